This design comes from an exercise in tuning for small area and a short achievable clock period on the open sky130 flow, not from production work. Where RTL was checked, it was by simulation tests only, not by an equivalence proof against the original. Runs are listed by start time; runs that overlapped did not see each other's results, and the first one shown may already differ from the original design. Some runs may be left out. An edit can pass the tests and still lose a function that they never use. The RTL of runs 3 to 8, 13 and 16 was laid out without a check of its function.

**flow/design.v**
```verilog
module GCC(READY_, Xc, Yc, Xi, Yi, Wi, RESET_, CLK);
input CLK, RESET_;
input [7:0] Xi, Yi;
input [3:0] Wi;
output READY_;
output [7:0] Xc, Yc;
reg READY_, delay;
reg [7:0] Xc, Yc;
reg [7:0] X_tmp[0:5];
reg [7:0] Y_tmp[0:5];
reg [3:0] W_tmp[0:5];
reg rm_valid;
reg [2:0] num, rm_num;
reg [16:0] distance[0:5];
reg [16:0] max_dis;
reg same_dis[0:5];
wire [14:0] XW_sum = X_tmp[0] * W_tmp[0] + X_tmp[1] * W_tmp[1] + X_tmp[2] * W_tmp[2] + X_tmp[3] * W_tmp[3] + X_tmp[4] * W_tmp[4] + X_tmp[5] * W_tmp[5];
wire [14:0] YW_sum = Y_tmp[0] * W_tmp[0] + Y_tmp[1] * W_tmp[1] + Y_tmp[2] * W_tmp[2] + Y_tmp[3] * W_tmp[3] + Y_tmp[4] * W_tmp[4] + Y_tmp[5] * W_tmp[5];
wire [6:0] W_sum = W_tmp[0] + W_tmp[1] + W_tmp[2] + W_tmp[3] + W_tmp[4] + W_tmp[5];
wire [7:0] Xc_n = (W_sum == 7'd0) ? 8'd0 : (XW_sum + W_sum[6:1]) / W_sum;
wire [7:0] Yc_n = (W_sum == 7'd0) ? 8'd0 : (YW_sum + W_sum[6:1]) / W_sum;
integer i, j;
always@(posedge CLK, negedge RESET_)begin
    if(!RESET_)begin
        for(i = 0; i < 6; i = i + 1)begin
            X_tmp[i] <= 8'd0;
            Y_tmp[i] <= 8'd0;
            W_tmp[i] <= 4'd0;
        end
    end
    else begin
        if(rm_valid)begin
            X_tmp[rm_num] <= Xi;
            Y_tmp[rm_num] <= Yi;
            W_tmp[rm_num] <= Wi;
        end
        else begin
            X_tmp[num] <= Xi;
            Y_tmp[num] <= Yi;
            W_tmp[num] <= Wi;
        end
    end
end
always@(posedge CLK, negedge RESET_)begin
    if(!RESET_)begin
        READY_ <= 1'b1;
        delay <= 1'b1;
        Xc <= 8'd0;
        Yc <= 8'd0;
        num <= 3'd0;
        rm_valid <= 1'b0;
    end
    else begin
        Xc <= Xc_n;
        Yc <= Yc_n;
        delay <= 1'b0;
        READY_ <= delay;
        if(num < 3'd6) num <= num + 1'd1;
        if(num > 3'd4) rm_valid <= 1'b1;
    end
end
always@(*)begin
    for(j = 0; j < 6; j = j + 1)begin
        distance[j] = (X_tmp[j] - Xc_n) * (X_tmp[j] - Xc_n) + (Y_tmp[j] - Yc_n) * (Y_tmp[j] - Yc_n);
    end
    max_dis = distance[0];
    rm_num = 3'd0;
    for(j = 1; j < 6; j = j + 1)begin
        if(max_dis < distance[j])begin
            max_dis = distance[j];
            rm_num = j;
        end
    end
end
endmodule
```
**flow/run.sh**
```bash
#!/bin/bash
# synth_recipe.tcl (not shown) runs the flow's synth.tcl, then flattens the netlist and writes it again
# the make line also repeats each setting of config.mk as NAME=value (left out here)
make -C /OpenROAD-flow-scripts/flow DESIGN_CONFIG=/design/flow/config.mk WORK_HOME=/design/flow/orfs CLKGATE_MAP_FILE= SYNTH_SCRIPT=/design/flow/synth_recipe.tcl finish
```
**flow/config.mk**
```make
export PLATFORM = sky130hd
export DESIGN_NAME = GCC
export DESIGN_NICKNAME = GCC
export VERILOG_FILES = /design/flow/design.v
export SDC_FILE = /design/flow/constraint.sdc
export NUM_CORES = 4
export LEC_CHECK = 0
export CAP_MARGIN = 20
export CORE_MARGIN = 2
export CORE_UTILIZATION = 40
export PLACE_DENSITY = 0.6
export SLEW_MARGIN = 20
```
**flow/constraint.sdc**
```tcl
create_clock -name core_clock -period 52.0 [get_ports {CLK}]
set_input_delay 10.4000 -clock core_clock [delete_from_list [all_inputs] [get_ports {CLK}]]
set_output_delay 10.4000 -clock core_clock [all_outputs]
set_load 0.01 [all_outputs]
```
==> qor_table.md, run 1 <==
| Stage | Metric | This run |
| --- | --- | --- |
| route | Via density per instance | 5.17 |
| route | Total Routed Length | 187 mm |
| worst setup path | Worst R2R Start | W_tmp[5][2] |
| yosys | Synth Warn # | 5 |
| floorplan | Core Region | 160000 um2 |
| hold path | Worst Min Path Start | delay |
| yosys | Adder-Cell Fraction of Synth Area | 0.534 |
| yosys | Syn Std Cell Area | 64400 um2 |
| cells and area | # nets final | 9505 |
| floorplan | Boundary pin count | 39 |
| floorplan | Vertical die dimension | 405 um |
| yosys | Most used standard cells in the synthesized netlist | inv_1, fa_1, ha_1, nand2_1, nor2_1 |
| cells and area | Synth-to-Final Area Change | 10.9% |
| flow run | Max-Cap Viols | 0 |
| global routing | Number of antenna violations at the first check in global routing | 20 |
| yosys | Net count of the mapped netlist | 9236 |
| hold path | Hold Path Sink | READY_ |
| timing | Final-report hold violation count | 0 |
| timing | Max Fclk | 20.1 MHz |
| global routing | Pin count of the biggest net entering global routing | 76 |
| yosys | Xor and xnor fraction of the mapped netlist area | 0.0424 |
| global routing | Number of global-route vias before repair | 52500 |
| clocking | Number of CTS-inserted buffers | 17 |
| timing | Relative slew slack | 0.156 |
| clocking | Root Driver | clkbuf_16 |
| yosys | Synthesized instance count | 7173 |
| cells and area | Number of fill cells in the layout | 15500 |
| clocking | Worst-Skew Late Latency | 0.52 ns |
| floorplan | Effective utilization at floorplan | 0.402 |
| placed design | HPWL after detailed placement | 159 mm |
| yosys | Post-synthesis sequential area ratio | 0.0552 |
| worst setup path | Terminus of the critical flop-to-flop path | Y_tmp[2][4] |
| timing | Slew at the pin with the worst max-slew slack | 1.26 ns |
| clocking | Maximum root-to-sink buffer count | 2 |
| worst setup path | FF-to-FF setup slack | 2.29 ns |
| worst setup path | Cell type with the highest occurrence count on the critical path | o21a_1 |
| placed design | Placer congestion estimate | 0.971 |
| yosys | Fraction of post-synthesis cell area in the top cell type by area | 0.367 |
| yosys | Multiplexer fraction of the synthesized cell area | 0.0313 |
| cells and area | Final design utilization | 0.446 |
| yosys | Post-synthesis share of cell area spent on and, or, nand and nor gates | 0.130 |
| route | DR pass1 iterations | 6 |
| yosys | Share of synthesized flip-flops with an asynchronous set or reset | 1.00 |
| yosys | Largest cells by area after synthesis | fa_1, ha_1, inv_1, dfrtp_1, nand2_1 |
| worst setup path | Category of the worst setup path capture point | register |
| outcome | Status | no timing/DRC/antenna violations |
| yosys | Combinational family with the most area after synthesis | adder cells |
| timing | Count of endpoints failing setup in the final report | 0 |
| clocking | Clock H-tree levels | 4 |
| floorplan | Die area | 164000 um2 |
| global routing | Global-route usage over all layers | 0.232 |
| yosys | Top-count cell post-synth | inv_1 |
| route | Number of vias after detailed routing | 49800 |
| worst setup path | Worst-path fanout max | 20 |
| route | Violation count after the first detailed-routing iteration | 3192 |
| clocking | Clock tree from TritonCTS | done |
| worst setup path | Kind of start point of the critical path | register |
| yosys | Most area-hungry cell type in the Yosys netlist | fa_1 |
| worst setup path | Number of cells on the worst reg-to-reg path | 251 |
| yosys | Synthesized flop and latch total | 142 |
| global routing | Overall overflow remaining after global route | 0 |
| timing | Setup skew after layout | 0.0252 ns |
| timing | Time the final worst path needs with I/O delays and setup | 49.71 ns |
| route | Count of nets left with antenna violations after detail routing | 0 |
| global routing | Wire length of the first global-routing pass | 296 mm |
| placed design | Count of input and output buffers | 38 |
| yosys | Synthesized-area fraction occupied by ao, oa, aoi and oai cells | 0.102 |
| worst setup path | Worst stage delay on the critical path | 0.58 ns |
| hold path | Type of the tightest min-delay check | reg2reg |
| timing | Pins Over Slew Limit | 0 |
| route | Remaining DRCs | 0 |
| yosys | Synthesized area per cell | 8.98 um2 |
| clocking | Count of clock tree sinks | 142 |
| clocking | Post-cts hold buffer count | 0 |
| worst setup path | Data required time at the worst endpoint | 52.39 ns |
| worst setup path | Cell with the biggest individual delay on the critical path | or4b_4 |
| floorplan | Die W | 405 um |
| yosys | Prevailing post-synth register cell | dfrtp_1 |
| yosys | Number of distinct standard cells referenced by the synthesized netlist | 115 |
| route | Avg WL per Cell | 19.4 um |
| timing | Fraction of the cycle the final worst path needs | 0.956 |
| worst setup path | Arrival time reported for the critical path endpoint | 50.10 ns |
| worst setup path | Type of the worst setup path | reg2reg |
| yosys | Number of synthesized flops with an enable pin | 0 |
| clocking | CTS clk-pin slew, worst paths | 0.09 ns |
| hold path | WHS Path Cells | 0 |
| cells and area | Share of layout cells above drive strength 1 | 0.105 |
| floorplan | Number of cell rows | 147 |
## per-stage QoR
step	area, um2	setup TNS [ns]	hold slack, ns	worst slack, ns	std cells
after floorplan	64400	0	0.345	0.0775	7173
after global placement	68900	-0.631	0.347	-0.0764	9490
after detailed placement	68900	-112.29	0.347	-1.15	9490
after CTS	69700	0	0.358	0.000881	9522
after global routing	71400	-37.70	0.361	-0.382	9614
final	71400	0	0.357	2.29	9620
## cell usage in the layout (no fill, tap or decap), types with 79 or more instances in the layout
master,instances
inv_1,1654
fa_1,1170
ha_1,843
nand2_1,645
nor2_1,338
buf_4,308
and2_1,298
xnor2_1,219
a21oi_1,180
mux2_2,141
dfrtp_1,140
a21o_1,131
nor3_1,102
o21a_1,93
o21ai_0,86
xor2_1,79
## flip-flops by register name, summed over array words and instances (netlist names)
signal,cells
delay,1
Y_tmp,48
Yc,8
Xc,8
READY_,1
X_tmp,48
num,3
W_tmp,24
rm_valid,1
## what timing repair did
action                     in CTS  in global routing
pin swaps                       3                120
gates cloned                    0                  3
setup endpoints to repair     120                120
gates resized for setup        35                273
buffers inserted                1                 89
## critical path, delay by kind of cell (launching register included)
family	cells	cell delay, ns
compound gates	125	22.47
xor+xnor	2	0.36
buf+inv	22	2.22
simple gates	55	7.59
mux	7	1.95
fa+ha+maj	40	14.56
flops	1	0.41
## area by class of cell
class                   instances  area, um2  area share
flip-flops and latches        142       3560      0.0498
repair buffers                361       2930      0.0410
well taps                    2160       2700      0.0378
clock buffers                  18        429     0.00601
inverters                    1680       6320      0.0884
multi-input cells            5240      55300       0.774
clock inverters                13        181     0.00254
diodes                          6       15.0    0.000210
## worst max path at each step
| stage | from | end | slack [ns] |
|---|---|---|---|
| finish | W_tmp[5][2] | Y_tmp[2][4] | 2.29 |
| global route | W_tmp[2][2] | Y_tmp[1][7] | -0.38 |
| CTS | W_tmp[0][3] | W_tmp[0][1] | 0.0009 |
| detailed placement | W_tmp[3][3] | X_tmp[0][0] | -1.15 |
| global placement | W_tmp[3][3] | W_tmp[0][3] | -0.08 |
| floorplan | W_tmp[4][3] | W_tmp[3][0] | 0.08 |
## cell families after synthesis
family | after synthesis
xor gates and xnor gates | 312
other | 1
and+or+nand+nor | 1751
muxes | 180
AOI/OAI and AO/OA | 955
adders and majority gates | 2041
DFF | 142
buffers and inverters | 1791
## layer usage
| layer | share of wire | global-route usage | wire [um] |
|---|---|---|---|
| met5 | 0.00040 | 0 | 75 |
| met4 | 0.033 | 0.0685 | 6240 |
| met3 | 0.065 | 0.0365 | 12100 |
| met2 | 0.47 | 0.384 | 88000 |
| met1 | 0.43 | 0.314 | 80500 |
Power of run 1 is left out: the tool's default activity adds up to more than one toggle a clock period on the data nets, which glitch-free logic cannot reach.
## Run 2: large edit since run 1, in outline
flow/design.v: 75 -> 5313 lines; modules unchanged: 0
  GCC: edited, 75 -> 5306 lines, shown in part
  fa: new, 7 lines
==> module GCC, changes in run 2, first 55 of 5357 lines <==
@@ -6,70 +6,5301 @@
 output [7:0] Xc, Yc;
 reg READY_, delay;
 reg [7:0] Xc, Yc;
-reg [7:0] X_tmp[0:5];
-reg [7:0] Y_tmp[0:5];
-reg [3:0] W_tmp[0:5];
-reg rm_valid;
-reg [2:0] num, rm_num;
-reg [16:0] distance[0:5];
-reg [16:0] max_dis;
-reg same_dis[0:5];
-wire [14:0] XW_sum = X_tmp[0] * W_tmp[0] + X_tmp[1] * W_tmp[1] + X_tmp[2] * W_tmp[2] + X_tmp[3] * W_tmp[3] + X_tmp[4] * W_tmp[4] + X_tmp[5] * W_tmp[5];
-wire [14:0] YW_sum = Y_tmp[0] * W_tmp[0] + Y_tmp[1] * W_tmp[1] + Y_tmp[2] * W_tmp[2] + Y_tmp[3] * W_tmp[3] + Y_tmp[4] * W_tmp[4] + Y_tmp[5] * W_tmp[5];
-wire [6:0] W_sum = W_tmp[0] + W_tmp[1] + W_tmp[2] + W_tmp[3] + W_tmp[4] + W_tmp[5];
-wire [7:0] Xc_n = (W_sum == 7'd0) ? 8'd0 : (XW_sum + W_sum[6:1]) / W_sum;
-wire [7:0] Yc_n = (W_sum == 7'd0) ? 8'd0 : (YW_sum + W_sum[6:1]) / W_sum;
-integer i, j;
-always@(posedge CLK, negedge RESET_)begin
-    if(!RESET_)begin
-        for(i = 0; i < 6; i = i + 1)begin
-            X_tmp[i] <= 8'd0;
-            Y_tmp[i] <= 8'd0;
-            W_tmp[i] <= 4'd0;
-        end
-    end
-    else begin
-        if(rm_valid)begin
-            X_tmp[rm_num] <= Xi;
-            Y_tmp[rm_num] <= Yi;
-            W_tmp[rm_num] <= Wi;
-        end
-        else begin
-            X_tmp[num] <= Xi;
-            Y_tmp[num] <= Yi;
-            W_tmp[num] <= Wi;
-        end
+reg [7:0] x0, x1, x2, x3, x4, x5;
+reg [7:0] y0, y1, y2, y3, y4, y5;
+reg [3:0] w0, w1, w2, w3, w4, w5;
+reg [2:0] num;
+reg full;
+reg [6:0] S;
+reg [14:0] NX, NY;
+wire [7:0] cx, cy;       
+wire [5:0] e;            
+wire [6:0] Sn;           
+wire [14:0] NXn, NYn;    
+wire [5:0] fe;
+assign fe[0] = num == 3'd0;
+assign fe[1] = num == 3'd1;
+assign fe[2] = num == 3'd2;
+assign fe[3] = num == 3'd3;
+assign fe[4] = num == 3'd4;
+assign fe[5] = num == 3'd5;
==> module fa as of run 2 <==
module fa(a, b, c, s, co);
input a, b, c;
output s, co;
wire x = a ^ b;
assign s = x ^ c;
assign co = (a & b) | (x & c);
endmodule
--- a/flow/config.mk
+++ b/flow/config.mk
@@ -5,8 +5,10 @@
 export SDC_FILE = /design/flow/constraint.sdc
 export NUM_CORES = 4
 export LEC_CHECK = 0
+export ABC_AREA = 1
 export CAP_MARGIN = 20
 export CORE_MARGIN = 2
 export CORE_UTILIZATION = 40
 export PLACE_DENSITY = 0.6
 export SLEW_MARGIN = 20
+export SYNTH_HIERARCHICAL = 1
==> qor_table.md, run 2 <==
| Stage | Metric | This run | Delta |
| --- | --- | --- | --- |
| outcome | Status | no timing/DRC/antenna violations |  |
| yosys | Synth Warn # | 7 | +2 |
| timing | Slew at the pin with the worst max-slew slack | 1.09 ns | -0.169 ns |
| worst setup path | Cell type with the highest occurrence count on the critical path | inv_1 |  |
| worst setup path | FF-to-FF setup slack | 28.57 ns | +26.27 ns |
| timing | Count of endpoints failing setup in the final report | 0 | unchanged |
| clocking | CTS clk-pin slew, worst paths | 0.07 ns | -0.02 ns |
| cells and area | Seq. cell area | 4480 um2 | +26% |
| yosys | Most used standard cells in the synthesized netlist | nand2_1, fa_1, inv_1, nor2_1, ha_1 |  |
| clocking | Clock tree from TritonCTS | done |  |
| worst setup path | Arrival time reported for the critical path endpoint | 23.84 ns | -26.26 ns |
| clocking | Root Driver | clkbuf_16 |  |
| floorplan | Vertical die dimension | 313 um | -23% |
| worst setup path | Terminus of the critical flop-to-flop path | NY[12] |  |
| clocking | Worst-Skew Late Latency | 0.48 ns | -0.04 ns |
| worst setup path | Worst-path fanout max | 41 | +110% |
| worst setup path | Kind of start point of the critical path | register |  |
| clocking | Post-cts hold buffer count | 0 | unchanged |
| yosys | Share of synthesized flip-flops with an asynchronous set or reset | 1.00 | unchanged |
| cells and area | Antenna diode instance count | 0 | -6 |
| floorplan | Boundary pin count | 39 | unchanged |
| clocking | Maximum root-to-sink buffer count | 2 | unchanged |
| global routing | Global-route usage over all layers | 0.235 | +0.00207 |
| hold path | Type of the tightest min-delay check | reg2reg |  |
| clocking | Resize count post-CTS | 0 | -100% |
| placed design | HPWL after detailed placement | 92.7 mm | -42% |
| worst setup path | Data required time at the worst endpoint | 52.41 ns | +0.02 ns |
| yosys | Synthesized area per cell | 8.85 um2 | -1.5% |
| cells and area | Most frequent standard cell in the layout excluding fill and tap cells | nand2_1 |  |
| timing | Max Fclk | 42.7 MHz | +110% |
| yosys | Fraction of post-synthesis cell area in the top cell type by area | 0.345 | -0.0217 |
| placed design | Placer congestion estimate | 0.939 | -3.2% |
| floorplan | Core Region | 94700 um2 | -41% |
| global routing | Wire length of the first global-routing pass | 177 mm | -40% |
| worst setup path | Worst stage delay on the critical path | 0.81 ns | +0.23 ns |
| yosys | Syn Std Cell Area | 38100 um2 | -41% |
| cells and area | Area of the multi-input gates | 30700 um2 | -45% |
| floorplan | Number of cell rows | 113 | -23% |
| cells and area | Synth-to-Final Area Change | 5.88% |  |
| cells and area | # nets final | 5386 | -43% |
| yosys | Post-synthesis sequential area ratio | 0.118 | +0.0625 |
| timing | Relative slew slack | 0.269 | +0.114 |
| route | Number of vias after detailed routing | 29700 | -40% |
| worst setup path | Combined buffer and inverter count along the critical path | 22 | unchanged |
| timing | Setup skew after layout | 0.0183 ns | -0.00691 ns |
| yosys | Synthesized flop and latch total | 179 | +26% |
| timing | Unrepaired setup endpoints after global routing | no |  |
| timing | Final-report hold violation count | 0 | unchanged |
| cells and area | Share of layout cells above drive strength 1 | 0.0593 | -0.0461 |
| hold path | Worst Min Path Start | delay |  |
| global routing | Number of antenna violations at the first check in global routing | 0 | -100% |
| clocking | Count of clock tree sinks | 179 | +26% |
| route | DR pass1 iterations | 7 | +1 |
| timing | Pins Over Slew Limit | 0 | unchanged |
| global routing | Number of global-route vias before repair | 30100 | -43% |
| route | Count of nets left with antenna violations after detail routing | 0 | unchanged |
| route | Remaining DRCs | 0 | unchanged |
| yosys | Most area-hungry cell type in the Yosys netlist | fa_1 |  |
| cells and area | Commonest non-fill, non-tap cells in the layout | nand2_1, fa_1, inv_1 |  |
| clocking | Number of CTS-inserted buffers | 17 | unchanged |
| clocking | Total setup buffers inserted after CTS | 0 | -1 |
| worst setup path | Worst R2R Start | S[6] |  |
| clocking | Clock H-tree levels | 4 | unchanged |
| worst setup path | Type of the worst setup path | reg2reg |  |
| hold path | Hold Path Sink | READY_ |  |
| worst setup path | Category of the worst setup path capture point | register |  |
| worst setup path | Cell with the biggest individual delay on the critical path | xnor2_1 |  |
| flow run | Max-Cap Viols | 0 | unchanged |
| floorplan | Die W | 313 um | -23% |
| timing | Time the final worst path needs with I/O delays and setup | 23.43 ns | -26.27 ns |
| route | Total Routed Length | 113 mm | -39% |
| yosys | Largest cells by area after synthesis | fa_1, ha_1, dfrtp_1, nand2_1, inv_1 |  |
| floorplan | Effective utilization at floorplan | 0.402 | about the same |
| timing | Accumulated negative setup slack | 0 ns | unchanged |
| global routing | Overall overflow remaining after global route | 0 | unchanged |
| floorplan | Die area | 97700 um2 | -41% |
| hold path | WHS Path Cells | 0 | unchanged |
| yosys | Top-count cell post-synth | nand2_1 |  |
| route | Via density per instance | 5.37 | +3.8% |
| yosys | Prevailing post-synth register cell | dfrtp_1 |  |
| route | Violation count after the first detailed-routing iteration | 2359 | -26% |
| yosys | Number of distinct standard cells referenced by the synthesized netlist | 60 | -48% |
| placed design | Count of input and output buffers | 38 | unchanged |
| worst setup path | Largest delay contributor family on the critical path | adder cells |  |
| yosys | Number of synthesized flops with an enable pin | 0 | unchanged |
| yosys | Net count of the mapped netlist | 5441 | -41% |
| global routing | Pin count of the biggest net entering global routing | 75 | -1.3% |
| cells and area | Registers with the most flip-flops | NX x15, NY x15 |  |
| worst setup path | Number of cells on the worst reg-to-reg path | 104 | -59% |
| route | Avg WL per Cell | 20.5 um | +5.3% |
| timing | Fraction of the cycle the final worst path needs | 0.451 | -0.505 |
| yosys | Synthesized instance count | 4305 | -40% |
| cells and area | Number of fill cells in the layout | 9399 | -39% |
[run 2: area by class of cell]
cell class | instances | share of cell area
Clock inverter | 9 | 0.00202
Timing Repair Buffer | 82 | 0.0176
Inverter | 612 | 0.0573
Sequential cell | 179 | 0.111
Tap cell | 1265 | 0.0393
Clock buffer | 23 | 0.0123
Multi-Input combinational cell | 3358 | 0.760
[run 2: how the worst max path moves through the flow]
stage,startpoint,end,slack (ns),depth (start not counted)
after CTS,S[4],NX[12],28.59,103
final,S[6],NY[12],28.57,104
after global routing,S[3],NX[12],26.68,116
after detailed placement,S[4],NX[12],28.67,103
after global placement,S[4],NX[12],28.97,107
after floorplan,S[1],NX[12],32.37,102
[run 2: cell families after synthesis]
logic type | Yosys count | synth area share
simple gates | 1387 | 0.151
fa+ha+maj | 1114 | 0.495
buf+inv | 768 | 0.0777
compound gates | 622 | 0.0972
flops | 179 | 0.118
xor+xnor | 151 | 0.0361
mux | 83 | 0.0245
other cells | 1 | 0.0000985
[run 2: Yosys stat by module (local to each module, per instance)]
module	cells	times used	area, um2	flip-flops and latches
GCC	3776	1	27500	179
fa	1	529	20.0	0
[run 2: per-stage QoR]
step	instance area [um2]	hold WS [ns]	std cells	worst slack [ns]	utilization
final	40300	0.360	5528	28.57	0.426
after floorplan	38100	0.345	4305	32.37	-
after CTS	40300	0.361	5528	28.59	0.426
after global routing	40300	0.367	5528	26.68	0.426
after global placement	39700	0.349	5496	28.97	0.420
after detailed placement	39700	0.351	5496	28.67	0.420
[run 2: per-layer routing]
layer / vias to the layer above / GRT usage / share of wire
li1: 13700 / - / -
met4: 0 / 0.0779 / 0.037
met3: 164 / 0.0230 / 0.056
met1: 14800 / 0.326 / 0.43
met2: 997 / 0.385 / 0.47
met5: - / 0 / 0
Power of run 2 is left out for the same reason.
==> run 3: too many edits to list; what changed since run 2 <==
flow/design.v: 5313 -> 4772 lines; modules unchanged: 1
  GCC: edited, 5306 -> 4765 lines, shown in part
==> module GCC, changes in run 3, first 76 of 9951 lines <==
@@ -13,6 +13,8 @@
 reg full;
 reg [6:0] S;
 reg [14:0] NX, NY;
+reg [8:0] S3;        
+wire [8:0] S3n;
 wire [7:0] cx, cy;       
 wire [5:0] e;            
 wire [6:0] Sn;           
@@ -30,5246 +32,4703 @@
 wire n3 = n2 | S[4];
 wire n4 = n3 | S[5];
 wire n5 = n4 | S[6];
-wire n6 = S[1] & S[0];
-wire n7 = S[2] & S[1];
-wire n8 = S[3] & S[2];
-wire n9 = S[4] & S[3];
-wire n10 = S[5] & S[4];
-wire n11 = S[6] & S[5];
-wire n12 = S[1] ^ S[0];
-wire n13 = S[2] ^ S[1];
-wire n14 = S[3] ^ S[2];
-wire n15 = S[4] ^ S[3];
-wire n16 = S[5] ^ S[4];
-wire n17 = S[6] ^ S[5];
-wire n18 = n12 & S[0];
-wire n19 = n14 & n7;
-wire n20 = n8 | n19;
-wire n21 = n14 & n13;
-wire n22 = n16 & n9;
-wire n23 = n10 | n22;
-wire n24 = n16 & n15;
-wire n25 = S[6] & n11;
-wire n26 = S[6] & n17;
-wire n27 = n21 & n6;
-wire n28 = n20 | n27;
-wire n29 = n21 & n18;
-wire n30 = n26 & n23;
-wire n31 = n25 | n30;
-wire n32 = n26 & n24;
-wire n33 = n32 & n28;
-wire n34 = n31 | n33;
-wire n35 = n32 & n29;
-wire n36 = n24 & n28;
-wire n37 = n23 | n36;
-wire n38 = n24 & n29;
-wire n39 = n13 & n6;
-wire n40 = n7 | n39;
-wire n41 = n13 & n18;
-wire n42 = n15 & n28;
-wire n43 = n9 | n42;
-wire n44 = n15 & n29;
+wire n6 = NX[6] & ~S[0];
+wire n7 = NX[7] & ~S[1];
+wire n8 = NX[8] & ~S[2];
+wire n9 = NX[9] & ~S[3];
+wire n10 = NX[10] & ~S[4];
+wire n11 = NX[11] & ~S[5];
+wire n12 = NX[12] & ~S[6];
+wire n13 = NX[6] ^ ~S[0];
+wire n14 = NX[7] ^ ~S[1];
+wire n15 = NX[8] ^ ~S[2];
+wire n16 = NX[9] ^ ~S[3];
+wire n17 = NX[10] ^ ~S[4];
+wire n18 = NX[11] ^ ~S[5];
+wire n19 = NX[12] ^ ~S[6];
+wire n20 = n6 | n13;
+wire n21 = n14 & n20;
+wire n22 = n7 | n21;
+wire n23 = n14 & n13;
+wire n24 = n16 & n8;
+wire n25 = n9 | n24;
+wire n26 = n16 & n15;
+wire n27 = n18 & n10;
+wire n28 = n11 | n27;
+wire n29 = n18 & n17;
==> qor_table.md, run 3 <==
| Stage | Metric | This run | Delta |
| --- | --- | --- | --- |
| global routing | Overall overflow remaining after global route | 0 | unchanged |
| worst setup path | Worst-path fanout max | 60 | +46% |
| clocking | Total setup buffers inserted after CTS | 0 | unchanged |
| yosys | Top-count cell post-synth | nand2_1 |  |
| route | Number of vias after detailed routing | 31000 | +4.6% |
| floorplan | Effective utilization at floorplan | 0.402 | about the same |
| yosys | Prevailing post-synth register cell | dfrtp_1 |  |
| outcome | Status | no timing/DRC/antenna violations |  |
| global routing | Number of antenna violations at the first check in global routing | 2 | +2 |
| route | Violation count after the first detailed-routing iteration | 2980 | +26% |
| global routing | Wire length of the first global-routing pass | 186 mm | +5.3% |
| clocking | Clock tree from TritonCTS | done |  |
| floorplan | Vertical die dimension | 315 um | +0.87% |
| route | Count of nets left with antenna violations after detail routing | 0 | unchanged |
| timing | Slew at the pin with the worst max-slew slack | 1.09 ns | +0.00568 ns |
| worst setup path | Instance count on the critical path | 87 | -16% |
| yosys | Syn Std Cell Area | 38800 um2 | +1.8% |
| clocking | Count of clock tree sinks | 187 | +4.5% |
| floorplan | Number of cell rows | 114 | +0.88% |
| placed design | HPWL after detailed placement | 98.7 mm | +6.4% |
| yosys | Largest cells by area after synthesis | fa_1, ha_1, dfrtp_1, nand2_1, inv_1 |  |
| clocking | Worst-Skew Late Latency | 0.46 ns | -0.02 ns |
| yosys | Synthesized instance count | 4557 | +5.9% |
| global routing | Number of global-route vias before repair | 31300 | +4.1% |
| yosys | Most used standard cells in the synthesized netlist | nand2_1, inv_1, fa_1, nor2_1, ha_1 |  |
| cells and area | Antenna diode instance count | 0 | unchanged |
| timing | Final-report hold violation count | 0 | unchanged |
| hold path | Type of the tightest min-delay check | reg2reg |  |
| placed design | Placer congestion estimate | 0.975 | +3.8% |
| timing | Fraction of the cycle the final worst path needs | 0.428 | -0.0228 |
| worst setup path | Number of cells on the worst reg-to-reg path | 87 | -16% |
| cells and area | Commonest non-fill, non-tap cells in the layout | nand2_1, inv_1, fa_1 |  |
| yosys | Number of synthesized flops with an enable pin | 0 | unchanged |
| cells and area | Share of layout cells above drive strength 1 | 0.0477 | -0.0117 |
| yosys | Synth Warn # | 7 | unchanged |
| floorplan | Die W | 315 um | +0.87% |
| yosys | Share of synthesized flip-flops with an asynchronous set or reset | 1.00 | unchanged |
| worst setup path | Worst R2R Start | S[6] |  |
| cells and area | Registers with the most flip-flops | NX x15, NY x15, S3 x9 |  |
| clocking | Post-cts hold buffer count | 0 | unchanged |
| cells and area | Synth-to-Final Area Change | 5.56% |  |
| timing | Accumulated negative setup slack | 0 ns | unchanged |
| worst setup path | Cell with the biggest individual delay on the critical path | xnor2_1 |  |
| clocking | Resize count post-CTS | 0 | unchanged |
| timing | Max Fclk | 45.0 MHz | +5.3% |
| placed design | Count of input and output buffers | 38 | unchanged |
| yosys | Number of distinct standard cells referenced by the synthesized netlist | 64 | +6.7% |
| yosys | Net count of the mapped netlist | 5672 | +4.2% |
| worst setup path | Arrival time reported for the critical path endpoint | 22.64 ns | -1.20 ns |
| route | Total Routed Length | 120 mm | +5.7% |
| floorplan | Die area | 99400 um2 | +1.7% |
| yosys | Synthesized flop and latch total | 187 | +4.5% |
| timing | Pins Over Slew Limit | 0 | unchanged |
| worst setup path | Worst setup path startpoint | S[6] |  |
| timing | Time the final worst path needs with I/O delays and setup | 22.24 ns | -1.19 ns |
| yosys | Synthesized area per cell | 8.50 um2 | -3.9% |
| clocking | Clock H-tree levels | 4 | unchanged |
| worst setup path | Worst stage delay on the critical path | 0.74 ns | -0.07 ns |
| yosys | Post-synthesis sequential area ratio | 0.121 | +0.00312 |
| worst setup path | Combined buffer and inverter count along the critical path | 14 | -36% |
| hold path | Worst Min Path Start | delay |  |
| floorplan | Core Region | 96400 um2 | +1.8% |
| timing | Count of endpoints failing setup in the final report | 0 | unchanged |
| clocking | CTS clk-pin slew, worst paths | 0.10 ns | +0.03 ns |
| route | Remaining DRCs | 0 | unchanged |
| route | DR pass1 iterations | 7 | unchanged |
| global routing | Pin count of the biggest net entering global routing | 71 | -5.3% |
| cells and area | # nets final | 5611 | +4.2% |
| global routing | Global-route usage over all layers | 0.243 | +0.00853 |
| route | Avg WL per Cell | 20.7 um | +0.96% |
| hold path | WHS Path Cells | 0 | unchanged |
| timing | Setup skew after layout | 0.0220 ns | +0.00367 ns |
| clocking | Number of CTS-inserted buffers | 17 | unchanged |
| yosys | Fraction of post-synthesis cell area in the top cell type by area | 0.333 | -0.0122 |
| worst setup path | Category of the worst setup path capture point | register |  |
| route | Via density per instance | 5.37 | about the same |
| timing | Unrepaired setup endpoints after global routing | no |  |
| worst setup path | Type of the worst setup path | reg2reg |  |
| worst setup path | Kind of start point of the critical path | register |  |
| worst setup path | Data required time at the worst endpoint | 52.40 ns | about the same |
| flow run | Max-Cap Viols | 0 | unchanged |
| floorplan | Boundary pin count | 39 | unchanged |
| yosys | Most area-hungry cell type in the Yosys netlist | fa_1 |  |
| cells and area | Number of fill cells in the layout | 9681 | +3.0% |
| timing | Relative slew slack | 0.265 | -0.00382 |
| clocking | Maximum root-to-sink buffer count | 2 | unchanged |
| cells and area | Most frequent standard cell in the layout excluding fill and tap cells | nand2_1 |  |
| clocking | Root Driver | clkbuf_16 |  |
| worst setup path | Largest delay contributor family on the critical path | adder cells |  |
## run 3: changes by cell type after synthesis, sizes merged, moves of 31 or more
cell   previous run  this run
nand3           136       188
nor2            483       614
a21oi           227       265
inv             595       678
nand2           733       764
mux2             82         0
## run 3: modules after synthesis (local to each module, per instance)
module,cells,flops+latches,copies in the design,cell area [um2]
fa,1,0,535,20.0
GCC,4022,187,1,28000
## run 3: area by class of cell
type | instances | area, um2 | area share
Clock inverter | 15 | 196 | 0.00480
Timing Repair Buffer | 78 | 684 | 0.0167
Sequential cell | 187 | 4680 | 0.114
Multi-Input combinational cell | 3528 | 30800 | 0.752
Clock buffer | 17 | 425 | 0.0104
Tap cell | 1276 | 1600 | 0.0390
Inverter | 684 | 2570 | 0.0629
## run 3: final timing paths
| path | end | slack, ns |
|---|---|---|
| worst max register to register | NY[12] | 29.76 |
| worst min register to register | READY_ | 0.37 |
| worst max-delay path | NY[12] | 29.76 |
| min in group asynchronous | x4[6] | 9.91 |
| max in group asynchronous | NY[10] | 40.78 |
| worst min-delay path | READY_ | 0.37 |
## run 3: cell families after synthesis
family | count (synthesis) | share of synthesized area
flops | 187 | 0.121
buf+inv | 842 | 0.0861
other cells | 1 | 0.0000968
xor+xnor | 145 | 0.0352
simple gates | 1617 | 0.175
fa+ha+maj | 1094 | 0.478
mux | 1 | 0.000258
compound gates | 670 | 0.105
## run 3: metrics by stage
step | hold slack, ns | instances | util | setup WS, ns | cell area (um2)
6_report | 0.372 | 5785 | 0.424 | 29.76 | 40900
4_1_cts | 0.372 | 5785 | 0.424 | 29.81 | 40900
3_5_place_dp | 0.351 | 5753 | 0.418 | 29.90 | 40300
3_3_place_gp | 0.355 | 5753 | 0.418 | 30.03 | 40300
2_1_floorplan | 0.345 | 4557 | - | 33.80 | 38800
5_1_grt | 0.376 | 5785 | 0.424 | 28.01 | 40900
## run 3: per-layer routing
metal  up-vias  global-route usage  wire length, um
met5         -                   0                0
met4         0              0.0788             4310
met3       160              0.0205             6600
met2      1085               0.400            55900
met1     15400               0.339            52700
li1      14400                   -                -
Power of run 3 is left out for the same reason.
==> run 4, diff against run 3 <==
--- a/flow/config.mk
+++ b/flow/config.mk
@@ -8,7 +8,7 @@
 export ABC_AREA = 1
 export CAP_MARGIN = 20
 export CORE_MARGIN = 2
-export CORE_UTILIZATION = 40
-export PLACE_DENSITY = 0.6
+export CORE_UTILIZATION = 60
+export PLACE_DENSITY = 0.75
 export SLEW_MARGIN = 20
 export SYNTH_HIERARCHICAL = 1
==> qor_table.md, run 4 <==
| Stage | Metric | This run | Delta |
| --- | --- | --- | --- |
| cells and area | # nets final | 5608 | -0.053% |
| yosys | Syn Std Cell Area | 38800 um2 | unchanged |
| cells and area | Non-filler instance count after layout | 5362 | -7.3% |
| worst setup path | Worst setup path startpoint | S[5] |  |
| worst setup path | Category of the worst setup path capture point | register |  |
| clocking | CTS clk-pin slew, worst paths | 0.08 ns | -0.02 ns |
| placed design | Count of input and output buffers | 38 | unchanged |
| cells and area | Area of the multi-input gates | 30700 um2 | about the same |
| global routing | Global-route usage over all layers | 0.347 | +0.104 |
| clocking | Root Driver | clkbuf_16 |  |
| clocking | Worst-Skew Late Latency | 0.48 ns | +0.02 ns |
| worst setup path | Capturing instance or port of the critical path | NX[12] |  |
| timing | Setup skew after layout | 0.0244 ns | +0.00247 ns |
| yosys | Combinational family with the most area after synthesis | adder cells |  |
| global routing | Overall overflow remaining after global route | 0 | unchanged |
| timing | Fraction of the cycle the final worst path needs | 0.430 | +0.00252 |
| timing | Relative slew slack | 0.270 | +0.00440 |
| yosys | Synthesized-area fraction occupied by ao, oa, aoi and oai cells | 0.105 | unchanged |
| placed design | HPWL after detailed placement | 92.9 mm | -5.8% |
| yosys | Synthesized area per cell | 8.50 um2 | unchanged |
| worst setup path | Cell with the biggest individual delay on the critical path | xnor2_1 |  |
| clocking | Maximum root-to-sink buffer count | 2 | unchanged |
| timing | Count of endpoints failing setup in the final report | 0 | unchanged |
| floorplan | Die W | 258 um | -18% |
| clocking | Clock tree from TritonCTS | done |  |
| timing | Worst hold margin | 0.358 ns | -0.0140 ns |
| yosys | Share of synthesized flip-flops with an asynchronous set or reset | 1.00 | unchanged |
| route | Count of nets left with antenna violations after detail routing | 0 | unchanged |
| floorplan | Die area | 66600 um2 | -33% |
| clocking | Resize count post-CTS | 0 | unchanged |
| cells and area | Most frequent standard cell in the layout excluding fill and tap cells | nand2_1 |  |
| clocking | Post-cts hold buffer count | 0 | unchanged |
| yosys | Synthesized flop and latch total | 187 | unchanged |
| cells and area | Commonest non-fill, non-tap cells in the layout | nand2_1, inv_1, fa_1 |  |
| hold path | Type of the tightest min-delay check | reg2reg |  |
| cells and area | Registers with the most flip-flops | NX x15, NY x15, S3 x9 |  |
| floorplan | Boundary pin count | 39 | unchanged |
| worst setup path | Instance count on the critical path | 100 | +15% |
| floorplan | Number of cell rows | 93 | -18% |
| cells and area | Final std cell area, no fill | 40400 um2 | -1.3% |
| outcome | Status | no timing/DRC/antenna violations |  |
| route | Number of vias after detailed routing | 31600 | +1.9% |
| clocking | Number of CTS-inserted buffers | 17 | unchanged |
| yosys | Top-count cell post-synth | nand2_1 |  |
| global routing | Pin count of the biggest net entering global routing | 111 | +56% |
| worst setup path | Cell type with the highest occurrence count on the critical path | nand2_1 |  |
| yosys | Synthesized instance count | 4557 | unchanged |
| worst setup path | Worst stage delay on the critical path | 0.73 ns | about the same |
| clocking | Clock H-tree levels | 4 | unchanged |
| yosys | Multiplexer fraction of the synthesized cell area | 0.000258 | unchanged |
| worst setup path | Number of cells on the worst reg-to-reg path | 100 | +15% |
| route | DR pass1 iterations | 6 | -1 |
| cells and area | Seq. cell area | 4680 um2 | unchanged |
| yosys | Synth Warn # | 7 | unchanged |
| flow run | Max-Cap Viols | 0 | unchanged |
| placed design | Instance area after placement | 39700 um2 | -1.4% |
| clocking | Count of clock tree sinks | 187 | unchanged |
| placed design | Number of cells in the design after placement | 5329 | -7.4% |
| worst setup path | Kind of start point of the critical path | register |  |
| yosys | Prevailing post-synth register cell | dfrtp_1 |  |
| global routing | Number of global-route vias before repair | 31500 | +0.58% |
| timing | Unrepaired setup endpoints after global routing | no |  |
| yosys | Post-synthesis share of cell area spent on and, or, nand and nor gates | 0.175 | unchanged |
| yosys | Adder-Cell Fraction of Synth Area | 0.478 | unchanged |
| route | Total Routed Length | 113 mm | -5.6% |
| worst setup path | Terminus of the critical flop-to-flop path | NX[12] |  |
| floorplan | Effective utilization at floorplan | 0.604 | +0.203 |
| worst setup path | Worst R2R Start | S[5] |  |
| yosys | Fraction of post-synthesis cell area in the top cell type by area | 0.333 | unchanged |
| timing | Max Fclk | 44.7 MHz | -0.59% |
| yosys | Number of synthesized flops with an enable pin | 0 | unchanged |
| yosys | Xor and xnor fraction of the mapped netlist area | 0.0352 | unchanged |
| timing | Final-report hold violation count | 0 | unchanged |
| route | Avg WL per Cell | 21.0 um | +1.9% |
| clocking | Total setup buffers inserted after CTS | 0 | unchanged |
| worst setup path | Arrival time reported for the critical path endpoint | 22.80 ns | +0.16 ns |
| route | Remaining DRCs | 0 | unchanged |
| worst setup path | Worst-path fanout max | 60 | unchanged |
| yosys | Most used standard cells in the synthesized netlist | nand2_1, inv_1, fa_1, nor2_1, ha_1 |  |
| timing | Slew at the pin with the worst max-slew slack | 1.09 ns | -0.00216 ns |
| worst setup path | Combined buffer and inverter count along the critical path | 19 | +5 |
| yosys | Number of distinct standard cells referenced by the synthesized netlist | 64 | unchanged |
| floorplan | Vertical die dimension | 258 um | -18% |
| worst setup path | Type of the worst setup path | reg2reg |  |
| global routing | Number of antenna violations at the first check in global routing | 3 | +1 |
| yosys | Post-synthesis sequential area ratio | 0.121 | unchanged |
| route | Violation count after the first detailed-routing iteration | 3356 | +13% |
| cells and area | Synth-to-Final Area Change | 4.20% |  |
| worst setup path | Data required time at the worst endpoint | 52.42 ns | +0.02 ns |
| yosys | Most area-hungry cell type in the Yosys netlist | fa_1 |  |
| yosys | Largest cells by area after synthesis | fa_1, ha_1, dfrtp_1, nand2_1, inv_1 |  |
| timing | Pins Over Slew Limit | 0 | unchanged |
| cells and area | Number of fill cells in the layout | 5501 | -43% |
| route | Via density per instance | 5.90 | +9.9% |
| placed design | Placer congestion estimate | 0.985 | +1.0% |
| global routing | Wire length of the first global-routing pass | 178 mm | -4.4% |
| floorplan | Core Region | 64100 um2 | -34% |
| worst setup path | Largest delay contributor family on the critical path | adder cells |  |
| cells and area | Share of layout cells above drive strength 1 | 0.0470 | -0.000634 |
| worst setup path | FF-to-FF setup slack | 29.63 ns | -0.13 ns |
| yosys | Net count of the mapped netlist | 5672 | unchanged |
| timing | Accumulated negative setup slack | 0 ns | unchanged |
| timing | Time the final worst path needs with I/O delays and setup | 22.37 ns | +0.131 ns |
[run 4: cell counts after synthesis]
No cell type changed its count.
[run 4: worst min path at each step]
stage               start     end  slack (ns)  cells past startpoint
floorplan           delay  READY_        0.35                      0
global placement    delay  READY_        0.35                      0
detailed placement  delay  READY_        0.35                      0
CTS                 delay  READY_        0.36                      0
global route        delay  READY_        0.36                      0
finish              delay  READY_        0.36                      0
[run 4: metrics by stage]
step / worst slack [ns] / util
after floorplan: 33.80 / -
after global placement: 30.29 / 0.620
after detailed placement: 30.04 / 0.620
after CTS: 30.02 / 0.630
after global routing: 28.15 / 0.630
final: 29.63 / 0.630
[run 4: logic make-up after synthesis]
kind of cell               Yosys count
adders and majority gates         1094
xor gates and xnor gates           145
DFF                                187
buffers and inverters              842
other                                1
muxes                                1
AOI/OAI and AO/OA                  670
and+or+nand+nor                   1617
[run 4: area by class of cell]
class | instances | share of cell area
clock inverter | 13 | 0.00474
multi-input combinational | 3528 | 0.761
clock buffer | 19 | 0.0112
sequential | 187 | 0.116
inverter | 684 | 0.0637
timing repair buffer | 75 | 0.0164
antenna | 1 | 0.0000620
tap | 855 | 0.0265
[run 4: Yosys stat by module, one instance, submodules excluded]
module	cells	flops+latches	area (um2)
GCC	4022	187	28000
fa	1	0	20.0
[run 4: per-layer routing]
| metal | part of all wire | vias up | track usage |
|---|---|---|---|
| li1 | - | 14400 | - |
| met1 | 0.42 | 15500 | 0.504 |
| met2 | 0.44 | 1527 | 0.529 |
| met3 | 0.11 | 181 | 0.0834 |
| met4 | 0.022 | 4 | 0.0785 |
| met5 | 0.00022 | - | 0 |
[run 4: worst reg2reg max path: cells and delay by family, from the launching register on]
family          cells  cell delay (ns)
fa+ha+maj          25             9.10
simple gates       36             3.77
compound gates     19             5.33
xor+xnor            1             0.73
buf+inv            19             2.82
flops               1             0.57
Power of run 4 is left out for the same reason.
==> run 5, diff against run 4 <==
--- a/flow/config.mk
+++ b/flow/config.mk
@@ -8,7 +8,7 @@
 export ABC_AREA = 1
 export CAP_MARGIN = 20
 export CORE_MARGIN = 2
-export CORE_UTILIZATION = 60
-export PLACE_DENSITY = 0.75
-export SLEW_MARGIN = 20
+export CORE_UTILIZATION = 40
+export PLACE_DENSITY = 0.6
+export SLEW_MARGIN = 70
 export SYNTH_HIERARCHICAL = 1
==> qor_table.md, run 5 <==
| Stage | Metric | This run | Delta |
| --- | --- | --- | --- |
| cells and area | Share of layout cells above drive strength 1 | 0.0760 | +0.0289 |
| worst setup path | Worst-path fanout max | 60 | unchanged |
| clocking | Maximum root-to-sink buffer count | 2 | unchanged |
| cells and area | Seq. cell area | 4690 um2 | +0.13% |
| timing | Accumulated negative setup slack | 0 ns | unchanged |
| timing | Unrepaired setup endpoints after global routing | no |  |
| yosys | Share of synthesized flip-flops with an asynchronous set or reset | 1.00 | unchanged |
| clocking | Resize count post-CTS | 0 | unchanged |
| worst setup path | Number of cells on the worst reg-to-reg path | 101 | +1.0% |
| route | Met2 WL | 56.7 mm | +13% |
| yosys | Net count of the mapped netlist | 5672 | unchanged |
| floorplan | Effective utilization at floorplan | 0.402 | -0.203 |
| floorplan | Vertical die dimension | 315 um | +22% |
| timing | Setup skew after layout | 0.0237 ns | -0.000724 ns |
| clocking | Count of clock tree sinks | 187 | unchanged |
| floorplan | Die area | 99400 um2 | +49% |
| yosys | Most used standard cells in the synthesized netlist | nand2_1, inv_1, fa_1, nor2_1, ha_1 |  |
| route | Avg WL per Cell | 20.6 um | -2.2% |
| floorplan | Die W | 315 um | +22% |
| global routing | Number of antenna violations at the first check in global routing | 0 | -3 |
| yosys | Syn Std Cell Area | 38800 um2 | unchanged |
| clocking | Root Driver | clkbuf_16 |  |
| worst setup path | Capturing instance or port of the critical path | NX[12] |  |
| worst setup path | Worst R2R Start | S[6] |  |
| yosys | Largest cells by area after synthesis | fa_1, ha_1, dfrtp_1, nand2_1, inv_1 |  |
| clocking | Worst-Skew Late Latency | 0.46 ns | -0.02 ns |
| worst setup path | Cell type with the highest occurrence count on the critical path | inv_1 |  |
| cells and area | Registers with the most flip-flops | NX x15, NY x15, S3 x9 |  |
| worst setup path | Data required time at the worst endpoint | 52.40 ns | -0.02 ns |
| yosys | Synth Warn # | 7 | unchanged |
| cells and area | Area of the multi-input gates | 31400 um2 | +2.1% |
| route | Highest Signal Layer | met4 |  |
| yosys | Xor and xnor fraction of the mapped netlist area | 0.0352 | unchanged |
| yosys | Synthesized flop and latch total | 187 | unchanged |
| route | M1 wire length | 52.4 mm | +9.6% |
| worst setup path | Kind of start point of the critical path | register |  |
| route | Total Routed Length | 120 mm | +6.1% |
| timing | Fraction of the cycle the final worst path needs | 0.402 | -0.0285 |
| global routing | Global-route usage over all layers | 0.244 | -0.103 |
| timing | Count of endpoints failing setup in the final report | 0 | unchanged |
| yosys | Post-synthesis sequential area ratio | 0.121 | unchanged |
| yosys | Combinational family with the most area after synthesis | adder cells |  |
| route | Count of nets left with antenna violations after detail routing | 0 | unchanged |
| placed design | Count of input and output buffers | 38 | unchanged |
| yosys | Most area-hungry cell type in the Yosys netlist | fa_1 |  |
| hold path | WHS Path Cells | 0 | unchanged |
| yosys | Multiplexer fraction of the synthesized cell area | 0.000258 | unchanged |
| worst setup path | Arrival time reported for the critical path endpoint | 21.30 ns | -1.50 ns |
| outcome | Status | no timing/DRC/antenna violations |  |
| worst setup path | Worst stage delay on the critical path | 0.57 ns | -0.16 ns |
| yosys | Synthesized-area fraction occupied by ao, oa, aoi and oai cells | 0.105 | unchanged |
| global routing | Overall overflow remaining after global route | 0 | unchanged |
| route | Remaining DRCs | 0 | unchanged |
| cells and area | Synth-to-Final Area Change | 8.07% |  |
| route | Via density per instance | 5.39 | -8.7% |
| route | Met3 wire length | 6.42 mm | -48% |
| route | DR pass1 iterations | 7 | +1 |
| clocking | Number of CTS-inserted buffers | 17 | unchanged |
| yosys | Number of distinct standard cells referenced by the synthesized netlist | 64 | unchanged |
| cells and area | Most frequent standard cell in the layout excluding fill and tap cells | nand2_1 |  |
| yosys | Fraction of post-synthesis cell area in the top cell type by area | 0.333 | unchanged |
| timing | Max Fclk | 47.9 MHz | +7.1% |
| placed design | HPWL after detailed placement | 99.3 mm | +6.9% |
| global routing | Wire length of the first global-routing pass | 187 mm | +5.2% |
| worst setup path | FF-to-FF setup slack | 31.11 ns | +1.48 ns |
| route | Violation count after the first detailed-routing iteration | 2997 | -11% |
| worst setup path | Worst setup path startpoint | S[6] |  |
| timing | Final-report hold violation count | 0 | unchanged |
| clocking | Clock tree from TritonCTS | done |  |
| yosys | Post-synthesis share of cell area spent on and, or, nand and nor gates | 0.175 | unchanged |
| yosys | Number of synthesized flops with an enable pin | 0 | unchanged |
| clocking | Total setup buffers inserted after CTS | 0 | unchanged |
| global routing | Pin count of the biggest net entering global routing | 61 | -45% |
| cells and area | # nets final | 5643 | +0.62% |
| route | Number of vias after detailed routing | 31300 | -0.93% |
| floorplan | Boundary pin count | 39 | unchanged |
| flow run | Max-Cap Viols | 0 | unchanged |
| worst setup path | Cell with the biggest individual delay on the critical path | fa_1 |  |
| worst setup path | Terminus of the critical flop-to-flop path | NX[12] |  |
| timing | Pins Over Slew Limit | 0 | unchanged |
| clocking | Post-cts hold buffer count | 0 | unchanged |
| global routing | Number of global-route vias before repair | 31700 | +0.74% |
| placed design | Placer congestion estimate | 0.975 | -1.0% |
| clocking | CTS clk-pin slew, worst paths | 0.09 ns | about the same |
| floorplan | Number of cell rows | 114 | +23% |
| clocking | Clock H-tree levels | 4 | unchanged |
| yosys | Adder-Cell Fraction of Synth Area | 0.478 | unchanged |
| yosys | Synthesized area per cell | 8.50 um2 | unchanged |
| yosys | Top-count cell post-synth | nand2_1 |  |
| cells and area | Number of fill cells in the layout | 9607 | +75% |
| hold path | Type of the tightest min-delay check | reg2reg |  |
| floorplan | Core Region | 96400 um2 | +50% |
| worst setup path | Type of the worst setup path | reg2reg |  |
| worst setup path | Category of the worst setup path capture point | register |  |
| cells and area | Antenna diode instance count | 0 | -1 |
| yosys | Synthesized instance count | 4557 | unchanged |
| yosys | Prevailing post-synth register cell | dfrtp_1 |  |
| timing | Time the final worst path needs with I/O delays and setup | 20.89 ns | -1.48 ns |
| cells and area | Commonest non-fill, non-tap cells in the layout | nand2_1, inv_1, fa_1 |  |
-- run 5: cells by family after synthesis --
| kind of cell | Yosys count |
|---|---|
| AOI/OAI and AO/OA | 670 |
| buffers and inverters | 842 |
| and+or+nand+nor | 1617 |
| muxes | 1 |
| xor gates and xnor gates | 145 |
| adders and majority gates | 1094 |
| other | 1 |
| DFF | 187 |
-- run 5: layer usage --
| layer | GRT usage | vias up |
|---|---|---|
| met3 | 0.0247 | 168 |
| met1 | 0.337 | 15600 |
| met2 | 0.401 | 1109 |
| met5 | 0 | - |
| met4 | 0.0830 | 0 |
| li1 | - | 14500 |
-- run 5: cell type report --
class	count	share of cell area
tap	1276	0.0381
timing repair buffer	110	0.0237
multi-input combinational	3528	0.749
clock inverter	15	0.00496
sequential	187	0.112
clock buffer	17	0.0102
inverter	684	0.0617
-- run 5: worst min path at each step --
stage / from / slack, ns / endpoint
after CTS: delay / 0.37 / READY_
after detailed placement: delay / 0.35 / READY_
after global placement: delay / 0.35 / READY_
after global routing: delay / 0.38 / READY_
after floorplan: delay / 0.35 / READY_
final: delay / 0.37 / READY_
-- run 5: modules after synthesis (local to each module, per instance) --
module	flip-flops and latches	cell area, um2
GCC	187	28000
fa	0	20.0
-- run 5: worst max-delay path, delay by kind of cell, from the launching register on --
family                     cells  cell delay (ns)
DFF                            1             0.53
and+or+nand+nor               34             3.74
xor gates and xnor gates       2             0.55
adders and majority gates     25             8.83
buffers and inverters         23             3.40
AOI/OAI and AO/OA             17             3.78
-- run 5: metrics by stage --
stage          area, um2  std cells  worst slack [ns]  hold WS [ns]   util
2_1_floorplan      38800       4557             33.80         0.345      -
3_3_place_gp       40300       5753             30.03         0.355  0.418
3_5_place_dp       41100       5781             31.35         0.351  0.426
4_1_cts            41700       5813             31.25         0.372  0.432
5_1_grt            41900       5817             29.70         0.376  0.434
6_report           41900       5817             31.11         0.371  0.434
Power of run 5 is left out for the same reason.
==> run 6, diff against run 5 <==
--- a/flow/config.mk
+++ b/flow/config.mk
@@ -6,9 +6,9 @@
 export NUM_CORES = 4
 export LEC_CHECK = 0
 export ABC_AREA = 1
-export CAP_MARGIN = 20
+export CAP_MARGIN = 60
 export CORE_MARGIN = 2
 export CORE_UTILIZATION = 40
 export PLACE_DENSITY = 0.6
-export SLEW_MARGIN = 70
+export SLEW_MARGIN = 50
 export SYNTH_HIERARCHICAL = 1
==> qor_table.md, run 6 <==
| Stage | Metric | This run | Delta |
| --- | --- | --- | --- |
| outcome | Status | no timing/DRC/antenna violations |  |
| timing | Pins Over Slew Limit | 0 | unchanged |
| yosys | Top-count cell post-synth | nand2_1 |  |
| global routing | Pin count of the biggest net entering global routing | 61 | unchanged |
| timing | Time the final worst path needs with I/O delays and setup | 21.04 ns | +0.149 ns |
| yosys | Synthesized instance count | 4557 | unchanged |
| timing | Setup skew after layout | 0.0194 ns | -0.00429 ns |
| yosys | Share of synthesized flip-flops with an asynchronous set or reset | 1.00 | unchanged |
| placed design | HPWL after detailed placement | 99.4 mm | +0.13% |
| clocking | Maximum root-to-sink buffer count | 2 | unchanged |
| cells and area | Commonest non-fill, non-tap cells in the layout | nand2_1, inv_1, fa_1 |  |
| floorplan | Die W | 315 um | unchanged |
| cells and area | # nets final | 5660 | +0.30% |
| global routing | Number of antenna violations at the first check in global routing | 0 | unchanged |
| hold path | Hold Path Sink | READY_ |  |
| cells and area | Share of layout cells above drive strength 1 | 0.0643 | -0.0117 |
| timing | Final-report hold violation count | 0 | unchanged |
| clocking | Clock H-tree levels | 4 | unchanged |
| yosys | Net count of the mapped netlist | 5672 | unchanged |
| global routing | Global-route usage over all layers | 0.244 | -0.000479 |
| cells and area | Synth-to-Final Area Change | 7.13% |  |
| yosys | Synthesized flop and latch total | 187 | unchanged |
| cells and area | Antenna diode instance count | 0 | unchanged |
| cells and area | Seq. cell area | 4680 um2 | -0.13% |
| floorplan | Vertical die dimension | 315 um | unchanged |
| timing | Relative slew slack | 0.589 |  |
| worst setup path | Cell with the biggest individual delay on the critical path | fa_1 |  |
| worst setup path | Type of the worst setup path | reg2reg |  |
| yosys | Prevailing post-synth register cell | dfrtp_1 |  |
| route | Violation count after the first detailed-routing iteration | 2948 | -1.6% |
| worst setup path | Worst-path fanout max | 51 | -15% |
| floorplan | Boundary pin count | 39 | unchanged |
| yosys | Syn Std Cell Area | 38800 um2 | unchanged |
| clocking | Count of clock tree sinks | 187 | unchanged |
| yosys | Number of distinct standard cells referenced by the synthesized netlist | 64 | unchanged |
| route | DR pass1 iterations | 8 | +1 |
| timing | Count of endpoints failing setup in the final report | 0 | unchanged |
| worst setup path | Cell type with the highest occurrence count on the critical path | nand2_1 |  |
| clocking | Post-cts hold buffer count | 0 | unchanged |
| cells and area | Most frequent standard cell in the layout excluding fill and tap cells | nand2_1 |  |
| clocking | Clock tree from TritonCTS | done |  |
| hold path | Worst Min Path Start | delay |  |
| worst setup path | Worst stage delay on the critical path | 0.61 ns | +0.04 ns |
| global routing | Wire length of the first global-routing pass | 187 mm | -0.22% |
| worst setup path | Combined buffer and inverter count along the critical path | 21 | -8.7% |
| route | Number of vias after detailed routing | 31400 | +0.093% |
| placed design | Placer congestion estimate | 0.975 | unchanged |
| worst setup path | Category of the worst setup path capture point | register |  |
| clocking | CTS clk-pin slew, worst paths | 0.09 ns | about the same |
| worst setup path | Kind of start point of the critical path | register |  |
| worst setup path | Arrival time reported for the critical path endpoint | 21.46 ns | +0.16 ns |
| cells and area | Registers with the most flip-flops | NX x15, NY x15, S3 x9 |  |
| route | Remaining DRCs | 0 | unchanged |
| floorplan | Die area | 99400 um2 | unchanged |
| timing | Fraction of the cycle the final worst path needs | 0.405 | +0.00286 |
| worst setup path | Largest delay contributor family on the critical path | adder cells |  |
| placed design | Count of input and output buffers | 38 | unchanged |
| route | Avg WL per Cell | 20.6 um | about the same |
| yosys | Most area-hungry cell type in the Yosys netlist | fa_1 |  |
| global routing | Overall overflow remaining after global route | 0 | unchanged |
| timing | Max Fclk | 47.5 MHz | -0.71% |
| worst setup path | Data required time at the worst endpoint | 52.41 ns | about the same |
| floorplan | Number of cell rows | 114 | unchanged |
| worst setup path | FF-to-FF setup slack | 30.96 ns | -0.15 ns |
| worst setup path | Terminus of the critical flop-to-flop path | NX[12] |  |
| yosys | Number of synthesized flops with an enable pin | 0 | unchanged |
| clocking | Resize count post-CTS | 0 | unchanged |
| yosys | Largest cells by area after synthesis | fa_1, ha_1, dfrtp_1, nand2_1, inv_1 |  |
| timing | Unrepaired setup endpoints after global routing | no |  |
| floorplan | Effective utilization at floorplan | 0.402 | unchanged |
| route | Count of nets left with antenna violations after detail routing | 0 | unchanged |
| timing | Accumulated negative setup slack | 0 ns | unchanged |
| clocking | Total setup buffers inserted after CTS | 0 | unchanged |
| yosys | Most used standard cells in the synthesized netlist | nand2_1, inv_1, fa_1, nor2_1, ha_1 |  |
| worst setup path | Worst R2R Start | S[6] |  |
| cells and area | Number of fill cells in the layout | 9601 | -0.062% |
| yosys | Synthesized area per cell | 8.50 um2 | unchanged |
| clocking | Worst-Skew Late Latency | 0.47 ns | about the same |
| cells and area | Area of the multi-input gates | 30900 um2 | -1.6% |
| route | Via density per instance | 5.37 | -0.20% |
| yosys | Post-synthesis sequential area ratio | 0.121 | unchanged |
| route | Total Routed Length | 120 mm | +0.25% |
| timing | Slew at the pin with the worst max-slew slack | 0.614 ns |  |
| worst setup path | Number of cells on the worst reg-to-reg path | 101 | unchanged |
| flow run | Max-Cap Viols | 0 | unchanged |
| clocking | Number of CTS-inserted buffers | 17 | unchanged |
| hold path | Type of the tightest min-delay check | reg2reg |  |
| floorplan | Core Region | 96400 um2 | unchanged |
| clocking | Root Driver | clkbuf_16 |  |
| global routing | Number of global-route vias before repair | 31600 | -0.39% |
| hold path | WHS Path Cells | 0 | unchanged |
| yosys | Fraction of post-synthesis cell area in the top cell type by area | 0.333 | unchanged |
| yosys | Synth Warn # | 7 | unchanged |
## run 6: cell counts after synthesis
No cell type changed its count.
## run 6: worst max-delay path by stage
| stage | from | endpoint | slack, ns | cells past startpoint |
|---|---|---|---|---|
| floorplan | S[1] | NX[12] | 33.80 | 92 |
| global placement | S[6] | NX[12] | 30.03 | 89 |
| detailed placement | S[6] | NX[12] | 30.88 | 101 |
| CTS | S[6] | NX[12] | 30.80 | 101 |
| global route | S[6] | NX[14] | 29.27 | 105 |
| finish | S[6] | NX[12] | 30.96 | 101 |
## run 6: worst register-to-register path, delay by kind of cell, from the launching register on
family                     cells  cell delay (ns)
xor gates and xnor gates       1             0.42
DFF                            1             0.52
AOI/OAI and AO/OA             19             4.53
buffers and inverters         21             3.01
adders and majority gates     24             8.84
and+or+nand+nor               36             3.67
## run 6: per-layer routing
layer	routed length, um	up-vias	global-route usage
met5	0	-	0
met4	4600	0	0.0837
met3	6390	169	0.0247
met2	56200	1079	0.399
met1	52900	15600	0.337
li1	-	14500	-
## run 6: logic make-up (layout without fill, tap and decap cells)
| family | count (synthesis) | after routing | synth area share |
|---|---|---|---|
| flops | 187 | 187 | 0.121 |
| compound gates | 670 | 670 | 0.105 |
| xor+xnor | 145 | 145 | 0.0352 |
| buf+inv | 842 | 843 | 0.0861 |
| other cells | 1 | 1 | 0.0000968 |
| fa+ha+maj | 1094 | 1094 | 0.478 |
| mux | 1 | 1 | 0.000258 |
| simple gates | 1617 | 1617 | 0.175 |
## run 6: cell type report
cell class	instances	share of cell area
clock buffers	17	0.0102
inverters	684	0.0620
well taps	1276	0.0385
clock inverters	15	0.00470
multi-input cells	3528	0.744
repair buffers	127	0.0276
flip-flops and latches	187	0.113
## run 6: stage by stage
| step | util | cell area (um2) | setup WS (ns) | instances | hold WS, ns |
|---|---|---|---|---|---|
| CTS | 0.429 | 41400 | 30.80 | 5820 | 0.372 |
| detailed placement | 0.422 | 40700 | 30.88 | 5788 | 0.351 |
| global route | 0.431 | 41500 | 29.27 | 5834 | 0.376 |
| global placement | 0.418 | 40300 | 30.03 | 5753 | 0.355 |
| finish | 0.431 | 41500 | 30.96 | 5834 | 0.371 |
| floorplan | - | 38800 | 33.80 | 4557 | 0.345 |
## run 6: modules after synthesis, one instance, submodules excluded
module / flip-flops and latches / times used / area (um2) / cells inside
GCC: 187 / 1 / 28000 / 4022
fa: 0 / 535 / 20.0 / 1
Power of run 6 is left out for the same reason.
==> run 7, diff against run 6 <==
==> flow/flow/run.sh (new file) <==
#!/bin/bash
cd "$(dirname "$0")/.."
cp standard.sh standard_sh.copy.log
cp config.mk config_mk.copy.log
export SETUP_SLACK_MARGIN=32
bash standard.sh > standard.log 2>&1
rc=$?
exit $rc
==> flow/standard.sh (new file) <==
#!/bin/bash
# synth_recipe.tcl (not shown) runs the flow's synth.tcl, then flattens the netlist and writes it again
# the make line also repeats each setting of config.mk as NAME=value (left out here)
make -C /OpenROAD-flow-scripts/flow DESIGN_CONFIG=/design/flow/config.mk WORK_HOME=/design/flow/orfs CLKGATE_MAP_FILE= SYNTH_SCRIPT=/design/flow/synth_recipe.tcl "${@:-finish}"
removed: flow/run.sh
==> qor_table.md, run 7 <==
| Stage | Metric | This run | Delta |
| --- | --- | --- | --- |
| worst setup path | Data required time at the worst endpoint | 52.42 ns | about the same |
| placed design | Placer congestion estimate | 0.975 | unchanged |
| global routing | Grt peak-use layer | met2 |  |
| global routing | Number of global-route vias before repair | 31700 | +0.50% |
| timing | Unrepaired setup endpoints after global routing | no |  |
| cells and area | Most frequent standard cell in the layout excluding fill and tap cells | nand2_1 |  |
| global routing | Routing usage on met1 | 0.337 | about the same |
| cells and area | Antenna diode instance count | 0 | unchanged |
| global routing | Wire length of the first global-routing pass | 188 mm | +0.31% |
| floorplan | Boundary pin count | 39 | unchanged |
| yosys | Prevailing post-synth register cell | dfrtp_1 |  |
| yosys | Most used standard cells in the synthesized netlist | nand2_1, inv_1, fa_1, nor2_1, ha_1 |  |
| cells and area | Number of fill cells in the layout | 9425 | -1.8% |
| yosys | Syn Std Cell Area | 38800 um2 | unchanged |
| timing | Slew at the pin with the worst max-slew slack | 0.603 ns | -0.0114 ns |
| yosys | Largest cells by area after synthesis | fa_1, ha_1, dfrtp_1, nand2_1, inv_1 |  |
| floorplan | Effective utilization at floorplan | 0.402 | unchanged |
| placed design | HPWL after detailed placement | 99.4 mm | unchanged |
| route | Total Routed Length | 124 mm | +2.9% |
| worst setup path | Type of the worst setup path | reg2reg |  |
| worst setup path | Cell with the biggest individual delay on the critical path | fa_2 |  |
| floorplan | Vertical die dimension | 315 um | unchanged |
| flow run | Max-Cap Viols | 0 | unchanged |
| clocking | Clock tree from TritonCTS | done |  |
| yosys | Synthesized area per cell | 8.50 um2 | unchanged |
| timing | Setup skew after layout | 0.0200 ns | +0.000556 ns |
| floorplan | Core Region | 96400 um2 | unchanged |
| global routing | Global-route usage over all layers | 0.245 | +0.000744 |
| clocking | Maximum root-to-sink buffer count | 2 | unchanged |
| route | Count of nets left with antenna violations after detail routing | 0 | unchanged |
| yosys | Number of distinct standard cells referenced by the synthesized netlist | 64 | unchanged |
| cells and area | Commonest non-fill, non-tap cells in the layout | nand2_1, inv_1, fa_1 |  |
| cells and area | Synth-to-Final Area Change | 11.3% |  |
| timing | Time the final worst path needs with I/O delays and setup | 18.91 ns | -2.14 ns |
| timing | Max Fclk | 52.9 MHz | +11% |
| hold path | Type of the tightest min-delay check | reg2reg |  |
| yosys | Top-count cell post-synth | nand2_1 |  |
| yosys | Most area-hungry cell type in the Yosys netlist | fa_1 |  |
| yosys | Synthesized flop and latch total | 187 | unchanged |
| clocking | Clock H-tree levels | 4 | unchanged |
| yosys | Post-synthesis sequential area ratio | 0.121 | unchanged |
| global routing | Number of antenna violations at the first check in global routing | 0 | unchanged |
| outcome | Status | no timing/DRC/antenna violations |  |
| placed design | Instance area after placement | 40700 um2 | unchanged |
| worst setup path | Worst-path fanout max | 21 | -59% |
| timing | Count of endpoints failing setup in the final report | 0 | unchanged |
| clocking | Count of clock tree sinks | 187 | unchanged |
| clocking | Worst-Skew Late Latency | 0.47 ns | about the same |
| yosys | Synth Warn # | 7 | unchanged |
| timing | Final-report hold violation count | 0 | unchanged |
| route | Remaining DRCs | 0 | unchanged |
| yosys | Share of synthesized flip-flops with an asynchronous set or reset | 1.00 | unchanged |
| yosys | Net count of the mapped netlist | 5672 | unchanged |
| global routing | Pin count of the biggest net entering global routing | 61 | unchanged |
| timing | Relative slew slack | 0.595 | +0.00671 |
| worst setup path | Cell type with the highest occurrence count on the critical path | nand2_1 |  |
| floorplan | Die W | 315 um | unchanged |
| yosys | Synthesized instance count | 4557 | unchanged |
| route | DR pass1 iterations | 6 | -2 |
| clocking | Post-cts hold buffer count | 0 | unchanged |
| cells and area | Share of layout cells above drive strength 1 | 0.109 | +0.0449 |
| yosys | Number of synthesized flops with an enable pin | 0 | unchanged |
| worst setup path | Kind of start point of the critical path | register |  |
| route | Violation count after the first detailed-routing iteration | 2963 | +0.51% |
| clocking | Number of CTS-inserted buffers | 17 | unchanged |
| global routing | Met2 demand-to-capacity share in global routing | 0.399 | about the same |
| global routing | Met3 layer usage reported by global route | 0.0264 | +0.00171 |
| placed design | Count of input and output buffers | 38 | unchanged |
| global routing | Overall overflow remaining after global route | 0 | unchanged |
| clocking | Root Driver | clkbuf_16 |  |
| timing | Accumulated negative setup slack | 0 ns | unchanged |
| worst setup path | Arrival time reported for the critical path endpoint | 19.32 ns | -2.14 ns |
| route | Avg WL per Cell | 21.0 um | +1.9% |
| route | Number of vias after detailed routing | 32000 | +2.0% |
| clocking | CTS clk-pin slew, worst paths | 0.09 ns | about the same |
| cells and area | # nets final | 5718 | +1.0% |
| floorplan | Die area | 99400 um2 | unchanged |
| yosys | Fraction of post-synthesis cell area in the top cell type by area | 0.333 | unchanged |
| route | Via density per instance | 5.43 | +0.97% |
| floorplan | Number of cell rows | 114 | unchanged |
| timing | Fraction of the cycle the final worst path needs | 0.364 | -0.0411 |
| cells and area | Final std cell area, no fill | 43100 um2 | +3.9% |
| worst setup path | Category of the worst setup path capture point | register |  |
| worst setup path | Worst stage delay on the critical path | 0.55 ns | -0.06 ns |
| cells and area | Registers with the most flip-flops | NX x15, NY x15, S3 x9 |  |
| timing | Pins Over Slew Limit | 0 | unchanged |
## run 7: routing by layer
layer | routed length (um) | share of wire | vias to the layer above
met2 | 57800 | 0.47 | 1193
li1 | - | - | 14600
met4 | 5310 | 0.043 | 0
met5 | 0 | 0 | -
met3 | 7090 | 0.057 | 205
met1 | 53300 | 0.43 | 15900
## run 7: timing repair
action | CTS | global route
resized for setup | 52 | 216
endpoints found under the setup margin | 20 | 28
pin swaps | 2 | 22
gates cloned | 0 | 7
buffers inserted | 12 | 46
## run 7: worst paths after layout
path / from / end / slack [ns] / cells after the start
min reg2reg: delay / READY_ / 0.37 / 0
max in group asynchronous: RESET_ / w2[0] / 41.15 / 3
max reg2reg: S[2] / NY[12] / 33.09 / 96
max: S[2] / NY[12] / 33.09 / 96
min: delay / READY_ / 0.37 / 0
min in group asynchronous: RESET_ / x4[6] / 9.89 / 1
## run 7: critical path, delay by kind of cell, from the launching register on
family	cells	cell delay (ns)
DFF	1	0.37
buffers and inverters	18	2.28
adders and majority gates	24	8.81
and+or+nand+nor	33	3.58
AOI/OAI and AO/OA	21	3.68
## run 7: cell type report
cell class / count / area, um2 / area share
Clock buffer: 17 / 425 / 0.00986
Timing Repair Buffer: 184 / 1840 / 0.0428
Clock inverter: 15 / 195 / 0.00453
Tap cell: 1276 / 1600 / 0.0370
Sequential cell: 187 / 4680 / 0.109
Inverter: 684 / 2610 / 0.0606
Multi-Input combinational cell: 3529 / 31800 / 0.737
## run 7: logic make-up after synthesis
logic type / Yosys count / synth area share
AO/OA/AOI/OAI: 670 / 0.105
XOR/XNOR: 145 / 0.0352
flip-flops: 187 / 0.121
buffers and inverters: 842 / 0.0861
adder cells (fa/ha/maj): 1094 / 0.478
AND/OR/NAND/NOR: 1617 / 0.175
other: 1 / 0.0000968
multiplexers: 1 / 0.000258
## run 7: Yosys stat by module, one instance, submodules excluded
module | flip-flops and latches | copies in the design
GCC | 187 | 1
fa | 0 | 535
## run 7: metrics by stage
| step | instances | setup WS (ns) | hold slack (ns) | util |
|---|---|---|---|---|
| 2_1_floorplan | 4557 | 33.80 | 0.345 | - |
| 3_3_place_gp | 5753 | 30.03 | 0.355 | 0.418 |
| 3_5_place_dp | 5788 | 30.88 | 0.351 | 0.422 |
| 4_1_cts | 5832 | 31.99 | 0.372 | 0.432 |
| 5_1_grt | 5892 | 31.89 | 0.376 | 0.447 |
| 6_report | 5892 | 33.09 | 0.371 | 0.447 |
Power of run 7 is left out for the same reason.
==> run 8, diff against run 7 <==
==> flow/flow/run.sh (replaced) <==
#!/bin/bash
cd "$(dirname "$0")/.."
cp standard.sh standard_sh.copy.log
cp config.mk config_mk.copy.log
export SETUP_SLACK_MARGIN=35
bash standard.sh > standard.log 2>&1
rc=$?
exit $rc
==> qor_table.md, run 8 <==
| Stage | Metric | This run | Delta |
| --- | --- | --- | --- |
| timing | Accumulated negative setup slack | 0 ns | unchanged |
| global routing | Overall overflow remaining after global route | 0 | unchanged |
| worst setup path | Worst stage delay on the critical path | 0.59 ns | +0.04 ns |
| yosys | Synthesized flop and latch total | 187 | unchanged |
| cells and area | Final design utilization | 0.508 | +0.0607 |
| cells and area | Number of fill cells in the layout | 8782 | -6.8% |
| timing | Count of endpoints failing setup in the final report | 0 | unchanged |
| yosys | Synth Warn # | 7 | unchanged |
| cells and area | # nets final | 6015 | +5.2% |
| floorplan | Core Region | 96400 um2 | unchanged |
| clocking | Number of CTS-inserted buffers | 17 | unchanged |
| clocking | Root Driver | clkbuf_16 |  |
| global routing | Met3 layer usage reported by global route | 0.0337 | +0.00724 |
| worst setup path | Worst-path fanout max | 8 | -62% |
| worst setup path | Largest delay contributor family on the critical path | adder cells |  |
| route | Avg WL per Cell | 21.9 um | +4.3% |
| route | Count of nets left with antenna violations after detail routing | 0 | unchanged |
| clocking | Post-cts hold buffer count | 0 | unchanged |
| floorplan | Effective utilization at floorplan | 0.402 | unchanged |
| placed design | Placer congestion estimate | 0.942 | -3.4% |
| floorplan | Die W | 315 um | unchanged |
| worst setup path | Combined buffer and inverter count along the critical path | 18 | unchanged |
| timing | Time the final worst path needs with I/O delays and setup | 17.90 ns | -1.00 ns |
| worst setup path | Type of the worst setup path | reg2reg |  |
| worst setup path | Worst R2R Start | S3[0] |  |
| worst setup path | Category of the worst setup path capture point | register |  |
| outcome | Status | no timing/DRC/antenna violations |  |
| route | Total Routed Length | 135 mm | +9.5% |
| cells and area | Synth-to-Final Area Change | 26.4% |  |
| route | Remaining DRCs | 0 | unchanged |
| worst setup path | Kind of start point of the critical path | register |  |
| yosys | Number of synthesized flops with an enable pin | 0 | unchanged |
| global routing | Number of global-route vias before repair | 34900 | +10% |
| yosys | Synthesized instance count | 4557 | unchanged |
| floorplan | Number of cell rows | 114 | unchanged |
| yosys | Top-count cell post-synth | nand2_1 |  |
| clocking | Maximum root-to-sink buffer count | 2 | unchanged |
| placed design | Count of input and output buffers | 38 | unchanged |
| clocking | CTS clk-pin slew, worst paths | 0.09 ns | about the same |
| hold path | WHS Path Cells | 0 | unchanged |
| global routing | Met2 demand-to-capacity share in global routing | 0.441 | +0.0413 |
| floorplan | Boundary pin count | 39 | unchanged |
| clocking | Worst-Skew Late Latency | 0.47 ns | about the same |
| clocking | Clock H-tree levels | 4 | unchanged |
| yosys | Share of synthesized flip-flops with an asynchronous set or reset | 1.00 | unchanged |
| timing | Final-report hold violation count | 0 | unchanged |
| worst setup path | Data required time at the worst endpoint | 52.37 ns | -0.05 ns |
| yosys | Prevailing post-synth register cell | dfrtp_1 |  |
| yosys | Syn Std Cell Area | 38800 um2 | unchanged |
| yosys | Synthesized area per cell | 8.50 um2 | unchanged |
| timing | Relative slew slack | 0.551 | -0.0447 |
| yosys | Net count of the mapped netlist | 5672 | unchanged |
| global routing | Wire length of the first global-routing pass | 206 mm | +9.9% |
| route | Number of vias after detailed routing | 34300 | +7.1% |
| worst setup path | Arrival time reported for the critical path endpoint | 18.27 ns | -1.05 ns |
| yosys | Number of distinct standard cells referenced by the synthesized netlist | 64 | unchanged |
| cells and area | Antenna diode instance count | 0 | unchanged |
| worst setup path | Number of cells on the worst reg-to-reg path | 92 | -4.2% |
| clocking | Clock tree from TritonCTS | done |  |
| timing | Pins Over Slew Limit | 0 | unchanged |
| flow run | Max-Cap Viols | 0 | unchanged |
| hold path | Type of the tightest min-delay check | reg2reg |  |
| floorplan | Die area | 99400 um2 | unchanged |
| timing | Fraction of the cycle the final worst path needs | 0.344 | -0.0193 |
| placed design | HPWL after detailed placement | 102 mm | +2.2% |
| route | Via density per instance | 5.53 | +2.0% |
| worst setup path | Terminus of the critical flop-to-flop path | NY[12] |  |
| yosys | Largest cells by area after synthesis | fa_1, ha_1, dfrtp_1, nand2_1, inv_1 |  |
| global routing | Routing usage on met1 | 0.350 | +0.0126 |
| global routing | Global-route usage over all layers | 0.270 | +0.0253 |
| worst setup path | Cell type with the highest occurrence count on the critical path | fa_2 |  |
| timing | Slew at the pin with the worst max-slew slack | 0.669 ns | +0.0666 ns |
| cells and area | Registers with the most flip-flops | NX x15, NY x15, S3 x9 |  |
| floorplan | Vertical die dimension | 315 um | unchanged |
| cells and area | Area of the multi-input gates | 34800 um2 | +9.4% |
| cells and area | Share of layout cells above drive strength 1 | 0.260 | +0.151 |
| worst setup path | FF-to-FF setup slack | 34.10 ns | +1.00 ns |
| cells and area | Most frequent standard cell in the layout excluding fill and tap cells | nand2_1 |  |
| clocking | Count of clock tree sinks | 187 | unchanged |
| route | Violation count after the first detailed-routing iteration | 3134 | +5.8% |
| yosys | Fraction of post-synthesis cell area in the top cell type by area | 0.333 | unchanged |
| yosys | Most used standard cells in the synthesized netlist | nand2_1, inv_1, fa_1, nor2_1, ha_1 |  |
| hold path | Worst Min Path Start | delay |  |
| worst setup path | Cell with the biggest individual delay on the critical path | fa_2 |  |
| timing | Setup skew after layout | 0.0183 ns | -0.00166 ns |
| cells and area | Seq. cell area | 4700 um2 | +0.43% |
| timing | Unrepaired setup endpoints after global routing | yes |  |
| route | DR pass1 iterations | 7 | +1 |
| yosys | Most area-hungry cell type in the Yosys netlist | fa_1 |  |
| yosys | Post-synthesis sequential area ratio | 0.121 | unchanged |
| cells and area | Commonest non-fill, non-tap cells in the layout | nand2_1, inv_1, nor2_1 |  |
| global routing | Number of antenna violations at the first check in global routing | 0 | unchanged |
| hold path | Hold Path Sink | READY_ |  |
| global routing | Pin count of the biggest net entering global routing | 79 | +30% |
| timing | Max Fclk | 55.9 MHz | +5.6% |
| global routing | Grt peak-use layer | met2 |  |
==> run 8: cell types whose count changed in the layout (fill, tap and decap cells not counted), sizes merged, moves of 2 or more <==
cell and change:
buf +295, clkinvlp +9, clkdlybuf4s15 -2, inv -8, clkbuf -7, bufbuf +10, clkdlybuf4s50 -4
==> run 8: how the worst max path moves through the flow <==
stage | endpoint | start | depth (start not counted)
floorplan | NX[12] | S[1] | 89
global placement | NX[12] | S[2] | 100
detailed placement | NX[12] | S[2] | 103
CTS | NY[12] | S3[0] | 99
global route | NY[12] | S[5] | 102
finish | NY[12] | S3[0] | 92
==> run 8: cells by family after synthesis <==
| group | synth area share |
|---|---|
| xor+xnor | 0.0352 |
| fa+ha+maj | 0.478 |
| flops | 0.121 |
| buf+inv | 0.0861 |
| other cells | 0.0000968 |
| compound gates | 0.105 |
| simple gates | 0.175 |
| mux | 0.000258 |
==> run 8: cell type report <==
cell class,instances,share of cell area
Multi-Input combinational cell,3532,0.709
Sequential cell,187,0.0960
Timing Repair Buffer,476,0.0943
Inverter,684,0.0547
Tap cell,1276,0.0326
Clock buffer,17,0.00868
Clock inverter,15,0.00393
Timing Repair inverter,2,0.000204
==> run 8: per-module statistics from Yosys, one instance, submodules excluded <==
module  copies in the design  cells inside
GCC                        1          4022
fa                       535             1
==> run 8: timing repair <==
action                     CTS  global route
setup endpoints to repair  141            30
buffers inserted           260           105
cloned                      17             4
gates resized for setup    551           272
pin swaps                  175           197
==> run 8: per-layer routing <==
metal	part of all wire	wire length, um
met5	0	0
met4	0.065	8840
met3	0.069	9310
met2	0.46	62900
met1	0.40	54300
==> run 8: per-stage QoR <==
stage | hold WS, ns | area (um2) | cells | setup slack [ns]
after global routing | 0.367 | 49000 | 6189 | 33.50
after global placement | 0.350 | 40700 | 5729 | 30.41
after CTS | 0.366 | 46900 | 6079 | 34.47
after floorplan | 0.345 | 39500 | 4557 | 34.98
final | 0.364 | 49000 | 6189 | 34.10
after detailed placement | 0.347 | 41300 | 5770 | 30.67
Power of run 8 is left out for the same reason.
## Run 9: large edit since run 8, in outline
flow/design.v: 4772 -> 4712 lines; modules unchanged: 1
  GCC: edited, 4765 -> 4705 lines, shown in part
==> module GCC as of run 9, first 76 of 4705 lines <==
module GCC(READY_, Xc, Yc, Xi, Yi, Wi, RESET_, CLK);
input CLK, RESET_;
input [7:0] Xi, Yi;
input [3:0] Wi;
output READY_;
output [7:0] Xc, Yc;
reg READY_, delay;
reg [7:0] Xc, Yc;
reg [7:0] x0, x1, x2, x3, x4, x5;
reg [7:0] y0, y1, y2, y3, y4, y5;
reg [3:0] w0, w1, w2, w3, w4, w5;
reg [2:0] num;
reg full;
reg [6:0] S;
reg [14:0] NX, NY;
reg [8:0] S3;        
wire [8:0] S3n;
wire [7:0] cx, cy;       
wire [5:0] e;            
wire [6:0] Sn;           
wire [14:0] NXn, NYn;    
wire [5:0] fe;
assign fe[0] = num == 3'd0;
assign fe[1] = num == 3'd1;
assign fe[2] = num == 3'd2;
assign fe[3] = num == 3'd3;
assign fe[4] = num == 3'd4;
assign fe[5] = num == 3'd5;
wire n0 = S[0] | S[1];
wire n1 = n0 | S[2];
wire n2 = n1 | S[3];
wire n3 = n2 | S[4];
wire n4 = n3 | S[5];
wire n5 = n4 | S[6];
wire n6 = NX[6] & ~S[0];
wire n7 = NX[7] & ~S[1];
wire n8 = NX[8] & ~S[2];
wire n9 = NX[9] & ~S[3];
wire n10 = NX[10] & ~S[4];
wire n11 = NX[11] & ~S[5];
wire n12 = NX[12] & ~S[6];
wire n13 = NX[6] ^ ~S[0];
wire n14 = NX[7] ^ ~S[1];
wire n15 = NX[8] ^ ~S[2];
wire n16 = NX[9] ^ ~S[3];
wire n17 = NX[10] ^ ~S[4];
wire n18 = NX[11] ^ ~S[5];
wire n19 = NX[12] ^ ~S[6];
wire n20 = n6 | n13;
wire n21 = n14 & n20;
wire n22 = n7 | n21;
wire n23 = n14 & n13;
wire n24 = n16 & n8;
wire n25 = n9 | n24;
wire n26 = n16 & n15;
wire n27 = n18 & n10;
wire n28 = n11 | n27;
wire n29 = n18 & n17;
wire n30 = ~NX[13] & n12;
wire n31 = NX[13] | n30;
wire n32 = ~NX[13] & n19;
wire n33 = n15 & n22;
wire n34 = n8 | n33;
wire n35 = n15 & n23;
wire n36 = n26 & n22;
wire n37 = n25 | n36;
wire n38 = n26 & n23;
wire n39 = n19 & n28;
wire n40 = n12 | n39;
wire n41 = n19 & n29;
wire n42 = n32 & n28;
wire n43 = n31 | n42;
wire n44 = n32 & n29;
wire n45 = n17 & n37;
wire n46 = n10 | n45;
wire n47 = n17 & n38;
==> flow/flow/run.sh (replaced) <==
#!/bin/bash
cd "$(dirname "$0")/.."
cp standard.sh standard_sh.copy.log
cp config.mk config_mk.copy.log
export SETUP_SLACK_MARGIN=32
bash standard.sh > standard.log 2>&1
rc=$?
exit $rc
==> qor_table.md, run 9 <==
| Stage | Metric | This run | Delta |
| --- | --- | --- | --- |
| yosys | Most used standard cells in the synthesized netlist | nand2_1, inv_1, fa_1, nor2_1, ha_1 |  |
| cells and area | Number of fill cells in the layout | 9478 | +7.9% |
| global routing | Number of antenna violations at the first check in global routing | 5 | +5 |
| route | Avg WL per Cell | 20.7 um | -5.2% |
| timing | Setup skew after layout | 0.0185 ns | +0.000201 ns |
| global routing | Pin count of the biggest net entering global routing | 51 | -35% |
| timing | Count of endpoints failing setup in the final report | 0 | unchanged |
| timing | Unrepaired setup endpoints after global routing | yes |  |
| worst setup path | Largest delay contributor family on the critical path | adder cells |  |
| placed design | Placer congestion estimate | 0.955 | +1.4% |
| flow run | Max-Cap Viols | 0 | unchanged |
| route | Count of nets left with antenna violations after detail routing | 0 | unchanged |
| worst setup path | Worst R2R Start | S[3] |  |
| clocking | Maximum root-to-sink buffer count | 2 | unchanged |
| timing | Pins Over Slew Limit | 0 | unchanged |
| yosys | Synthesized flop and latch total | 187 | unchanged |
| floorplan | Vertical die dimension | 313 um | -0.79% |
| worst setup path | Data required time at the worst endpoint | 52.34 ns | -0.03 ns |
| floorplan | Effective utilization at floorplan | 0.403 | +0.000650 |
| cells and area | Share of layout cells above drive strength 1 | 0.100 | -0.160 |
| yosys | Synth Warn # | 7 | unchanged |
| clocking | CTS clk-pin slew, worst paths | 0.08 ns | about the same |
| worst setup path | Cell with the biggest individual delay on the critical path | fa_1 |  |
| placed design | Count of input and output buffers | 38 | unchanged |
| yosys | Number of synthesized flops with an enable pin | 0 | unchanged |
| global routing | Global-route usage over all layers | 0.250 | -0.0195 |
| route | Via density per instance | 5.35 | -3.4% |
| yosys | Fraction of post-synthesis cell area in the top cell type by area | 0.344 | +0.0117 |
| worst setup path | Arrival time reported for the critical path endpoint | 19.28 ns | +1.01 ns |
| route | Violation count after the first detailed-routing iteration | 2846 | -9.2% |
| yosys | Synthesized area per cell | 8.45 um2 | -0.64% |
| placed design | HPWL after detailed placement | 99.7 mm | -1.9% |
| route | DR pass1 iterations | 6 | -1 |
| worst setup path | FF-to-FF setup slack | 33.06 ns | -1.04 ns |
| floorplan | Die W | 313 um | -0.79% |
| cells and area | Commonest non-fill, non-tap cells in the layout | nand2_1, inv_1, fa_1 |  |
| timing | Slew at the pin with the worst max-slew slack | 0.610 ns | -0.0598 ns |
| yosys | Most area-hungry cell type in the Yosys netlist | fa_1 |  |
| cells and area | Synth-to-Final Area Change | 9.69% |  |
| timing | Accumulated negative setup slack | 0 ns | unchanged |
| yosys | Net count of the mapped netlist | 5514 | -2.8% |
| worst setup path | Terminus of the critical flop-to-flop path | NX[10] |  |
| floorplan | Die area | 97800 um2 | -1.6% |
| clocking | Root Driver | clkbuf_16 |  |
| route | Remaining DRCs | 0 | unchanged |
| worst setup path | Type of the worst setup path | reg2reg |  |
| clocking | Number of CTS-inserted buffers | 17 | unchanged |
| cells and area | # nets final | 5579 | -7.2% |
| floorplan | Number of cell rows | 113 | -0.88% |
| hold path | Worst Min Path Start | delay |  |
| worst setup path | Number of cells on the worst reg-to-reg path | 96 | +4.3% |
| clocking | Clock tree from TritonCTS | done |  |
| hold path | WHS Path Cells | 0 | unchanged |
| route | Number of vias after detailed routing | 31300 | -8.6% |
| yosys | Syn Std Cell Area | 38100 um2 | -1.6% |
| cells and area | Most frequent standard cell in the layout excluding fill and tap cells | nand2_1 |  |
| clocking | Clock H-tree levels | 4 | unchanged |
| yosys | Prevailing post-synth register cell | dfrtp_1 |  |
| cells and area | Area of the multi-input gates | 30800 um2 | -12% |
| outcome | Status | no timing/DRC/antenna violations |  |
| timing | Relative slew slack | 0.593 | +0.0427 |
| hold path | Type of the tightest min-delay check | reg2reg |  |
| timing | Final-report hold violation count | 0 | unchanged |
| clocking | Worst-Skew Late Latency | 0.47 ns | about the same |
| yosys | Largest cells by area after synthesis | fa_1, dfrtp_1, ha_1, nand2_1, inv_1 |  |
| timing | Fraction of the cycle the final worst path needs | 0.364 | +0.0200 |
| worst setup path | Worst-path fanout max | 26 | +18 |
| timing | Max Fclk | 52.8 MHz | -5.5% |
| worst setup path | Kind of start point of the critical path | register |  |
| floorplan | Boundary pin count | 39 | unchanged |
| clocking | Count of clock tree sinks | 187 | unchanged |
| worst setup path | Category of the worst setup path capture point | register |  |
| worst setup path | Combined buffer and inverter count along the critical path | 19 | +1 |
| worst setup path | Worst stage delay on the critical path | 0.64 ns | +0.05 ns |
| yosys | Share of synthesized flip-flops with an asynchronous set or reset | 1.00 | unchanged |
| yosys | Post-synthesis sequential area ratio | 0.123 | +0.00196 |
| hold path | Hold Path Sink | READY_ |  |
| route | Total Routed Length | 121 mm | -10% |
| global routing | Wire length of the first global-routing pass | 188 mm | -8.8% |
| cells and area | Seq. cell area | 4680 um2 | -0.43% |
| yosys | Number of distinct standard cells referenced by the synthesized netlist | 64 | unchanged |
| cells and area | Registers with the most flip-flops | NX x15, NY x15, S3 x9 |  |
| yosys | Top-count cell post-synth | nand2_1 |  |
| floorplan | Core Region | 94700 um2 | -1.8% |
| yosys | Synthesized instance count | 4513 | -0.97% |
| timing | Time the final worst path needs with I/O delays and setup | 18.94 ns | +1.04 ns |
| global routing | Overall overflow remaining after global route | 0 | unchanged |
| global routing | Number of global-route vias before repair | 31900 | -8.7% |
run 9: cell count changes in the layout (fill, tap and decap cells not counted), sizes merged, moves of 14 or more:
| cell | delta |
|---|---|
| buf | -307 |
| inv | +29 |
| mux2 | +50 |
| a21oi | -63 |
| a21o | -14 |
| o22ai | -20 |
| xor2 | +27 |
| nor2 | +19 |
| xnor2 | -22 |
| a31o | -14 |
| ha | -126 |
| nand2 | +76 |
run 9: final cells by class:
cell class	count	share of cell area
sequential	187	0.112
antenna	1	0.0000598
inverter	713	0.0647
multi-input combinational	3499	0.735
clock inverter	13	0.00434
clock buffer	19	0.0103
timing repair buffer	160	0.0356
tap	1265	0.0378
run 9: cells by family (layout without fill, tap and decap cells):
group / after synthesis / count (layout) / share of synthesized area
muxes: 51 / 51 / 0.0160
buffers and inverters: 828 / 905 / 0.0872
xor gates and xnor gates: 150 / 150 / 0.0368
DFF: 187 / 187 / 0.123
other: 1 / 2 / 0.0000983
and+or+nand+nor: 1731 / 1732 / 0.192
AOI/OAI and AO/OA: 586 / 586 / 0.0945
adders and majority gates: 979 / 979 / 0.450
run 9: routing by layer:
metal / share of wire / track usage / wire length, um
met1: 0.44 / 0.345 / 52900
met2: 0.46 / 0.406 / 56400
met3: 0.071 / 0.0439 / 8590
met4: 0.029 / 0.0687 / 3520
met5: 0 / 0 / 0
run 9: how the worst max path moves through the flow:
stage / from / to / slack, ns / cells after the start
floorplan: Wi[1] / NY[12] / 34.46 / 24
global placement: S[2] / NY[12] / 31.31 / 91
detailed placement: S[6] / NY[12] / 32.04 / 103
CTS: S[6] / NY[12] / 32.14 / 102
global route: S[3] / NX[10] / 31.92 / 97
finish: S[3] / NX[10] / 33.06 / 96
run 9: Yosys stat by module (local to each module, per instance):
module,area (um2),flip-flops and latches,cells inside
fa,20.0,0,1
GCC,27500,187,3984
run 9: metrics by stage:
stage | cells | hold WS [ns] | instance area, um2 | utilization | worst slack [ns]
detailed placement | 5784 | 0.350 | 40500 | 0.428 | 32.04
finish | 5857 | 0.359 | 41800 | 0.442 | 33.06
global route | 5856 | 0.365 | 41800 | 0.442 | 31.92
global placement | 5744 | 0.346 | 39800 | 0.420 | 31.31
floorplan | 4513 | 0.345 | 38100 | - | 34.46
CTS | 5816 | 0.362 | 41100 | 0.434 | 32.14
run 9: what timing repair did:
| item | 4_1_cts | 5_1_grt |
|---|---|---|
| cloned | 0 | 2 |
| pin swaps | 0 | 5 |
| hold buffers | 0 | 0 |
| setup buffers | 0 | 22 |
| endpoints found under the setup margin | 1 | 24 |
| resized for setup | 2 | 78 |
Power of run 9 is left out for the same reason.
==> run 10, diff against run 9 <==
==> flow/flow/run.sh (replaced) <==
#!/bin/bash
cd "$(dirname "$0")/.."
cp standard.sh standard_sh.copy.log
cp config.mk config_mk.copy.log
export SETUP_SLACK_MARGIN=33
bash standard.sh > standard.log 2>&1
rc=$?
exit $rc
==> qor_table.md, run 10 <==
| Stage | Metric | This run | Delta |
| --- | --- | --- | --- |
| yosys | Prevailing post-synth register cell | dfrtp_1 |  |
| timing | Worst hold margin | 0.360 ns | +0.000194 ns |
| timing | Unrepaired setup endpoints after global routing | no |  |
| worst setup path | Type of the worst setup path | reg2reg |  |
| floorplan | Vertical die dimension | 313 um | unchanged |
| cells and area | Area of the multi-input gates | 31200 um2 | +1.4% |
| timing | Relative slew slack | 0.597 | +0.00340 |
| cells and area | Registers with the most flip-flops | NX x15, NY x15, S3 x9 |  |
| yosys | Largest cells by area after synthesis | fa_1, dfrtp_1, ha_1, nand2_1, inv_1 |  |
| clocking | Number of CTS-inserted buffers | 17 | unchanged |
| worst setup path | Worst stage delay on the critical path | 0.75 ns | +0.11 ns |
| yosys | Syn Std Cell Area | 38100 um2 | unchanged |
| hold path | Type of the tightest min-delay check | reg2reg |  |
| route | Remaining DRCs | 0 | unchanged |
| timing | Max Fclk | 54.9 MHz | +4.0% |
| yosys | Synthesized-area fraction occupied by ao, oa, aoi and oai cells | 0.0945 | unchanged |
| worst setup path | Worst-path fanout max | 13 | -50% |
| clocking | Root Driver | clkbuf_16 |  |
| placed design | HPWL after detailed placement | 99.7 mm | unchanged |
| route | Total Routed Length | 124 mm | +2.0% |
| yosys | Synth Warn # | 7 | unchanged |
| worst setup path | Terminus of the critical flop-to-flop path | NX[12] |  |
| timing | Accumulated negative setup slack | 0 ns | unchanged |
| route | Violation count after the first detailed-routing iteration | 2835 | -0.39% |
| timing | Setup skew after layout | 0.0170 ns | -0.00155 ns |
| yosys | Combinational family with the most area after synthesis | adder cells |  |
| worst setup path | Largest delay contributor family on the critical path | adder cells |  |
| yosys | Synthesized flop and latch total | 187 | unchanged |
| timing | Slew at the pin with the worst max-slew slack | 0.601 ns | -0.00890 ns |
| yosys | Synthesized area per cell | 8.45 um2 | unchanged |
| outcome | Status | no timing/DRC/antenna violations |  |
| timing | Post-layout worst setup margin | 33.79 ns | +0.734 ns |
| floorplan | Number of cell rows | 113 | unchanged |
| yosys | Multiplexer fraction of the synthesized cell area | 0.0160 | unchanged |
| yosys | Number of distinct standard cells referenced by the synthesized netlist | 64 | unchanged |
| clocking | CTS clk-pin slew, worst paths | 0.08 ns | about the same |
| yosys | Most area-hungry cell type in the Yosys netlist | fa_1 |  |
| timing | Count of endpoints failing setup in the final report | 0 | unchanged |
| worst setup path | Cell with the biggest individual delay on the critical path | fa_1 |  |
| worst setup path | Category of the worst setup path capture point | register |  |
| yosys | Number of synthesized flops with an enable pin | 0 | unchanged |
| worst setup path | Number of cells on the worst reg-to-reg path | 96 | unchanged |
| global routing | Wire length of the first global-routing pass | 188 mm | -0.18% |
| global routing | Overall overflow remaining after global route | 0 | unchanged |
| yosys | Post-synthesis sequential area ratio | 0.123 | unchanged |
| worst setup path | Kind of start point of the critical path | register |  |
| global routing | Number of global-route vias before repair | 32000 | +0.37% |
| worst setup path | FF-to-FF setup slack | 33.79 ns | +0.73 ns |
| placed design | Count of input and output buffers | 38 | unchanged |
| yosys | Fraction of post-synthesis cell area in the top cell type by area | 0.344 | unchanged |
| floorplan | Effective utilization at floorplan | 0.403 | unchanged |
| timing | Pins Over Slew Limit | 0 | unchanged |
| route | DR pass1 iterations | 6 | unchanged |
| floorplan | Core Region | 94700 um2 | unchanged |
| clocking | Worst-Skew Late Latency | 0.48 ns | about the same |
| route | Number of vias after detailed routing | 31900 | +1.7% |
| worst setup path | Data required time at the worst endpoint | 52.41 ns | +0.07 ns |
| yosys | Post-synthesis share of cell area spent on and, or, nand and nor gates | 0.192 | unchanged |
| floorplan | Boundary pin count | 39 | unchanged |
| hold path | Worst Min Path Start | delay |  |
| floorplan | Die W | 313 um | unchanged |
| yosys | Most used standard cells in the synthesized netlist | nand2_1, inv_1, fa_1, nor2_1, ha_1 |  |
| cells and area | # nets final | 5659 | +1.4% |
| worst setup path | Worst R2R Start | S[4] |  |
| timing | Final-report hold violation count | 0 | unchanged |
| clocking | Clock tree from TritonCTS | done |  |
| yosys | Net count of the mapped netlist | 5514 | unchanged |
| placed design | Placer congestion estimate | 0.955 | unchanged |
| clocking | Clock H-tree levels | 4 | unchanged |
| cells and area | Share of layout cells above drive strength 1 | 0.135 | +0.0347 |
| clocking | Post-cts hold buffer count | 0 | unchanged |
| worst setup path | Combined buffer and inverter count along the critical path | 18 | -1 |
| yosys | Adder-Cell Fraction of Synth Area | 0.450 | unchanged |
| yosys | Synthesized instance count | 4513 | unchanged |
| yosys | Share of synthesized flip-flops with an asynchronous set or reset | 1.00 | unchanged |
| floorplan | Die area | 97800 um2 | unchanged |
| flow run | Max-Cap Viols | 0 | unchanged |
| yosys | Xor and xnor fraction of the mapped netlist area | 0.0368 | unchanged |
| worst setup path | Cell type with the highest occurrence count on the critical path | nand2_1 |  |
| cells and area | Commonest non-fill, non-tap cells in the layout | nand2_1, inv_1, fa_1 |  |
| clocking | Count of clock tree sinks | 187 | unchanged |
| cells and area | Most frequent standard cell in the layout excluding fill and tap cells | nand2_1 |  |
| yosys | Top-count cell post-synth | nand2_1 |  |
| route | Via density per instance | 5.37 | +0.37% |
| clocking | Maximum root-to-sink buffer count | 2 | unchanged |
| timing | Fraction of the cycle the final worst path needs | 0.350 | -0.0141 |
| route | Count of nets left with antenna violations after detail routing | 0 | unchanged |
| global routing | Number of antenna violations at the first check in global routing | 5 | unchanged |
| placed design | Worst setup timing slack at the placement stage | 32.04 ns | unchanged |
| hold path | WHS Path Cells | 0 | unchanged |
| cells and area | Synth-to-Final Area Change | 13.0% |  |
| route | Avg WL per Cell | 20.9 um | +0.67% |
| timing | Time the final worst path needs with I/O delays and setup | 18.21 ns | -0.734 ns |
| cells and area | Number of fill cells in the layout | 9380 | -1.0% |
| cells and area | Seq. cell area | 4690 um2 | about the same |
| worst setup path | Arrival time reported for the critical path endpoint | 18.62 ns | -0.66 ns |
| global routing | Pin count of the biggest net entering global routing | 51 | unchanged |
| hold path | Hold Path Sink | READY_ |  |
| global routing | Global-route usage over all layers | 0.251 | +0.000464 |
-- run 10: cell counts after synthesis --
Identical to the previous run, type by type.
-- run 10: how the worst max path moves through the flow --
| stage | cells after the start | slack [ns] | startpoint | end |
|---|---|---|---|---|
| floorplan | 24 | 34.46 | Wi[1] | NY[12] |
| global placement | 91 | 31.31 | S[2] | NY[12] |
| detailed placement | 103 | 32.04 | S[6] | NY[12] |
| CTS | 103 | 32.97 | S[5] | NX[12] |
| global route | 102 | 32.77 | S3[0] | NY[12] |
| finish | 96 | 33.79 | S[4] | NX[12] |
-- run 10: layer usage --
layer	vias up	part of all wire	GRT usage	routed length, um
li1	14600	-	-	-
met1	15900	0.42	0.338	52200
met2	1232	0.46	0.402	57300
met3	199	0.084	0.0538	10400
met4	0	0.033	0.0826	4090
met5	-	0	0	0
-- run 10: worst reg2reg max path: cells and delay by family (launching register included) --
| family | cells | cell delay (ns) |
|---|---|---|
| adders and majority gates | 23 | 8.87 |
| xor gates and xnor gates | 1 | 0.49 |
| AOI/OAI and AO/OA | 11 | 1.84 |
| DFF | 1 | 0.38 |
| and+or+nand+nor | 43 | 4.23 |
| buffers and inverters | 18 | 2.37 |
-- run 10: cell type report --
class / count / area share
antenna: 1 / 0.0000581
clock buffer: 19 / 0.0100
clock inverter: 13 / 0.00421
inverter: 713 / 0.0633
multi-input combinational: 3505 / 0.724
sequential: 187 / 0.109
tap: 1265 / 0.0367
timing repair buffer: 234 / 0.0530
-- run 10: what timing repair did --
item,4_1_cts,5_1_grt
setup buffers,10,83
pin swaps,2,50
resized for setup,48,182
cloned,0,13
setup endpoints to repair,18,29
-- run 10: cell families (layout without fill, tap and decap cells) --
logic type	count (synthesis)	count (layout)
AND/OR/NAND/NOR	1731	1738
multiplexers	51	51
buffers and inverters	828	979
flip-flops	187	187
AO/OA/AOI/OAI	586	586
XOR/XNOR	150	150
adder cells (fa/ha/maj)	979	979
other	1	2
-- run 10: modules after synthesis (local to each module, per instance) --
module,flops+latches,copies in the design
GCC,187,1
fa,0,529
-- run 10: stage by stage --
stage | cell area, um2 | instances | utilization
final | 43100 | 5937 | 0.455
after global routing | 43100 | 5937 | 0.455
after CTS | 41400 | 5826 | 0.437
after detailed placement | 40500 | 5784 | 0.428
after global placement | 39800 | 5744 | 0.420
after floorplan | 38100 | 4513 | -
Power of run 10 is left out for the same reason.
==> run 11, diff against run 10 <==
--- a/flow/design.v
+++ b/flow/design.v
@@ -4199,113 +4199,113 @@
 assign S3n[6] = n4526;
 assign S3n[7] = n4527;
 assign S3n[8] = n4508;
-wire n4528 = Xi[0] & Wi[0];
-wire n4529 = Xi[0] & Wi[1];
-wire n4530 = Xi[0] & Wi[2];
-wire n4531 = Xi[0] & Wi[3];
-wire n4532 = Xi[1] & Wi[0];
-wire n4533 = Xi[1] & Wi[1];
-wire n4534 = Xi[1] & Wi[2];
-wire n4535 = Xi[1] & Wi[3];
-wire n4536 = Xi[2] & Wi[0];
-wire n4537 = Xi[2] & Wi[1];
-wire n4538 = Xi[2] & Wi[2];
-wire n4539 = Xi[2] & Wi[3];
-wire n4540 = Xi[3] & Wi[0];
-wire n4541 = Xi[3] & Wi[1];
-wire n4542 = Xi[3] & Wi[2];
-wire n4543 = Xi[3] & Wi[3];
-wire n4544 = Xi[4] & Wi[0];
-wire n4545 = Xi[4] & Wi[1];
-wire n4546 = Xi[4] & Wi[2];
-wire n4547 = Xi[4] & Wi[3];
-wire n4548 = Xi[5] & Wi[0];
-wire n4549 = Xi[5] & Wi[1];
-wire n4550 = Xi[5] & Wi[2];
-wire n4551 = Xi[5] & Wi[3];
-wire n4552 = Xi[6] & Wi[0];
-wire n4553 = Xi[6] & Wi[1];
-wire n4554 = Xi[6] & Wi[2];
-wire n4555 = Xi[6] & Wi[3];
-wire n4556 = Xi[7] & Wi[0];
-wire n4557 = Xi[7] & Wi[1];
-wire n4558 = Xi[7] & Wi[2];
-wire n4559 = Xi[7] & Wi[3];
-wire n4560 = n4261 & n4217;
-wire n4561 = n4261 & n4228;
-wire n4562 = n4261 & n4239;
-wire n4563 = n4261 & n4250;
-wire n4564 = n4272 & n4217;
-wire n4565 = n4272 & n4228;
-wire n4566 = n4272 & n4239;
-wire n4567 = n4272 & n4250;
-wire n4568 = n4283 & n4217;
-wire n4569 = n4283 & n4228;
-wire n4570 = n4283 & n4239;
-wire n4571 = n4283 & n4250;
-wire n4572 = n4294 & n4217;
-wire n4573 = n4294 & n4228;
-wire n4574 = n4294 & n4239;
-wire n4575 = n4294 & n4250;
-wire n4576 = n4305 & n4217;
-wire n4577 = n4305 & n4228;
-wire n4578 = n4305 & n4239;
-wire n4579 = n4305 & n4250;
-wire n4580 = n4316 & n4217;
-wire n4581 = n4316 & n4228;
-wire n4582 = n4316 & n4239;
-wire n4583 = n4316 & n4250;
-wire n4584 = n4327 & n4217;
-wire n4585 = n4327 & n4228;
-wire n4586 = n4327 & n4239;
-wire n4587 = n4327 & n4250;
-wire n4588 = n4338 & n4217;
-wire n4589 = n4338 & n4228;
-wire n4590 = n4338 & n4239;
-wire n4591 = n4338 & n4250;
-wire n4592, n4593; fa un4592(NX[0], ~S[1], n4528, n4592, n4593);
-wire n4594, n4595; fa un4594(n4592, ~n4560, n4474, n4594, n4595);
-wire n4596, n4597; fa un4596(NX[1], n4529, n4532, n4596, n4597);
-wire n4598, n4599; fa un4598(~S[2], n4593, n4596, n4598, n4599);
+wire n4528 = ~(Xi[0] & Wi[0]);
+wire n4529 = ~(Xi[0] & Wi[1]);
+wire n4530 = ~(Xi[0] & Wi[2]);
+wire n4531 = ~(Xi[0] & Wi[3]);
+wire n4532 = ~(Xi[1] & Wi[0]);
+wire n4533 = ~(Xi[1] & Wi[1]);
+wire n4534 = ~(Xi[1] & Wi[2]);
+wire n4535 = ~(Xi[1] & Wi[3]);
+wire n4536 = ~(Xi[2] & Wi[0]);
+wire n4537 = ~(Xi[2] & Wi[1]);
+wire n4538 = ~(Xi[2] & Wi[2]);
+wire n4539 = ~(Xi[2] & Wi[3]);
+wire n4540 = ~(Xi[3] & Wi[0]);
+wire n4541 = ~(Xi[3] & Wi[1]);
+wire n4542 = ~(Xi[3] & Wi[2]);
+wire n4543 = ~(Xi[3] & Wi[3]);
+wire n4544 = ~(Xi[4] & Wi[0]);
+wire n4545 = ~(Xi[4] & Wi[1]);
+wire n4546 = ~(Xi[4] & Wi[2]);
+wire n4547 = ~(Xi[4] & Wi[3]);
+wire n4548 = ~(Xi[5] & Wi[0]);
+wire n4549 = ~(Xi[5] & Wi[1]);
+wire n4550 = ~(Xi[5] & Wi[2]);
+wire n4551 = ~(Xi[5] & Wi[3]);
+wire n4552 = ~(Xi[6] & Wi[0]);
+wire n4553 = ~(Xi[6] & Wi[1]);
+wire n4554 = ~(Xi[6] & Wi[2]);
+wire n4555 = ~(Xi[6] & Wi[3]);
+wire n4556 = ~(Xi[7] & Wi[0]);
+wire n4557 = ~(Xi[7] & Wi[1]);
+wire n4558 = ~(Xi[7] & Wi[2]);
+wire n4559 = ~(Xi[7] & Wi[3]);
+wire n4560 = ~(n4261 & n4217);
+wire n4561 = ~(n4261 & n4228);
+wire n4562 = ~(n4261 & n4239);
+wire n4563 = ~(n4261 & n4250);
+wire n4564 = ~(n4272 & n4217);
+wire n4565 = ~(n4272 & n4228);
+wire n4566 = ~(n4272 & n4239);
+wire n4567 = ~(n4272 & n4250);
+wire n4568 = ~(n4283 & n4217);
+wire n4569 = ~(n4283 & n4228);
+wire n4570 = ~(n4283 & n4239);
+wire n4571 = ~(n4283 & n4250);
+wire n4572 = ~(n4294 & n4217);
+wire n4573 = ~(n4294 & n4228);
+wire n4574 = ~(n4294 & n4239);
+wire n4575 = ~(n4294 & n4250);
+wire n4576 = ~(n4305 & n4217);
+wire n4577 = ~(n4305 & n4228);
+wire n4578 = ~(n4305 & n4239);
+wire n4579 = ~(n4305 & n4250);
+wire n4580 = ~(n4316 & n4217);
+wire n4581 = ~(n4316 & n4228);
+wire n4582 = ~(n4316 & n4239);
+wire n4583 = ~(n4316 & n4250);
+wire n4584 = ~(n4327 & n4217);
+wire n4585 = ~(n4327 & n4228);
+wire n4586 = ~(n4327 & n4239);
+wire n4587 = ~(n4327 & n4250);
+wire n4588 = ~(n4338 & n4217);
+wire n4589 = ~(n4338 & n4228);
+wire n4590 = ~(n4338 & n4239);
+wire n4591 = ~(n4338 & n4250);
+wire n4592, n4593; fa un4592(~NX[0], S[1], n4528, n4592, n4593);
+wire n4594, n4595; fa un4594(~n4592, n4560, n4474, n4594, n4595);
+wire n4596, n4597; fa un4596(S[2], n4529, n4532, n4596, n4597);
+wire n4598, n4599; fa un4598(~NX[1], n4593, n4596, n4598, n4599);
 wire n4600, n4601; fa un4600(~n4598, n4561, n4564, n4600, n4601);
-wire n4602, n4603; fa un4602(~n4600, n4475, n4595, n4602, n4603);
-wire n4604, n4605; fa un4604(NX[2], n4530, n4533, n4604, n4605);
-wire n4606, n4607; fa un4606(~S[3], n4536, n4597, n4606, n4607);
+wire n4602, n4603; fa un4602(n4600, n4475, n4595, n4602, n4603);
+wire n4604, n4605; fa un4604(S[3], n4530, n4533, n4604, n4605);
+wire n4606, n4607; fa un4606(~NX[2], n4536, n4597, n4606, n4607);
 wire n4608, n4609; fa un4608(n4604, n4599, n4606, n4608, n4609);
 wire n4610, n4611; fa un4610(n4562, n4565, n4568, n4610, n4611);
 wire n4612, n4613; fa un4612(~n4608, n4601, n4610, n4612, n4613);
-wire n4614, n4615; fa un4614(~n4612, n4476, n4603, n4614, n4615);
-wire n4616, n4617; fa un4616(NX[3], n4531, n4534, n4616, n4617);
-wire n4618, n4619; fa un4618(~S[4], n4537, n4540, n4618, n4619);
+wire n4614, n4615; fa un4614(n4612, n4476, n4603, n4614, n4615);
+wire n4616, n4617; fa un4616(S[4], n4531, n4534, n4616, n4617);
+wire n4618, n4619; fa un4618(~NX[3], n4537, n4540, n4618, n4619);
 wire n4620, n4621; fa un4620(n4605, n4616, n4618, n4620, n4621);
 wire n4622, n4623; fa un4622(n4607, n4620, n4609, n4622, n4623);
 wire n4624, n4625; fa un4624(n4563, n4566, n4569, n4624, n4625);
 wire n4626, n4627; fa un4626(~n4622, n4572, n4611, n4626, n4627);
 wire n4628, n4629; fa un4628(n4624, n4613, n4626, n4628, n4629);
-wire n4630, n4631; fa un4630(n4477, ~n4628, n4615, n4630, n4631);
+wire n4630, n4631; fa un4630(n4477, n4628, n4615, n4630, n4631);
 wire n4632 = NX[4] ^ ~S[5];
 wire n4633 = NX[4] | ~S[5];
-wire n4634, n4635; fa un4634(n4535, n4538, n4541, n4634, n4635);
-wire n4636, n4637; fa un4636(n4544, n4617, n4619, n4636, n4637);
-wire n4638, n4639; fa un4638(n4634, n4621, n4636, n4638, n4639);
-wire n4640, n4641; fa un4640(~n4632, n4638, n4623, n4640, n4641);
+wire n4634, n4635; fa un4634(n4632, n4535, n4538, n4634, n4635);
+wire n4636, n4637; fa un4636(n4541, n4544, n4617, n4636, n4637);
+wire n4638, n4639; fa un4638(n4619, n4634, n4621, n4638, n4639);
+wire n4640, n4641; fa un4640(n4636, n4638, n4623, n4640, n4641);
 wire n4642, n4643; fa un4642(n4567, n4570, n4573, n4642, n4643);
 wire n4644, n4645; fa un4644(~n4640, n4576, n4625, n4644, n4645);
 wire n4646, n4647; fa un4646(n4642, n4627, n4644, n4646, n4647);
-wire n4648, n4649; fa un4648(n4629, n4646, ~n4478, n4648, n4649);
+wire n4648, n4649; fa un4648(n4629, n4646, n4478, n4648, n4649);
 wire n4650, n4651; fa un4650(NX[5], ~S[6], n4633, n4650, n4651);
-wire n4652, n4653; fa un4652(n4650, n4539, n4542, n4652, n4653);
-wire n4654, n4655; fa un4654(n4545, n4548, n4635, n4654, n4655);
+wire n4652, n4653; fa un4652(n4539, n4542, n4545, n4652, n4653);
+wire n4654, n4655; fa un4654(~n4650, n4548, n4635, n4654, n4655);
 wire n4656, n4657; fa un4656(n4652, n4637, n4654, n4656, n4657);
 wire n4658, n4659; fa un4658(n4639, n4656, n4641, n4658, n4659);
 wire n4660, n4661; fa un4660(n4571, n4574, n4577, n4660, n4661);
 wire n4662, n4663; fa un4662(~n4658, n4580, n4643, n4662, n4663);
 wire n4664, n4665; fa un4664(n4660, n4645, n4662, n4664, n4665);
-wire n4666, n4667; fa un4666(n4647, n4664, ~n4479, n4666, n4667);
+wire n4666, n4667; fa un4666(n4647, n4664, n4479, n4666, n4667);
 wire n4668 = NX[6] ^ n4651;
 wire n4669 = NX[6] | n4651;
-wire n4670, n4671; fa un4670(n4543, n4546, n4549, n4670, n4671);
-wire n4672, n4673; fa un4672(~n4668, n4552, n4653, n4672, n4673);
+wire n4670, n4671; fa un4670(n4668, n4543, n4546, n4670, n4671);
+wire n4672, n4673; fa un4672(n4549, n4552, n4653, n4672, n4673);
 wire n4674, n4675; fa un4674(n4670, n4655, n4672, n4674, n4675);
 wire n4676, n4677; fa un4676(n4657, n4674, n4659, n4676, n4677);
 wire n4678, n4679; fa un4678(n4575, n4578, n4581, n4678, n4679);
@@ -4314,57 +4314,57 @@
 wire n4684, n4685; fa un4684(n4665, n4682, n4667, n4684, n4685);
 wire n4686 = NX[7] ^ n4669;
 wire n4687 = NX[7] | n4669;
-wire n4688, n4689; fa un4688(n4547, n4550, n4553, n4688, n4689);
-wire n4690, n4691; fa un4690(~n4686, n4556, n4671, n4690, n4691);
+wire n4688, n4689; fa un4688(n4686, n4547, n4550, n4688, n4689);
+wire n4690, n4691; fa un4690(n4553, n4556, n4671, n4690, n4691);
 wire n4692, n4693; fa un4692(n4688, n4673, n4690, n4692, n4693);
 wire n4694, n4695; fa un4694(n4675, n4692, n4677, n4694, n4695);
 wire n4696, n4697; fa un4696(n4579, n4582, n4585, n4696, n4697);
 wire n4698, n4699; fa un4698(~n4694, n4588, n4679, n4698, n4699);
 wire n4700, n4701; fa un4700(n4696, n4681, n4698, n4700, n4701);
-wire n4702 = ~n4683 ^ ~n4700;
-wire n4703 = ~n4683 & ~n4700;
-wire n4704, n4705; fa un4704(NX[8], n4687, n4551, n4704, n4705);
-wire n4706, n4707; fa un4706(n4554, n4557, n4689, n4706, n4707);
-wire n4708, n4709; fa un4708(n4704, n4691, n4706, n4708, n4709);
+wire n4702 = n4683 ^ n4700;
+wire n4703 = n4683 & n4700;
+wire n4704, n4705; fa un4704(n4551, n4554, n4557, n4704, n4705);
+wire n4706, n4707; fa un4706(NX[8], n4687, ~n4689, n4706, n4707);
+wire n4708, n4709; fa un4708(n4704, n4691, ~n4706, n4708, n4709);
 wire n4710, n4711; fa un4710(n4693, n4708, n4695, n4710, n4711);
 wire n4712, n4713; fa un4712(n4583, n4586, n4589, n4712, n4713);
 wire n4714, n4715; fa un4714(~n4710, n4697, n4712, n4714, n4715);
 wire n4716, n4717; fa un4716(n4699, n4714, n4701, n4716, n4717);
-wire n4718, n4719; fa un4718(NX[9], n4555, n4558, n4718, n4719);
-wire n4720, n4721; fa un4720(n4705, n4718, n4707, n4720, n4721);
+wire n4718, n4719; fa un4718(~NX[9], n4555, n4558, n4718, n4719);
+wire n4720, n4721; fa un4720(n4705, n4718, ~n4707, n4720, n4721);
 wire n4722, n4723; fa un4722(n4709, n4720, n4711, n4722, n4723);
 wire n4724, n4725; fa un4724(~n4722, n4587, n4590, n4724, n4725);
 wire n4726, n4727; fa un4726(n4713, n4724, n4715, n4726, n4727);
-wire n4728, n4729; fa un4728(NX[10], n4559, n4719, n4728, n4729);
+wire n4728, n4729; fa un4728(~NX[10], n4559, n4719, n4728, n4729);
 wire n4730, n4731; fa un4730(n4728, n4721, n4723, n4730, n4731);
 wire n4732, n4733; fa un4732(~n4730, n4591, n4725, n4732, n4733);
-wire n4734, n4735; fa un4734(NX[11], n4729, n4731, n4734, n4735);
+wire n4734, n4735; fa un4734(~NX[11], n4729, n4731, n4734, n4735);
 wire n4736 = NX[13] ^ NX[12];
 wire n4737 = NX[13] | NX[12];
 wire n4738 = NX[14] ^ n4737;
 wire n4739 = NX[14] | n4737;
-wire n4740 = n4631 & ~n4648;
-wire n4741 = ~n4649 & ~n4666;
-wire n4742 = ~n4685 & n4702;
-wire n4743 = n4703 & ~n4716;
-wire n4744 = ~n4717 & ~n4726;
-wire n4745 = ~n4727 & ~n4732;
-wire n4746 = ~n4733 & n4734;
-wire n4747 = n4735 & ~NX[12];
-wire n4748 = n4631 ^ ~n4648;
-wire n4749 = ~n4649 ^ ~n4666;
-wire n4750 = ~n4685 ^ n4702;
-wire n4751 = n4703 ^ ~n4716;
-wire n4752 = ~n4717 ^ ~n4726;
-wire n4753 = ~n4727 ^ ~n4732;
-wire n4754 = ~n4733 ^ n4734;
-wire n4755 = n4735 ^ ~NX[12];
+wire n4740 = n4631 & n4648;
+wire n4741 = n4649 & n4666;
+wire n4742 = n4685 & n4702;
+wire n4743 = n4703 & n4716;
+wire n4744 = n4717 & n4726;
+wire n4745 = n4727 & n4732;
+wire n4746 = n4733 & ~n4734;
+wire n4747 = ~n4735 & ~NX[12];
+wire n4748 = n4631 ^ n4648;
+wire n4749 = n4649 ^ n4666;
+wire n4750 = n4685 ^ n4702;
+wire n4751 = n4703 ^ n4716;
+wire n4752 = n4717 ^ n4726;
+wire n4753 = n4727 ^ n4732;
+wire n4754 = n4733 ^ ~n4734;
+wire n4755 = ~n4735 ^ ~NX[12];
 wire n4756 = n4602 & n4594;
 wire n4757 = n4630 & n4614;
 wire n4758 = n4749 & n4740;
 wire n4759 = n4741 | n4758;
 wire n4760 = n4749 & n4748;
-wire n4761 = n4750 & ~n4684;
+wire n4761 = n4750 & n4684;
 wire n4762 = n4752 & n4743;
 wire n4763 = n4744 | n4762;
 wire n4764 = n4752 & n4751;
@@ -4393,8 +4393,8 @@
 wire n4787 = n4769 & n4780;
 wire n4788 = n4614 & n4756;
 wire n4789 = n4748 & n4770;
-wire n4790 = ~n4684 & n4759;
-wire n4791 = ~n4684 & n4781;
+wire n4790 = n4684 & n4759;
+wire n4791 = n4684 & n4781;
 wire n4792 = n4751 & n4772;
 wire n4793 = n4743 | n4792;
 wire n4794 = n4751 & n4777;
@@ -4407,7 +4407,7 @@
 wire n4801 = ~n4738 & n4786;
 wire n4802 = ~n4738 & n4787;
 wire n4803 = n4749 ^ n4740;
-wire n4804 = ~n4684 ^ n4759;
+wire n4804 = n4684 ^ n4759;
 wire n4805 = n4750 ^ n4790;
 wire n4806 = n4751 ^ n4772;
 wire n4807 = n4752 ^ n4793;
@@ -4431,113 +4431,113 @@
 assign NXn[12] = n4810;
 assign NXn[13] = n4811;
 assign NXn[14] = n4812;
-wire n4813 = Yi[0] & Wi[0];
-wire n4814 = Yi[0] & Wi[1];
-wire n4815 = Yi[0] & Wi[2];
-wire n4816 = Yi[0] & Wi[3];
-wire n4817 = Yi[1] & Wi[0];
-wire n4818 = Yi[1] & Wi[1];
-wire n4819 = Yi[1] & Wi[2];
-wire n4820 = Yi[1] & Wi[3];
-wire n4821 = Yi[2] & Wi[0];
-wire n4822 = Yi[2] & Wi[1];
-wire n4823 = Yi[2] & Wi[2];
-wire n4824 = Yi[2] & Wi[3];
-wire n4825 = Yi[3] & Wi[0];
-wire n4826 = Yi[3] & Wi[1];
-wire n4827 = Yi[3] & Wi[2];
-wire n4828 = Yi[3] & Wi[3];
-wire n4829 = Yi[4] & Wi[0];
-wire n4830 = Yi[4] & Wi[1];
-wire n4831 = Yi[4] & Wi[2];
-wire n4832 = Yi[4] & Wi[3];
-wire n4833 = Yi[5] & Wi[0];
-wire n4834 = Yi[5] & Wi[1];
-wire n4835 = Yi[5] & Wi[2];
-wire n4836 = Yi[5] & Wi[3];
-wire n4837 = Yi[6] & Wi[0];
-wire n4838 = Yi[6] & Wi[1];
-wire n4839 = Yi[6] & Wi[2];
-wire n4840 = Yi[6] & Wi[3];
-wire n4841 = Yi[7] & Wi[0];
-wire n4842 = Yi[7] & Wi[1];
-wire n4843 = Yi[7] & Wi[2];
-wire n4844 = Yi[7] & Wi[3];
-wire n4845 = n4349 & n4217;
-wire n4846 = n4349 & n4228;
-wire n4847 = n4349 & n4239;
-wire n4848 = n4349 & n4250;
-wire n4849 = n4360 & n4217;
-wire n4850 = n4360 & n4228;
-wire n4851 = n4360 & n4239;
-wire n4852 = n4360 & n4250;
-wire n4853 = n4371 & n4217;
-wire n4854 = n4371 & n4228;
-wire n4855 = n4371 & n4239;
-wire n4856 = n4371 & n4250;
-wire n4857 = n4382 & n4217;
-wire n4858 = n4382 & n4228;
-wire n4859 = n4382 & n4239;
-wire n4860 = n4382 & n4250;
-wire n4861 = n4393 & n4217;
-wire n4862 = n4393 & n4228;
-wire n4863 = n4393 & n4239;
-wire n4864 = n4393 & n4250;
-wire n4865 = n4404 & n4217;
-wire n4866 = n4404 & n4228;
-wire n4867 = n4404 & n4239;
-wire n4868 = n4404 & n4250;
-wire n4869 = n4415 & n4217;
-wire n4870 = n4415 & n4228;
-wire n4871 = n4415 & n4239;
-wire n4872 = n4415 & n4250;
-wire n4873 = n4426 & n4217;
-wire n4874 = n4426 & n4228;
-wire n4875 = n4426 & n4239;
-wire n4876 = n4426 & n4250;
-wire n4877, n4878; fa un4877(NY[0], ~S[1], n4813, n4877, n4878);
-wire n4879, n4880; fa un4879(n4877, ~n4845, n4474, n4879, n4880);
-wire n4881, n4882; fa un4881(NY[1], n4814, n4817, n4881, n4882);
-wire n4883, n4884; fa un4883(~S[2], n4878, n4881, n4883, n4884);
+wire n4813 = ~(Yi[0] & Wi[0]);
+wire n4814 = ~(Yi[0] & Wi[1]);
+wire n4815 = ~(Yi[0] & Wi[2]);
+wire n4816 = ~(Yi[0] & Wi[3]);
+wire n4817 = ~(Yi[1] & Wi[0]);
+wire n4818 = ~(Yi[1] & Wi[1]);
+wire n4819 = ~(Yi[1] & Wi[2]);
+wire n4820 = ~(Yi[1] & Wi[3]);
+wire n4821 = ~(Yi[2] & Wi[0]);
+wire n4822 = ~(Yi[2] & Wi[1]);
+wire n4823 = ~(Yi[2] & Wi[2]);
+wire n4824 = ~(Yi[2] & Wi[3]);
+wire n4825 = ~(Yi[3] & Wi[0]);
+wire n4826 = ~(Yi[3] & Wi[1]);
+wire n4827 = ~(Yi[3] & Wi[2]);
+wire n4828 = ~(Yi[3] & Wi[3]);
+wire n4829 = ~(Yi[4] & Wi[0]);
+wire n4830 = ~(Yi[4] & Wi[1]);
+wire n4831 = ~(Yi[4] & Wi[2]);
+wire n4832 = ~(Yi[4] & Wi[3]);
+wire n4833 = ~(Yi[5] & Wi[0]);
+wire n4834 = ~(Yi[5] & Wi[1]);
+wire n4835 = ~(Yi[5] & Wi[2]);
+wire n4836 = ~(Yi[5] & Wi[3]);
+wire n4837 = ~(Yi[6] & Wi[0]);
+wire n4838 = ~(Yi[6] & Wi[1]);
+wire n4839 = ~(Yi[6] & Wi[2]);
+wire n4840 = ~(Yi[6] & Wi[3]);
+wire n4841 = ~(Yi[7] & Wi[0]);
+wire n4842 = ~(Yi[7] & Wi[1]);
+wire n4843 = ~(Yi[7] & Wi[2]);
+wire n4844 = ~(Yi[7] & Wi[3]);
+wire n4845 = ~(n4349 & n4217);
+wire n4846 = ~(n4349 & n4228);
+wire n4847 = ~(n4349 & n4239);
+wire n4848 = ~(n4349 & n4250);
+wire n4849 = ~(n4360 & n4217);
+wire n4850 = ~(n4360 & n4228);
+wire n4851 = ~(n4360 & n4239);
+wire n4852 = ~(n4360 & n4250);
+wire n4853 = ~(n4371 & n4217);
+wire n4854 = ~(n4371 & n4228);
+wire n4855 = ~(n4371 & n4239);
+wire n4856 = ~(n4371 & n4250);
+wire n4857 = ~(n4382 & n4217);
+wire n4858 = ~(n4382 & n4228);
+wire n4859 = ~(n4382 & n4239);
+wire n4860 = ~(n4382 & n4250);
+wire n4861 = ~(n4393 & n4217);
+wire n4862 = ~(n4393 & n4228);
+wire n4863 = ~(n4393 & n4239);
+wire n4864 = ~(n4393 & n4250);
+wire n4865 = ~(n4404 & n4217);
+wire n4866 = ~(n4404 & n4228);
+wire n4867 = ~(n4404 & n4239);
+wire n4868 = ~(n4404 & n4250);
+wire n4869 = ~(n4415 & n4217);
+wire n4870 = ~(n4415 & n4228);
+wire n4871 = ~(n4415 & n4239);
+wire n4872 = ~(n4415 & n4250);
+wire n4873 = ~(n4426 & n4217);
+wire n4874 = ~(n4426 & n4228);
+wire n4875 = ~(n4426 & n4239);
+wire n4876 = ~(n4426 & n4250);
+wire n4877, n4878; fa un4877(~NY[0], S[1], n4813, n4877, n4878);
+wire n4879, n4880; fa un4879(~n4877, n4845, n4474, n4879, n4880);
+wire n4881, n4882; fa un4881(S[2], n4814, n4817, n4881, n4882);
+wire n4883, n4884; fa un4883(~NY[1], n4878, n4881, n4883, n4884);
 wire n4885, n4886; fa un4885(~n4883, n4846, n4849, n4885, n4886);
-wire n4887, n4888; fa un4887(~n4885, n4475, n4880, n4887, n4888);
-wire n4889, n4890; fa un4889(NY[2], n4815, n4818, n4889, n4890);
-wire n4891, n4892; fa un4891(~S[3], n4821, n4882, n4891, n4892);
+wire n4887, n4888; fa un4887(n4885, n4475, n4880, n4887, n4888);
+wire n4889, n4890; fa un4889(S[3], n4815, n4818, n4889, n4890);
+wire n4891, n4892; fa un4891(~NY[2], n4821, n4882, n4891, n4892);
 wire n4893, n4894; fa un4893(n4889, n4884, n4891, n4893, n4894);
 wire n4895, n4896; fa un4895(n4847, n4850, n4853, n4895, n4896);
 wire n4897, n4898; fa un4897(~n4893, n4886, n4895, n4897, n4898);
-wire n4899, n4900; fa un4899(~n4897, n4476, n4888, n4899, n4900);
-wire n4901, n4902; fa un4901(NY[3], n4816, n4819, n4901, n4902);
-wire n4903, n4904; fa un4903(~S[4], n4822, n4825, n4903, n4904);
+wire n4899, n4900; fa un4899(n4897, n4476, n4888, n4899, n4900);
+wire n4901, n4902; fa un4901(S[4], n4816, n4819, n4901, n4902);
+wire n4903, n4904; fa un4903(~NY[3], n4822, n4825, n4903, n4904);
 wire n4905, n4906; fa un4905(n4890, n4901, n4903, n4905, n4906);
 wire n4907, n4908; fa un4907(n4892, n4905, n4894, n4907, n4908);
 wire n4909, n4910; fa un4909(n4848, n4851, n4854, n4909, n4910);
 wire n4911, n4912; fa un4911(~n4907, n4857, n4896, n4911, n4912);
 wire n4913, n4914; fa un4913(n4909, n4898, n4911, n4913, n4914);
-wire n4915, n4916; fa un4915(n4477, ~n4913, n4900, n4915, n4916);
+wire n4915, n4916; fa un4915(n4477, n4913, n4900, n4915, n4916);
 wire n4917 = NY[4] ^ ~S[5];
 wire n4918 = NY[4] | ~S[5];
-wire n4919, n4920; fa un4919(n4820, n4823, n4826, n4919, n4920);
-wire n4921, n4922; fa un4921(n4829, n4902, n4904, n4921, n4922);
-wire n4923, n4924; fa un4923(n4919, n4906, n4921, n4923, n4924);
-wire n4925, n4926; fa un4925(~n4917, n4923, n4908, n4925, n4926);
+wire n4919, n4920; fa un4919(n4917, n4820, n4823, n4919, n4920);
+wire n4921, n4922; fa un4921(n4826, n4829, n4902, n4921, n4922);
+wire n4923, n4924; fa un4923(n4904, n4919, n4906, n4923, n4924);
+wire n4925, n4926; fa un4925(n4921, n4923, n4908, n4925, n4926);
 wire n4927, n4928; fa un4927(n4852, n4855, n4858, n4927, n4928);
 wire n4929, n4930; fa un4929(~n4925, n4861, n4910, n4929, n4930);
 wire n4931, n4932; fa un4931(n4927, n4912, n4929, n4931, n4932);
-wire n4933, n4934; fa un4933(n4914, n4931, ~n4478, n4933, n4934);
+wire n4933, n4934; fa un4933(n4914, n4931, n4478, n4933, n4934);
 wire n4935, n4936; fa un4935(NY[5], ~S[6], n4918, n4935, n4936);
-wire n4937, n4938; fa un4937(n4935, n4824, n4827, n4937, n4938);
-wire n4939, n4940; fa un4939(n4830, n4833, n4920, n4939, n4940);
+wire n4937, n4938; fa un4937(n4824, n4827, n4830, n4937, n4938);
+wire n4939, n4940; fa un4939(~n4935, n4833, n4920, n4939, n4940);
 wire n4941, n4942; fa un4941(n4937, n4922, n4939, n4941, n4942);
 wire n4943, n4944; fa un4943(n4924, n4941, n4926, n4943, n4944);
 wire n4945, n4946; fa un4945(n4856, n4859, n4862, n4945, n4946);
 wire n4947, n4948; fa un4947(~n4943, n4865, n4928, n4947, n4948);
 wire n4949, n4950; fa un4949(n4945, n4930, n4947, n4949, n4950);
-wire n4951, n4952; fa un4951(n4932, n4949, ~n4479, n4951, n4952);
+wire n4951, n4952; fa un4951(n4932, n4949, n4479, n4951, n4952);
 wire n4953 = NY[6] ^ n4936;
 wire n4954 = NY[6] | n4936;
-wire n4955, n4956; fa un4955(n4828, n4831, n4834, n4955, n4956);
-wire n4957, n4958; fa un4957(~n4953, n4837, n4938, n4957, n4958);
+wire n4955, n4956; fa un4955(n4953, n4828, n4831, n4955, n4956);
+wire n4957, n4958; fa un4957(n4834, n4837, n4938, n4957, n4958);
 wire n4959, n4960; fa un4959(n4955, n4940, n4957, n4959, n4960);
 wire n4961, n4962; fa un4961(n4942, n4959, n4944, n4961, n4962);
 wire n4963, n4964; fa un4963(n4860, n4863, n4866, n4963, n4964);
@@ -4546,57 +4546,57 @@
 wire n4969, n4970; fa un4969(n4950, n4967, n4952, n4969, n4970);
 wire n4971 = NY[7] ^ n4954;
 wire n4972 = NY[7] | n4954;
-wire n4973, n4974; fa un4973(n4832, n4835, n4838, n4973, n4974);
-wire n4975, n4976; fa un4975(~n4971, n4841, n4956, n4975, n4976);
+wire n4973, n4974; fa un4973(n4971, n4832, n4835, n4973, n4974);
+wire n4975, n4976; fa un4975(n4838, n4841, n4956, n4975, n4976);
 wire n4977, n4978; fa un4977(n4973, n4958, n4975, n4977, n4978);
 wire n4979, n4980; fa un4979(n4960, n4977, n4962, n4979, n4980);
 wire n4981, n4982; fa un4981(n4864, n4867, n4870, n4981, n4982);
 wire n4983, n4984; fa un4983(~n4979, n4873, n4964, n4983, n4984);
 wire n4985, n4986; fa un4985(n4981, n4966, n4983, n4985, n4986);
-wire n4987 = ~n4968 ^ ~n4985;
-wire n4988 = ~n4968 & ~n4985;
-wire n4989, n4990; fa un4989(NY[8], n4972, n4836, n4989, n4990);
-wire n4991, n4992; fa un4991(n4839, n4842, n4974, n4991, n4992);
-wire n4993, n4994; fa un4993(n4989, n4976, n4991, n4993, n4994);
+wire n4987 = n4968 ^ n4985;
+wire n4988 = n4968 & n4985;
+wire n4989, n4990; fa un4989(n4836, n4839, n4842, n4989, n4990);
+wire n4991, n4992; fa un4991(NY[8], n4972, ~n4974, n4991, n4992);
+wire n4993, n4994; fa un4993(n4989, n4976, ~n4991, n4993, n4994);
 wire n4995, n4996; fa un4995(n4978, n4993, n4980, n4995, n4996);
 wire n4997, n4998; fa un4997(n4868, n4871, n4874, n4997, n4998);
 wire n4999, n5000; fa un4999(~n4995, n4982, n4997, n4999, n5000);
 wire n5001, n5002; fa un5001(n4984, n4999, n4986, n5001, n5002);
-wire n5003, n5004; fa un5003(NY[9], n4840, n4843, n5003, n5004);
-wire n5005, n5006; fa un5005(n4990, n5003, n4992, n5005, n5006);
+wire n5003, n5004; fa un5003(~NY[9], n4840, n4843, n5003, n5004);
+wire n5005, n5006; fa un5005(n4990, n5003, ~n4992, n5005, n5006);
 wire n5007, n5008; fa un5007(n4994, n5005, n4996, n5007, n5008);
 wire n5009, n5010; fa un5009(~n5007, n4872, n4875, n5009, n5010);
 wire n5011, n5012; fa un5011(n4998, n5009, n5000, n5011, n5012);
-wire n5013, n5014; fa un5013(NY[10], n4844, n5004, n5013, n5014);
+wire n5013, n5014; fa un5013(~NY[10], n4844, n5004, n5013, n5014);
 wire n5015, n5016; fa un5015(n5013, n5006, n5008, n5015, n5016);
 wire n5017, n5018; fa un5017(~n5015, n4876, n5010, n5017, n5018);
-wire n5019, n5020; fa un5019(NY[11], n5014, n5016, n5019, n5020);
+wire n5019, n5020; fa un5019(~NY[11], n5014, n5016, n5019, n5020);
 wire n5021 = NY[13] ^ NY[12];
 wire n5022 = NY[13] | NY[12];
 wire n5023 = NY[14] ^ n5022;
 wire n5024 = NY[14] | n5022;
-wire n5025 = n4916 & ~n4933;
-wire n5026 = ~n4934 & ~n4951;
-wire n5027 = ~n4970 & n4987;
-wire n5028 = n4988 & ~n5001;
-wire n5029 = ~n5002 & ~n5011;
-wire n5030 = ~n5012 & ~n5017;
-wire n5031 = ~n5018 & n5019;
-wire n5032 = n5020 & ~NY[12];
-wire n5033 = n4916 ^ ~n4933;
-wire n5034 = ~n4934 ^ ~n4951;
-wire n5035 = ~n4970 ^ n4987;
-wire n5036 = n4988 ^ ~n5001;
-wire n5037 = ~n5002 ^ ~n5011;
-wire n5038 = ~n5012 ^ ~n5017;
-wire n5039 = ~n5018 ^ n5019;
-wire n5040 = n5020 ^ ~NY[12];
+wire n5025 = n4916 & n4933;
+wire n5026 = n4934 & n4951;
+wire n5027 = n4970 & n4987;
+wire n5028 = n4988 & n5001;
+wire n5029 = n5002 & n5011;
+wire n5030 = n5012 & n5017;
+wire n5031 = n5018 & ~n5019;
+wire n5032 = ~n5020 & ~NY[12];
+wire n5033 = n4916 ^ n4933;
+wire n5034 = n4934 ^ n4951;
+wire n5035 = n4970 ^ n4987;
+wire n5036 = n4988 ^ n5001;
+wire n5037 = n5002 ^ n5011;
+wire n5038 = n5012 ^ n5017;
+wire n5039 = n5018 ^ ~n5019;
+wire n5040 = ~n5020 ^ ~NY[12];
 wire n5041 = n4887 & n4879;
 wire n5042 = n4915 & n4899;
 wire n5043 = n5034 & n5025;
 wire n5044 = n5026 | n5043;
 wire n5045 = n5034 & n5033;
-wire n5046 = n5035 & ~n4969;
+wire n5046 = n5035 & n4969;
 wire n5047 = n5037 & n5028;
 wire n5048 = n5029 | n5047;
 wire n5049 = n5037 & n5036;
@@ -4625,8 +4625,8 @@
 wire n5072 = n5054 & n5065;
 wire n5073 = n4899 & n5041;
 wire n5074 = n5033 & n5055;
-wire n5075 = ~n4969 & n5044;
-wire n5076 = ~n4969 & n5066;
+wire n5075 = n4969 & n5044;
+wire n5076 = n4969 & n5066;
 wire n5077 = n5036 & n5057;
 wire n5078 = n5028 | n5077;
 wire n5079 = n5036 & n5062;
@@ -4639,7 +4639,7 @@
 wire n5086 = ~n5023 & n5071;
 wire n5087 = ~n5023 & n5072;
 wire n5088 = n5034 ^ n5025;
-wire n5089 = ~n4969 ^ n5044;
+wire n5089 = n4969 ^ n5044;
 wire n5090 = n5035 ^ n5075;
 wire n5091 = n5036 ^ n5057;
 wire n5092 = n5037 ^ n5078;
==> flow/flow/run.sh (replaced) <==
#!/bin/bash
cd "$(dirname "$0")/.."
cp standard.sh standard_sh.copy.log
cp config.mk config_mk.copy.log
export SETUP_SLACK_MARGIN=34
bash standard.sh > standard.log 2>&1
rc=$?
exit $rc
==> qor_table.md, run 11 <==
| Stage | Metric | This run | Delta |
| --- | --- | --- | --- |
| route | Avg WL per Cell | 20.9 um | +0.14% |
| floorplan | Effective utilization at floorplan | 0.405 | +0.00205 |
| clocking | CTS clk-pin slew, worst paths | 0.08 ns | about the same |
| clocking | Clock H-tree levels | 4 | unchanged |
| worst setup path | Data required time at the worst endpoint | 52.36 ns | -0.05 ns |
| worst setup path | Kind of start point of the critical path | register |  |
| clocking | Clock tree from TritonCTS | done |  |
| worst setup path | FF-to-FF setup slack | 34.28 ns | +0.48 ns |
| yosys | Most area-hungry cell type in the Yosys netlist | fa_1 |  |
| timing | Final-report hold violation count | 0 | unchanged |
| cells and area | Number of fill cells in the layout | 8797 | -6.2% |
| floorplan | Boundary pin count | 39 | unchanged |
| cells and area | Registers with the most flip-flops | NX x15, NY x15, S3 x9 |  |
| hold path | WHS Path Cells | 0 | unchanged |
| timing | Pins Over Slew Limit | 0 | unchanged |
| yosys | Prevailing post-synth register cell | dfrtp_1 |  |
| hold path | Worst Min Path Start | delay |  |
| worst setup path | Terminus of the critical flop-to-flop path | NX[13] |  |
| yosys | Syn Std Cell Area | 37800 um2 | -0.83% |
| yosys | Net count of the mapped netlist | 5534 | +0.36% |
| placed design | HPWL after detailed placement | 96.4 mm | -3.3% |
| worst setup path | Worst stage delay on the critical path | 0.63 ns | -0.12 ns |
| global routing | Global-route usage over all layers | 0.251 | +0.000402 |
| route | Via density per instance | 5.37 | about the same |
| cells and area | Share of layout cells above drive strength 1 | 0.234 | +0.0991 |
| timing | Fraction of the cycle the final worst path needs | 0.341 | -0.00929 |
| cells and area | Area of the multi-input gates | 32500 um2 | +4.3% |
| timing | Relative slew slack | 0.592 | -0.00464 |
| floorplan | Die area | 97000 um2 | -0.82% |
| yosys | Synthesized flop and latch total | 187 | unchanged |
| yosys | Synthesized instance count | 4533 | +0.44% |
| yosys | Post-synthesis sequential area ratio | 0.124 | +0.00102 |
| clocking | Maximum root-to-sink buffer count | 2 | unchanged |
| route | Number of vias after detailed routing | 33100 | +3.9% |
| worst setup path | Cell type with the highest occurrence count on the critical path | fa_2 |  |
| route | Remaining DRCs | 0 | unchanged |
| worst setup path | Category of the worst setup path capture point | register |  |
| global routing | Number of antenna violations at the first check in global routing | 4 | -1 |
| global routing | Overall overflow remaining after global route | 0 | unchanged |
| cells and area | # nets final | 5896 | +4.2% |
| yosys | Fraction of post-synthesis cell area in the top cell type by area | 0.347 | +0.00287 |
| floorplan | Number of cell rows | 112 | -0.88% |
| global routing | Pin count of the biggest net entering global routing | 61 | +20% |
| yosys | Top-count cell post-synth | nand2_1 |  |
| placed design | Placer congestion estimate | 0.926 | -3.1% |
| route | Count of nets left with antenna violations after detail routing | 0 | unchanged |
| worst setup path | Worst-path fanout max | 8 | -5 |
| worst setup path | Arrival time reported for the critical path endpoint | 18.08 ns | -0.54 ns |
| cells and area | Commonest non-fill, non-tap cells in the layout | nand2_1, nor2_1, fa_1 |  |
| placed design | Count of input and output buffers | 38 | unchanged |
| worst setup path | Type of the worst setup path | reg2reg |  |
| global routing | Number of global-route vias before repair | 32100 | +0.26% |
| timing | Max Fclk | 56.4 MHz | +2.7% |
| route | Total Routed Length | 129 mm | +4.0% |
| outcome | Status | no timing/DRC/antenna violations |  |
| timing | Time the final worst path needs with I/O delays and setup | 17.72 ns | -0.483 ns |
| hold path | Hold Path Sink | READY_ |  |
| cells and area | Most frequent standard cell in the layout excluding fill and tap cells | nand2_1 |  |
| yosys | Synthesized area per cell | 8.34 um2 | -1.3% |
| hold path | Type of the tightest min-delay check | reg2reg |  |
| yosys | Number of distinct standard cells referenced by the synthesized netlist | 66 | +3.1% |
| cells and area | Synth-to-Final Area Change | 22.1% |  |
| worst setup path | Worst R2R Start | S[2] |  |
| flow run | Max-Cap Viols | 0 | unchanged |
| yosys | Share of synthesized flip-flops with an asynchronous set or reset | 1.00 | unchanged |
| worst setup path | Cell with the biggest individual delay on the critical path | fa_2 |  |
| floorplan | Vertical die dimension | 312 um | -0.41% |
| timing | Unrepaired setup endpoints after global routing | yes |  |
| route | Violation count after the first detailed-routing iteration | 3023 | +6.6% |
| worst setup path | Number of cells on the worst reg-to-reg path | 103 | +7.3% |
| clocking | Root Driver | clkbuf_16 |  |
| timing | Slew at the pin with the worst max-slew slack | 0.609 ns | +0.00829 ns |
| yosys | Most used standard cells in the synthesized netlist | nand2_1, fa_1, inv_1, nor2_1, ha_1 |  |
| floorplan | Core Region | 93500 um2 | -1.3% |
| clocking | Worst-Skew Late Latency | 0.47 ns | about the same |
| global routing | Wire length of the first global-routing pass | 189 mm | +0.83% |
| timing | Setup skew after layout | 0.0156 ns | -0.00139 ns |
| floorplan | Die W | 312 um | -0.41% |
| timing | Count of endpoints failing setup in the final report | 0 | unchanged |
| clocking | Count of clock tree sinks | 187 | unchanged |
| yosys | Synth Warn # | 7 | unchanged |
| route | DR pass1 iterations | 8 | +2 |
| clocking | Number of CTS-inserted buffers | 17 | unchanged |
| yosys | Number of synthesized flops with an enable pin | 0 | unchanged |
| yosys | Largest cells by area after synthesis | fa_1, dfrtp_1, ha_1, nand2_1, inv_1 |  |
| cells and area | Seq. cell area | 4690 um2 | +0.11% |
| timing | Accumulated negative setup slack | 0 ns | unchanged |
## run 11: cell types whose count changed after synthesis, moves of 10 or more
| cell | delta |
|---|---|
| nor2_1 | +17 |
| a21oi_1 | +56 |
| o21ai_0 | +15 |
| nand3_1 | -47 |
| mux2_2 | -24 |
| inv_1 | -50 |
| nor2_2 | -13 |
| nand2_1 | +85 |
| mux2_4 | -10 |
| o22ai_1 | +11 |
## run 11: cells by family (layout without fill, tap and decap cells)
logic type,count (synthesis),in the layout,share of synthesized area
other cells,1,3,0.0000991
fa+ha+maj,980,980,0.454
xor+xnor,148,148,0.0361
buf+inv,783,1153,0.0831
compound gates,658,658,0.105
flops,187,187,0.124
mux,9,9,0.00265
simple gates,1767,1771,0.195
## run 11: per-module statistics from Yosys, one instance, submodules excluded
module  cell area (um2)  times used  cells inside
GCC               27200           1          4004
fa                 20.0         529             1
## run 11: metal layers
metal  up-vias  wire [um]  GRT usage
met5         -         24          0
met4         4       6010     0.0903
met2      1291      61100      0.417
met3       288       7990     0.0264
met1     16400      53800      0.340
li1      15100          -          -
## run 11: what timing repair did
item                                    CTS  global route
cloned                                    4            15
pin swaps                                23           261
resized for setup                       178           543
setup buffers                            38           281
endpoints found under the setup margin   31            29
hold buffers                              0             0
## run 11: final cells by class
type,count,share of cell area
multi-input combinational,3567,0.704
antenna,2,0.000108
sequential,187,0.102
clock buffer,17,0.00921
inverter,670,0.0573
clock inverter,14,0.00284
tap,1254,0.0340
timing repair buffer,451,0.0907
timing repair inverter,1,0.000108
## run 11: critical path, delay by kind of cell, from the launching register on
family          cells  cell delay, ns
buf+inv            25            2.50
flops               1            0.40
fa+ha+maj          23            8.44
compound gates     19            2.94
xor+xnor            1            0.12
simple gates       35            3.18
## run 11: how the worst max path moves through the flow
stage | cells past startpoint | startpoint | slack [ns] | to
after floorplan | 22 | Wi[1] | 34.48 | NY[12]
after global placement | 86 | S[5] | 31.90 | NX[13]
after detailed placement | 91 | S[5] | 31.96 | NY[12]
after CTS | 101 | S3[0] | 34.01 | NX[13]
after global routing | 103 | S[2] | 33.60 | NX[12]
final | 103 | S[2] | 34.28 | NX[13]
## run 11: through the flow
stage	area, um2	hold WS [ns]	setup WS (ns)	instances	utilization
after floorplan	37800	0.345	34.48	4533	-
after global placement	39500	0.347	31.90	5756	0.423
after detailed placement	40000	0.348	31.96	5783	0.428
after CTS	41500	0.362	34.01	5856	0.444
after global routing	46200	0.367	33.60	6161	0.494
final	46200	0.359	34.28	6163	0.494
Power of run 11 is left out for the same reason.
==> run 12, diff against run 11 <==
==> flow/flow/run.sh (replaced) <==
#!/bin/bash
cd "$(dirname "$0")/.."
cp standard.sh standard_sh.copy.log
cp config.mk config_mk.copy.log
export SETUP_SLACK_MARGIN=33
bash standard.sh > standard.log 2>&1
rc=$?
exit $rc
==> qor_table.md, run 12 <==
| Stage | Metric | This run | Delta |
| --- | --- | --- | --- |
| worst setup path | Cell with the biggest individual delay on the critical path | fa_2 |  |
| route | DR pass1 iterations | 6 | -2 |
| timing | Time the final worst path needs with I/O delays and setup | 18.06 ns | +0.338 ns |
| yosys | Synthesized instance count | 4533 | unchanged |
| cells and area | Synth-to-Final Area Change | 11.6% |  |
| clocking | Clock H-tree levels | 4 | unchanged |
| yosys | Share of synthesized flip-flops with an asynchronous set or reset | 1.00 | unchanged |
| cells and area | Share of layout cells above drive strength 1 | 0.123 | -0.111 |
| clocking | Clock tree from TritonCTS | done |  |
| worst setup path | Worst-path fanout max | 29 | +21 |
| global routing | Global-route usage over all layers | 0.247 | -0.00442 |
| worst setup path | Worst R2R Start | S3[0] |  |
| yosys | Number of synthesized flops with an enable pin | 0 | unchanged |
| yosys | Fraction of post-synthesis cell area in the top cell type by area | 0.347 | unchanged |
| worst setup path | Kind of start point of the critical path | register |  |
| worst setup path | Worst stage delay on the critical path | 0.64 ns | about the same |
| worst setup path | Arrival time reported for the critical path endpoint | 18.42 ns | +0.34 ns |
| yosys | Net count of the mapped netlist | 5534 | unchanged |
| timing | Count of endpoints failing setup in the final report | 0 | unchanged |
| route | Number of vias after detailed routing | 31400 | -5.2% |
| route | Total Routed Length | 120 mm | -6.8% |
| route | Via density per instance | 5.31 | -1.2% |
| global routing | Number of antenna violations at the first check in global routing | 4 | unchanged |
| global routing | Number of global-route vias before repair | 31700 | -1.4% |
| global routing | Pin count of the biggest net entering global routing | 61 | unchanged |
| hold path | Hold Path Sink | READY_ |  |
| clocking | Number of CTS-inserted buffers | 17 | unchanged |
| yosys | Syn Std Cell Area | 37800 um2 | unchanged |
| clocking | Count of clock tree sinks | 187 | unchanged |
| floorplan | Die area | 97000 um2 | unchanged |
| timing | Setup skew after layout | 0.0149 ns | -0.000700 ns |
| route | Avg WL per Cell | 20.3 um | -2.9% |
| yosys | Largest cells by area after synthesis | fa_1, dfrtp_1, ha_1, nand2_1, inv_1 |  |
| placed design | Placer congestion estimate | 0.926 | unchanged |
| timing | Final-report hold violation count | 0 | unchanged |
| floorplan | Number of cell rows | 112 | unchanged |
| timing | Max Fclk | 55.4 MHz | -1.9% |
| timing | Pins Over Slew Limit | 0 | unchanged |
| clocking | Worst-Skew Late Latency | 0.47 ns | about the same |
| timing | Slew at the pin with the worst max-slew slack | 0.610 ns | +0.000868 ns |
| yosys | Synthesized flop and latch total | 187 | unchanged |
| outcome | Status | no timing/DRC/antenna violations |  |
| flow run | Max-Cap Viols | 0 | unchanged |
| route | Remaining DRCs | 0 | unchanged |
| floorplan | Die W | 312 um | unchanged |
| worst setup path | Cell type with the highest occurrence count on the critical path | nand2_1 |  |
| yosys | Top-count cell post-synth | nand2_1 |  |
| worst setup path | Category of the worst setup path capture point | register |  |
| hold path | WHS Path Cells | 0 | unchanged |
| timing | Unrepaired setup endpoints after global routing | no |  |
| yosys | Most area-hungry cell type in the Yosys netlist | fa_1 |  |
| yosys | Number of distinct standard cells referenced by the synthesized netlist | 66 | unchanged |
| timing | Relative slew slack | 0.591 | about the same |
| placed design | Count of input and output buffers | 38 | unchanged |
| cells and area | Number of fill cells in the layout | 9242 | +5.1% |
| worst setup path | Data required time at the worst endpoint | 52.36 ns | about the same |
| floorplan | Core Region | 93500 um2 | unchanged |
| yosys | Synth Warn # | 7 | unchanged |
| placed design | HPWL after detailed placement | 96.4 mm | unchanged |
| worst setup path | FF-to-FF setup slack | 33.94 ns | -0.34 ns |
| clocking | Root Driver | clkbuf_16 |  |
| cells and area | Registers with the most flip-flops | NX x15, NY x15, S3 x9 |  |
| cells and area | # nets final | 5646 | -4.2% |
| yosys | Most used standard cells in the synthesized netlist | nand2_1, fa_1, inv_1, nor2_1, ha_1 |  |
| clocking | Post-cts hold buffer count | 0 | unchanged |
| worst setup path | Number of cells on the worst reg-to-reg path | 100 | -2.9% |
| floorplan | Vertical die dimension | 312 um | unchanged |
| route | Count of nets left with antenna violations after detail routing | 0 | unchanged |
| hold path | Type of the tightest min-delay check | reg2reg |  |
| route | Violation count after the first detailed-routing iteration | 2700 | -11% |
| global routing | Overall overflow remaining after global route | 0 | unchanged |
| timing | Fraction of the cycle the final worst path needs | 0.347 | +0.00649 |
| cells and area | Most frequent standard cell in the layout excluding fill and tap cells | nand2_1 |  |
| yosys | Prevailing post-synth register cell | dfrtp_1 |  |
| global routing | Wire length of the first global-routing pass | 186 mm | -1.6% |
| floorplan | Boundary pin count | 39 | unchanged |
| clocking | CTS clk-pin slew, worst paths | 0.08 ns | about the same |
| timing | Accumulated negative setup slack | 0 ns | unchanged |
| floorplan | Effective utilization at floorplan | 0.405 | unchanged |
| worst setup path | Type of the worst setup path | reg2reg |  |
| worst setup path | Terminus of the critical flop-to-flop path | NX[13] |  |
| yosys | Post-synthesis sequential area ratio | 0.124 | unchanged |
| clocking | Maximum root-to-sink buffer count | 2 | unchanged |
| hold path | Worst Min Path Start | delay |  |
| yosys | Synthesized area per cell | 8.34 um2 | unchanged |
| cells and area | Commonest non-fill, non-tap cells in the layout | nand2_1, nor2_1, fa_1 |  |
[run 12: cell counts after synthesis]
Identical to the previous run, type by type.
[run 12: worst max-delay path by stage]
stage          startpoint     end  slack [ns]  cells after the start
2_1_floorplan       Wi[1]  NY[12]       34.48                     22
5_1_grt             S3[0]  NY[13]       32.88                     99
3_3_place_gp         S[5]  NX[13]       31.90                     86
6_report            S3[0]  NX[13]       33.94                    100
3_5_place_dp         S[5]  NY[12]       31.96                     91
4_1_cts              S[2]  NX[13]       33.00                     98
[run 12: metrics by stage]
stage / hold WS (ns) / worst slack, ns / instances / utilization / instance area (um2)
floorplan: 0.345 / 34.48 / 4533 / - / 37800
global placement: 0.347 / 31.90 / 5756 / 0.423 / 39500
detailed placement: 0.348 / 31.96 / 5783 / 0.428 / 40000
CTS: 0.362 / 33.00 / 5820 / 0.436 / 40800
global route: 0.367 / 32.88 / 5911 / 0.451 / 42200
finish: 0.359 / 33.94 / 5912 / 0.451 / 42200
[run 12: cell type report]
class	count	area, um2	share of cell area
Multi-Input combinational cell	3564	30900	0.733
Clock buffer	17	425	0.0101
Inverter	670	2570	0.0610
Clock inverter	14	131	0.00311
Sequential cell	187	4690	0.111
Timing Repair Buffer	205	1880	0.0446
Tap cell	1254	1570	0.0372
Antenna cell	1	2.50	0.0000593
[run 12: worst max-delay path, delay by kind of cell, from the launching register on]
| family | cells | cell delay (ns) |
|---|---|---|
| buffers and inverters | 18 | 1.83 |
| flip-flops | 1 | 0.40 |
| AND/OR/NAND/NOR | 39 | 3.72 |
| adder cells (fa/ha/maj) | 25 | 9.11 |
| XOR/XNOR | 2 | 0.31 |
| AO/OA/AOI/OAI | 16 | 2.56 |
[run 12: cells by family after synthesis]
| kind of cell | synth area share |
|---|---|
| compound gates | 0.105 |
| xor+xnor | 0.0361 |
| fa+ha+maj | 0.454 |
| buf+inv | 0.0831 |
| flops | 0.124 |
| mux | 0.00265 |
| other cells | 0.0000991 |
| simple gates | 0.195 |
[run 12: routing by layer]
layer / vias to the layer above / wire length (um) / GRT usage
met5: - / 24 / 0
met4: 4 / 4430 / 0.0823
met3: 199 / 6590 / 0.0237
met2: 1073 / 57100 / 0.411
met1: 15500 / 51900 / 0.337
li1: 14600 / - / -
[run 12: repair_timing]
action                     CTS  global route
setup buffers                6            77
pin swaps                    1            38
setup endpoints to repair   20            29
gates cloned                 0             5
resized for setup           48           205
[run 12: per-module statistics from Yosys, one instance, submodules excluded]
module  flip-flops and latches  cell area, um2  times used  cells inside
fa                           0            20.0         529             1
GCC                        187           27200           1          4004
Power of run 12 is left out for the same reason.
==> run 13, diff against run 12 <==
--- a/flow/design.v
+++ b/flow/design.v
@@ -4665,17 +4665,9 @@
 assign NYn[14] = n5097;
 always @(posedge CLK, negedge RESET_) begin
     if (!RESET_) begin
-        x0 <= 8'd0; x1 <= 8'd0; x2 <= 8'd0; x3 <= 8'd0; x4 <= 8'd0; x5 <= 8'd0;
-        y0 <= 8'd0; y1 <= 8'd0; y2 <= 8'd0; y3 <= 8'd0; y4 <= 8'd0; y5 <= 8'd0;
         w0 <= 4'd0; w1 <= 4'd0; w2 <= 4'd0; w3 <= 4'd0; w4 <= 4'd0; w5 <= 4'd0;
         S <= 7'd0; NX <= 15'd0; NY <= 15'd0; S3 <= 9'd0;
     end else begin
-        if (e[0]) begin x0 <= Xi; y0 <= Yi; end
-        if (e[1]) begin x1 <= Xi; y1 <= Yi; end
-        if (e[2]) begin x2 <= Xi; y2 <= Yi; end
-        if (e[3]) begin x3 <= Xi; y3 <= Yi; end
-        if (e[4]) begin x4 <= Xi; y4 <= Yi; end
-        if (e[5]) begin x5 <= Xi; y5 <= Yi; end
         if (e[0]) w0 <= Wi;
         if (e[1]) w1 <= Wi;
         if (e[2]) w2 <= Wi;
@@ -4685,6 +4677,14 @@
         S <= Sn; NX <= NXn; NY <= NYn; S3 <= S3n;
     end
 end
+always @(posedge CLK) begin
+        if (e[0]) begin x0 <= Xi; y0 <= Yi; end
+        if (e[1]) begin x1 <= Xi; y1 <= Yi; end
+        if (e[2]) begin x2 <= Xi; y2 <= Yi; end
+        if (e[3]) begin x3 <= Xi; y3 <= Yi; end
+        if (e[4]) begin x4 <= Xi; y4 <= Yi; end
+        if (e[5]) begin x5 <= Xi; y5 <= Yi; end
+end
 always @(posedge CLK, negedge RESET_) begin
     if (!RESET_) begin
         READY_ <= 1'b1;
==> qor_table.md, run 13 <==
| Stage | Metric | This run | Delta |
| --- | --- | --- | --- |
| outcome | Status | no timing/DRC/antenna violations |  |
| global routing | Overall overflow remaining after global route | 0 | unchanged |
| floorplan | Die area | 95400 um2 | -1.7% |
| worst setup path | Type of the worst setup path | reg2reg |  |
| placed design | HPWL after detailed placement | 95.9 mm | -0.56% |
| floorplan | Effective utilization at floorplan | 0.404 | about the same |
| timing | Final-report hold violation count | 0 | unchanged |
| route | Number of vias after detailed routing | 30900 | -1.6% |
| global routing | Global-route usage over all layers | 0.252 | +0.00512 |
| clocking | Root Driver | clkbuf_16 |  |
| yosys | Net count of the mapped netlist | 5322 | -3.8% |
| cells and area | Final std cell area, no fill | 42300 um2 | +0.14% |
| global routing | Wire length of the first global-routing pass | 182 mm | -2.1% |
| worst setup path | Combined buffer and inverter count along the critical path | 13 | -5 |
| floorplan | Core Region | 91900 um2 | -1.6% |
| yosys | Most used standard cells in the synthesized netlist | nand2_1, fa_1, inv_1, nor2_1, ha_1 |  |
| worst setup path | Kind of start point of the critical path | register |  |
| hold path | Worst Min Path Start | delay |  |
| yosys | Syn Std Cell Area | 37200 um2 | -1.7% |
| route | Avg WL per Cell | 20.9 um | +3.0% |
| worst setup path | FF-to-FF setup slack | 33.87 ns | -0.07 ns |
| worst setup path | Category of the worst setup path capture point | register |  |
| global routing | Number of global-route vias before repair | 30600 | -3.2% |
| yosys | Post-synthesis sequential area ratio | 0.139 | +0.0151 |
| yosys | Synthesized instance count | 4321 | -4.7% |
| worst setup path | Terminus of the critical flop-to-flop path | NX[12] |  |
| hold path | Type of the tightest min-delay check | reg2reg |  |
| timing | Slew at the pin with the worst max-slew slack | 0.621 ns | +0.0108 ns |
| floorplan | Die W | 309 um | -0.85% |
| worst setup path | Largest delay contributor family on the critical path | adder cells |  |
| route | Count of nets left with antenna violations after detail routing | 0 | unchanged |
| timing | Max Fclk | 55.1 MHz | -0.40% |
| route | Total Routed Length | 121 mm | +0.44% |
| yosys | Number of synthesized flops with an enable pin | 96 | +96 |
| timing | Post-layout worst setup margin | 33.87 ns | -0.0731 ns |
| flow run | Max-Cap Viols | 0 | unchanged |
| timing | Accumulated negative setup slack | 0 ns | unchanged |
| worst setup path | Worst-path fanout max | 44 | +52% |
| route | DR pass1 iterations | 7 | +1 |
| timing | Count of endpoints failing setup in the final report | 0 | unchanged |
| clocking | Clock tree from TritonCTS | done |  |
| worst setup path | Arrival time reported for the critical path endpoint | 18.49 ns | +0.07 ns |
| cells and area | Most frequent standard cell in the layout excluding fill and tap cells | nand2_1 |  |
| cells and area | Registers with the most flip-flops | NX x15, NY x15, S3 x9 |  |
| worst setup path | Capturing instance or port of the critical path | NX[12] |  |
| timing | Pins Over Slew Limit | 0 | unchanged |
| hold path | WHS Path Cells | 0 | unchanged |
| clocking | CTS clk-pin slew, worst paths | 0.09 ns | about the same |
| floorplan | Vertical die dimension | 309 um | -0.85% |
| worst setup path | Worst R2R Start | S3[0] |  |
| worst setup path | Instance count on the critical path | 93 | -7.0% |
| clocking | Number of CTS-inserted buffers | 17 | unchanged |
| yosys | Synthesized flop and latch total | 187 | unchanged |
| timing | Relative slew slack | 0.584 | -0.00721 |
| route | Remaining DRCs | 0 | unchanged |
| worst setup path | Cell with the biggest individual delay on the critical path | fa_1 |  |
| floorplan | Number of cell rows | 111 | -0.89% |
| worst setup path | Worst setup path startpoint | S3[0] |  |
| yosys | Largest cells by area after synthesis | fa_1, ha_1, nand2_1, edfxtp_1, inv_1 |  |
| placed design | Instance area after placement | 39600 um2 | -0.93% |
| clocking | Clock H-tree levels | 4 | unchanged |
| clocking | Count of clock tree sinks | 187 | unchanged |
| yosys | Top-count cell post-synth | nand2_1 |  |
| route | Violation count after the first detailed-routing iteration | 2929 | +8.5% |
| timing | Unrepaired setup endpoints after global routing | no |  |
| cells and area | Commonest non-fill, non-tap cells in the layout | nand2_1, fa_1, nor2_1 |  |
| yosys | Synth Warn # | 7 | unchanged |
| clocking | Post-cts hold buffer count | 0 | unchanged |
| yosys | Share of synthesized flip-flops with an asynchronous set or reset | 0.487 | -0.513 |
| cells and area | # nets final | 5507 | -2.5% |
| global routing | Pin count of the biggest net entering global routing | 52 | -15% |
| yosys | Most area-hungry cell type in the Yosys netlist | fa_1 |  |
| worst setup path | Number of cells on the worst reg-to-reg path | 93 | -7.0% |
| cells and area | Share of layout cells above drive strength 1 | 0.137 | +0.0135 |
| clocking | Maximum root-to-sink buffer count | 2 | unchanged |
| yosys | Number of distinct standard cells referenced by the synthesized netlist | 62 | -6.1% |
| placed design | Placer congestion estimate | 0.977 | +5.5% |
| route | Via density per instance | 5.35 | +0.92% |
| clocking | Worst-Skew Late Latency | 0.48 ns | about the same |
| timing | Setup skew after layout | 0.0238 ns | +0.00890 ns |
| floorplan | Boundary pin count | 39 | unchanged |
| placed design | Count of input and output buffers | 38 | unchanged |
| timing | Fraction of the cycle the final worst path needs | 0.349 | +0.00141 |
| worst setup path | Worst stage delay on the critical path | 0.77 ns | +0.13 ns |
| yosys | Fraction of post-synthesis cell area in the top cell type by area | 0.353 | +0.00603 |
| yosys | Prevailing post-synth register cell | edfxtp_1 |  |
| timing | Time the final worst path needs with I/O delays and setup | 18.13 ns | +0.0731 ns |
| cells and area | Synth-to-Final Area Change | 13.7% |  |
| global routing | Number of antenna violations at the first check in global routing | 5 | +1 |
| worst setup path | Data required time at the worst endpoint | 52.35 ns | about the same |
| yosys | Synthesized area per cell | 8.60 um2 | +3.1% |
| placed design | Worst setup timing slack at the placement stage | 31.77 ns | -0.190 ns |
-- run 13: worst min-delay path by stage --
stage / to / slack [ns]
floorplan: READY_ / 0.35
global placement: READY_ / 0.35
detailed placement: READY_ / 0.35
CTS: READY_ / 0.36
global route: READY_ / 0.36
finish: READY_ / 0.36
-- run 13: final cells by class --
cell class | count | area (um2)
repair buffers | 247 | 2150
flip-flops and latches | 187 | 5170
multi-input cells | 3400 | 30200
fillers | 9053 | 49700
diodes | 4 | 10.0
well taps | 1243 | 1560
clock buffers | 18 | 450
clock inverters | 14 | 153
inverters | 653 | 2530
-- run 13: logic make-up (layout without fill, tap and decap cells) --
group / after synthesis / after routing / synth area share
simple gates: 1714 / 1719 / 0.192
fa+ha+maj: 980 / 980 / 0.462
buf+inv: 739 / 932 / 0.0788
compound gates: 549 / 549 / 0.0903
flops: 187 / 187 / 0.139
xor+xnor: 150 / 150 / 0.0376
other cells: 1 / 5 / 0.000101
mux: 1 / 1 / 0.000269
-- run 13: worst register-to-register path: cells and delay by family, from the launching register on --
family	cells	cell delay, ns
buffers and inverters	13	1.76
and+or+nand+nor	38	3.47
AOI/OAI and AO/OA	18	3.02
adders and majority gates	23	9.10
DFF	1	0.37
xor gates and xnor gates	1	0.27
-- run 13: routing by layer --
metal	up-vias	GRT usage	wire length, um
met2	1271	0.408	56400
li1	14100	-	-
met3	176	0.0355	9250
met1	15400	0.354	51200
met5	-	0	0
met4	0	0.0682	3750
-- run 13: timing repair --
action	CTS	global route
setup buffers	8	115
gates resized for setup	72	206
gates cloned	0	6
pin swaps	4	54
setup endpoints to repair	21	25
-- run 13: modules after synthesis, one instance, submodules excluded --
module  times used  cell area [um2]  cells inside  flip-flops and latches
GCC              1            26600          3792                     187
fa             529             20.0             1                       0
-- run 13: stage by stage --
stage | utilization | hold slack [ns] | instances
2_1_floorplan | - | 0.345 | 4321
3_3_place_gp | 0.424 | 0.346 | 5564
3_5_place_dp | 0.431 | 0.348 | 5596
4_1_cts | 0.441 | 0.361 | 5636
5_1_grt | 0.460 | 0.362 | 5766
6_report | 0.460 | 0.360 | 5766
Power of run 13 is left out for the same reason.
==> run 14, diff against run 13 <==
--- a/flow/design.v
+++ b/flow/design.v
@@ -4665,9 +4665,17 @@
 assign NYn[14] = n5097;
 always @(posedge CLK, negedge RESET_) begin
     if (!RESET_) begin
+        x0 <= 8'd0; x1 <= 8'd0; x2 <= 8'd0; x3 <= 8'd0; x4 <= 8'd0; x5 <= 8'd0;
+        y0 <= 8'd0; y1 <= 8'd0; y2 <= 8'd0; y3 <= 8'd0; y4 <= 8'd0; y5 <= 8'd0;
         w0 <= 4'd0; w1 <= 4'd0; w2 <= 4'd0; w3 <= 4'd0; w4 <= 4'd0; w5 <= 4'd0;
         S <= 7'd0; NX <= 15'd0; NY <= 15'd0; S3 <= 9'd0;
     end else begin
+        if (e[0]) begin x0 <= Xi; y0 <= Yi; end
+        if (e[1]) begin x1 <= Xi; y1 <= Yi; end
+        if (e[2]) begin x2 <= Xi; y2 <= Yi; end
+        if (e[3]) begin x3 <= Xi; y3 <= Yi; end
+        if (e[4]) begin x4 <= Xi; y4 <= Yi; end
+        if (e[5]) begin x5 <= Xi; y5 <= Yi; end
         if (e[0]) w0 <= Wi;
         if (e[1]) w1 <= Wi;
         if (e[2]) w2 <= Wi;
@@ -4677,14 +4685,6 @@
         S <= Sn; NX <= NXn; NY <= NYn; S3 <= S3n;
     end
 end
-always @(posedge CLK) begin
-        if (e[0]) begin x0 <= Xi; y0 <= Yi; end
-        if (e[1]) begin x1 <= Xi; y1 <= Yi; end
-        if (e[2]) begin x2 <= Xi; y2 <= Yi; end
-        if (e[3]) begin x3 <= Xi; y3 <= Yi; end
-        if (e[4]) begin x4 <= Xi; y4 <= Yi; end
-        if (e[5]) begin x5 <= Xi; y5 <= Yi; end
-end
 always @(posedge CLK, negedge RESET_) begin
     if (!RESET_) begin
         READY_ <= 1'b1;
--- a/flow/config.mk
+++ b/flow/config.mk
@@ -8,7 +8,7 @@
 export ABC_AREA = 1
 export CAP_MARGIN = 60
 export CORE_MARGIN = 2
-export CORE_UTILIZATION = 40
-export PLACE_DENSITY = 0.6
+export CORE_UTILIZATION = 55
+export PLACE_DENSITY = 0.7
 export SLEW_MARGIN = 50
 export SYNTH_HIERARCHICAL = 1
==> qor_table.md, run 14 <==
| Stage | Metric | This run | Delta |
| --- | --- | --- | --- |
| worst setup path | Kind of start point of the critical path | register |  |
| timing | Slew at the pin with the worst max-slew slack | 0.634 ns | +0.0135 ns |
| worst setup path | Arrival time reported for the critical path endpoint | 18.49 ns | about the same |
| yosys | Synthesized flop and latch total | 187 | unchanged |
| worst setup path | Worst stage delay on the critical path | 0.55 ns | -0.22 ns |
| yosys | Synthesized instance count | 4533 | +4.9% |
| worst setup path | Data required time at the worst endpoint | 52.34 ns | about the same |
| worst setup path | Worst setup path startpoint | S3[0] |  |
| timing | Final-report hold violation count | 0 | unchanged |
| worst setup path | Cell type with the highest occurrence count on the critical path | nand2_1 |  |
| global routing | Overall overflow remaining after global route | 0 | unchanged |
| route | Remaining DRCs | 0 | unchanged |
| route | Via density per instance | 5.81 | +8.5% |
| cells and area | Synth-to-Final Area Change | 10.5% |  |
| clocking | CTS clk-pin slew, worst paths | 0.07 ns | -0.02 ns |
| route | Avg WL per Cell | 21.1 um | +1.0% |
| global routing | Number of antenna violations at the first check in global routing | 1 | -4 |
| yosys | Synth Warn # | 7 | unchanged |
| clocking | Count of clock tree sinks | 187 | unchanged |
| timing | Setup skew after layout | 0.0168 ns | -0.00694 ns |
| placed design | Placer congestion estimate | 0.981 | +0.43% |
| cells and area | Antenna diode instance count | 0 | -4 |
| clocking | Post-cts hold buffer count | 0 | unchanged |
| worst setup path | Category of the worst setup path capture point | register |  |
| global routing | Number of global-route vias before repair | 32300 | +5.5% |
| hold path | Type of the tightest min-delay check | reg2reg |  |
| cells and area | Commonest non-fill, non-tap cells in the layout | nand2_1, nor2_1, fa_1 |  |
| yosys | Fraction of post-synthesis cell area in the top cell type by area | 0.347 | -0.00603 |
| timing | Unrepaired setup endpoints after global routing | no |  |
| timing | Fraction of the cycle the final worst path needs | 0.349 | about the same |
| cells and area | Share of layout cells above drive strength 1 | 0.118 | -0.0183 |
| placed design | HPWL after detailed placement | 93.2 mm | -2.8% |
| floorplan | Number of cell rows | 96 | -14% |
| yosys | Most area-hungry cell type in the Yosys netlist | fa_1 |  |
| clocking | Clock H-tree levels | 4 | unchanged |
| global routing | Global-route usage over all layers | 0.331 | +0.0790 |
| clocking | Number of CTS-inserted buffers | 17 | unchanged |
| yosys | Number of synthesized flops with an enable pin | 0 | -100% |
| route | Count of nets left with antenna violations after detail routing | 0 | unchanged |
| floorplan | Effective utilization at floorplan | 0.553 | +0.149 |
| yosys | Largest cells by area after synthesis | fa_1, dfrtp_1, ha_1, nand2_1, inv_1 |  |
| yosys | Number of distinct standard cells referenced by the synthesized netlist | 66 | +6.5% |
| floorplan | Boundary pin count | 39 | unchanged |
| clocking | Root Driver | clkbuf_16 |  |
| yosys | Share of synthesized flip-flops with an asynchronous set or reset | 1.00 | +0.513 |
| floorplan | Core Region | 68300 um2 | -26% |
| route | Violation count after the first detailed-routing iteration | 2989 | +2.0% |
| cells and area | Final design utilization | 0.611 | +0.152 |
| route | Total Routed Length | 117 mm | -3.0% |
| floorplan | Vertical die dimension | 266 um | -14% |
| route | DR pass1 iterations | 7 | unchanged |
| timing | Time the final worst path needs with I/O delays and setup | 18.15 ns | +0.0145 ns |
| worst setup path | Type of the worst setup path | reg2reg |  |
| worst setup path | Worst-path fanout max | 29 | -34% |
| cells and area | Registers with the most flip-flops | NX x15, NY x15, S3 x9 |  |
| worst setup path | Cell with the biggest individual delay on the critical path | fa_2 |  |
| cells and area | # nets final | 5642 | +2.5% |
| yosys | Syn Std Cell Area | 37800 um2 | +1.7% |
| yosys | Top-count cell post-synth | nand2_1 |  |
| worst setup path | Number of cells on the worst reg-to-reg path | 101 | +8.6% |
| placed design | Instance area after placement | 39700 um2 | +0.17% |
| route | Number of vias after detailed routing | 32200 | +4.2% |
| cells and area | Final std cell area, no fill | 41800 um2 | -1.1% |
| worst setup path | FF-to-FF setup slack | 33.85 ns | about the same |
| yosys | Post-synthesis sequential area ratio | 0.124 | -0.0151 |
| timing | Pins Over Slew Limit | 0 | unchanged |
| clocking | Maximum root-to-sink buffer count | 2 | unchanged |
| cells and area | Area of the multi-input gates | 30900 um2 | +2.2% |
| timing | Max Fclk | 55.1 MHz | about the same |
| yosys | Synthesized area per cell | 8.34 um2 | -3.0% |
| timing | Relative slew slack | 0.575 | -0.00902 |
| global routing | Wire length of the first global-routing pass | 181 mm | -0.96% |
| yosys | Prevailing post-synth register cell | dfrtp_1 |  |
| cells and area | Number of fill cells in the layout | 5910 | -35% |
| worst setup path | Worst R2R Start | S3[0] |  |
| outcome | Status | no timing/DRC/antenna violations |  |
| timing | Count of endpoints failing setup in the final report | 0 | unchanged |
| placed design | Count of input and output buffers | 38 | unchanged |
| global routing | Pin count of the biggest net entering global routing | 79 | +52% |
| worst setup path | Terminus of the critical flop-to-flop path | NX[13] |  |
| floorplan | Die W | 266 um | -14% |
| timing | Worst hold margin | 0.357 ns | -0.00307 ns |
| flow run | Max-Cap Viols | 0 | unchanged |
| cells and area | Most frequent standard cell in the layout excluding fill and tap cells | nand2_1 |  |
| clocking | Clock tree from TritonCTS | done |  |
| floorplan | Die area | 70900 um2 | -26% |
| clocking | Worst-Skew Late Latency | 0.46 ns | -0.02 ns |
| cells and area | Seq. cell area | 4680 um2 | -9.4% |
| yosys | Most used standard cells in the synthesized netlist | nand2_1, fa_1, inv_1, nor2_1, ha_1 |  |
| hold path | WHS Path Cells | 0 | unchanged |
| worst setup path | Capturing instance or port of the critical path | NX[13] |  |
| yosys | Net count of the mapped netlist | 5534 | +4.0% |
| timing | Accumulated negative setup slack | 0 ns | unchanged |
-- run 14: changes by cell type after synthesis, moves of 8 or more --
cell | before | now
dfrtp_1 | 89 | 185
edfxtp_1 | 96 | 0
a21oi_1 | 190 | 246
nand2_1 | 857 | 883
o21ai_0 | 106 | 132
nor2_1 | 603 | 627
buf_2 | 4 | 20
nand3_1 | 108 | 124
o22ai_1 | 28 | 39
inv_1 | 627 | 637
nor2_2 | 16 | 6
nand4_1 | 37 | 29
-- run 14: cell type report --
type | count | share of cell area
Timing Repair Buffer | 201 | 0.0462
Inverter | 670 | 0.0608
Clock buffer | 22 | 0.0113
Clock inverter | 9 | 0.00326
Multi-Input combinational cell | 3564 | 0.740
Tap cell | 882 | 0.0264
Sequential cell | 187 | 0.112
-- run 14: worst max-delay path: cells and delay by family, from the launching register on --
family          cells  cell delay [ns]
compound gates     15             2.46
xor+xnor            1             0.13
simple gates       42             3.66
fa+ha+maj          25             9.34
flops               1             0.40
buf+inv            18             1.99
-- run 14: stage by stage --
stage | cells | setup WS [ns]
6_report | 5535 | 33.85
5_1_grt | 5535 | 32.85
4_1_cts | 5454 | 33.00
3_5_place_dp | 5422 | 32.44
3_3_place_gp | 5386 | 31.92
2_1_floorplan | 4533 | 34.48
-- run 14: how the worst min path moves through the flow --
stage / startpoint / to / slack [ns]
5_1_grt: delay / READY_ / 0.37
4_1_cts: delay / READY_ / 0.36
6_report: delay / READY_ / 0.36
3_3_place_gp: delay / READY_ / 0.35
2_1_floorplan: delay / READY_ / 0.35
3_5_place_dp: delay / READY_ / 0.35
-- run 14: kinds of logic (layout without fill, tap and decap cells) --
family,Yosys count,in the layout,share of synthesized area
flops,187,187,0.124
xor+xnor,148,148,0.0361
compound gates,658,658,0.105
buf+inv,783,902,0.0831
other cells,1,1,0.0000991
simple gates,1767,1768,0.195
fa+ha+maj,980,980,0.454
mux,9,9,0.00265
-- run 14: per-layer routing --
| metal | wire length [um] | global-route usage | vias to the layer above | share of wire |
|---|---|---|---|---|
| li1 | - | - | 14500 | - |
| met1 | 46300 | 0.426 | 15900 | 0.40 |
| met2 | 55600 | 0.543 | 1435 | 0.48 |
| met3 | 8270 | 0.0501 | 315 | 0.071 |
| met4 | 6830 | 0.170 | 2 | 0.058 |
| met5 | 13 | 0 | - | 0.00011 |
-- run 14: repair_timing --
item	CTS	global route
buffers inserted	1	70
pin swaps	1	49
cloned	0	6
resized for setup	33	209
setup endpoints to repair	14	28
-- run 14: modules after synthesis (local to each module, per instance) --
module | cells | flops+latches
fa | 1 | 0
GCC | 4004 | 187
Power of run 14 is left out for the same reason.
==> run 15, diff against run 14 <==
--- a/flow/config.mk
+++ b/flow/config.mk
@@ -8,7 +8,8 @@
 export ABC_AREA = 1
 export CAP_MARGIN = 60
 export CORE_MARGIN = 2
-export CORE_UTILIZATION = 55
-export PLACE_DENSITY = 0.7
+export CORE_UTILIZATION = 40
+export PLACE_DENSITY = 0.6
 export SLEW_MARGIN = 50
 export SYNTH_HIERARCHICAL = 1
+export TNS_END_PERCENT = 20
==> qor_table.md, run 15 <==
| Stage | Metric | This run | Delta |
| --- | --- | --- | --- |
| outcome | Status | no timing/DRC/antenna violations |  |
| global routing | Number of global-route vias before repair | 31700 | -2.1% |
| timing | Pins Over Slew Limit | 0 | unchanged |
| yosys | Top-count cell post-synth | nand2_1 |  |
| yosys | Synthesized flop and latch total | 187 | unchanged |
| clocking | Number of CTS-inserted buffers | 17 | unchanged |
| yosys | Share of synthesized flip-flops with an asynchronous set or reset | 1.00 | unchanged |
| timing | Relative slew slack | 0.591 | +0.0162 |
| global routing | Overall overflow remaining after global route | 0 | unchanged |
| floorplan | Core Region | 93500 um2 | +37% |
| yosys | Number of synthesized flops with an enable pin | 0 | unchanged |
| worst setup path | Cell type with the highest occurrence count on the critical path | nand2_1 |  |
| global routing | Global-route usage over all layers | 0.247 | -0.0841 |
| placed design | Count of input and output buffers | 38 | unchanged |
| placed design | Placer congestion estimate | 0.926 | -5.6% |
| timing | Count of endpoints failing setup in the final report | 0 | unchanged |
| yosys | Largest cells by area after synthesis | fa_1, dfrtp_1, ha_1, nand2_1, inv_1 |  |
| placed design | HPWL after detailed placement | 96.4 mm | +3.4% |
| floorplan | Boundary pin count | 39 | unchanged |
| yosys | Most used standard cells in the synthesized netlist | nand2_1, fa_1, inv_1, nor2_1, ha_1 |  |
| yosys | Synth Warn # | 7 | unchanged |
| route | Remaining DRCs | 0 | unchanged |
| timing | Accumulated negative setup slack | 0 ns | unchanged |
| clocking | Clock tree from TritonCTS | done |  |
| timing | Fraction of the cycle the final worst path needs | 0.347 | -0.00168 |
| cells and area | Synth-to-Final Area Change | 11.6% |  |
| yosys | Net count of the mapped netlist | 5534 | unchanged |
| floorplan | Die W | 312 um | +17% |
| route | Count of nets left with antenna violations after detail routing | 0 | unchanged |
| cells and area | Commonest non-fill, non-tap cells in the layout | nand2_1, nor2_1, fa_1 |  |
| yosys | Prevailing post-synth register cell | dfrtp_1 |  |
| yosys | Synthesized instance count | 4533 | unchanged |
| timing | Final-report hold violation count | 0 | unchanged |
| floorplan | Number of cell rows | 112 | +17% |
| timing | Worst hold margin | 0.359 ns | +0.00257 ns |
| worst setup path | Category of the worst setup path capture point | register |  |
| worst setup path | Type of the worst setup path | reg2reg |  |
| route | Number of vias after detailed routing | 31400 | -2.5% |
| clocking | Worst-Skew Late Latency | 0.47 ns | about the same |
| cells and area | Most frequent standard cell in the layout excluding fill and tap cells | nand2_1 |  |
| global routing | Number of antenna violations at the first check in global routing | 4 | +3 |
| global routing | Pin count of the biggest net entering global routing | 61 | -23% |
| timing | Unrepaired setup endpoints after global routing | no |  |
| cells and area | # nets final | 5646 | +0.071% |
| worst setup path | Worst-path fanout max | 29 | unchanged |
| timing | Time the final worst path needs with I/O delays and setup | 18.06 ns | -0.0876 ns |
| floorplan | Effective utilization at floorplan | 0.405 | -0.149 |
| timing | Slew at the pin with the worst max-slew slack | 0.610 ns | -0.0242 ns |
| route | Total Routed Length | 120 mm | +2.7% |
| route | DR pass1 iterations | 6 | -1 |
| global routing | Wire length of the first global-routing pass | 186 mm | +3.1% |
| worst setup path | Kind of start point of the critical path | register |  |
| timing | Setup skew after layout | 0.0149 ns | -0.00196 ns |
| floorplan | Vertical die dimension | 312 um | +17% |
| yosys | Syn Std Cell Area | 37800 um2 | unchanged |
| floorplan | Die area | 97000 um2 | +37% |
| cells and area | Final design utilization | 0.451 | -0.160 |
| hold path | Type of the tightest min-delay check | reg2reg |  |
| route | Violation count after the first detailed-routing iteration | 2700 | -9.7% |
| clocking | Root Driver | clkbuf_16 |  |
| worst setup path | Arrival time reported for the critical path endpoint | 18.42 ns | -0.07 ns |
| yosys | Most area-hungry cell type in the Yosys netlist | fa_1 |  |
| clocking | CTS clk-pin slew, worst paths | 0.08 ns | about the same |
| clocking | Clock H-tree levels | 4 | unchanged |
| worst setup path | Data required time at the worst endpoint | 52.36 ns | +0.02 ns |
| flow run | Max-Cap Viols | 0 | unchanged |
| clocking | Count of clock tree sinks | 187 | unchanged |
| worst setup path | Cell with the biggest individual delay on the critical path | fa_2 |  |
| worst setup path | Worst stage delay on the critical path | 0.64 ns | +0.09 ns |
| cells and area | Registers with the most flip-flops | NX x15, NY x15, S3 x9 |  |
| yosys | Post-synthesis sequential area ratio | 0.124 | unchanged |
| cells and area | Share of layout cells above drive strength 1 | 0.123 | +0.00484 |
| route | Via density per instance | 5.31 | -8.7% |
| clocking | Maximum root-to-sink buffer count | 2 | unchanged |
| route | Avg WL per Cell | 20.3 um | -3.9% |
| cells and area | Number of fill cells in the layout | 9242 | +56% |
| timing | Max Fclk | 55.4 MHz | +0.49% |
| yosys | Fraction of post-synthesis cell area in the top cell type by area | 0.347 | unchanged |
| yosys | Number of distinct standard cells referenced by the synthesized netlist | 66 | unchanged |
| yosys | Synthesized area per cell | 8.34 um2 | unchanged |
## run 15: cell counts after synthesis
Identical to the previous run, type by type.
## run 15: cell families (layout without fill, tap and decap cells)
family                   after synthesis  count (layout)  synth area share
buffers and inverters                783             906            0.0831
other                                  1               2         0.0000991
multiplexers                           9               9           0.00265
XOR/XNOR                             148             148            0.0361
flip-flops                           187             187             0.124
AO/OA/AOI/OAI                        658             658             0.105
AND/OR/NAND/NOR                     1767            1768             0.195
adder cells (fa/ha/maj)              980             980             0.454
## run 15: worst paths after layout
kind                        start     end  slack (ns)  cells after the start
setup / recovery            S3[0]  NX[13]       33.94                    100
hold / removal              delay  READY_        0.36                      0
setup reg to reg            S3[0]  NX[13]       33.94                    100
hold reg to reg             delay  READY_        0.36                      0
max in group asynchronous  RESET_   x5[2]       40.58                      5
min in group asynchronous  RESET_   Yc[7]        9.89                      1
## run 15: worst max-delay path: cells and delay by family (launching register included)
family	cells	cell delay [ns]
simple gates	39	3.72
compound gates	16	2.56
flops	1	0.40
fa+ha+maj	25	9.11
buf+inv	18	1.83
xor+xnor	2	0.31
## run 15: final cells by class
cell class | count | area, um2 | area share
repair buffers | 205 | 1880 | 0.0446
multi-input cells | 3564 | 30900 | 0.733
diodes | 1 | 2.50 | 0.0000593
clock inverters | 14 | 131 | 0.00311
inverters | 670 | 2570 | 0.0610
well taps | 1254 | 1570 | 0.0372
clock buffers | 17 | 425 | 0.0101
flip-flops and latches | 187 | 4690 | 0.111
## run 15: timing repair
action | CTS | global route
pin swaps | 1 | 38
gates resized for setup | 48 | 205
hold buffers | 0 | 0
setup endpoints to repair | 20 | 29
buffers inserted | 6 | 77
gates cloned | 0 | 5
## run 15: metal layers
| layer | vias up | wire, um | GRT usage |
|---|---|---|---|
| met5 | - | 24 | 0 |
| met4 | 4 | 4430 | 0.0823 |
| met3 | 199 | 6590 | 0.0237 |
| met2 | 1073 | 57100 | 0.411 |
| met1 | 15500 | 51900 | 0.337 |
| li1 | 14600 | - | - |
## run 15: metrics by stage
step	std cells	cell area (um2)	setup slack [ns]
final	5912	42200	33.94
after global routing	5911	42200	32.88
after global placement	5756	39500	31.90
after floorplan	4533	37800	34.48
after CTS	5820	40800	33.00
after detailed placement	5783	40000	31.96
## run 15: Yosys stat by module, one instance, submodules excluded
module,area [um2],flops+latches
fa,20.0,0
GCC,27200,187
Power of run 15 is left out for the same reason.
--- run 16: outline of the changes from run 15 ---
flow/design.v: 4712 -> 4894 lines; modules unchanged: 1
  GCC: edited, 4705 -> 4887 lines, shown in part
==> module GCC as of run 16, first 76 of 4887 lines <==
module GCC(READY_, Xc, Yc, Xi, Yi, Wi, RESET_, CLK);
input CLK, RESET_;
input [7:0] Xi, Yi;
input [3:0] Wi;
output READY_;
output [7:0] Xc, Yc;
reg READY_, delay;
reg [7:0] Xc, Yc;
reg [7:0] x0, x1, x2, x3, x4, x5;
reg [7:0] y0, y1, y2, y3, y4, y5;
reg [3:0] w0, w1, w2, w3, w4, w5;
reg [2:0] num;
reg full;
reg [6:0] S;
reg [14:0] NX, NY;
reg [8:0] S3;        
wire [8:0] S3n;
wire [7:0] cx, cy;       
wire [5:0] e;            
wire [6:0] Sn;           
wire [14:0] NXn, NYn;    
wire [5:0] fe;
assign fe[0] = num == 3'd0;
assign fe[1] = num == 3'd1;
assign fe[2] = num == 3'd2;
assign fe[3] = num == 3'd3;
assign fe[4] = num == 3'd4;
assign fe[5] = num == 3'd5;
wire n0 = S[0] | S[1];
wire n1 = n0 | S[2];
wire n2 = n1 | S[3];
wire n3 = n2 | S[4];
wire n4 = n3 | S[5];
wire n5 = n4 | S[6];
wire n6 = NX[6] & ~S[0];
wire n7 = NX[7] & ~S[1];
wire n8 = NX[8] & ~S[2];
wire n9 = NX[9] & ~S[3];
wire n10 = NX[10] & ~S[4];
wire n11 = NX[11] & ~S[5];
wire n12 = NX[12] & ~S[6];
wire n13 = NX[6] ^ ~S[0];
wire n14 = NX[7] ^ ~S[1];
wire n15 = NX[8] ^ ~S[2];
wire n16 = NX[9] ^ ~S[3];
wire n17 = NX[10] ^ ~S[4];
wire n18 = NX[11] ^ ~S[5];
wire n19 = NX[12] ^ ~S[6];
wire n20 = n6 | n13;
wire n21 = n14 & n20;
wire n22 = n7 | n21;
wire n23 = n14 & n13;
wire n24 = n16 & n8;
wire n25 = n9 | n24;
wire n26 = n16 & n15;
wire n27 = n18 & n10;
wire n28 = n11 | n27;
wire n29 = n18 & n17;
wire n30 = ~NX[13] & n12;
wire n31 = NX[13] | n30;
wire n32 = ~NX[13] & n19;
wire n33 = n15 & n22;
wire n34 = n8 | n33;
wire n35 = n15 & n23;
wire n36 = n26 & n22;
wire n37 = n25 | n36;
wire n38 = n26 & n23;
wire n39 = n19 & n28;
wire n40 = n12 | n39;
wire n41 = n19 & n29;
wire n42 = n32 & n28;
wire n43 = n31 | n42;
wire n44 = n32 & n29;
wire n45 = n17 & n37;
wire n46 = n10 | n45;
wire n47 = n17 & n38;
--- a/flow/config.mk
+++ b/flow/config.mk
@@ -12,4 +12,3 @@
 export PLACE_DENSITY = 0.6
 export SLEW_MARGIN = 50
 export SYNTH_HIERARCHICAL = 1
-export TNS_END_PERCENT = 20
==> qor_table.md, run 16 <==
| Stage | Metric | This run | Delta |
| --- | --- | --- | --- |
| route | Violation count after the first detailed-routing iteration | 2699 | -0.037% |
| floorplan | Number of cell rows | 113 | +0.89% |
| worst setup path | Type of the worst setup path | reg2reg |  |
| floorplan | Effective utilization at floorplan | 0.402 | -0.00247 |
| timing | Max Fclk | 55.3 MHz | -0.12% |
| timing | Relative slew slack | 0.466 | -0.125 |
| worst setup path | Terminus of the critical flop-to-flop path | NX[14] |  |
| yosys | Number of synthesized flops with an enable pin | 0 | unchanged |
| yosys | Number of distinct standard cells referenced by the synthesized netlist | 51 | -23% |
| floorplan | Die area | 97700 um2 | +0.72% |
| worst setup path | Cell type with the highest occurrence count on the critical path | nand2_1 |  |
| cells and area | Number of fill cells in the layout | 9474 | +2.5% |
| floorplan | Core Region | 94700 um2 | +1.3% |
| global routing | Overall overflow remaining after global route | 0 | unchanged |
| yosys | Synthesized instance count | 4895 | +8.0% |
| cells and area | Final std cell area, no fill | 43200 um2 | +2.3% |
| yosys | Share of synthesized flip-flops with an asynchronous set or reset | 1.00 | unchanged |
| yosys | Top-count cell post-synth | nand2_1 |  |
| cells and area | Share of layout cells above drive strength 1 | 0.121 | -0.00213 |
| worst setup path | Worst-path fanout max | 14 | -52% |
| clocking | Post-cts hold buffer count | 0 | unchanged |
| worst setup path | Number of cells on the worst reg-to-reg path | 106 | +6.0% |
| placed design | Placer congestion estimate | 0.967 | +4.5% |
| global routing | Pin count of the biggest net entering global routing | 84 | +38% |
| global routing | Wire length of the first global-routing pass | 190 mm | +1.8% |
| hold path | Type of the tightest min-delay check | reg2reg |  |
| worst setup path | Worst R2R Start | S3[0] |  |
| timing | Accumulated negative setup slack | 0 ns | unchanged |
| yosys | Synthesized flop and latch total | 187 | unchanged |
| timing | Time the final worst path needs with I/O delays and setup | 18.08 ns | +0.0220 ns |
| worst setup path | Data required time at the worst endpoint | 52.41 ns | +0.05 ns |
| yosys | Synthesized area per cell | 7.78 um2 | -6.7% |
| route | Count of nets left with antenna violations after detail routing | 0 | unchanged |
| placed design | Count of input and output buffers | 38 | unchanged |
| global routing | Number of antenna violations at the first check in global routing | 3 | -1 |
| worst setup path | Category of the worst setup path capture point | register |  |
| worst setup path | Worst setup path startpoint | S3[0] |  |
| route | Via density per instance | 5.23 | -1.5% |
| yosys | Largest cells by area after synthesis | fa_1, dfrtp_1, nand2_1, ha_1, nor2_1 |  |
| timing | Worst hold margin | 0.358 ns | -0.00170 ns |
| clocking | Count of clock tree sinks | 187 | unchanged |
| route | DR pass1 iterations | 8 | +2 |
| cells and area | Synth-to-Final Area Change | 13.3% |  |
| timing | Count of endpoints failing setup in the final report | 0 | unchanged |
| worst setup path | Largest delay contributor family on the critical path | adder cells |  |
| timing | Pins Over Slew Limit | 0 | unchanged |
| worst setup path | Cell with the biggest individual delay on the critical path | fa_2 |  |
| placed design | Worst setup timing slack at the placement stage | 31.81 ns | -0.147 ns |
| timing | Final-report hold violation count | 0 | unchanged |
| clocking | Clock tree from TritonCTS | done |  |
| timing | Post-layout worst setup margin | 33.92 ns | -0.0220 ns |
| yosys | Post-synthesis sequential area ratio | 0.123 | -0.000894 |
| yosys | Fraction of post-synthesis cell area in the top cell type by area | 0.332 | -0.0151 |
| worst setup path | Combined buffer and inverter count along the critical path | 16 | -2 |
| yosys | Synth Warn # | 7 | unchanged |
| clocking | Clock H-tree levels | 4 | unchanged |
| worst setup path | Worst stage delay on the critical path | 0.67 ns | +0.03 ns |
| worst setup path | FF-to-FF setup slack | 33.92 ns | -0.02 ns |
| floorplan | Die W | 313 um | +0.36% |
| cells and area | Commonest non-fill, non-tap cells in the layout | nand2_1, nor2_1, inv_1 |  |
| timing | Unrepaired setup endpoints after global routing | yes |  |
| yosys | Net count of the mapped netlist | 5866 | +6.0% |
| cells and area | Most frequent standard cell in the layout excluding fill and tap cells | nand2_1 |  |
| global routing | Global-route usage over all layers | 0.251 | +0.00408 |
| clocking | CTS clk-pin slew, worst paths | 0.08 ns | about the same |
| outcome | Status | no timing/DRC/antenna violations |  |
| cells and area | Registers with the most flip-flops | NX x15, NY x15, S3 x9 |  |
| route | Number of vias after detailed routing | 33000 | +5.1% |
| route | Remaining DRCs | 0 | unchanged |
| route | Avg WL per Cell | 19.7 um | -2.8% |
| worst setup path | Capturing instance or port of the critical path | NX[14] |  |
| global routing | Number of global-route vias before repair | 32700 | +3.2% |
| yosys | Most area-hungry cell type in the Yosys netlist | fa_1 |  |
| clocking | Worst-Skew Late Latency | 0.50 ns | +0.03 ns |
| route | Total Routed Length | 125 mm | +3.8% |
| placed design | Instance area after placement | 40400 um2 | +0.97% |
| clocking | Number of CTS-inserted buffers | 17 | unchanged |
| floorplan | Boundary pin count | 39 | unchanged |
| yosys | Prevailing post-synth register cell | dfrtp_1 |  |
| worst setup path | Instance count on the critical path | 106 | +6.0% |
| floorplan | Vertical die dimension | 313 um | +0.36% |
| placed design | HPWL after detailed placement | 99.1 mm | +2.8% |
| timing | Setup skew after layout | 0.0113 ns | -0.00361 ns |
| worst setup path | Arrival time reported for the critical path endpoint | 18.49 ns | +0.07 ns |
| cells and area | # nets final | 6005 | +6.4% |
| clocking | Root Driver | clkbuf_16 |  |
| timing | Slew at the pin with the worst max-slew slack | 0.795 ns | +0.185 ns |
| timing | Fraction of the cycle the final worst path needs | 0.348 | +0.000423 |
| yosys | Most used standard cells in the synthesized netlist | nand2_1, nor2_1, inv_1, fa_1, ha_1 |  |
| flow run | Max-Cap Viols | 0 | unchanged |
| yosys | Syn Std Cell Area | 38100 um2 | +0.73% |
| worst setup path | Kind of start point of the critical path | register |  |
| clocking | Maximum root-to-sink buffer count | 2 | unchanged |
-- run 16: cell types whose count changed after synthesis, moves of 18 or more --
cell and delta:
nand3_1 +59, a22oi_1 -92, o22ai_1 -21, inv_1 +50
mux2_2 +18, nor2_1 +67, nand2_2 +22, fa_1 -24
nand2_1 +350
-- run 16: layout make-up --
cell class / instances / area [um2] / share of cell area
Clock inverter: 8 / 133 / 0.00307
Tap cell: 1265 / 1580 / 0.0367
Clock buffer: 22 / 484 / 0.0112
Antenna cell: 2 / 5.00 / 0.000116
Inverter: 702 / 2670 / 0.0619
Multi-Input combinational cell: 3903 / 31400 / 0.728
Timing Repair Buffer: 223 / 2160 / 0.0501
Sequential cell: 187 / 4690 / 0.109
-- run 16: cells by family after synthesis --
logic type	Yosys count	synth area share
and+or+nand+nor	2261	0.241
adders and majority gates	949	0.436
buffers and inverters	809	0.0825
AOI/OAI and AO/OA	528	0.0771
DFF	187	0.123
xor gates and xnor gates	136	0.0326
muxes	24	0.00709
other	1	0.0000984
-- run 16: worst min-delay path by stage --
stage          start     end  slack, ns  depth (start not counted)
2_1_floorplan  delay  READY_       0.35                          0
3_3_place_gp   delay  READY_       0.35                          0
3_5_place_dp   delay  READY_       0.35                          0
4_1_cts        delay  READY_       0.36                          0
5_1_grt        delay  READY_       0.36                          0
6_report       delay  READY_       0.36                          0
-- run 16: through the flow --
stage               std cells   util
floorplan                4895      -
global placement         6128  0.421
detailed placement       6158  0.426
CTS                      6195  0.435
global route             6312  0.456
finish                   6312  0.456
-- run 16: modules after synthesis, one instance, submodules excluded --
module	flip-flops and latches	cells
GCC	187	4366
fa	0	1
-- run 16: metal layers --
metal / routed length (um) / global-route usage / up-vias
met3: 7650 / 0.0290 / 208
met1: 53500 / 0.339 / 16200
met4: 4560 / 0.0844 / 2
met5: 13 / 0 / -
met2: 58900 / 0.420 / 1120
li1: - / - / 15500
-- run 16: what timing repair did --
action / in CTS / in global routing
endpoints found under the setup margin: 21 / 25
hold endpoints to repair: 0 / 0
gates resized for setup: 53 / 254
gates cloned: 0 / 13
buffers inserted: 7 / 92
pin swaps: 4 / 48
Power of run 16 is left out for the same reason.
==> run 17, diff against run 16 <==
==> flow/design.v: back to that of run 11 <==
--- a/flow/config.mk
+++ b/flow/config.mk
@@ -6,9 +6,9 @@
 export NUM_CORES = 4
 export LEC_CHECK = 0
 export ABC_AREA = 1
-export CAP_MARGIN = 60
+export CAP_MARGIN = 20
 export CORE_MARGIN = 2
 export CORE_UTILIZATION = 40
 export PLACE_DENSITY = 0.6
-export SLEW_MARGIN = 50
+export SLEW_MARGIN = 20
 export SYNTH_HIERARCHICAL = 1
==> qor_table.md, run 17 <==
| Stage | Metric | This run | Delta |
| --- | --- | --- | --- |
| outcome | Status | no timing/DRC/antenna violations |  |
| yosys | Synthesized flop and latch total | 187 | unchanged |
| floorplan | Effective utilization at floorplan | 0.405 | +0.00247 |
| global routing | Wire length of the first global-routing pass | 186 mm | -1.7% |
| timing | Fraction of the cycle the final worst path needs | 0.348 | about the same |
| cells and area | Number of fill cells in the layout | 9304 | -1.8% |
| worst setup path | Worst-path fanout max | 19 | +5 |
| clocking | Clock H-tree levels | 4 | unchanged |
| global routing | Number of global-route vias before repair | 31700 | -2.9% |
| placed design | Placer congestion estimate | 0.926 | -4.3% |
| cells and area | Commonest non-fill, non-tap cells in the layout | nand2_1, nor2_1, fa_1 |  |
| clocking | Post-cts hold buffer count | 0 | unchanged |
| timing | Relative slew slack | 0.252 | -0.215 |
| hold path | Type of the tightest min-delay check | reg2reg |  |
| yosys | Synthesized area per cell | 8.34 um2 | +7.2% |
| worst setup path | Cell with the biggest individual delay on the critical path | o21ai_0 |  |
| yosys | Post-synthesis sequential area ratio | 0.124 | +0.000894 |
| flow run | Max-Cap Viols | 0 | unchanged |
| floorplan | Die area | 97000 um2 | -0.71% |
| placed design | HPWL after detailed placement | 95.8 mm | -3.3% |
| yosys | Fraction of post-synthesis cell area in the top cell type by area | 0.347 | +0.0151 |
| yosys | Syn Std Cell Area | 37800 um2 | -0.72% |
| cells and area | Share of layout cells above drive strength 1 | 0.122 | +0.00135 |
| timing | Unrepaired setup endpoints after global routing | no |  |
| global routing | Overall overflow remaining after global route | 0 | unchanged |
| route | Number of vias after detailed routing | 31500 | -4.5% |
| timing | Slew at the pin with the worst max-slew slack | 1.11 ns | +0.319 ns |
| placed design | Count of input and output buffers | 38 | unchanged |
| timing | Post-layout worst setup margin | 33.92 ns | +0.00280 ns |
| route | Remaining DRCs | 0 | unchanged |
| timing | Time the final worst path needs with I/O delays and setup | 18.08 ns | -0.00280 ns |
| worst setup path | Number of cells on the worst reg-to-reg path | 83 | -22% |
| yosys | Prevailing post-synth register cell | dfrtp_1 |  |
| global routing | Global-route usage over all layers | 0.248 | -0.00316 |
| clocking | Clock tree from TritonCTS | done |  |
| yosys | Number of distinct standard cells referenced by the synthesized netlist | 66 | +29% |
| timing | Setup skew after layout | 0.0126 ns | +0.00133 ns |
| timing | Count of endpoints failing setup in the final report | 0 | unchanged |
| floorplan | Number of cell rows | 112 | -0.88% |
| yosys | Number of synthesized flops with an enable pin | 0 | unchanged |
| worst setup path | Kind of start point of the critical path | register |  |
| clocking | CTS clk-pin slew, worst paths | 0.08 ns | about the same |
| clocking | Number of CTS-inserted buffers | 17 | unchanged |
| floorplan | Die W | 312 um | -0.36% |
| clocking | Worst-Skew Late Latency | 0.47 ns | -0.03 ns |
| route | Avg WL per Cell | 20.6 um | +4.4% |
| global routing | Pin count of the biggest net entering global routing | 68 | -19% |
| cells and area | Most frequent standard cell in the layout excluding fill and tap cells | nand2_1 |  |
| cells and area | Registers with the most flip-flops | NX x15, NY x15, S3 x9 |  |
| route | Violation count after the first detailed-routing iteration | 2839 | +5.2% |
| floorplan | Core Region | 93500 um2 | -1.3% |
| clocking | Root Driver | clkbuf_16 |  |
| floorplan | Vertical die dimension | 312 um | -0.36% |
| cells and area | # nets final | 5643 | -6.0% |
| worst setup path | Worst stage delay on the critical path | 0.62 ns | -0.05 ns |
| floorplan | Boundary pin count | 39 | unchanged |
| worst setup path | Type of the worst setup path | reg2reg |  |
| worst setup path | Cell type with the highest occurrence count on the critical path | fa_1 |  |
| yosys | Most area-hungry cell type in the Yosys netlist | fa_1 |  |
| cells and area | Synth-to-Final Area Change | 11.9% |  |
| route | Via density per instance | 5.33 | +2.0% |
| worst setup path | Data required time at the worst endpoint | 52.36 ns | -0.05 ns |
| yosys | Top-count cell post-synth | nand2_1 |  |
| route | Total Routed Length | 122 mm | -2.3% |
| timing | Accumulated negative setup slack | 0 ns | unchanged |
| worst setup path | Category of the worst setup path capture point | register |  |
| yosys | Net count of the mapped netlist | 5534 | -5.7% |
| timing | Max Fclk | 55.3 MHz | about the same |
| timing | Final-report hold violation count | 0 | unchanged |
| route | DR pass1 iterations | 6 | -2 |
| yosys | Largest cells by area after synthesis | fa_1, dfrtp_1, ha_1, nand2_1, inv_1 |  |
| worst setup path | Arrival time reported for the critical path endpoint | 18.44 ns | -0.05 ns |
| placed design | Worst setup timing slack at the placement stage | 31.55 ns | -0.268 ns |
| yosys | Synth Warn # | 7 | unchanged |
| timing | Pins Over Slew Limit | 0 | unchanged |
| clocking | Maximum root-to-sink buffer count | 2 | unchanged |
| route | Count of nets left with antenna violations after detail routing | 0 | unchanged |
| hold path | WHS Path Cells | 0 | unchanged |
| yosys | Most used standard cells in the synthesized netlist | nand2_1, fa_1, inv_1, nor2_1, ha_1 |  |
| yosys | Synthesized instance count | 4533 | -7.4% |
| clocking | Count of clock tree sinks | 187 | unchanged |
| yosys | Share of synthesized flip-flops with an asynchronous set or reset | 1.00 | unchanged |
| global routing | Number of antenna violations at the first check in global routing | 3 | unchanged |
-- run 17: through the flow --
stage | instances | hold slack [ns] | utilization | instance area [um2]
5_1_grt | 5908 | 0.367 | 0.453 | 42300
3_5_place_dp | 5756 | 0.348 | 0.423 | 39500
3_3_place_gp | 5756 | 0.347 | 0.423 | 39500
4_1_cts | 5807 | 0.362 | 0.435 | 40700
6_report | 5909 | 0.359 | 0.453 | 42300
2_1_floorplan | 4533 | 0.345 | - | 37800
-- run 17: what timing repair did --
item                                    in CTS  in global routing
gates resized for setup                     92                230
gates cloned                                 0                  8
setup buffers                               20                 93
endpoints found under the setup margin      24                 29
pin swaps                                    1                 48
hold endpoints to repair                     0                  0
-- run 17: logic make-up (layout without fill, tap and decap cells) --
logic type,count (synthesis),after routing,share of synthesized area
other cells,1,2,0.0000991
flops,187,187,0.124
compound gates,658,658,0.105
fa+ha+maj,980,980,0.454
simple gates,1767,1770,0.195
buf+inv,783,901,0.0831
xor+xnor,148,148,0.0361
mux,9,9,0.00265
-- run 17: worst max-delay path, delay by kind of cell, from the launching register on --
family / cells / cell delay (ns)
buffers and inverters: 11 / 1.39
and+or+nand+nor: 29 / 3.17
adders and majority gates: 22 / 8.79
xor gates and xnor gates: 2 / 0.45
DFF: 1 / 0.36
AOI/OAI and AO/OA: 19 / 3.76
-- run 17: final timing paths --
check,from,end,slack (ns)
worst max-delay path,S3[0],NX[13],33.92
worst min-delay path,delay,READY_,0.36
worst max register to register,S3[0],NX[13],33.92
worst min register to register,delay,READY_,0.36
max in group asynchronous,RESET_,x4[2],40.00
min in group asynchronous,RESET_,Yc[7],9.88
-- run 17: area by class of cell --
cell class                      count  area, um2  area share
Tap cell                         1254       1570      0.0371
Sequential cell                   187       4690       0.111
Antenna cell                        1       2.50   0.0000591
Multi-Input combinational cell   3566      31000       0.732
Timing Repair Buffer              200       1920      0.0453
Inverter                          670       2590      0.0612
Clock buffer                       17        425      0.0101
Clock inverter                     14        133     0.00313
-- run 17: metal layers --
metal,part of all wire,track usage,vias up
li1,-,-,14600
met4,0.040,0.0844,4
met2,0.48,0.416,1133
met1,0.43,0.334,15600
met3,0.058,0.0263,189
met5,0.00012,0,-
-- run 17: Yosys stat by module (local to each module, per instance) --
module	copies in the design	cells	flip-flops and latches
fa	529	1	0
GCC	1	4004	187
Power of run 17 is left out for the same reason.
==> run 18, diff against run 17 <==
==> flow/flow/run.sh (replaced) <==
#!/bin/bash
cd "$(dirname "$0")/.."
cp standard.sh standard_sh.copy.log
cp config.mk config_mk.copy.log
export SETUP_SLACK_MARGIN=33.5
bash standard.sh > standard.log 2>&1
rc=$?
exit $rc
==> qor_table.md, run 18 <==
| Stage | Metric | This run | Delta |
| --- | --- | --- | --- |
| outcome | Status | no timing/DRC/antenna violations |  |
| yosys | Synthesized flop and latch total | 187 | unchanged |
| clocking | Maximum root-to-sink buffer count | 2 | unchanged |
| timing | Relative slew slack | 0.274 | +0.0223 |
| worst setup path | Data required time at the worst endpoint | 52.36 ns | about the same |
| hold path | WHS Path Cells | 0 | unchanged |
| timing | Time the final worst path needs with I/O delays and setup | 18.00 ns | -0.0836 ns |
| clocking | CTS clk-pin slew, worst paths | 0.08 ns | about the same |
| worst setup path | Worst R2R Start | S[2] |  |
| floorplan | Die W | 312 um | unchanged |
| placed design | HPWL after detailed placement | 95.8 mm | unchanged |
| worst setup path | Category of the worst setup path capture point | register |  |
| global routing | Number of global-route vias before repair | 31700 | +0.063% |
| yosys | Top-count cell post-synth | nand2_1 |  |
| worst setup path | Combined buffer and inverter count along the critical path | 2 | -9 |
| yosys | Synth Warn # | 7 | unchanged |
| cells and area | Share of layout cells above drive strength 1 | 0.148 | +0.0260 |
| floorplan | Effective utilization at floorplan | 0.405 | unchanged |
| route | Via density per instance | 5.33 | about the same |
| yosys | Syn Std Cell Area | 37800 um2 | unchanged |
| route | Total Routed Length | 124 mm | +1.5% |
| hold path | Hold Path Sink | READY_ |  |
| floorplan | Boundary pin count | 39 | unchanged |
| worst setup path | Arrival time reported for the critical path endpoint | 18.36 ns | -0.08 ns |
| placed design | Count of input and output buffers | 38 | unchanged |
| yosys | Share of synthesized flip-flops with an asynchronous set or reset | 1.00 | unchanged |
| timing | Unrepaired setup endpoints after global routing | yes |  |
| route | Count of nets left with antenna violations after detail routing | 0 | unchanged |
| worst setup path | Largest delay contributor family on the critical path | adder cells |  |
| clocking | Clock H-tree levels | 4 | unchanged |
| route | Avg WL per Cell | 20.7 um | +0.60% |
| floorplan | Die area | 97000 um2 | unchanged |
| yosys | Number of distinct standard cells referenced by the synthesized netlist | 66 | unchanged |
| timing | Final-report hold violation count | 0 | unchanged |
| global routing | Wire length of the first global-routing pass | 187 mm | +0.28% |
| global routing | Global-route usage over all layers | 0.248 | +0.000683 |
| cells and area | Commonest non-fill, non-tap cells in the layout | nand2_1, nor2_1, fa_1 |  |
| yosys | Most area-hungry cell type in the Yosys netlist | fa_1 |  |
| flow run | Max-Cap Viols | 0 | unchanged |
| yosys | Prevailing post-synth register cell | dfrtp_1 |  |
| timing | Setup skew after layout | 0.00986 ns | -0.00273 ns |
| route | Violation count after the first detailed-routing iteration | 2618 | -7.8% |
| global routing | Overall overflow remaining after global route | 0 | unchanged |
| worst setup path | Kind of start point of the critical path | input port |  |
| worst setup path | Worst stage delay on the critical path | 1.10 ns | +0.48 ns |
| global routing | Number of antenna violations at the first check in global routing | 3 | unchanged |
| floorplan | Vertical die dimension | 312 um | unchanged |
| timing | Accumulated negative setup slack | 0 ns | unchanged |
| global routing | Pin count of the biggest net entering global routing | 68 | unchanged |
| worst setup path | Cell with the biggest individual delay on the critical path | clkdlybuf4s50_1 |  |
| floorplan | Core Region | 93500 um2 | unchanged |
| worst setup path | Type of the worst setup path | in2reg |  |
| yosys | Number of synthesized flops with an enable pin | 0 | unchanged |
| timing | Pins Over Slew Limit | 0 | unchanged |
| clocking | Number of CTS-inserted buffers | 17 | unchanged |
| timing | Max Fclk | 55.6 MHz | +0.46% |
| clocking | Count of clock tree sinks | 187 | unchanged |
| worst setup path | Terminus of the critical flop-to-flop path | NX[13] |  |
| cells and area | Synth-to-Final Area Change | 14.3% |  |
| cells and area | Antenna diode instance count | 0 | -1 |
| floorplan | Number of cell rows | 112 | unchanged |
| hold path | Worst Min Path Start | delay |  |
| timing | Fraction of the cycle the final worst path needs | 0.346 | -0.00161 |
| yosys | Fraction of post-synthesis cell area in the top cell type by area | 0.347 | unchanged |
| yosys | Post-synthesis sequential area ratio | 0.124 | unchanged |
| yosys | Net count of the mapped netlist | 5534 | unchanged |
| yosys | Synthesized instance count | 4533 | unchanged |
| clocking | Clock tree from TritonCTS | done |  |
| route | Number of vias after detailed routing | 31800 | +0.96% |
| worst setup path | Worst-path fanout max | 19 | unchanged |
| clocking | Post-cts hold buffer count | 0 | unchanged |
| route | Remaining DRCs | 0 | unchanged |
| timing | Slew at the pin with the worst max-slew slack | 1.08 ns | -0.0333 ns |
| route | DR pass1 iterations | 6 | unchanged |
| cells and area | Most frequent standard cell in the layout excluding fill and tap cells | nand2_1 |  |
| timing | Count of endpoints failing setup in the final report | 0 | unchanged |
| worst setup path | FF-to-FF setup slack | 34.14 ns | +0.22 ns |
| worst setup path | Number of cells on the worst reg-to-reg path | 94 | +13% |
| yosys | Largest cells by area after synthesis | fa_1, dfrtp_1, ha_1, nand2_1, inv_1 |  |
| placed design | Placer congestion estimate | 0.926 | unchanged |
| worst setup path | Cell type with the highest occurrence count on the critical path | fa_1 |  |
| clocking | Worst-Skew Late Latency | 0.47 ns | about the same |
| yosys | Synthesized area per cell | 8.34 um2 | unchanged |
| cells and area | Registers with the most flip-flops | NX x15, NY x15, S3 x9 |  |
| worst setup path | Cell breakdown of the critical path | clkdlybuf4s50_1 -> nand2_1 -> fa_1 -> fa_1 -> fa_1 -> fa_1 -> fa_1 -> fa_1 -> fa_1 -> fa_1 -> fa_1 -> fa_1 -> inv_1 -> fa_1 -> fa_1 -> ha_1 -> a21oi_1 -> o21ai_2 -> a21oi_2 -> o21bai_2 -> fa_1 -> xnor2_1 |  |
| yosys | Most used standard cells in the synthesized netlist | nand2_1, fa_1, inv_1, nor2_1, ha_1 |  |
| clocking | Root Driver | clkbuf_16 |  |
| cells and area | # nets final | 5697 | +0.96% |
| hold path | Type of the tightest min-delay check | reg2reg |  |
==> run 18: cell types whose count changed in the layout (fill, tap and decap cells not counted), moves of 7 or more <==
cell and delta:
fa_1 -11, ha_4 +9, fa_2 +11, nand2_2 +13
buf_4 +45, nand2_1 -15, inv_1 -9, ha_1 -11
nor2_4 +7, nor2_1 -8
==> run 18: metrics by stage <==
| stage | hold slack (ns) | cells | setup slack [ns] | utilization | instance area [um2] |
|---|---|---|---|---|---|
| after floorplan | 0.345 | 4533 | 34.48 | - | 37800 |
| after global placement | 0.347 | 5756 | 31.90 | 0.423 | 39500 |
| after detailed placement | 0.348 | 5756 | 31.55 | 0.423 | 39500 |
| after CTS | 0.362 | 5819 | 33.51 | 0.438 | 40900 |
| after global routing | 0.367 | 5962 | 33.29 | 0.462 | 43200 |
| final | 0.359 | 5962 | 34.00 | 0.462 | 43200 |
==> run 18: what timing repair did <==
item                       CTS  global route
gates cloned                 1            12
gates resized for setup    130           294
buffers inserted            31           131
setup endpoints to repair   31            29
pin swaps                    8           101
==> run 18: modules after synthesis, one instance, submodules excluded <==
module | times used | flip-flops and latches | cell area (um2)
GCC | 1 | 187 | 27200
fa | 529 | 0 | 20.0
==> run 18: kinds of logic (layout without fill, tap and decap cells) <==
| family | count (synthesis) | after routing | synth area share |
|---|---|---|---|
| buffers and inverters | 783 | 954 | 0.0831 |
| adders and majority gates | 980 | 980 | 0.454 |
| other | 1 | 1 | 0.0000991 |
| and+or+nand+nor | 1767 | 1771 | 0.195 |
| AOI/OAI and AO/OA | 658 | 658 | 0.105 |
| DFF | 187 | 187 | 0.124 |
| muxes | 9 | 9 | 0.00265 |
| xor gates and xnor gates | 148 | 148 | 0.0361 |
==> run 18: cell type report <==
| cell class | count | area, um2 |
|---|---|---|
| Clock inverter | 14 | 133 |
| Tap cell | 1254 | 1570 |
| Fill cell | 9184 | 50200 |
| Inverter | 670 | 2600 |
| Timing Repair Buffer | 253 | 2420 |
| Multi-Input combinational cell | 3567 | 31400 |
| Sequential cell | 187 | 4690 |
| Clock buffer | 17 | 425 |
==> run 18: routing by layer <==
metal | routed length (um) | vias to the layer above | GRT usage | part of all wire
met2 | 58600 | 1146 | 0.416 | 0.47
met4 | 5300 | 6 | 0.0860 | 0.043
met1 | 52800 | 15800 | 0.333 | 0.43
met5 | 29 | - | 0 | 0.00023
li1 | - | 14700 | - | -
met3 | 6850 | 211 | 0.0286 | 0.055
==> run 18: how the worst max path moves through the flow <==
| stage | startpoint | to | slack, ns | depth (start not counted) |
|---|---|---|---|---|
| final | Wi[1] | NX[13] | 34.00 | 22 |
| after floorplan | Wi[1] | NY[12] | 34.48 | 22 |
| after detailed placement | S[5] | NX[13] | 31.55 | 92 |
| after global routing | S[2] | NX[13] | 33.29 | 101 |
| after global placement | S[5] | NX[13] | 31.90 | 86 |
| after CTS | S[1] | NY[13] | 33.51 | 102 |
Power of run 18 is left out for the same reason.
==> run 19, diff against run 18 <==
==> flow/flow/run.sh (replaced) <==
#!/bin/bash
cd "$(dirname "$0")/.."
rm -rf scripts_alt
cp -r "$FLOW_HOME/scripts" scripts_alt
printf 'strash\ndch\nmap -a -B 0.9\ntopo\nstime -c\nbuffer -c\nupsize -c\ndnsize -c\n' > scripts_alt/abc_area.script
export SCRIPTS_DIR="$PWD/scripts_alt"
export SETUP_SLACK_MARGIN=33
bash standard.sh > standard.log 2>&1
exit $?
--- a/flow/config.mk
+++ b/flow/config.mk
@@ -6,9 +6,9 @@
 export NUM_CORES = 4
 export LEC_CHECK = 0
 export ABC_AREA = 1
-export CAP_MARGIN = 20
+export CAP_MARGIN = 60
 export CORE_MARGIN = 2
 export CORE_UTILIZATION = 40
 export PLACE_DENSITY = 0.6
-export SLEW_MARGIN = 20
+export SLEW_MARGIN = 50
 export SYNTH_HIERARCHICAL = 1
==> qor_table.md, run 19 <==
| Stage | Metric | This run | Delta |
| --- | --- | --- | --- |
| clocking | Post-cts hold buffer count | 0 | unchanged |
| route | Total Routed Length | 124 mm | +0.33% |
| floorplan | Effective utilization at floorplan | 0.403 | -0.00212 |
| global routing | Routing usage on met1 | 0.371 | +0.0379 |
| timing | Unrepaired setup endpoints after global routing | yes |  |
| cells and area | Registers with the most flip-flops | NX x15, NY x15, S3 x9 |  |
| worst setup path | Capturing instance or port of the critical path | NX[12] |  |
| worst setup path | Terminus of the critical flop-to-flop path | NX[12] |  |
| global routing | Overall overflow remaining after global route | 0 | unchanged |
| yosys | Xor and xnor fraction of the mapped netlist area | 0.0375 | +0.00142 |
| worst setup path | Number of cells on the worst reg-to-reg path | 97 | +3.2% |
| clocking | Maximum root-to-sink buffer count | 2 | unchanged |
| yosys | Net count of the mapped netlist | 4929 | -11% |
| floorplan | Die area | 91200 um2 | -6.0% |
| yosys | Synthesized flop and latch total | 187 | unchanged |
| yosys | Syn Std Cell Area | 35500 um2 | -6.1% |
| clocking | CTS clk-pin slew, worst paths | 0.09 ns | about the same |
| cells and area | Antenna diode instance count | 0 | unchanged |
| worst setup path | Data required time at the worst endpoint | 52.35 ns | about the same |
| worst setup path | Worst-path fanout max | 7 | -12 |
| worst setup path | Category of the worst setup path capture point | register |  |
| hold path | Type of the tightest min-delay check | reg2reg |  |
| floorplan | Boundary pin count | 39 | unchanged |
| timing | Setup skew after layout | 0.0251 ns | +0.0153 ns |
| placed design | HPWL after detailed placement | 93.0 mm | -2.9% |
| worst setup path | Cell with the biggest individual delay on the critical path | fa_2 |  |
| floorplan | Core Region | 88200 um2 | -5.6% |
| route | Violation count after the first detailed-routing iteration | 2723 | +4.0% |
| route | Remaining DRCs | 0 | unchanged |
| yosys | Adder-Cell Fraction of Synth Area | 0.489 | +0.0344 |
| clocking | Clock tree from TritonCTS | done |  |
| yosys | Fraction of post-synthesis cell area in the top cell type by area | 0.370 | +0.0225 |
| worst setup path | Cell type with the highest occurrence count on the critical path | fa_2 |  |
| yosys | Share of synthesized flip-flops with an asynchronous set or reset | 1.00 | unchanged |
| clocking | Number of CTS-inserted buffers | 17 | unchanged |
| yosys | Multiplexer fraction of the synthesized cell area | 0.00380 | +0.00116 |
| worst setup path | Worst setup path startpoint | S3[0] |  |
| timing | Max Fclk | 52.7 MHz | -5.2% |
| placed design | Instance area after placement | 37900 um2 | -4.0% |
| cells and area | Final std cell area, no fill | 44200 um2 | +2.3% |
| worst setup path | Arrival time reported for the critical path endpoint | 19.33 ns | +0.97 ns |
| timing | Accumulated negative setup slack | 0 ns | unchanged |
| clocking | Clock H-tree levels | 4 | unchanged |
| yosys | Most used standard cells in the synthesized netlist | fa_1, inv_1, nor2_1, nand2_1, ha_1 |  |
| worst setup path | Combined buffer and inverter count along the critical path | 19 | +17 |
| floorplan | Number of cell rows | 109 | -2.7% |
| global routing | Global-route usage over all layers | 0.266 | +0.0180 |
| worst setup path | Worst stage delay on the critical path | 0.70 ns | -0.40 ns |
| global routing | Grt peak-use layer | met2 |  |
| placed design | Worst setup timing slack at the placement stage | 28.69 ns | -2.86 ns |
| yosys | Post-synthesis share of cell area spent on and, or, nand and nor gates | 0.119 | -0.0762 |
| cells and area | Commonest non-fill, non-tap cells in the layout | fa_1, inv_1, nor2_1 |  |
| outcome | Status | no timing/DRC/antenna violations |  |
| timing | Pins Over Slew Limit | 0 | unchanged |
| global routing | Met3 layer usage reported by global route | 0.0241 | -0.00442 |
| global routing | Met2 demand-to-capacity share in global routing | 0.432 | +0.0161 |
| timing | Relative slew slack | 0.547 | +0.273 |
| cells and area | Share of layout cells above drive strength 1 | 0.244 | +0.0958 |
| cells and area | # nets final | 5286 | -7.2% |
| yosys | Synth Warn # | 7 | unchanged |
| cells and area | Most frequent standard cell in the layout excluding fill and tap cells | fa_1 |  |
| flow run | Max-Cap Viols | 0 | unchanged |
| worst setup path | Kind of start point of the critical path | register |  |
| global routing | Pin count of the biggest net entering global routing | 89 | +31% |
| yosys | Prevailing post-synth register cell | dfrtp_1 |  |
| global routing | Number of global-route vias before repair | 30900 | -2.7% |
| floorplan | Vertical die dimension | 302 um | -3.1% |
| timing | Slew at the pin with the worst max-slew slack | 0.677 ns | -0.404 ns |
| route | Via density per instance | 5.69 | +6.7% |
| yosys | Post-synthesis sequential area ratio | 0.132 | +0.00803 |
| route | DR pass1 iterations | 7 | +1 |
| yosys | Number of synthesized flops with an enable pin | 0 | unchanged |
| route | Count of nets left with antenna violations after detail routing | 0 | unchanged |
| route | Number of vias after detailed routing | 31100 | -2.3% |
| clocking | Root Driver | clkbuf_16 |  |
| worst setup path | FF-to-FF setup slack | 33.02 ns | -1.12 ns |
| placed design | Count of input and output buffers | 38 | unchanged |
| yosys | Synthesized area per cell | 9.04 um2 | +8.4% |
| worst setup path | Largest delay contributor family on the critical path | adder cells |  |
| worst setup path | Instance count on the critical path | 97 | +340% |
| timing | Fraction of the cycle the final worst path needs | 0.365 | +0.0189 |
| global routing | Number of antenna violations at the first check in global routing | 0 | -3 |
| route | Avg WL per Cell | 22.7 um | +9.5% |
| yosys | Top-count cell post-synth | fa_1 |  |
| yosys | Synthesized-area fraction occupied by ao, oa, aoi and oai cells | 0.140 | +0.0344 |
| yosys | Most area-hungry cell type in the Yosys netlist | fa_1 |  |
| timing | Post-layout worst setup margin | 33.02 ns | -0.982 ns |
| timing | Time the final worst path needs with I/O delays and setup | 18.98 ns | +0.982 ns |
| global routing | Wire length of the first global-routing pass | 185 mm | -1.2% |
| floorplan | Die W | 302 um | -3.1% |
| placed design | Placer congestion estimate | 0.989 | +6.8% |
| cells and area | Synth-to-Final Area Change | 24.5% |  |
| timing | Final-report hold violation count | 0 | unchanged |
| yosys | Number of distinct standard cells referenced by the synthesized netlist | 51 | -23% |
| yosys | Largest cells by area after synthesis | fa_1, dfrtp_1, ha_1, inv_1, nor2_1 |  |
| worst setup path | Type of the worst setup path | reg2reg |  |
| yosys | Combinational family with the most area after synthesis | adder cells |  |
| cells and area | Number of fill cells in the layout | 7978 | -13% |
| timing | Count of endpoints failing setup in the final report | 0 | unchanged |
| clocking | Count of clock tree sinks | 187 | unchanged |
| clocking | Worst-Skew Late Latency | 0.49 ns | +0.02 ns |
| worst setup path | Worst R2R Start | S3[0] |  |
| yosys | Synthesized instance count | 3928 | -13% |
## run 19: metrics by stage
| step | hold WS, ns | util | instances |
|---|---|---|---|
| after detailed placement | 0.349 | 0.430 | 5103 |
| after CTS | 0.362 | 0.472 | 5306 |
| final | 0.361 | 0.501 | 5463 |
| after global routing | 0.367 | 0.501 | 5463 |
| after floorplan | 0.345 | - | 3928 |
| after global placement | 0.345 | 0.424 | 5072 |
## run 19: worst min path at each step
stage | from | end | slack (ns) | cells past startpoint
6_report | delay | READY_ | 0.36 | 0
5_1_grt | delay | READY_ | 0.37 | 0
4_1_cts | delay | READY_ | 0.36 | 0
3_5_place_dp | delay | READY_ | 0.35 | 0
3_3_place_gp | delay | READY_ | 0.35 | 0
2_1_floorplan | delay | READY_ | 0.35 | 0
## run 19: cell families after synthesis
group	Yosys count
AND/OR/NAND/NOR	1070
adder cells (fa/ha/maj)	996
AO/OA/AOI/OAI	762
buffers and inverters	748
flip-flops	187
XOR/XNOR	152
multiplexers	12
other	1
## run 19: layout make-up
class,count,area [um2],area share
sequential,187,4690,0.106
inverter,639,2560,0.0579
timing repair buffer,444,3980,0.0899
tap,1165,1460,0.0330
timing repair inverter,2,15.0,0.000340
clock buffer,21,470,0.0106
multi-input combinational,2994,30900,0.699
clock inverter,11,140,0.00317
## run 19: layer usage
metal	up-vias	wire length, um	part of all wire
met3	277	8800	0.071
li1	13600	-	-
met2	1458	57300	0.46
met4	0	6150	0.050
met1	15700	51700	0.42
met5	-	0	0
## run 19: what timing repair did
item,in CTS,in global routing
resized for setup,418,321
cloned,11,3
buffers inserted,160,148
pin swaps,123,200
endpoints found under the setup margin,45,29
## run 19: worst register-to-register path: cells and delay by family, from the launching register on
family | cells | cell delay (ns)
AND/OR/NAND/NOR | 24 | 2.11
AO/OA/AOI/OAI | 28 | 4.18
flip-flops | 1 | 0.43
buffers and inverters | 19 | 2.25
adder cells (fa/ha/maj) | 26 | 9.91
## run 19: Yosys stat by module, one instance, submodules excluded
| module | area (um2) | times used |
|---|---|---|
| fa | 20.0 | 529 |
| GCC | 24900 | 1 |
Power of run 19 is left out for the same reason.
==> run 20, diff against run 19 <==
==> flow/flow/run.sh (replaced) <==
#!/bin/bash
cd "$(dirname "$0")/.."
rm -rf scripts_alt
cp -r "$FLOW_HOME/scripts" scripts_alt
printf 'strash\ndch\nmap -a -B 0.9\ntopo\nstime -c\nbuffer -c\nupsize -c\ndnsize -c\n' > scripts_alt/abc_area.script
export SCRIPTS_DIR="$PWD/scripts_alt"
export SETUP_SLACK_MARGIN=32
bash standard.sh > standard.log 2>&1
exit $?
==> qor_table.md, run 20 <==
| Stage | Metric | This run | Delta |
| --- | --- | --- | --- |
| outcome | Status | no timing/DRC/antenna violations |  |
| route | Via density per instance | 5.66 | -0.51% |
| route | Violation count after the first detailed-routing iteration | 2902 | +6.6% |
| global routing | Overall overflow remaining after global route | 0 | unchanged |
| floorplan | Boundary pin count | 39 | unchanged |
| worst setup path | FF-to-FF setup slack | 32.44 ns | -0.58 ns |
| cells and area | Synth-to-Final Area Change | 22.8% |  |
| yosys | Synthesized instance count | 3928 | unchanged |
| worst setup path | Instance count on the critical path | 98 | +1.0% |
| timing | Accumulated negative setup slack | 0 ns | unchanged |
| worst setup path | Terminus of the critical flop-to-flop path | NX[12] |  |
| worst setup path | Worst setup path startpoint | S[2] |  |
| yosys | Number of distinct standard cells referenced by the synthesized netlist | 51 | unchanged |
| route | Avg WL per Cell | 22.5 um | -0.79% |
| yosys | Number of synthesized flops with an enable pin | 0 | unchanged |
| global routing | Number of antenna violations at the first check in global routing | 1 | +1 |
| global routing | Met2 demand-to-capacity share in global routing | 0.424 | -0.00841 |
| worst setup path | Combined buffer and inverter count along the critical path | 15 | -4 |
| placed design | HPWL after detailed placement | 92.8 mm | -0.21% |
| worst setup path | Data required time at the worst endpoint | 52.36 ns | about the same |
| timing | Setup skew after layout | 0.0125 ns | -0.0126 ns |
| placed design | Count of input and output buffers | 38 | unchanged |
| placed design | Placer congestion estimate | 0.978 | -1.1% |
| route | Number of vias after detailed routing | 30800 | -0.86% |
| worst setup path | Worst stage delay on the critical path | 0.62 ns | -0.08 ns |
| global routing | Routing usage on met1 | 0.359 | -0.0120 |
| floorplan | Die area | 91200 um2 | unchanged |
| floorplan | Die W | 302 um | unchanged |
| worst setup path | Kind of start point of the critical path | register |  |
| yosys | Share of synthesized flip-flops with an asynchronous set or reset | 1.00 | unchanged |
| worst setup path | Type of the worst setup path | reg2reg |  |
| timing | Unrepaired setup endpoints after global routing | yes |  |
| global routing | Number of global-route vias before repair | 30000 | -2.8% |
| route | Total Routed Length | 123 mm | -1.1% |
| clocking | Worst-Skew Late Latency | 0.48 ns | about the same |
| cells and area | # nets final | 5266 | -0.38% |
| yosys | Net count of the mapped netlist | 4929 | unchanged |
| worst setup path | Capturing instance or port of the critical path | NX[12] |  |
| cells and area | Most frequent standard cell in the layout excluding fill and tap cells | fa_1 |  |
| yosys | Syn Std Cell Area | 35500 um2 | unchanged |
| clocking | Count of clock tree sinks | 187 | unchanged |
| global routing | Pin count of the biggest net entering global routing | 59 | -34% |
| timing | Max Fclk | 51.1 MHz | -3.0% |
| timing | Relative slew slack | 0.536 | -0.0108 |
| yosys | Synth Warn # | 7 | unchanged |
| clocking | Post-cts hold buffer count | 0 | unchanged |
| global routing | Global-route usage over all layers | 0.258 | -0.00864 |
| yosys | Prevailing post-synth register cell | dfrtp_1 |  |
| clocking | Clock H-tree levels | 4 | unchanged |
| worst setup path | Cell with the biggest individual delay on the critical path | fa_2 |  |
| global routing | Grt peak-use layer | met2 |  |
| timing | Pins Over Slew Limit | 0 | unchanged |
| cells and area | Registers with the most flip-flops | NX x15, NY x15, S3 x9 |  |
| yosys | Fraction of post-synthesis cell area in the top cell type by area | 0.370 | unchanged |
| timing | Time the final worst path needs with I/O delays and setup | 19.56 ns | +0.584 ns |
| timing | Slew at the pin with the worst max-slew slack | 0.689 ns | +0.0118 ns |
| clocking | Maximum root-to-sink buffer count | 2 | unchanged |
| worst setup path | Worst R2R Start | S[2] |  |
| clocking | Root Driver | clkbuf_16 |  |
| worst setup path | Worst-path fanout max | 7 | unchanged |
| timing | Final-report hold violation count | 0 | unchanged |
| yosys | Top-count cell post-synth | fa_1 |  |
| timing | Count of endpoints failing setup in the final report | 0 | unchanged |
| cells and area | Share of layout cells above drive strength 1 | 0.227 | -0.0173 |
| worst setup path | Arrival time reported for the critical path endpoint | 19.93 ns | +0.60 ns |
| worst setup path | Category of the worst setup path capture point | register |  |
| timing | Fraction of the cycle the final worst path needs | 0.376 | +0.0112 |
| route | DR pass1 iterations | 8 | +1 |
| worst setup path | Number of cells on the worst reg-to-reg path | 98 | +1.0% |
| worst setup path | Largest delay contributor family on the critical path | adder cells |  |
| global routing | Met3 layer usage reported by global route | 0.0184 | -0.00575 |
| route | Remaining DRCs | 0 | unchanged |
| cells and area | Commonest non-fill, non-tap cells in the layout | fa_1, inv_1, nor2_1 |  |
| clocking | Number of CTS-inserted buffers | 17 | unchanged |
| yosys | Most area-hungry cell type in the Yosys netlist | fa_1 |  |
| floorplan | Effective utilization at floorplan | 0.403 | unchanged |
| clocking | Clock tree from TritonCTS | done |  |
| worst setup path | Cell type with the highest occurrence count on the critical path | fa_2 |  |
| route | Count of nets left with antenna violations after detail routing | 0 | unchanged |
| floorplan | Vertical die dimension | 302 um | unchanged |
| floorplan | Core Region | 88200 um2 | unchanged |
| yosys | Synthesized area per cell | 9.04 um2 | unchanged |
| hold path | Type of the tightest min-delay check | reg2reg |  |
| flow run | Max-Cap Viols | 0 | unchanged |
| yosys | Post-synthesis sequential area ratio | 0.132 | unchanged |
| yosys | Synthesized flop and latch total | 187 | unchanged |
| yosys | Largest cells by area after synthesis | fa_1, dfrtp_1, ha_1, inv_1, nor2_1 |  |
| yosys | Most used standard cells in the synthesized netlist | fa_1, inv_1, nor2_1, nand2_1, ha_1 |  |
| floorplan | Number of cell rows | 109 | unchanged |
| global routing | Wire length of the first global-routing pass | 179 mm | -3.0% |
| clocking | CTS clk-pin slew, worst paths | 0.08 ns | about the same |
-- run 20: cell counts after synthesis --
No cell type changed its count.
-- run 20: timing repair --
item	in CTS	in global routing
gates cloned	5	12
pin swaps	26	205
buffers inserted	39	232
endpoints found under the setup margin	37	29
gates resized for setup	202	465
-- run 20: cell families after synthesis --
kind of cell             after synthesis  share of synthesized area
AO/OA/AOI/OAI                        762                      0.140
XOR/XNOR                             152                     0.0375
adder cells (fa/ha/maj)              996                      0.489
buffers and inverters                748                     0.0798
flip-flops                           187                      0.132
multiplexers                          12                    0.00380
other                                  1                   0.000106
AND/OR/NAND/NOR                     1070                      0.119
-- run 20: modules after synthesis (local to each module, per instance) --
module	cells inside	times used	cell area, um2	flip-flops and latches
GCC	3399	1	24900	187
fa	1	529	20.0	0
-- run 20: area by class of cell --
class / instances / area, um2
sequential: 187 / 4690
fill: 8049 / 44600
clock inverter: 11 / 126
timing repair inverter: 3 / 20.0
clock buffer: 21 / 460
tap: 1165 / 1460
multi-input combinational: 2995 / 30400
inverter: 639 / 2560
antenna: 1 / 2.50
timing repair buffer: 422 / 3860
-- run 20: worst register-to-register path, delay by kind of cell, from the launching register on --
family	cells	cell delay, ns
and+or+nand+nor	31	3.19
adders and majority gates	25	9.86
AOI/OAI and AO/OA	26	3.82
DFF	1	0.39
xor gates and xnor gates	1	0.18
buffers and inverters	15	2.02
-- run 20: worst min path at each step --
stage               startpoint  cells past startpoint  endpoint
floorplan                delay                      0    READY_
global placement         delay                      0    READY_
detailed placement       delay                      0    READY_
CTS                      delay                      0    READY_
global route             delay                      0    READY_
finish                   delay                      0    READY_
-- run 20: metal layers --
layer  up-vias  part of all wire
met5         -                 0
met4         0             0.041
met3       278             0.062
met2      1332              0.48
met1     15700              0.42
li1      13600                 -
-- run 20: per-stage QoR --
stage	std cells	hold WS (ns)	instance area (um2)	utilization	setup slack (ns)
global route	5444	0.369	43600	0.494	31.60
global placement	5075	0.347	37300	0.423	28.54
CTS	5189	0.370	39700	0.450	32.01
floorplan	3928	0.345	35500	-	32.37
detailed placement	5113	0.357	38000	0.430	29.45
finish	5444	0.366	43600	0.494	32.44
Power of run 20 is left out for the same reason.

-- re-timing with driven ports --
In the flow no input, the clock included, has a driving cell. The finished layouts below were timed again as built, in two steps.
Step 1 (the two cells are an assumption about what drives the block):
set clk [get_ports {CLK}]
set_driving_cell -lib_cell sky130_fd_sc_hd__clkbuf_16 $clk
set_driving_cell -lib_cell sky130_fd_sc_hd__buf_2 [delete_from_list [all_inputs] $clk]
Step 2 also shifts input and output timing later by t, the mid clock arrival at the registers, as if the neighbouring blocks saw the same clock.
Three values: ideal, step 1, step 2; two values: the first two.
run | t (ns) | setup WS [ns] | worst setup path after step 2 | slew at the worst register clock pin (ns)
run 1 | 0.579 | 2.294 / 2.294 / 2.294 | register to register | 0.09 / 0.09
run 2 | 0.514 | 28.568 / 28.568 / 28.568 | register to register | 0.08 / 0.08
run 3 | 0.504 | 29.756 / 29.756 / 29.756 | register to register | 0.10 / 0.10
run 4 | 0.518 | 29.625 / 29.625 / 29.625 | register to register | 0.09 / 0.09
run 5 | 0.508 | 31.106 / 31.106 / 31.106 | register to register | 0.09 / 0.09
run 6 | 0.510 | 30.957 / 30.957 / 30.957 | register to register | 0.09 / 0.09
run 7 | 0.513 | 33.095 / 33.095 / 33.095 | register to register | 0.09 / 0.09
run 8 | 0.512 | 34.099 / 34.099 / 34.078 | input to register | 0.09 / 0.09
run 9 | 0.521 | 33.058 / 33.058 / 33.058 | register to register | 0.09 / 0.09
run 10 | 0.522 | 33.792 / 33.792 / 33.683 | input to register | 0.08 / 0.08
run 11 | 0.512 | 34.276 / 34.262 / 33.750 | input to register | 0.09 / 0.09
run 12 | 0.516 | 33.938 / 33.938 / 33.765 | input to register | 0.08 / 0.08
run 13 | 0.522 | 33.865 / 33.865 / 33.834 | input to register | 0.09 / 0.09
run 14 | 0.506 | 33.850 / 33.850 / 33.692 | input to register | 0.08 / 0.08
run 15 | 0.516 | 33.938 / 33.938 / 33.765 | input to register | 0.08 / 0.08
run 16 | 0.550 | 33.916 / 33.916 / 33.916 | register to register | 0.08 / 0.08
run 17 | 0.520 | 33.919 / 33.919 / 33.499 | input to register | 0.08 / 0.08
run 18 | 0.528 | 34.002 / 34.036 / 33.508 | input to register | 0.08 / 0.08
run 19 | 0.530 | 33.021 / 33.021 / 33.021 | register to register | 0.09 / 0.09
run 20 | 0.528 | 32.437 / 32.437 / 32.437 | register to register | 0.08 / 0.08
After both steps every run listed still meets setup and hold. For run 11, which loses most, drivers alone change the setup slack by -0.014 ns; drivers and shift together by -0.526 ns.
